Source: an optimization exercise on an open RTL-to-GDS flow (aim: small area). Production flows keep margins and buffers that such runs may drop. Only simulation tests tie the RTL to the original design; equivalence was not proved. The runs stand in the order in which they began. Some may have run side by side, so a run need not build on the results above it, and the first need not be the original design. Some runs may be left out. An edit can pass the tests and still lose a function that they never use.

<file path="flow/design.v">
module Systolic_CONV_MAC_top
(
    input clk,
    input rst_n,
    input relu,
    input [2:0] out_data_width,
    input dat_vld,
    input [127:0] dat,
    input CHinKyKx_max_now,
    input Wout_loop_start,
    input Wout_loop_end,
    input CHinKyKxWout_loop_end,
    input wt_vld,
    input [127:0] wt,
    input [2:0] wt_cnt,
    input [5:0] conv_out_shift,
    output reg conv_out_dat_vld,
    output reg [63:0] conv_out_dat
);
reg wfree, wfull;
wire wcopy = wfree & wfull;
always @(posedge clk or negedge rst_n)
if (~rst_n) begin
    wfree <= 1'b1;
    wfull <= 1'b0;
end else begin
    wfree <= (wfree & ~wcopy) | (dat_vld & Wout_loop_end);
    wfull <= (wfull & ~wcopy) | (wt_vld & (wt_cnt == 3'd7));
end
reg [127:0] wl [0:7];
reg [127:0] wa [0:7];
genvar go;
generate
    for (go = 0; go < 8; go = go + 1) begin : g_w
        always @(posedge clk) if (wt_vld & (wt_cnt == go)) wl[go] <= wt;
        always @(posedge clk) if (wcopy) wa[go] <= wl[go];
    end
endgenerate
reg [127:0] dat_r;
always @(posedge clk) dat_r <= dat;
reg v1, e1, m1, f1;
always @(posedge clk or negedge rst_n)
if (~rst_n) {v1, e1, m1, f1} <= 4'd0;
else {v1, e1, m1, f1} <= {dat_vld, Wout_loop_end, CHinKyKx_max_now, CHinKyKxWout_loop_end};
wire [9:0] lo [0:7];
wire [7:0] ci;
wire [8:0] r0 [0:7];
wire [8:0] r1 [0:7];
generate
    for (go = 0; go < 8; go = go + 1) begin : g_dot
        dotp u_dot (dat_r, wa[go], lo[go], ci[go], r0[go], r1[go]);
    end
endgenerate
reg [9:0] lo_q [0:7];
reg [7:0] ci_q;
reg [8:0] r0_q [0:7];
reg [8:0] r1_q [0:7];
integer n;
always @(posedge clk) begin
    ci_q <= ci;
    for (n = 0; n < 8; n = n + 1) begin
        lo_q[n] <= lo[n];
        r0_q[n] <= r0[n];
        r1_q[n] <= r1[n];
    end
end
reg v2, e2, m2, f2;
always @(posedge clk or negedge rst_n)
if (~rst_n) {v2, e2, m2, f2} <= 4'd0;
else {v2, e2, m2, f2} <= {v1, e1, m1, f1};
reg [2:0] ptr;
reg first;
always @(posedge clk or negedge rst_n)
if (~rst_n) begin
    ptr <= 3'd0;
    first <= 1'b1;
end else if (v2) begin
    ptr <= e2 ? 3'd0 : ptr + 3'd1;
    if (f2) first <= 1'b1;
    else if (e2) first <= 1'b0;
end
wire [4:0] sh = conv_out_shift[4:0];
wire [31:0] rnd = (sh == 5'd0) ? 32'd0 : (32'd1 << (sh - 5'd1));
wire fmt8 = (out_data_width == 3'b111);
wire fmt4 = (out_data_width == 3'b011);
wire fmt2 = (out_data_width == 3'b001);
wire fmt1 = ~(fmt8 | fmt4 | fmt2);
wire [5:0] th = {1'b0, sh} + (fmt8 ? 6'd7 : fmt4 ? 6'd3 : 6'd1);
wire [31:0] ovm;
genvar gb;
generate
    for (gb = 0; gb < 32; gb = gb + 1) begin : g_ovm
        assign ovm[gb] = (gb >= th);
    end
endgenerate
wire [7:0] vmax = fmt8 ? 8'h7f : fmt4 ? 8'h07 : 8'h01;
wire sh31 = (sh == 5'd31);
wire [8:0] rsel = first ? 9'h100 : (9'h001 << ptr);
wire [7:0] wen = v2 ? (8'h01 << ptr) : 8'h00;
wire [63:0] q;
genvar gn;
generate
    for (gn = 0; gn < 8; gn = gn + 1) begin : g_acc
        reg [31:0] acc [0:7];
        wire [31:0] base;
        for (gb = 0; gb < 32; gb = gb + 1) begin : g_rd
            wire y0, y1, y2;
            seln u0 (rsel[0], acc[0][gb], rsel[1], acc[1][gb], rsel[2], acc[2][gb], y0);
            seln u1 (rsel[3], acc[3][gb], rsel[4], acc[4][gb], rsel[5], acc[5][gb], y1);
            seln u2 (rsel[6], acc[6][gb], rsel[7], acc[7][gb], rsel[8], rnd[gb], y2);
            assign base[gb] = ~(y0 & y1 & y2);
        end
        wire [8:0] ndh = r0_q[gn] + r1_q[gn] + ci_q[gn];
        wire [18:0] nd = {ndh, lo_q[gn]};
        wire [19:0] lo = {1'b0, base[18:0]} + {1'b0, ~nd} + 20'd1;
        wire [12:0] hi = base[31:19] + {13{~lo[19] & ~nd[18]}} + {12'd0, lo[19] & nd[18]};
        wire [31:0] x = {hi, lo[18:0]};
        for (gb = 0; gb < 8; gb = gb + 1) begin : g_wr
            always @(posedge clk) if (wen[gb]) acc[gb] <= x;
        end
        wire sx = x[31] & ~sh31;
        wire [39:0] xe = {{8{sx}}, x};
        wire [14:0] wa8;
        wire [8:0] wa2;
        for (gb = 0; gb < 15; gb = gb + 1) begin : g_w8
            assign wa8[gb] = sh[4] ? (sh[3] ? xe[gb+24] : xe[gb+16]) : (sh[3] ? xe[gb+8] : xe[gb]);
        end
        for (gb = 0; gb < 9; gb = gb + 1) begin : g_w2
            assign wa2[gb] = sh[2] ? (sh[1] ? wa8[gb+6] : wa8[gb+4]) : (sh[1] ? wa8[gb+2] : wa8[gb]);
        end
        wire [7:0] win = sh[0] ? wa2[8:1] : wa2[7:0];
        wire ovf = sx ? |(~x & ovm) : |(x & ovm);
        assign q[8*gn+:8] = fmt1 ? {7'd0, sx} :
                            (relu & sx) ? 8'd0 :
                            ovf ? (sx ? ~vmax : vmax) : win;
    end
endgenerate
always @(posedge clk) conv_out_dat <= q;
always @(posedge clk or negedge rst_n)
if (~rst_n) conv_out_dat_vld <= 1'b0;
else conv_out_dat_vld <= v2 & m2;
endmodule
module fa(input a, input b, input c, output s, output co);
assign s = a ^ b ^ c;
assign co = (a & b) | (a & c) | (b & c);
endmodule
module ha(input a, input b, output s, output co);
assign s = a ^ b;
assign co = a & b;
endmodule
module seln(input a1, input a2, input b1, input b2, input c1, input c2, output y);
assign y = ~((a1 & a2) | (b1 & b2) | (c1 & c2));
endmodule
module selp(input a1, input a2, input b1, input b2, input c1, input c2, output y);
assign y = (a1 & a2) | (b1 & b2) | (c1 & c2);
endmodule
module dotp(input [127:0] d, input [127:0] w,
            output [9:0] lo, output ci, output [8:0] r0, output [8:0] r1);
wire signed [8:0] S0 = $signed(w[0+:8]) + $signed(w[8+:8]);
wire signed [8:0] S1 = $signed(w[16+:8]) + $signed(w[24+:8]);
wire signed [8:0] S2 = $signed(w[32+:8]) + $signed(w[40+:8]);
wire signed [8:0] S3 = $signed(w[48+:8]) + $signed(w[56+:8]);
wire signed [8:0] S4 = $signed(w[64+:8]) + $signed(w[72+:8]);
wire signed [8:0] S5 = $signed(w[80+:8]) + $signed(w[88+:8]);
wire signed [8:0] S6 = $signed(w[96+:8]) + $signed(w[104+:8]);
wire signed [8:0] S7 = $signed(w[112+:8]) + $signed(w[120+:8]);
wire [63:0] s01, s10, s11;
genvar gk, gi;
generate for (gk = 0; gk < 8; gk = gk + 1) begin : g_pair
    for (gi = 0; gi < 8; gi = gi + 1) begin : g_plane
        assign s01[8*gk+gi] = d[16*gk+gi] & ~d[16*gk+8+gi];
        assign s10[8*gk+gi] = ~d[16*gk+gi] & d[16*gk+8+gi];
        assign s11[8*gk+gi] = d[16*gk+gi] & d[16*gk+8+gi];
    end
end endgenerate
wire y000; seln uy000 (s01[0], w[0], s10[0], w[8], s11[0], S0[0], y000);
wire y001; seln uy001 (s01[0], w[1], s10[0], w[9], s11[0], S0[1], y001);
wire y002; seln uy002 (s01[0], w[2], s10[0], w[10], s11[0], S0[2], y002);
wire y003; seln uy003 (s01[0], w[3], s10[0], w[11], s11[0], S0[3], y003);
wire y004; seln uy004 (s01[0], w[4], s10[0], w[12], s11[0], S0[4], y004);
wire y005; seln uy005 (s01[0], w[5], s10[0], w[13], s11[0], S0[5], y005);
wire y006; seln uy006 (s01[0], w[6], s10[0], w[14], s11[0], S0[6], y006);
wire y007; seln uy007 (s01[0], w[7], s10[0], w[15], s11[0], S0[7], y007);
wire y008; selp uy008 (s01[0], w[7], s10[0], w[15], s11[0], S0[8], y008);
wire y010; seln uy010 (s01[1], w[0], s10[1], w[8], s11[1], S0[0], y010);
wire y011; seln uy011 (s01[1], w[1], s10[1], w[9], s11[1], S0[1], y011);
wire y012; seln uy012 (s01[1], w[2], s10[1], w[10], s11[1], S0[2], y012);
wire y013; seln uy013 (s01[1], w[3], s10[1], w[11], s11[1], S0[3], y013);
wire y014; seln uy014 (s01[1], w[4], s10[1], w[12], s11[1], S0[4], y014);
wire y015; seln uy015 (s01[1], w[5], s10[1], w[13], s11[1], S0[5], y015);
wire y016; seln uy016 (s01[1], w[6], s10[1], w[14], s11[1], S0[6], y016);
wire y017; seln uy017 (s01[1], w[7], s10[1], w[15], s11[1], S0[7], y017);
wire y018; selp uy018 (s01[1], w[7], s10[1], w[15], s11[1], S0[8], y018);
wire y020; seln uy020 (s01[2], w[0], s10[2], w[8], s11[2], S0[0], y020);
wire y021; seln uy021 (s01[2], w[1], s10[2], w[9], s11[2], S0[1], y021);
wire y022; seln uy022 (s01[2], w[2], s10[2], w[10], s11[2], S0[2], y022);
wire y023; seln uy023 (s01[2], w[3], s10[2], w[11], s11[2], S0[3], y023);
wire y024; seln uy024 (s01[2], w[4], s10[2], w[12], s11[2], S0[4], y024);
wire y025; seln uy025 (s01[2], w[5], s10[2], w[13], s11[2], S0[5], y025);
wire y026; seln uy026 (s01[2], w[6], s10[2], w[14], s11[2], S0[6], y026);
wire y027; seln uy027 (s01[2], w[7], s10[2], w[15], s11[2], S0[7], y027);
wire y028; selp uy028 (s01[2], w[7], s10[2], w[15], s11[2], S0[8], y028);
wire y030; seln uy030 (s01[3], w[0], s10[3], w[8], s11[3], S0[0], y030);
wire y031; seln uy031 (s01[3], w[1], s10[3], w[9], s11[3], S0[1], y031);
wire y032; seln uy032 (s01[3], w[2], s10[3], w[10], s11[3], S0[2], y032);
wire y033; seln uy033 (s01[3], w[3], s10[3], w[11], s11[3], S0[3], y033);
wire y034; seln uy034 (s01[3], w[4], s10[3], w[12], s11[3], S0[4], y034);
wire y035; seln uy035 (s01[3], w[5], s10[3], w[13], s11[3], S0[5], y035);
wire y036; seln uy036 (s01[3], w[6], s10[3], w[14], s11[3], S0[6], y036);
wire y037; seln uy037 (s01[3], w[7], s10[3], w[15], s11[3], S0[7], y037);
wire y038; selp uy038 (s01[3], w[7], s10[3], w[15], s11[3], S0[8], y038);
wire y040; seln uy040 (s01[4], w[0], s10[4], w[8], s11[4], S0[0], y040);
wire y041; seln uy041 (s01[4], w[1], s10[4], w[9], s11[4], S0[1], y041);
wire y042; seln uy042 (s01[4], w[2], s10[4], w[10], s11[4], S0[2], y042);
wire y043; seln uy043 (s01[4], w[3], s10[4], w[11], s11[4], S0[3], y043);
wire y044; seln uy044 (s01[4], w[4], s10[4], w[12], s11[4], S0[4], y044);
wire y045; seln uy045 (s01[4], w[5], s10[4], w[13], s11[4], S0[5], y045);
wire y046; seln uy046 (s01[4], w[6], s10[4], w[14], s11[4], S0[6], y046);
wire y047; seln uy047 (s01[4], w[7], s10[4], w[15], s11[4], S0[7], y047);
wire y048; selp uy048 (s01[4], w[7], s10[4], w[15], s11[4], S0[8], y048);
wire y050; seln uy050 (s01[5], w[0], s10[5], w[8], s11[5], S0[0], y050);
wire y051; seln uy051 (s01[5], w[1], s10[5], w[9], s11[5], S0[1], y051);
wire y052; seln uy052 (s01[5], w[2], s10[5], w[10], s11[5], S0[2], y052);
wire y053; seln uy053 (s01[5], w[3], s10[5], w[11], s11[5], S0[3], y053);
wire y054; seln uy054 (s01[5], w[4], s10[5], w[12], s11[5], S0[4], y054);
wire y055; seln uy055 (s01[5], w[5], s10[5], w[13], s11[5], S0[5], y055);
wire y056; seln uy056 (s01[5], w[6], s10[5], w[14], s11[5], S0[6], y056);
wire y057; seln uy057 (s01[5], w[7], s10[5], w[15], s11[5], S0[7], y057);
wire y058; selp uy058 (s01[5], w[7], s10[5], w[15], s11[5], S0[8], y058);
wire y060; seln uy060 (s01[6], w[0], s10[6], w[8], s11[6], S0[0], y060);
wire y061; seln uy061 (s01[6], w[1], s10[6], w[9], s11[6], S0[1], y061);
wire y062; seln uy062 (s01[6], w[2], s10[6], w[10], s11[6], S0[2], y062);
wire y063; seln uy063 (s01[6], w[3], s10[6], w[11], s11[6], S0[3], y063);
wire y064; seln uy064 (s01[6], w[4], s10[6], w[12], s11[6], S0[4], y064);
wire y065; seln uy065 (s01[6], w[5], s10[6], w[13], s11[6], S0[5], y065);
wire y066; seln uy066 (s01[6], w[6], s10[6], w[14], s11[6], S0[6], y066);
wire y067; seln uy067 (s01[6], w[7], s10[6], w[15], s11[6], S0[7], y067);
wire y068; selp uy068 (s01[6], w[7], s10[6], w[15], s11[6], S0[8], y068);
wire y070; selp uy070 (s01[7], w[0], s10[7], w[8], s11[7], S0[0], y070);
wire y071; selp uy071 (s01[7], w[1], s10[7], w[9], s11[7], S0[1], y071);
wire y072; selp uy072 (s01[7], w[2], s10[7], w[10], s11[7], S0[2], y072);
wire y073; selp uy073 (s01[7], w[3], s10[7], w[11], s11[7], S0[3], y073);
wire y074; selp uy074 (s01[7], w[4], s10[7], w[12], s11[7], S0[4], y074);
wire y075; selp uy075 (s01[7], w[5], s10[7], w[13], s11[7], S0[5], y075);
wire y076; selp uy076 (s01[7], w[6], s10[7], w[14], s11[7], S0[6], y076);
wire y077; selp uy077 (s01[7], w[7], s10[7], w[15], s11[7], S0[7], y077);
wire y078; seln uy078 (s01[7], w[7], s10[7], w[15], s11[7], S0[8], y078);
wire y100; seln uy100 (s01[8], w[16], s10[8], w[24], s11[8], S1[0], y100);
wire y101; seln uy101 (s01[8], w[17], s10[8], w[25], s11[8], S1[1], y101);
wire y102; seln uy102 (s01[8], w[18], s10[8], w[26], s11[8], S1[2], y102);
wire y103; seln uy103 (s01[8], w[19], s10[8], w[27], s11[8], S1[3], y103);
wire y104; seln uy104 (s01[8], w[20], s10[8], w[28], s11[8], S1[4], y104);
wire y105; seln uy105 (s01[8], w[21], s10[8], w[29], s11[8], S1[5], y105);
wire y106; seln uy106 (s01[8], w[22], s10[8], w[30], s11[8], S1[6], y106);
wire y107; seln uy107 (s01[8], w[23], s10[8], w[31], s11[8], S1[7], y107);
wire y108; selp uy108 (s01[8], w[23], s10[8], w[31], s11[8], S1[8], y108);
wire y110; seln uy110 (s01[9], w[16], s10[9], w[24], s11[9], S1[0], y110);
wire y111; seln uy111 (s01[9], w[17], s10[9], w[25], s11[9], S1[1], y111);
wire y112; seln uy112 (s01[9], w[18], s10[9], w[26], s11[9], S1[2], y112);
wire y113; seln uy113 (s01[9], w[19], s10[9], w[27], s11[9], S1[3], y113);
wire y114; seln uy114 (s01[9], w[20], s10[9], w[28], s11[9], S1[4], y114);
wire y115; seln uy115 (s01[9], w[21], s10[9], w[29], s11[9], S1[5], y115);
wire y116; seln uy116 (s01[9], w[22], s10[9], w[30], s11[9], S1[6], y116);
wire y117; seln uy117 (s01[9], w[23], s10[9], w[31], s11[9], S1[7], y117);
wire y118; selp uy118 (s01[9], w[23], s10[9], w[31], s11[9], S1[8], y118);
wire y120; seln uy120 (s01[10], w[16], s10[10], w[24], s11[10], S1[0], y120);
wire y121; seln uy121 (s01[10], w[17], s10[10], w[25], s11[10], S1[1], y121);
wire y122; seln uy122 (s01[10], w[18], s10[10], w[26], s11[10], S1[2], y122);
wire y123; seln uy123 (s01[10], w[19], s10[10], w[27], s11[10], S1[3], y123);
wire y124; seln uy124 (s01[10], w[20], s10[10], w[28], s11[10], S1[4], y124);
wire y125; seln uy125 (s01[10], w[21], s10[10], w[29], s11[10], S1[5], y125);
wire y126; seln uy126 (s01[10], w[22], s10[10], w[30], s11[10], S1[6], y126);
wire y127; seln uy127 (s01[10], w[23], s10[10], w[31], s11[10], S1[7], y127);
wire y128; selp uy128 (s01[10], w[23], s10[10], w[31], s11[10], S1[8], y128);
wire y130; seln uy130 (s01[11], w[16], s10[11], w[24], s11[11], S1[0], y130);
wire y131; seln uy131 (s01[11], w[17], s10[11], w[25], s11[11], S1[1], y131);
wire y132; seln uy132 (s01[11], w[18], s10[11], w[26], s11[11], S1[2], y132);
wire y133; seln uy133 (s01[11], w[19], s10[11], w[27], s11[11], S1[3], y133);
wire y134; seln uy134 (s01[11], w[20], s10[11], w[28], s11[11], S1[4], y134);
wire y135; seln uy135 (s01[11], w[21], s10[11], w[29], s11[11], S1[5], y135);
wire y136; seln uy136 (s01[11], w[22], s10[11], w[30], s11[11], S1[6], y136);
wire y137; seln uy137 (s01[11], w[23], s10[11], w[31], s11[11], S1[7], y137);
wire y138; selp uy138 (s01[11], w[23], s10[11], w[31], s11[11], S1[8], y138);
wire y140; seln uy140 (s01[12], w[16], s10[12], w[24], s11[12], S1[0], y140);
wire y141; seln uy141 (s01[12], w[17], s10[12], w[25], s11[12], S1[1], y141);
wire y142; seln uy142 (s01[12], w[18], s10[12], w[26], s11[12], S1[2], y142);
wire y143; seln uy143 (s01[12], w[19], s10[12], w[27], s11[12], S1[3], y143);
wire y144; seln uy144 (s01[12], w[20], s10[12], w[28], s11[12], S1[4], y144);
wire y145; seln uy145 (s01[12], w[21], s10[12], w[29], s11[12], S1[5], y145);
wire y146; seln uy146 (s01[12], w[22], s10[12], w[30], s11[12], S1[6], y146);
wire y147; seln uy147 (s01[12], w[23], s10[12], w[31], s11[12], S1[7], y147);
wire y148; selp uy148 (s01[12], w[23], s10[12], w[31], s11[12], S1[8], y148);
wire y150; seln uy150 (s01[13], w[16], s10[13], w[24], s11[13], S1[0], y150);
wire y151; seln uy151 (s01[13], w[17], s10[13], w[25], s11[13], S1[1], y151);
wire y152; seln uy152 (s01[13], w[18], s10[13], w[26], s11[13], S1[2], y152);
wire y153; seln uy153 (s01[13], w[19], s10[13], w[27], s11[13], S1[3], y153);
wire y154; seln uy154 (s01[13], w[20], s10[13], w[28], s11[13], S1[4], y154);
wire y155; seln uy155 (s01[13], w[21], s10[13], w[29], s11[13], S1[5], y155);
wire y156; seln uy156 (s01[13], w[22], s10[13], w[30], s11[13], S1[6], y156);
wire y157; seln uy157 (s01[13], w[23], s10[13], w[31], s11[13], S1[7], y157);
wire y158; selp uy158 (s01[13], w[23], s10[13], w[31], s11[13], S1[8], y158);
wire y160; seln uy160 (s01[14], w[16], s10[14], w[24], s11[14], S1[0], y160);
wire y161; seln uy161 (s01[14], w[17], s10[14], w[25], s11[14], S1[1], y161);
wire y162; seln uy162 (s01[14], w[18], s10[14], w[26], s11[14], S1[2], y162);
wire y163; seln uy163 (s01[14], w[19], s10[14], w[27], s11[14], S1[3], y163);
wire y164; seln uy164 (s01[14], w[20], s10[14], w[28], s11[14], S1[4], y164);
wire y165; seln uy165 (s01[14], w[21], s10[14], w[29], s11[14], S1[5], y165);
wire y166; seln uy166 (s01[14], w[22], s10[14], w[30], s11[14], S1[6], y166);
wire y167; seln uy167 (s01[14], w[23], s10[14], w[31], s11[14], S1[7], y167);
wire y168; selp uy168 (s01[14], w[23], s10[14], w[31], s11[14], S1[8], y168);
wire y170; selp uy170 (s01[15], w[16], s10[15], w[24], s11[15], S1[0], y170);
wire y171; selp uy171 (s01[15], w[17], s10[15], w[25], s11[15], S1[1], y171);
wire y172; selp uy172 (s01[15], w[18], s10[15], w[26], s11[15], S1[2], y172);
wire y173; selp uy173 (s01[15], w[19], s10[15], w[27], s11[15], S1[3], y173);
wire y174; selp uy174 (s01[15], w[20], s10[15], w[28], s11[15], S1[4], y174);
wire y175; selp uy175 (s01[15], w[21], s10[15], w[29], s11[15], S1[5], y175);
wire y176; selp uy176 (s01[15], w[22], s10[15], w[30], s11[15], S1[6], y176);
wire y177; selp uy177 (s01[15], w[23], s10[15], w[31], s11[15], S1[7], y177);
wire y178; seln uy178 (s01[15], w[23], s10[15], w[31], s11[15], S1[8], y178);
wire y200; seln uy200 (s01[16], w[32], s10[16], w[40], s11[16], S2[0], y200);
wire y201; seln uy201 (s01[16], w[33], s10[16], w[41], s11[16], S2[1], y201);
wire y202; seln uy202 (s01[16], w[34], s10[16], w[42], s11[16], S2[2], y202);
wire y203; seln uy203 (s01[16], w[35], s10[16], w[43], s11[16], S2[3], y203);
wire y204; seln uy204 (s01[16], w[36], s10[16], w[44], s11[16], S2[4], y204);
wire y205; seln uy205 (s01[16], w[37], s10[16], w[45], s11[16], S2[5], y205);
wire y206; seln uy206 (s01[16], w[38], s10[16], w[46], s11[16], S2[6], y206);
wire y207; seln uy207 (s01[16], w[39], s10[16], w[47], s11[16], S2[7], y207);
wire y208; selp uy208 (s01[16], w[39], s10[16], w[47], s11[16], S2[8], y208);
wire y210; seln uy210 (s01[17], w[32], s10[17], w[40], s11[17], S2[0], y210);
wire y211; seln uy211 (s01[17], w[33], s10[17], w[41], s11[17], S2[1], y211);
wire y212; seln uy212 (s01[17], w[34], s10[17], w[42], s11[17], S2[2], y212);
wire y213; seln uy213 (s01[17], w[35], s10[17], w[43], s11[17], S2[3], y213);
wire y214; seln uy214 (s01[17], w[36], s10[17], w[44], s11[17], S2[4], y214);
wire y215; seln uy215 (s01[17], w[37], s10[17], w[45], s11[17], S2[5], y215);
wire y216; seln uy216 (s01[17], w[38], s10[17], w[46], s11[17], S2[6], y216);
wire y217; seln uy217 (s01[17], w[39], s10[17], w[47], s11[17], S2[7], y217);
wire y218; selp uy218 (s01[17], w[39], s10[17], w[47], s11[17], S2[8], y218);
wire y220; seln uy220 (s01[18], w[32], s10[18], w[40], s11[18], S2[0], y220);
wire y221; seln uy221 (s01[18], w[33], s10[18], w[41], s11[18], S2[1], y221);
wire y222; seln uy222 (s01[18], w[34], s10[18], w[42], s11[18], S2[2], y222);
wire y223; seln uy223 (s01[18], w[35], s10[18], w[43], s11[18], S2[3], y223);
wire y224; seln uy224 (s01[18], w[36], s10[18], w[44], s11[18], S2[4], y224);
wire y225; seln uy225 (s01[18], w[37], s10[18], w[45], s11[18], S2[5], y225);
wire y226; seln uy226 (s01[18], w[38], s10[18], w[46], s11[18], S2[6], y226);
wire y227; seln uy227 (s01[18], w[39], s10[18], w[47], s11[18], S2[7], y227);
wire y228; selp uy228 (s01[18], w[39], s10[18], w[47], s11[18], S2[8], y228);
wire y230; seln uy230 (s01[19], w[32], s10[19], w[40], s11[19], S2[0], y230);
wire y231; seln uy231 (s01[19], w[33], s10[19], w[41], s11[19], S2[1], y231);
wire y232; seln uy232 (s01[19], w[34], s10[19], w[42], s11[19], S2[2], y232);
wire y233; seln uy233 (s01[19], w[35], s10[19], w[43], s11[19], S2[3], y233);
wire y234; seln uy234 (s01[19], w[36], s10[19], w[44], s11[19], S2[4], y234);
wire y235; seln uy235 (s01[19], w[37], s10[19], w[45], s11[19], S2[5], y235);
wire y236; seln uy236 (s01[19], w[38], s10[19], w[46], s11[19], S2[6], y236);
wire y237; seln uy237 (s01[19], w[39], s10[19], w[47], s11[19], S2[7], y237);
wire y238; selp uy238 (s01[19], w[39], s10[19], w[47], s11[19], S2[8], y238);
wire y240; seln uy240 (s01[20], w[32], s10[20], w[40], s11[20], S2[0], y240);
wire y241; seln uy241 (s01[20], w[33], s10[20], w[41], s11[20], S2[1], y241);
wire y242; seln uy242 (s01[20], w[34], s10[20], w[42], s11[20], S2[2], y242);
wire y243; seln uy243 (s01[20], w[35], s10[20], w[43], s11[20], S2[3], y243);
wire y244; seln uy244 (s01[20], w[36], s10[20], w[44], s11[20], S2[4], y244);
wire y245; seln uy245 (s01[20], w[37], s10[20], w[45], s11[20], S2[5], y245);
wire y246; seln uy246 (s01[20], w[38], s10[20], w[46], s11[20], S2[6], y246);
wire y247; seln uy247 (s01[20], w[39], s10[20], w[47], s11[20], S2[7], y247);
wire y248; selp uy248 (s01[20], w[39], s10[20], w[47], s11[20], S2[8], y248);
wire y250; seln uy250 (s01[21], w[32], s10[21], w[40], s11[21], S2[0], y250);
wire y251; seln uy251 (s01[21], w[33], s10[21], w[41], s11[21], S2[1], y251);
wire y252; seln uy252 (s01[21], w[34], s10[21], w[42], s11[21], S2[2], y252);
wire y253; seln uy253 (s01[21], w[35], s10[21], w[43], s11[21], S2[3], y253);
wire y254; seln uy254 (s01[21], w[36], s10[21], w[44], s11[21], S2[4], y254);
wire y255; seln uy255 (s01[21], w[37], s10[21], w[45], s11[21], S2[5], y255);
wire y256; seln uy256 (s01[21], w[38], s10[21], w[46], s11[21], S2[6], y256);
wire y257; seln uy257 (s01[21], w[39], s10[21], w[47], s11[21], S2[7], y257);
wire y258; selp uy258 (s01[21], w[39], s10[21], w[47], s11[21], S2[8], y258);
wire y260; seln uy260 (s01[22], w[32], s10[22], w[40], s11[22], S2[0], y260);
wire y261; seln uy261 (s01[22], w[33], s10[22], w[41], s11[22], S2[1], y261);
wire y262; seln uy262 (s01[22], w[34], s10[22], w[42], s11[22], S2[2], y262);
wire y263; seln uy263 (s01[22], w[35], s10[22], w[43], s11[22], S2[3], y263);
wire y264; seln uy264 (s01[22], w[36], s10[22], w[44], s11[22], S2[4], y264);
wire y265; seln uy265 (s01[22], w[37], s10[22], w[45], s11[22], S2[5], y265);
wire y266; seln uy266 (s01[22], w[38], s10[22], w[46], s11[22], S2[6], y266);
wire y267; seln uy267 (s01[22], w[39], s10[22], w[47], s11[22], S2[7], y267);
wire y268; selp uy268 (s01[22], w[39], s10[22], w[47], s11[22], S2[8], y268);
wire y270; selp uy270 (s01[23], w[32], s10[23], w[40], s11[23], S2[0], y270);
wire y271; selp uy271 (s01[23], w[33], s10[23], w[41], s11[23], S2[1], y271);
wire y272; selp uy272 (s01[23], w[34], s10[23], w[42], s11[23], S2[2], y272);
wire y273; selp uy273 (s01[23], w[35], s10[23], w[43], s11[23], S2[3], y273);
wire y274; selp uy274 (s01[23], w[36], s10[23], w[44], s11[23], S2[4], y274);
wire y275; selp uy275 (s01[23], w[37], s10[23], w[45], s11[23], S2[5], y275);
wire y276; selp uy276 (s01[23], w[38], s10[23], w[46], s11[23], S2[6], y276);
wire y277; selp uy277 (s01[23], w[39], s10[23], w[47], s11[23], S2[7], y277);
wire y278; seln uy278 (s01[23], w[39], s10[23], w[47], s11[23], S2[8], y278);
wire y300; seln uy300 (s01[24], w[48], s10[24], w[56], s11[24], S3[0], y300);
wire y301; seln uy301 (s01[24], w[49], s10[24], w[57], s11[24], S3[1], y301);
wire y302; seln uy302 (s01[24], w[50], s10[24], w[58], s11[24], S3[2], y302);
wire y303; seln uy303 (s01[24], w[51], s10[24], w[59], s11[24], S3[3], y303);
wire y304; seln uy304 (s01[24], w[52], s10[24], w[60], s11[24], S3[4], y304);
wire y305; seln uy305 (s01[24], w[53], s10[24], w[61], s11[24], S3[5], y305);
wire y306; seln uy306 (s01[24], w[54], s10[24], w[62], s11[24], S3[6], y306);
wire y307; seln uy307 (s01[24], w[55], s10[24], w[63], s11[24], S3[7], y307);
wire y308; selp uy308 (s01[24], w[55], s10[24], w[63], s11[24], S3[8], y308);
wire y310; seln uy310 (s01[25], w[48], s10[25], w[56], s11[25], S3[0], y310);
wire y311; seln uy311 (s01[25], w[49], s10[25], w[57], s11[25], S3[1], y311);
wire y312; seln uy312 (s01[25], w[50], s10[25], w[58], s11[25], S3[2], y312);
wire y313; seln uy313 (s01[25], w[51], s10[25], w[59], s11[25], S3[3], y313);
wire y314; seln uy314 (s01[25], w[52], s10[25], w[60], s11[25], S3[4], y314);
wire y315; seln uy315 (s01[25], w[53], s10[25], w[61], s11[25], S3[5], y315);
wire y316; seln uy316 (s01[25], w[54], s10[25], w[62], s11[25], S3[6], y316);
wire y317; seln uy317 (s01[25], w[55], s10[25], w[63], s11[25], S3[7], y317);
wire y318; selp uy318 (s01[25], w[55], s10[25], w[63], s11[25], S3[8], y318);
wire y320; seln uy320 (s01[26], w[48], s10[26], w[56], s11[26], S3[0], y320);
wire y321; seln uy321 (s01[26], w[49], s10[26], w[57], s11[26], S3[1], y321);
wire y322; seln uy322 (s01[26], w[50], s10[26], w[58], s11[26], S3[2], y322);
wire y323; seln uy323 (s01[26], w[51], s10[26], w[59], s11[26], S3[3], y323);
wire y324; seln uy324 (s01[26], w[52], s10[26], w[60], s11[26], S3[4], y324);
wire y325; seln uy325 (s01[26], w[53], s10[26], w[61], s11[26], S3[5], y325);
wire y326; seln uy326 (s01[26], w[54], s10[26], w[62], s11[26], S3[6], y326);
wire y327; seln uy327 (s01[26], w[55], s10[26], w[63], s11[26], S3[7], y327);
wire y328; selp uy328 (s01[26], w[55], s10[26], w[63], s11[26], S3[8], y328);
wire y330; seln uy330 (s01[27], w[48], s10[27], w[56], s11[27], S3[0], y330);
wire y331; seln uy331 (s01[27], w[49], s10[27], w[57], s11[27], S3[1], y331);
wire y332; seln uy332 (s01[27], w[50], s10[27], w[58], s11[27], S3[2], y332);
wire y333; seln uy333 (s01[27], w[51], s10[27], w[59], s11[27], S3[3], y333);
wire y334; seln uy334 (s01[27], w[52], s10[27], w[60], s11[27], S3[4], y334);
wire y335; seln uy335 (s01[27], w[53], s10[27], w[61], s11[27], S3[5], y335);
wire y336; seln uy336 (s01[27], w[54], s10[27], w[62], s11[27], S3[6], y336);
wire y337; seln uy337 (s01[27], w[55], s10[27], w[63], s11[27], S3[7], y337);
wire y338; selp uy338 (s01[27], w[55], s10[27], w[63], s11[27], S3[8], y338);
wire y340; seln uy340 (s01[28], w[48], s10[28], w[56], s11[28], S3[0], y340);
wire y341; seln uy341 (s01[28], w[49], s10[28], w[57], s11[28], S3[1], y341);
wire y342; seln uy342 (s01[28], w[50], s10[28], w[58], s11[28], S3[2], y342);
wire y343; seln uy343 (s01[28], w[51], s10[28], w[59], s11[28], S3[3], y343);
wire y344; seln uy344 (s01[28], w[52], s10[28], w[60], s11[28], S3[4], y344);
wire y345; seln uy345 (s01[28], w[53], s10[28], w[61], s11[28], S3[5], y345);
wire y346; seln uy346 (s01[28], w[54], s10[28], w[62], s11[28], S3[6], y346);
wire y347; seln uy347 (s01[28], w[55], s10[28], w[63], s11[28], S3[7], y347);
wire y348; selp uy348 (s01[28], w[55], s10[28], w[63], s11[28], S3[8], y348);
wire y350; seln uy350 (s01[29], w[48], s10[29], w[56], s11[29], S3[0], y350);
wire y351; seln uy351 (s01[29], w[49], s10[29], w[57], s11[29], S3[1], y351);
wire y352; seln uy352 (s01[29], w[50], s10[29], w[58], s11[29], S3[2], y352);
wire y353; seln uy353 (s01[29], w[51], s10[29], w[59], s11[29], S3[3], y353);
wire y354; seln uy354 (s01[29], w[52], s10[29], w[60], s11[29], S3[4], y354);
wire y355; seln uy355 (s01[29], w[53], s10[29], w[61], s11[29], S3[5], y355);
wire y356; seln uy356 (s01[29], w[54], s10[29], w[62], s11[29], S3[6], y356);
wire y357; seln uy357 (s01[29], w[55], s10[29], w[63], s11[29], S3[7], y357);
wire y358; selp uy358 (s01[29], w[55], s10[29], w[63], s11[29], S3[8], y358);
wire y360; seln uy360 (s01[30], w[48], s10[30], w[56], s11[30], S3[0], y360);
wire y361; seln uy361 (s01[30], w[49], s10[30], w[57], s11[30], S3[1], y361);
wire y362; seln uy362 (s01[30], w[50], s10[30], w[58], s11[30], S3[2], y362);
wire y363; seln uy363 (s01[30], w[51], s10[30], w[59], s11[30], S3[3], y363);
wire y364; seln uy364 (s01[30], w[52], s10[30], w[60], s11[30], S3[4], y364);
wire y365; seln uy365 (s01[30], w[53], s10[30], w[61], s11[30], S3[5], y365);
wire y366; seln uy366 (s01[30], w[54], s10[30], w[62], s11[30], S3[6], y366);
wire y367; seln uy367 (s01[30], w[55], s10[30], w[63], s11[30], S3[7], y367);
wire y368; selp uy368 (s01[30], w[55], s10[30], w[63], s11[30], S3[8], y368);
wire y370; selp uy370 (s01[31], w[48], s10[31], w[56], s11[31], S3[0], y370);
wire y371; selp uy371 (s01[31], w[49], s10[31], w[57], s11[31], S3[1], y371);
wire y372; selp uy372 (s01[31], w[50], s10[31], w[58], s11[31], S3[2], y372);
wire y373; selp uy373 (s01[31], w[51], s10[31], w[59], s11[31], S3[3], y373);
wire y374; selp uy374 (s01[31], w[52], s10[31], w[60], s11[31], S3[4], y374);
wire y375; selp uy375 (s01[31], w[53], s10[31], w[61], s11[31], S3[5], y375);
wire y376; selp uy376 (s01[31], w[54], s10[31], w[62], s11[31], S3[6], y376);
wire y377; selp uy377 (s01[31], w[55], s10[31], w[63], s11[31], S3[7], y377);
wire y378; seln uy378 (s01[31], w[55], s10[31], w[63], s11[31], S3[8], y378);
wire y400; seln uy400 (s01[32], w[64], s10[32], w[72], s11[32], S4[0], y400);
wire y401; seln uy401 (s01[32], w[65], s10[32], w[73], s11[32], S4[1], y401);
wire y402; seln uy402 (s01[32], w[66], s10[32], w[74], s11[32], S4[2], y402);
wire y403; seln uy403 (s01[32], w[67], s10[32], w[75], s11[32], S4[3], y403);
wire y404; seln uy404 (s01[32], w[68], s10[32], w[76], s11[32], S4[4], y404);
wire y405; seln uy405 (s01[32], w[69], s10[32], w[77], s11[32], S4[5], y405);
wire y406; seln uy406 (s01[32], w[70], s10[32], w[78], s11[32], S4[6], y406);
wire y407; seln uy407 (s01[32], w[71], s10[32], w[79], s11[32], S4[7], y407);
wire y408; selp uy408 (s01[32], w[71], s10[32], w[79], s11[32], S4[8], y408);
wire y410; seln uy410 (s01[33], w[64], s10[33], w[72], s11[33], S4[0], y410);
wire y411; seln uy411 (s01[33], w[65], s10[33], w[73], s11[33], S4[1], y411);
wire y412; seln uy412 (s01[33], w[66], s10[33], w[74], s11[33], S4[2], y412);
wire y413; seln uy413 (s01[33], w[67], s10[33], w[75], s11[33], S4[3], y413);
wire y414; seln uy414 (s01[33], w[68], s10[33], w[76], s11[33], S4[4], y414);
wire y415; seln uy415 (s01[33], w[69], s10[33], w[77], s11[33], S4[5], y415);
wire y416; seln uy416 (s01[33], w[70], s10[33], w[78], s11[33], S4[6], y416);
wire y417; seln uy417 (s01[33], w[71], s10[33], w[79], s11[33], S4[7], y417);
wire y418; selp uy418 (s01[33], w[71], s10[33], w[79], s11[33], S4[8], y418);
wire y420; seln uy420 (s01[34], w[64], s10[34], w[72], s11[34], S4[0], y420);
wire y421; seln uy421 (s01[34], w[65], s10[34], w[73], s11[34], S4[1], y421);
wire y422; seln uy422 (s01[34], w[66], s10[34], w[74], s11[34], S4[2], y422);
wire y423; seln uy423 (s01[34], w[67], s10[34], w[75], s11[34], S4[3], y423);
wire y424; seln uy424 (s01[34], w[68], s10[34], w[76], s11[34], S4[4], y424);
wire y425; seln uy425 (s01[34], w[69], s10[34], w[77], s11[34], S4[5], y425);
wire y426; seln uy426 (s01[34], w[70], s10[34], w[78], s11[34], S4[6], y426);
wire y427; seln uy427 (s01[34], w[71], s10[34], w[79], s11[34], S4[7], y427);
wire y428; selp uy428 (s01[34], w[71], s10[34], w[79], s11[34], S4[8], y428);
wire y430; seln uy430 (s01[35], w[64], s10[35], w[72], s11[35], S4[0], y430);
wire y431; seln uy431 (s01[35], w[65], s10[35], w[73], s11[35], S4[1], y431);
wire y432; seln uy432 (s01[35], w[66], s10[35], w[74], s11[35], S4[2], y432);
wire y433; seln uy433 (s01[35], w[67], s10[35], w[75], s11[35], S4[3], y433);
wire y434; seln uy434 (s01[35], w[68], s10[35], w[76], s11[35], S4[4], y434);
wire y435; seln uy435 (s01[35], w[69], s10[35], w[77], s11[35], S4[5], y435);
wire y436; seln uy436 (s01[35], w[70], s10[35], w[78], s11[35], S4[6], y436);
wire y437; seln uy437 (s01[35], w[71], s10[35], w[79], s11[35], S4[7], y437);
wire y438; selp uy438 (s01[35], w[71], s10[35], w[79], s11[35], S4[8], y438);
wire y440; seln uy440 (s01[36], w[64], s10[36], w[72], s11[36], S4[0], y440);
wire y441; seln uy441 (s01[36], w[65], s10[36], w[73], s11[36], S4[1], y441);
wire y442; seln uy442 (s01[36], w[66], s10[36], w[74], s11[36], S4[2], y442);
wire y443; seln uy443 (s01[36], w[67], s10[36], w[75], s11[36], S4[3], y443);
wire y444; seln uy444 (s01[36], w[68], s10[36], w[76], s11[36], S4[4], y444);
wire y445; seln uy445 (s01[36], w[69], s10[36], w[77], s11[36], S4[5], y445);
wire y446; seln uy446 (s01[36], w[70], s10[36], w[78], s11[36], S4[6], y446);
wire y447; seln uy447 (s01[36], w[71], s10[36], w[79], s11[36], S4[7], y447);
wire y448; selp uy448 (s01[36], w[71], s10[36], w[79], s11[36], S4[8], y448);
wire y450; seln uy450 (s01[37], w[64], s10[37], w[72], s11[37], S4[0], y450);
wire y451; seln uy451 (s01[37], w[65], s10[37], w[73], s11[37], S4[1], y451);
wire y452; seln uy452 (s01[37], w[66], s10[37], w[74], s11[37], S4[2], y452);
wire y453; seln uy453 (s01[37], w[67], s10[37], w[75], s11[37], S4[3], y453);
wire y454; seln uy454 (s01[37], w[68], s10[37], w[76], s11[37], S4[4], y454);
wire y455; seln uy455 (s01[37], w[69], s10[37], w[77], s11[37], S4[5], y455);
wire y456; seln uy456 (s01[37], w[70], s10[37], w[78], s11[37], S4[6], y456);
wire y457; seln uy457 (s01[37], w[71], s10[37], w[79], s11[37], S4[7], y457);
wire y458; selp uy458 (s01[37], w[71], s10[37], w[79], s11[37], S4[8], y458);
wire y460; seln uy460 (s01[38], w[64], s10[38], w[72], s11[38], S4[0], y460);
wire y461; seln uy461 (s01[38], w[65], s10[38], w[73], s11[38], S4[1], y461);
wire y462; seln uy462 (s01[38], w[66], s10[38], w[74], s11[38], S4[2], y462);
wire y463; seln uy463 (s01[38], w[67], s10[38], w[75], s11[38], S4[3], y463);
wire y464; seln uy464 (s01[38], w[68], s10[38], w[76], s11[38], S4[4], y464);
wire y465; seln uy465 (s01[38], w[69], s10[38], w[77], s11[38], S4[5], y465);
wire y466; seln uy466 (s01[38], w[70], s10[38], w[78], s11[38], S4[6], y466);
wire y467; seln uy467 (s01[38], w[71], s10[38], w[79], s11[38], S4[7], y467);
wire y468; selp uy468 (s01[38], w[71], s10[38], w[79], s11[38], S4[8], y468);
wire y470; selp uy470 (s01[39], w[64], s10[39], w[72], s11[39], S4[0], y470);
wire y471; selp uy471 (s01[39], w[65], s10[39], w[73], s11[39], S4[1], y471);
wire y472; selp uy472 (s01[39], w[66], s10[39], w[74], s11[39], S4[2], y472);
wire y473; selp uy473 (s01[39], w[67], s10[39], w[75], s11[39], S4[3], y473);
wire y474; selp uy474 (s01[39], w[68], s10[39], w[76], s11[39], S4[4], y474);
wire y475; selp uy475 (s01[39], w[69], s10[39], w[77], s11[39], S4[5], y475);
wire y476; selp uy476 (s01[39], w[70], s10[39], w[78], s11[39], S4[6], y476);
wire y477; selp uy477 (s01[39], w[71], s10[39], w[79], s11[39], S4[7], y477);
wire y478; seln uy478 (s01[39], w[71], s10[39], w[79], s11[39], S4[8], y478);
wire y500; seln uy500 (s01[40], w[80], s10[40], w[88], s11[40], S5[0], y500);
wire y501; seln uy501 (s01[40], w[81], s10[40], w[89], s11[40], S5[1], y501);
wire y502; seln uy502 (s01[40], w[82], s10[40], w[90], s11[40], S5[2], y502);
wire y503; seln uy503 (s01[40], w[83], s10[40], w[91], s11[40], S5[3], y503);
wire y504; seln uy504 (s01[40], w[84], s10[40], w[92], s11[40], S5[4], y504);
wire y505; seln uy505 (s01[40], w[85], s10[40], w[93], s11[40], S5[5], y505);
wire y506; seln uy506 (s01[40], w[86], s10[40], w[94], s11[40], S5[6], y506);
wire y507; seln uy507 (s01[40], w[87], s10[40], w[95], s11[40], S5[7], y507);
wire y508; selp uy508 (s01[40], w[87], s10[40], w[95], s11[40], S5[8], y508);
wire y510; seln uy510 (s01[41], w[80], s10[41], w[88], s11[41], S5[0], y510);
wire y511; seln uy511 (s01[41], w[81], s10[41], w[89], s11[41], S5[1], y511);
wire y512; seln uy512 (s01[41], w[82], s10[41], w[90], s11[41], S5[2], y512);
wire y513; seln uy513 (s01[41], w[83], s10[41], w[91], s11[41], S5[3], y513);
wire y514; seln uy514 (s01[41], w[84], s10[41], w[92], s11[41], S5[4], y514);
wire y515; seln uy515 (s01[41], w[85], s10[41], w[93], s11[41], S5[5], y515);
wire y516; seln uy516 (s01[41], w[86], s10[41], w[94], s11[41], S5[6], y516);
wire y517; seln uy517 (s01[41], w[87], s10[41], w[95], s11[41], S5[7], y517);
wire y518; selp uy518 (s01[41], w[87], s10[41], w[95], s11[41], S5[8], y518);
wire y520; seln uy520 (s01[42], w[80], s10[42], w[88], s11[42], S5[0], y520);
wire y521; seln uy521 (s01[42], w[81], s10[42], w[89], s11[42], S5[1], y521);
wire y522; seln uy522 (s01[42], w[82], s10[42], w[90], s11[42], S5[2], y522);
wire y523; seln uy523 (s01[42], w[83], s10[42], w[91], s11[42], S5[3], y523);
wire y524; seln uy524 (s01[42], w[84], s10[42], w[92], s11[42], S5[4], y524);
wire y525; seln uy525 (s01[42], w[85], s10[42], w[93], s11[42], S5[5], y525);
wire y526; seln uy526 (s01[42], w[86], s10[42], w[94], s11[42], S5[6], y526);
wire y527; seln uy527 (s01[42], w[87], s10[42], w[95], s11[42], S5[7], y527);
wire y528; selp uy528 (s01[42], w[87], s10[42], w[95], s11[42], S5[8], y528);
wire y530; seln uy530 (s01[43], w[80], s10[43], w[88], s11[43], S5[0], y530);
wire y531; seln uy531 (s01[43], w[81], s10[43], w[89], s11[43], S5[1], y531);
wire y532; seln uy532 (s01[43], w[82], s10[43], w[90], s11[43], S5[2], y532);
wire y533; seln uy533 (s01[43], w[83], s10[43], w[91], s11[43], S5[3], y533);
wire y534; seln uy534 (s01[43], w[84], s10[43], w[92], s11[43], S5[4], y534);
wire y535; seln uy535 (s01[43], w[85], s10[43], w[93], s11[43], S5[5], y535);
wire y536; seln uy536 (s01[43], w[86], s10[43], w[94], s11[43], S5[6], y536);
wire y537; seln uy537 (s01[43], w[87], s10[43], w[95], s11[43], S5[7], y537);
wire y538; selp uy538 (s01[43], w[87], s10[43], w[95], s11[43], S5[8], y538);
wire y540; seln uy540 (s01[44], w[80], s10[44], w[88], s11[44], S5[0], y540);
wire y541; seln uy541 (s01[44], w[81], s10[44], w[89], s11[44], S5[1], y541);
wire y542; seln uy542 (s01[44], w[82], s10[44], w[90], s11[44], S5[2], y542);
wire y543; seln uy543 (s01[44], w[83], s10[44], w[91], s11[44], S5[3], y543);
wire y544; seln uy544 (s01[44], w[84], s10[44], w[92], s11[44], S5[4], y544);
wire y545; seln uy545 (s01[44], w[85], s10[44], w[93], s11[44], S5[5], y545);
wire y546; seln uy546 (s01[44], w[86], s10[44], w[94], s11[44], S5[6], y546);
wire y547; seln uy547 (s01[44], w[87], s10[44], w[95], s11[44], S5[7], y547);
wire y548; selp uy548 (s01[44], w[87], s10[44], w[95], s11[44], S5[8], y548);
wire y550; seln uy550 (s01[45], w[80], s10[45], w[88], s11[45], S5[0], y550);
wire y551; seln uy551 (s01[45], w[81], s10[45], w[89], s11[45], S5[1], y551);
wire y552; seln uy552 (s01[45], w[82], s10[45], w[90], s11[45], S5[2], y552);
wire y553; seln uy553 (s01[45], w[83], s10[45], w[91], s11[45], S5[3], y553);
wire y554; seln uy554 (s01[45], w[84], s10[45], w[92], s11[45], S5[4], y554);
wire y555; seln uy555 (s01[45], w[85], s10[45], w[93], s11[45], S5[5], y555);
wire y556; seln uy556 (s01[45], w[86], s10[45], w[94], s11[45], S5[6], y556);
wire y557; seln uy557 (s01[45], w[87], s10[45], w[95], s11[45], S5[7], y557);
wire y558; selp uy558 (s01[45], w[87], s10[45], w[95], s11[45], S5[8], y558);
wire y560; seln uy560 (s01[46], w[80], s10[46], w[88], s11[46], S5[0], y560);
wire y561; seln uy561 (s01[46], w[81], s10[46], w[89], s11[46], S5[1], y561);
wire y562; seln uy562 (s01[46], w[82], s10[46], w[90], s11[46], S5[2], y562);
wire y563; seln uy563 (s01[46], w[83], s10[46], w[91], s11[46], S5[3], y563);
wire y564; seln uy564 (s01[46], w[84], s10[46], w[92], s11[46], S5[4], y564);
wire y565; seln uy565 (s01[46], w[85], s10[46], w[93], s11[46], S5[5], y565);
wire y566; seln uy566 (s01[46], w[86], s10[46], w[94], s11[46], S5[6], y566);
wire y567; seln uy567 (s01[46], w[87], s10[46], w[95], s11[46], S5[7], y567);
wire y568; selp uy568 (s01[46], w[87], s10[46], w[95], s11[46], S5[8], y568);
wire y570; selp uy570 (s01[47], w[80], s10[47], w[88], s11[47], S5[0], y570);
wire y571; selp uy571 (s01[47], w[81], s10[47], w[89], s11[47], S5[1], y571);
wire y572; selp uy572 (s01[47], w[82], s10[47], w[90], s11[47], S5[2], y572);
wire y573; selp uy573 (s01[47], w[83], s10[47], w[91], s11[47], S5[3], y573);
wire y574; selp uy574 (s01[47], w[84], s10[47], w[92], s11[47], S5[4], y574);
wire y575; selp uy575 (s01[47], w[85], s10[47], w[93], s11[47], S5[5], y575);
wire y576; selp uy576 (s01[47], w[86], s10[47], w[94], s11[47], S5[6], y576);
wire y577; selp uy577 (s01[47], w[87], s10[47], w[95], s11[47], S5[7], y577);
wire y578; seln uy578 (s01[47], w[87], s10[47], w[95], s11[47], S5[8], y578);
wire y600; seln uy600 (s01[48], w[96], s10[48], w[104], s11[48], S6[0], y600);
wire y601; seln uy601 (s01[48], w[97], s10[48], w[105], s11[48], S6[1], y601);
wire y602; seln uy602 (s01[48], w[98], s10[48], w[106], s11[48], S6[2], y602);
wire y603; seln uy603 (s01[48], w[99], s10[48], w[107], s11[48], S6[3], y603);
wire y604; seln uy604 (s01[48], w[100], s10[48], w[108], s11[48], S6[4], y604);
wire y605; seln uy605 (s01[48], w[101], s10[48], w[109], s11[48], S6[5], y605);
wire y606; seln uy606 (s01[48], w[102], s10[48], w[110], s11[48], S6[6], y606);
wire y607; seln uy607 (s01[48], w[103], s10[48], w[111], s11[48], S6[7], y607);
wire y608; selp uy608 (s01[48], w[103], s10[48], w[111], s11[48], S6[8], y608);
wire y610; seln uy610 (s01[49], w[96], s10[49], w[104], s11[49], S6[0], y610);
wire y611; seln uy611 (s01[49], w[97], s10[49], w[105], s11[49], S6[1], y611);
wire y612; seln uy612 (s01[49], w[98], s10[49], w[106], s11[49], S6[2], y612);
wire y613; seln uy613 (s01[49], w[99], s10[49], w[107], s11[49], S6[3], y613);
wire y614; seln uy614 (s01[49], w[100], s10[49], w[108], s11[49], S6[4], y614);
wire y615; seln uy615 (s01[49], w[101], s10[49], w[109], s11[49], S6[5], y615);
wire y616; seln uy616 (s01[49], w[102], s10[49], w[110], s11[49], S6[6], y616);
wire y617; seln uy617 (s01[49], w[103], s10[49], w[111], s11[49], S6[7], y617);
wire y618; selp uy618 (s01[49], w[103], s10[49], w[111], s11[49], S6[8], y618);
wire y620; seln uy620 (s01[50], w[96], s10[50], w[104], s11[50], S6[0], y620);
wire y621; seln uy621 (s01[50], w[97], s10[50], w[105], s11[50], S6[1], y621);
wire y622; seln uy622 (s01[50], w[98], s10[50], w[106], s11[50], S6[2], y622);
wire y623; seln uy623 (s01[50], w[99], s10[50], w[107], s11[50], S6[3], y623);
wire y624; seln uy624 (s01[50], w[100], s10[50], w[108], s11[50], S6[4], y624);
wire y625; seln uy625 (s01[50], w[101], s10[50], w[109], s11[50], S6[5], y625);
wire y626; seln uy626 (s01[50], w[102], s10[50], w[110], s11[50], S6[6], y626);
wire y627; seln uy627 (s01[50], w[103], s10[50], w[111], s11[50], S6[7], y627);
wire y628; selp uy628 (s01[50], w[103], s10[50], w[111], s11[50], S6[8], y628);
wire y630; seln uy630 (s01[51], w[96], s10[51], w[104], s11[51], S6[0], y630);
wire y631; seln uy631 (s01[51], w[97], s10[51], w[105], s11[51], S6[1], y631);
wire y632; seln uy632 (s01[51], w[98], s10[51], w[106], s11[51], S6[2], y632);
wire y633; seln uy633 (s01[51], w[99], s10[51], w[107], s11[51], S6[3], y633);
wire y634; seln uy634 (s01[51], w[100], s10[51], w[108], s11[51], S6[4], y634);
wire y635; seln uy635 (s01[51], w[101], s10[51], w[109], s11[51], S6[5], y635);
wire y636; seln uy636 (s01[51], w[102], s10[51], w[110], s11[51], S6[6], y636);
wire y637; seln uy637 (s01[51], w[103], s10[51], w[111], s11[51], S6[7], y637);
wire y638; selp uy638 (s01[51], w[103], s10[51], w[111], s11[51], S6[8], y638);
wire y640; seln uy640 (s01[52], w[96], s10[52], w[104], s11[52], S6[0], y640);
wire y641; seln uy641 (s01[52], w[97], s10[52], w[105], s11[52], S6[1], y641);
wire y642; seln uy642 (s01[52], w[98], s10[52], w[106], s11[52], S6[2], y642);
wire y643; seln uy643 (s01[52], w[99], s10[52], w[107], s11[52], S6[3], y643);
wire y644; seln uy644 (s01[52], w[100], s10[52], w[108], s11[52], S6[4], y644);
wire y645; seln uy645 (s01[52], w[101], s10[52], w[109], s11[52], S6[5], y645);
wire y646; seln uy646 (s01[52], w[102], s10[52], w[110], s11[52], S6[6], y646);
wire y647; seln uy647 (s01[52], w[103], s10[52], w[111], s11[52], S6[7], y647);
wire y648; selp uy648 (s01[52], w[103], s10[52], w[111], s11[52], S6[8], y648);
wire y650; seln uy650 (s01[53], w[96], s10[53], w[104], s11[53], S6[0], y650);
wire y651; seln uy651 (s01[53], w[97], s10[53], w[105], s11[53], S6[1], y651);
wire y652; seln uy652 (s01[53], w[98], s10[53], w[106], s11[53], S6[2], y652);
wire y653; seln uy653 (s01[53], w[99], s10[53], w[107], s11[53], S6[3], y653);
wire y654; seln uy654 (s01[53], w[100], s10[53], w[108], s11[53], S6[4], y654);
wire y655; seln uy655 (s01[53], w[101], s10[53], w[109], s11[53], S6[5], y655);
wire y656; seln uy656 (s01[53], w[102], s10[53], w[110], s11[53], S6[6], y656);
wire y657; seln uy657 (s01[53], w[103], s10[53], w[111], s11[53], S6[7], y657);
wire y658; selp uy658 (s01[53], w[103], s10[53], w[111], s11[53], S6[8], y658);
wire y660; seln uy660 (s01[54], w[96], s10[54], w[104], s11[54], S6[0], y660);
wire y661; seln uy661 (s01[54], w[97], s10[54], w[105], s11[54], S6[1], y661);
wire y662; seln uy662 (s01[54], w[98], s10[54], w[106], s11[54], S6[2], y662);
wire y663; seln uy663 (s01[54], w[99], s10[54], w[107], s11[54], S6[3], y663);
wire y664; seln uy664 (s01[54], w[100], s10[54], w[108], s11[54], S6[4], y664);
wire y665; seln uy665 (s01[54], w[101], s10[54], w[109], s11[54], S6[5], y665);
wire y666; seln uy666 (s01[54], w[102], s10[54], w[110], s11[54], S6[6], y666);
wire y667; seln uy667 (s01[54], w[103], s10[54], w[111], s11[54], S6[7], y667);
wire y668; selp uy668 (s01[54], w[103], s10[54], w[111], s11[54], S6[8], y668);
wire y670; selp uy670 (s01[55], w[96], s10[55], w[104], s11[55], S6[0], y670);
wire y671; selp uy671 (s01[55], w[97], s10[55], w[105], s11[55], S6[1], y671);
wire y672; selp uy672 (s01[55], w[98], s10[55], w[106], s11[55], S6[2], y672);
wire y673; selp uy673 (s01[55], w[99], s10[55], w[107], s11[55], S6[3], y673);
wire y674; selp uy674 (s01[55], w[100], s10[55], w[108], s11[55], S6[4], y674);
wire y675; selp uy675 (s01[55], w[101], s10[55], w[109], s11[55], S6[5], y675);
wire y676; selp uy676 (s01[55], w[102], s10[55], w[110], s11[55], S6[6], y676);
wire y677; selp uy677 (s01[55], w[103], s10[55], w[111], s11[55], S6[7], y677);
wire y678; seln uy678 (s01[55], w[103], s10[55], w[111], s11[55], S6[8], y678);
wire y700; seln uy700 (s01[56], w[112], s10[56], w[120], s11[56], S7[0], y700);
wire y701; seln uy701 (s01[56], w[113], s10[56], w[121], s11[56], S7[1], y701);
wire y702; seln uy702 (s01[56], w[114], s10[56], w[122], s11[56], S7[2], y702);
wire y703; seln uy703 (s01[56], w[115], s10[56], w[123], s11[56], S7[3], y703);
wire y704; seln uy704 (s01[56], w[116], s10[56], w[124], s11[56], S7[4], y704);
wire y705; seln uy705 (s01[56], w[117], s10[56], w[125], s11[56], S7[5], y705);
wire y706; seln uy706 (s01[56], w[118], s10[56], w[126], s11[56], S7[6], y706);
wire y707; seln uy707 (s01[56], w[119], s10[56], w[127], s11[56], S7[7], y707);
wire y708; selp uy708 (s01[56], w[119], s10[56], w[127], s11[56], S7[8], y708);
wire y710; seln uy710 (s01[57], w[112], s10[57], w[120], s11[57], S7[0], y710);
wire y711; seln uy711 (s01[57], w[113], s10[57], w[121], s11[57], S7[1], y711);
wire y712; seln uy712 (s01[57], w[114], s10[57], w[122], s11[57], S7[2], y712);
wire y713; seln uy713 (s01[57], w[115], s10[57], w[123], s11[57], S7[3], y713);
wire y714; seln uy714 (s01[57], w[116], s10[57], w[124], s11[57], S7[4], y714);
wire y715; seln uy715 (s01[57], w[117], s10[57], w[125], s11[57], S7[5], y715);
wire y716; seln uy716 (s01[57], w[118], s10[57], w[126], s11[57], S7[6], y716);
wire y717; seln uy717 (s01[57], w[119], s10[57], w[127], s11[57], S7[7], y717);
wire y718; selp uy718 (s01[57], w[119], s10[57], w[127], s11[57], S7[8], y718);
wire y720; seln uy720 (s01[58], w[112], s10[58], w[120], s11[58], S7[0], y720);
wire y721; seln uy721 (s01[58], w[113], s10[58], w[121], s11[58], S7[1], y721);
wire y722; seln uy722 (s01[58], w[114], s10[58], w[122], s11[58], S7[2], y722);
wire y723; seln uy723 (s01[58], w[115], s10[58], w[123], s11[58], S7[3], y723);
wire y724; seln uy724 (s01[58], w[116], s10[58], w[124], s11[58], S7[4], y724);
wire y725; seln uy725 (s01[58], w[117], s10[58], w[125], s11[58], S7[5], y725);
wire y726; seln uy726 (s01[58], w[118], s10[58], w[126], s11[58], S7[6], y726);
wire y727; seln uy727 (s01[58], w[119], s10[58], w[127], s11[58], S7[7], y727);
wire y728; selp uy728 (s01[58], w[119], s10[58], w[127], s11[58], S7[8], y728);
wire y730; seln uy730 (s01[59], w[112], s10[59], w[120], s11[59], S7[0], y730);
wire y731; seln uy731 (s01[59], w[113], s10[59], w[121], s11[59], S7[1], y731);
wire y732; seln uy732 (s01[59], w[114], s10[59], w[122], s11[59], S7[2], y732);
wire y733; seln uy733 (s01[59], w[115], s10[59], w[123], s11[59], S7[3], y733);
wire y734; seln uy734 (s01[59], w[116], s10[59], w[124], s11[59], S7[4], y734);
wire y735; seln uy735 (s01[59], w[117], s10[59], w[125], s11[59], S7[5], y735);
wire y736; seln uy736 (s01[59], w[118], s10[59], w[126], s11[59], S7[6], y736);
wire y737; seln uy737 (s01[59], w[119], s10[59], w[127], s11[59], S7[7], y737);
wire y738; selp uy738 (s01[59], w[119], s10[59], w[127], s11[59], S7[8], y738);
wire y740; seln uy740 (s01[60], w[112], s10[60], w[120], s11[60], S7[0], y740);
wire y741; seln uy741 (s01[60], w[113], s10[60], w[121], s11[60], S7[1], y741);
wire y742; seln uy742 (s01[60], w[114], s10[60], w[122], s11[60], S7[2], y742);
wire y743; seln uy743 (s01[60], w[115], s10[60], w[123], s11[60], S7[3], y743);
wire y744; seln uy744 (s01[60], w[116], s10[60], w[124], s11[60], S7[4], y744);
wire y745; seln uy745 (s01[60], w[117], s10[60], w[125], s11[60], S7[5], y745);
wire y746; seln uy746 (s01[60], w[118], s10[60], w[126], s11[60], S7[6], y746);
wire y747; seln uy747 (s01[60], w[119], s10[60], w[127], s11[60], S7[7], y747);
wire y748; selp uy748 (s01[60], w[119], s10[60], w[127], s11[60], S7[8], y748);
wire y750; seln uy750 (s01[61], w[112], s10[61], w[120], s11[61], S7[0], y750);
wire y751; seln uy751 (s01[61], w[113], s10[61], w[121], s11[61], S7[1], y751);
wire y752; seln uy752 (s01[61], w[114], s10[61], w[122], s11[61], S7[2], y752);
wire y753; seln uy753 (s01[61], w[115], s10[61], w[123], s11[61], S7[3], y753);
wire y754; seln uy754 (s01[61], w[116], s10[61], w[124], s11[61], S7[4], y754);
wire y755; seln uy755 (s01[61], w[117], s10[61], w[125], s11[61], S7[5], y755);
wire y756; seln uy756 (s01[61], w[118], s10[61], w[126], s11[61], S7[6], y756);
wire y757; seln uy757 (s01[61], w[119], s10[61], w[127], s11[61], S7[7], y757);
wire y758; selp uy758 (s01[61], w[119], s10[61], w[127], s11[61], S7[8], y758);
wire y760; seln uy760 (s01[62], w[112], s10[62], w[120], s11[62], S7[0], y760);
wire y761; seln uy761 (s01[62], w[113], s10[62], w[121], s11[62], S7[1], y761);
wire y762; seln uy762 (s01[62], w[114], s10[62], w[122], s11[62], S7[2], y762);
wire y763; seln uy763 (s01[62], w[115], s10[62], w[123], s11[62], S7[3], y763);
wire y764; seln uy764 (s01[62], w[116], s10[62], w[124], s11[62], S7[4], y764);
wire y765; seln uy765 (s01[62], w[117], s10[62], w[125], s11[62], S7[5], y765);
wire y766; seln uy766 (s01[62], w[118], s10[62], w[126], s11[62], S7[6], y766);
wire y767; seln uy767 (s01[62], w[119], s10[62], w[127], s11[62], S7[7], y767);
wire y768; selp uy768 (s01[62], w[119], s10[62], w[127], s11[62], S7[8], y768);
wire y770; selp uy770 (s01[63], w[112], s10[63], w[120], s11[63], S7[0], y770);
wire y771; selp uy771 (s01[63], w[113], s10[63], w[121], s11[63], S7[1], y771);
wire y772; selp uy772 (s01[63], w[114], s10[63], w[122], s11[63], S7[2], y772);
wire y773; selp uy773 (s01[63], w[115], s10[63], w[123], s11[63], S7[3], y773);
wire y774; selp uy774 (s01[63], w[116], s10[63], w[124], s11[63], S7[4], y774);
wire y775; selp uy775 (s01[63], w[117], s10[63], w[125], s11[63], S7[5], y775);
wire y776; selp uy776 (s01[63], w[118], s10[63], w[126], s11[63], S7[6], y776);
wire y777; selp uy777 (s01[63], w[119], s10[63], w[127], s11[63], S7[7], y777);
wire y778; seln uy778 (s01[63], w[119], s10[63], w[127], s11[63], S7[8], y778);
wire t1, t2; fa ut1 (y020, y011, y002, t1, t2);
wire t3, t4; fa ut3 (y030, y021, y012, t3, t4);
wire t5, t6; fa ut5 (y003, t2, t3, t5, t6);
wire t7, t8; fa ut7 (y040, y031, y022, t7, t8);
wire t9, t10; fa ut9 (y013, y004, t4, t9, t10);
wire t11, t12; fa ut11 (t7, t6, t9, t11, t12);
wire t13, t14; fa ut13 (y050, y041, y032, t13, t14);
wire t15, t16; fa ut15 (y023, y014, t8, t15, t16);
wire t17, t18; fa ut17 (y005, t13, t10, t17, t18);
wire t19, t20; fa ut19 (t15, t17, t12, t19, t20);
wire t21, t22; fa ut21 (y060, y051, y042, t21, t22);
wire t23, t24; fa ut23 (y033, y024, t14, t23, t24);
wire t25, t26; fa ut25 (y015, t21, y006, t25, t26);
wire t27, t28; fa ut27 (t16, t23, t25, t27, t28);
wire t29, t30; fa ut29 (t18, t27, t20, t29, t30);
wire t31, t32; fa ut31 (y061, y070, y052, t31, t32);
wire t33, t34; fa ut33 (y043, y034, t22, t33, t34);
wire t35, t36; fa ut35 (y025, t31, y016, t35, t36);
wire t37, t38; fa ut37 (y007, t24, t33, t37, t38);
wire t39, t40; fa ut39 (t26, t35, t37, t39, t40);
wire t41, t42; fa ut41 (t28, t39, t30, t41, t42);
wire t43, t44; fa ut43 (y062, y071, y053, t43, t44);
wire t45, t46; fa ut45 (y044, t32, y035, t45, t46);
wire t47, t48; fa ut47 (y026, t43, y017, t47, t48);
wire t49, t50; fa ut49 (t34, y008, t36, t49, t50);
wire t51, t52; fa ut51 (t45, t47, t38, t51, t52);
wire t53, t54; fa ut53 (t49, t40, t51, t53, t54);
wire t55, t56; fa ut55 (y063, y072, y054, t55, t56);
wire t57, t58; fa ut57 (y045, t44, y036, t57, t58);
wire t59, t60; fa ut59 (y027, t55, t46, t59, t60);
wire t61, t62; fa ut61 (y018, t48, t57, t61, t62);
wire t63, t64; fa ut63 (t59, t50, t52, t63, t64);
wire t65, t66; fa ut65 (t61, t63, t54, t65, t66);
wire t67, t68; fa ut67 (y064, y073, y055, t67, t68);
wire t69, t70; fa ut69 (y046, t56, y037, t69, t70);
wire t71, t72; fa ut71 (t67, y028, t58, t71, t72);
wire t73, t74; fa ut73 (t60, t69, t62, t73, t74);
wire t75, t76; fa ut75 (t71, t73, t64, t75, t76);
wire t77, t78; fa ut77 (y065, y074, y056, t77, t78);
wire t79, t80; fa ut79 (y047, t68, y038, t79, t80);
wire t81, t82; fa ut81 (t77, t70, t72, t81, t82);
wire t83, t84; fa ut83 (t79, t81, t74, t83, t84);
wire t85, t86; fa ut85 (y066, y075, y057, t85, t86);
wire t87, t88; fa ut87 (t78, y048, t85, t87, t88);
wire t89, t90; fa ut89 (t80, t87, t82, t89, t90);
wire t91, t92; fa ut91 (y067, y076, y058, t91, t92);
wire t93, t94; fa ut93 (t86, t91, t88, t93, t94);
wire t95, t96; fa ut95 (y077, y068, t92, t95, t96);
wire t97, t98; fa ut97 (y120, y111, y102, t97, t98);
wire t99, t100; fa ut99 (y130, y121, y112, t99, t100);
wire t101, t102; fa ut101 (y103, t98, t99, t101, t102);
wire t103, t104; fa ut103 (y140, y131, y122, t103, t104);
wire t105, t106; fa ut105 (y113, y104, t100, t105, t106);
wire t107, t108; fa ut107 (t103, t102, t105, t107, t108);
wire t109, t110; fa ut109 (y150, y141, y132, t109, t110);
wire t111, t112; fa ut111 (y123, y114, t104, t111, t112);
wire t113, t114; fa ut113 (y105, t109, t106, t113, t114);
wire t115, t116; fa ut115 (t111, t113, t108, t115, t116);
wire t117, t118; fa ut117 (y160, y151, y142, t117, t118);
wire t119, t120; fa ut119 (y133, y124, t110, t119, t120);
wire t121, t122; fa ut121 (y115, t117, y106, t121, t122);
wire t123, t124; fa ut123 (t112, t119, t121, t123, t124);
wire t125, t126; fa ut125 (t114, t123, t116, t125, t126);
wire t127, t128; fa ut127 (y161, y170, y152, t127, t128);
wire t129, t130; fa ut129 (y143, y134, t118, t129, t130);
wire t131, t132; fa ut131 (y125, t127, y116, t131, t132);
wire t133, t134; fa ut133 (y107, t120, t129, t133, t134);
wire t135, t136; fa ut135 (t122, t131, t133, t135, t136);
wire t137, t138; fa ut137 (t124, t135, t126, t137, t138);
wire t139, t140; fa ut139 (y162, y171, y153, t139, t140);
wire t141, t142; fa ut141 (y144, t128, y135, t141, t142);
wire t143, t144; fa ut143 (y126, t139, y117, t143, t144);
wire t145, t146; fa ut145 (t130, y108, t132, t145, t146);
wire t147, t148; fa ut147 (t141, t143, t134, t147, t148);
wire t149, t150; fa ut149 (t145, t136, t147, t149, t150);
wire t151, t152; fa ut151 (y163, y172, y154, t151, t152);
wire t153, t154; fa ut153 (y145, t140, y136, t153, t154);
wire t155, t156; fa ut155 (y127, t151, t142, t155, t156);
wire t157, t158; fa ut157 (y118, t144, t153, t157, t158);
wire t159, t160; fa ut159 (t155, t146, t148, t159, t160);
wire t161, t162; fa ut161 (t157, t159, t150, t161, t162);
wire t163, t164; fa ut163 (y164, y173, y155, t163, t164);
wire t165, t166; fa ut165 (y146, t152, y137, t165, t166);
wire t167, t168; fa ut167 (t163, y128, t154, t167, t168);
wire t169, t170; fa ut169 (t156, t165, t158, t169, t170);
wire t171, t172; fa ut171 (t167, t169, t160, t171, t172);
wire t173, t174; fa ut173 (y165, y174, y156, t173, t174);
wire t175, t176; fa ut175 (y147, t164, y138, t175, t176);
wire t177, t178; fa ut177 (t173, t166, t168, t177, t178);
wire t179, t180; fa ut179 (t175, t177, t170, t179, t180);
wire t181, t182; fa ut181 (y166, y175, y157, t181, t182);
wire t183, t184; fa ut183 (t174, y148, t181, t183, t184);
wire t185, t186; fa ut185 (t176, t183, t178, t185, t186);
wire t187, t188; fa ut187 (y167, y176, y158, t187, t188);
wire t189, t190; fa ut189 (t182, t187, t184, t189, t190);
wire t191, t192; fa ut191 (y177, y168, t188, t191, t192);
wire t193, t194; fa ut193 (y220, y211, y202, t193, t194);
wire t195, t196; fa ut195 (y230, y221, y212, t195, t196);
wire t197, t198; fa ut197 (y203, t194, t195, t197, t198);
wire t199, t200; fa ut199 (y240, y231, y222, t199, t200);
wire t201, t202; fa ut201 (y213, y204, t196, t201, t202);
wire t203, t204; fa ut203 (t199, t198, t201, t203, t204);
wire t205, t206; fa ut205 (y250, y241, y232, t205, t206);
wire t207, t208; fa ut207 (y223, y214, t200, t207, t208);
wire t209, t210; fa ut209 (y205, t205, t202, t209, t210);
wire t211, t212; fa ut211 (t207, t209, t204, t211, t212);
wire t213, t214; fa ut213 (y260, y251, y242, t213, t214);
wire t215, t216; fa ut215 (y233, y224, t206, t215, t216);
wire t217, t218; fa ut217 (y215, t213, y206, t217, t218);
wire t219, t220; fa ut219 (t208, t215, t217, t219, t220);
wire t221, t222; fa ut221 (t210, t219, t212, t221, t222);
wire t223, t224; fa ut223 (y261, y270, y252, t223, t224);
wire t225, t226; fa ut225 (y243, y234, t214, t225, t226);
wire t227, t228; fa ut227 (y225, t223, y216, t227, t228);
wire t229, t230; fa ut229 (y207, t216, t225, t229, t230);
wire t231, t232; fa ut231 (t218, t227, t229, t231, t232);
wire t233, t234; fa ut233 (t220, t231, t222, t233, t234);
wire t235, t236; fa ut235 (y262, y271, y253, t235, t236);
wire t237, t238; fa ut237 (y244, t224, y235, t237, t238);
wire t239, t240; fa ut239 (y226, t235, y217, t239, t240);
wire t241, t242; fa ut241 (t226, y208, t228, t241, t242);
wire t243, t244; fa ut243 (t237, t239, t230, t243, t244);
wire t245, t246; fa ut245 (t241, t232, t243, t245, t246);
wire t247, t248; fa ut247 (y263, y272, y254, t247, t248);
wire t249, t250; fa ut249 (y245, t236, y236, t249, t250);
wire t251, t252; fa ut251 (y227, t247, t238, t251, t252);
wire t253, t254; fa ut253 (y218, t240, t249, t253, t254);
wire t255, t256; fa ut255 (t251, t242, t244, t255, t256);
wire t257, t258; fa ut257 (t253, t255, t246, t257, t258);
wire t259, t260; fa ut259 (y264, y273, y255, t259, t260);
wire t261, t262; fa ut261 (y246, t248, y237, t261, t262);
wire t263, t264; fa ut263 (t259, y228, t250, t263, t264);
wire t265, t266; fa ut265 (t252, t261, t254, t265, t266);
wire t267, t268; fa ut267 (t263, t265, t256, t267, t268);
wire t269, t270; fa ut269 (y265, y274, y256, t269, t270);
wire t271, t272; fa ut271 (y247, t260, y238, t271, t272);
wire t273, t274; fa ut273 (t269, t262, t264, t273, t274);
wire t275, t276; fa ut275 (t271, t273, t266, t275, t276);
wire t277, t278; fa ut277 (y266, y275, y257, t277, t278);
wire t279, t280; fa ut279 (t270, y248, t277, t279, t280);
wire t281, t282; fa ut281 (t272, t279, t274, t281, t282);
wire t283, t284; fa ut283 (y267, y276, y258, t283, t284);
wire t285, t286; fa ut285 (t278, t283, t280, t285, t286);
wire t287, t288; fa ut287 (y277, y268, t284, t287, t288);
wire t289, t290; fa ut289 (y320, y311, y302, t289, t290);
wire t291, t292; fa ut291 (y330, y321, y312, t291, t292);
wire t293, t294; fa ut293 (y303, t290, t291, t293, t294);
wire t295, t296; fa ut295 (y340, y331, y322, t295, t296);
wire t297, t298; fa ut297 (y313, y304, t292, t297, t298);
wire t299, t300; fa ut299 (t295, t294, t297, t299, t300);
wire t301, t302; fa ut301 (y350, y341, y332, t301, t302);
wire t303, t304; fa ut303 (y323, y314, t296, t303, t304);
wire t305, t306; fa ut305 (y305, t301, t298, t305, t306);
wire t307, t308; fa ut307 (t303, t305, t300, t307, t308);
wire t309, t310; fa ut309 (y360, y351, y342, t309, t310);
wire t311, t312; fa ut311 (y333, y324, t302, t311, t312);
wire t313, t314; fa ut313 (y315, t309, y306, t313, t314);
wire t315, t316; fa ut315 (t304, t311, t313, t315, t316);
wire t317, t318; fa ut317 (t306, t315, t308, t317, t318);
wire t319, t320; fa ut319 (y361, y370, y352, t319, t320);
wire t321, t322; fa ut321 (y343, y334, t310, t321, t322);
wire t323, t324; fa ut323 (y325, t319, y316, t323, t324);
wire t325, t326; fa ut325 (y307, t312, t321, t325, t326);
wire t327, t328; fa ut327 (t314, t323, t325, t327, t328);
wire t329, t330; fa ut329 (t316, t327, t318, t329, t330);
wire t331, t332; fa ut331 (y362, y371, y353, t331, t332);
wire t333, t334; fa ut333 (y344, t320, y335, t333, t334);
wire t335, t336; fa ut335 (y326, t331, y317, t335, t336);
wire t337, t338; fa ut337 (t322, y308, t324, t337, t338);
wire t339, t340; fa ut339 (t333, t335, t326, t339, t340);
wire t341, t342; fa ut341 (t337, t328, t339, t341, t342);
wire t343, t344; fa ut343 (y363, y372, y354, t343, t344);
wire t345, t346; fa ut345 (y345, t332, y336, t345, t346);
wire t347, t348; fa ut347 (y327, t343, t334, t347, t348);
wire t349, t350; fa ut349 (y318, t336, t345, t349, t350);
wire t351, t352; fa ut351 (t347, t338, t340, t351, t352);
wire t353, t354; fa ut353 (t349, t351, t342, t353, t354);
wire t355, t356; fa ut355 (y364, y373, y355, t355, t356);
wire t357, t358; fa ut357 (y346, t344, y337, t357, t358);
wire t359, t360; fa ut359 (t355, y328, t346, t359, t360);
wire t361, t362; fa ut361 (t348, t357, t350, t361, t362);
wire t363, t364; fa ut363 (t359, t361, t352, t363, t364);
wire t365, t366; fa ut365 (y365, y374, y356, t365, t366);
wire t367, t368; fa ut367 (y347, t356, y338, t367, t368);
wire t369, t370; fa ut369 (t365, t358, t360, t369, t370);
wire t371, t372; fa ut371 (t367, t369, t362, t371, t372);
wire t373, t374; fa ut373 (y366, y375, y357, t373, t374);
wire t375, t376; fa ut375 (t366, y348, t373, t375, t376);
wire t377, t378; fa ut377 (t368, t375, t370, t377, t378);
wire t379, t380; fa ut379 (y367, y376, y358, t379, t380);
wire t381, t382; fa ut381 (t374, t379, t376, t381, t382);
wire t383, t384; fa ut383 (y377, y368, t380, t383, t384);
wire t385, t386; fa ut385 (y420, y411, y402, t385, t386);
wire t387, t388; fa ut387 (y430, y421, y412, t387, t388);
wire t389, t390; fa ut389 (y403, t386, t387, t389, t390);
wire t391, t392; fa ut391 (y440, y431, y422, t391, t392);
wire t393, t394; fa ut393 (y413, y404, t388, t393, t394);
wire t395, t396; fa ut395 (t391, t390, t393, t395, t396);
wire t397, t398; fa ut397 (y450, y441, y432, t397, t398);
wire t399, t400; fa ut399 (y423, y414, t392, t399, t400);
wire t401, t402; fa ut401 (y405, t397, t394, t401, t402);
wire t403, t404; fa ut403 (t399, t401, t396, t403, t404);
wire t405, t406; fa ut405 (y460, y451, y442, t405, t406);
wire t407, t408; fa ut407 (y433, y424, t398, t407, t408);
wire t409, t410; fa ut409 (y415, t405, y406, t409, t410);
wire t411, t412; fa ut411 (t400, t407, t409, t411, t412);
wire t413, t414; fa ut413 (t402, t411, t404, t413, t414);
wire t415, t416; fa ut415 (y461, y470, y452, t415, t416);
wire t417, t418; fa ut417 (y443, y434, t406, t417, t418);
wire t419, t420; fa ut419 (y425, t415, y416, t419, t420);
wire t421, t422; fa ut421 (y407, t408, t417, t421, t422);
wire t423, t424; fa ut423 (t410, t419, t421, t423, t424);
wire t425, t426; fa ut425 (t412, t423, t414, t425, t426);
wire t427, t428; fa ut427 (y462, y471, y453, t427, t428);
wire t429, t430; fa ut429 (y444, t416, y435, t429, t430);
wire t431, t432; fa ut431 (y426, t427, y417, t431, t432);
wire t433, t434; fa ut433 (t418, y408, t420, t433, t434);
wire t435, t436; fa ut435 (t429, t431, t422, t435, t436);
wire t437, t438; fa ut437 (t433, t424, t435, t437, t438);
wire t439, t440; fa ut439 (y463, y472, y454, t439, t440);
wire t441, t442; fa ut441 (y445, t428, y436, t441, t442);
wire t443, t444; fa ut443 (y427, t439, t430, t443, t444);
wire t445, t446; fa ut445 (y418, t432, t441, t445, t446);
wire t447, t448; fa ut447 (t443, t434, t436, t447, t448);
wire t449, t450; fa ut449 (t445, t447, t438, t449, t450);
wire t451, t452; fa ut451 (y464, y473, y455, t451, t452);
wire t453, t454; fa ut453 (y446, t440, y437, t453, t454);
wire t455, t456; fa ut455 (t451, y428, t442, t455, t456);
wire t457, t458; fa ut457 (t444, t453, t446, t457, t458);
wire t459, t460; fa ut459 (t455, t457, t448, t459, t460);
wire t461, t462; fa ut461 (y465, y474, y456, t461, t462);
wire t463, t464; fa ut463 (y447, t452, y438, t463, t464);
wire t465, t466; fa ut465 (t461, t454, t456, t465, t466);
wire t467, t468; fa ut467 (t463, t465, t458, t467, t468);
wire t469, t470; fa ut469 (y466, y475, y457, t469, t470);
wire t471, t472; fa ut471 (t462, y448, t469, t471, t472);
wire t473, t474; fa ut473 (t464, t471, t466, t473, t474);
wire t475, t476; fa ut475 (y467, y476, y458, t475, t476);
wire t477, t478; fa ut477 (t470, t475, t472, t477, t478);
wire t479, t480; fa ut479 (y477, y468, t476, t479, t480);
wire t481, t482; fa ut481 (y520, y511, y502, t481, t482);
wire t483, t484; fa ut483 (y530, y521, y512, t483, t484);
wire t485, t486; fa ut485 (y503, t482, t483, t485, t486);
wire t487, t488; fa ut487 (y540, y531, y522, t487, t488);
wire t489, t490; fa ut489 (y513, y504, t484, t489, t490);
wire t491, t492; fa ut491 (t487, t486, t489, t491, t492);
wire t493, t494; fa ut493 (y550, y541, y532, t493, t494);
wire t495, t496; fa ut495 (y523, y514, t488, t495, t496);
wire t497, t498; fa ut497 (y505, t493, t490, t497, t498);
wire t499, t500; fa ut499 (t495, t497, t492, t499, t500);
wire t501, t502; fa ut501 (y560, y551, y542, t501, t502);
wire t503, t504; fa ut503 (y533, y524, t494, t503, t504);
wire t505, t506; fa ut505 (y515, t501, y506, t505, t506);
wire t507, t508; fa ut507 (t496, t503, t505, t507, t508);
wire t509, t510; fa ut509 (t498, t507, t500, t509, t510);
wire t511, t512; fa ut511 (y561, y570, y552, t511, t512);
wire t513, t514; fa ut513 (y543, y534, t502, t513, t514);
wire t515, t516; fa ut515 (y525, t511, y516, t515, t516);
wire t517, t518; fa ut517 (y507, t504, t513, t517, t518);
wire t519, t520; fa ut519 (t506, t515, t517, t519, t520);
wire t521, t522; fa ut521 (t508, t519, t510, t521, t522);
wire t523, t524; fa ut523 (y562, y571, y553, t523, t524);
wire t525, t526; fa ut525 (y544, t512, y535, t525, t526);
wire t527, t528; fa ut527 (y526, t523, y517, t527, t528);
wire t529, t530; fa ut529 (t514, y508, t516, t529, t530);
wire t531, t532; fa ut531 (t525, t527, t518, t531, t532);
wire t533, t534; fa ut533 (t529, t520, t531, t533, t534);
wire t535, t536; fa ut535 (y563, y572, y554, t535, t536);
wire t537, t538; fa ut537 (y545, t524, y536, t537, t538);
wire t539, t540; fa ut539 (y527, t535, t526, t539, t540);
wire t541, t542; fa ut541 (y518, t528, t537, t541, t542);
wire t543, t544; fa ut543 (t539, t530, t532, t543, t544);
wire t545, t546; fa ut545 (t541, t543, t534, t545, t546);
wire t547, t548; fa ut547 (y564, y573, y555, t547, t548);
wire t549, t550; fa ut549 (y546, t536, y537, t549, t550);
wire t551, t552; fa ut551 (t547, y528, t538, t551, t552);
wire t553, t554; fa ut553 (t540, t549, t542, t553, t554);
wire t555, t556; fa ut555 (t551, t553, t544, t555, t556);
wire t557, t558; fa ut557 (y565, y574, y556, t557, t558);
wire t559, t560; fa ut559 (y547, t548, y538, t559, t560);
wire t561, t562; fa ut561 (t557, t550, t552, t561, t562);
wire t563, t564; fa ut563 (t559, t561, t554, t563, t564);
wire t565, t566; fa ut565 (y566, y575, y557, t565, t566);
wire t567, t568; fa ut567 (t558, y548, t565, t567, t568);
wire t569, t570; fa ut569 (t560, t567, t562, t569, t570);
wire t571, t572; fa ut571 (y567, y576, y558, t571, t572);
wire t573, t574; fa ut573 (t566, t571, t568, t573, t574);
wire t575, t576; fa ut575 (y577, y568, t572, t575, t576);
wire t577, t578; fa ut577 (y620, y611, y602, t577, t578);
wire t579, t580; fa ut579 (y630, y621, y612, t579, t580);
wire t581, t582; fa ut581 (y603, t578, t579, t581, t582);
wire t583, t584; fa ut583 (y640, y631, y622, t583, t584);
wire t585, t586; fa ut585 (y613, y604, t580, t585, t586);
wire t587, t588; fa ut587 (t583, t582, t585, t587, t588);
wire t589, t590; fa ut589 (y650, y641, y632, t589, t590);
wire t591, t592; fa ut591 (y623, y614, t584, t591, t592);
wire t593, t594; fa ut593 (y605, t589, t586, t593, t594);
wire t595, t596; fa ut595 (t591, t593, t588, t595, t596);
wire t597, t598; fa ut597 (y660, y651, y642, t597, t598);
wire t599, t600; fa ut599 (y633, y624, t590, t599, t600);
wire t601, t602; fa ut601 (y615, t597, y606, t601, t602);
wire t603, t604; fa ut603 (t592, t599, t601, t603, t604);
wire t605, t606; fa ut605 (t594, t603, t596, t605, t606);
wire t607, t608; fa ut607 (y661, y670, y652, t607, t608);
wire t609, t610; fa ut609 (y643, y634, t598, t609, t610);
wire t611, t612; fa ut611 (y625, t607, y616, t611, t612);
wire t613, t614; fa ut613 (y607, t600, t609, t613, t614);
wire t615, t616; fa ut615 (t602, t611, t613, t615, t616);
wire t617, t618; fa ut617 (t604, t615, t606, t617, t618);
wire t619, t620; fa ut619 (y662, y671, y653, t619, t620);
wire t621, t622; fa ut621 (y644, t608, y635, t621, t622);
wire t623, t624; fa ut623 (y626, t619, y617, t623, t624);
wire t625, t626; fa ut625 (t610, y608, t612, t625, t626);
wire t627, t628; fa ut627 (t621, t623, t614, t627, t628);
wire t629, t630; fa ut629 (t625, t616, t627, t629, t630);
wire t631, t632; fa ut631 (y663, y672, y654, t631, t632);
wire t633, t634; fa ut633 (y645, t620, y636, t633, t634);
wire t635, t636; fa ut635 (y627, t631, t622, t635, t636);
wire t637, t638; fa ut637 (y618, t624, t633, t637, t638);
wire t639, t640; fa ut639 (t635, t626, t628, t639, t640);
wire t641, t642; fa ut641 (t637, t639, t630, t641, t642);
wire t643, t644; fa ut643 (y664, y673, y655, t643, t644);
wire t645, t646; fa ut645 (y646, t632, y637, t645, t646);
wire t647, t648; fa ut647 (t643, y628, t634, t647, t648);
wire t649, t650; fa ut649 (t636, t645, t638, t649, t650);
wire t651, t652; fa ut651 (t647, t649, t640, t651, t652);
wire t653, t654; fa ut653 (y665, y674, y656, t653, t654);
wire t655, t656; fa ut655 (y647, t644, y638, t655, t656);
wire t657, t658; fa ut657 (t653, t646, t648, t657, t658);
wire t659, t660; fa ut659 (t655, t657, t650, t659, t660);
wire t661, t662; fa ut661 (y666, y675, y657, t661, t662);
wire t663, t664; fa ut663 (t654, y648, t661, t663, t664);
wire t665, t666; fa ut665 (t656, t663, t658, t665, t666);
wire t667, t668; fa ut667 (y667, y676, y658, t667, t668);
wire t669, t670; fa ut669 (t662, t667, t664, t669, t670);
wire t671, t672; fa ut671 (y677, y668, t668, t671, t672);
wire t673, t674; fa ut673 (y720, y711, y702, t673, t674);
wire t675, t676; fa ut675 (y730, y721, y712, t675, t676);
wire t677, t678; fa ut677 (y703, t674, t675, t677, t678);
wire t679, t680; fa ut679 (y740, y731, y722, t679, t680);
wire t681, t682; fa ut681 (y713, y704, t676, t681, t682);
wire t683, t684; fa ut683 (t679, t678, t681, t683, t684);
wire t685, t686; fa ut685 (y750, y741, y732, t685, t686);
wire t687, t688; fa ut687 (y723, y714, t680, t687, t688);
wire t689, t690; fa ut689 (y705, t685, t682, t689, t690);
wire t691, t692; fa ut691 (t687, t689, t684, t691, t692);
wire t693, t694; fa ut693 (y760, y751, y742, t693, t694);
wire t695, t696; fa ut695 (y733, y724, t686, t695, t696);
wire t697, t698; fa ut697 (y715, t693, y706, t697, t698);
wire t699, t700; fa ut699 (t688, t695, t697, t699, t700);
wire t701, t702; fa ut701 (t690, t699, t692, t701, t702);
wire t703, t704; fa ut703 (y761, y770, y752, t703, t704);
wire t705, t706; fa ut705 (y743, y734, t694, t705, t706);
wire t707, t708; fa ut707 (y725, t703, y716, t707, t708);
wire t709, t710; fa ut709 (y707, t696, t705, t709, t710);
wire t711, t712; fa ut711 (t698, t707, t709, t711, t712);
wire t713, t714; fa ut713 (t700, t711, t702, t713, t714);
wire t715, t716; fa ut715 (y762, y771, y753, t715, t716);
wire t717, t718; fa ut717 (y744, t704, y735, t717, t718);
wire t719, t720; fa ut719 (y726, t715, y717, t719, t720);
wire t721, t722; fa ut721 (t706, y708, t708, t721, t722);
wire t723, t724; fa ut723 (t717, t719, t710, t723, t724);
wire t725, t726; fa ut725 (t721, t712, t723, t725, t726);
wire t727, t728; fa ut727 (y763, y772, y754, t727, t728);
wire t729, t730; fa ut729 (y745, t716, y736, t729, t730);
wire t731, t732; fa ut731 (y727, t727, t718, t731, t732);
wire t733, t734; fa ut733 (y718, t720, t729, t733, t734);
wire t735, t736; fa ut735 (t731, t722, t724, t735, t736);
wire t737, t738; fa ut737 (t733, t735, t726, t737, t738);
wire t739, t740; fa ut739 (y764, y773, y755, t739, t740);
wire t741, t742; fa ut741 (y746, t728, y737, t741, t742);
wire t743, t744; fa ut743 (t739, y728, t730, t743, t744);
wire t745, t746; fa ut745 (t732, t741, t734, t745, t746);
wire t747, t748; fa ut747 (t743, t745, t736, t747, t748);
wire t749, t750; fa ut749 (y765, y774, y756, t749, t750);
wire t751, t752; fa ut751 (y747, t740, y738, t751, t752);
wire t753, t754; fa ut753 (t749, t742, t744, t753, t754);
wire t755, t756; fa ut755 (t751, t753, t746, t755, t756);
wire t757, t758; fa ut757 (y766, y775, y757, t757, t758);
wire t759, t760; fa ut759 (t750, y748, t757, t759, t760);
wire t761, t762; fa ut761 (t752, t759, t754, t761, t762);
wire t763, t764; fa ut763 (y767, y776, y758, t763, t764);
wire t765, t766; fa ut765 (t758, t763, t760, t765, t766);
wire t767, t768; fa ut767 (y777, y768, t764, t767, t768);
wire t769, t770; fa ut769 (y000, y100, y200, t769, t770);
wire t771, t772; fa ut771 (y300, y400, y500, t771, t772);
wire t773, t774; fa ut773 (y600, y700, t769, t773, t774);
wire t775, t776; fa ut775 (y010, y110, y210, t775, t776);
wire t777, t778; fa ut777 (y310, y410, y510, t777, t778);
wire t779, t780; fa ut779 (y610, y710, y001, t779, t780);
wire t781, t782; fa ut781 (y101, y201, y301, t781, t782);
wire t783, t784; fa ut783 (y401, y501, y601, t783, t784);
wire t785, t786; fa ut785 (y701, t770, t772, t785, t786);
wire t787, t788; fa ut787 (t775, t777, t779, t787, t788);
wire t789, t790; fa ut789 (t781, t783, t774, t789, t790);
wire t791, t792; ha ut791 (t785, t787, t791, t792);
wire t793, t794; fa ut793 (t776, t778, t780, t793, t794);
wire t795, t796; fa ut795 (t782, t784, t1, t795, t796);
wire t797, t798; fa ut797 (t97, t193, t289, t797, t798);
wire t799, t800; fa ut799 (t385, t481, t577, t799, t800);
wire t801, t802; fa ut801 (t673, t786, t788, t801, t802);
wire t803, t804; fa ut803 (t793, t795, t797, t803, t804);
wire t805, t806; fa ut805 (t799, t790, t792, t805, t806);
wire t807, t808; ha ut807 (t801, t803, t807, t808);
wire t809, t810; fa ut809 (1'b1, t794, t796, t809, t810);
wire t811, t812; fa ut811 (t798, t800, t5, t811, t812);
wire t813, t814; fa ut813 (t101, t197, t293, t813, t814);
wire t815, t816; fa ut815 (t389, t485, t581, t815, t816);
wire t817, t818; fa ut817 (t677, t802, t809, t817, t818);
wire t819, t820; fa ut819 (t804, t811, t813, t819, t820);
wire t821, t822; fa ut821 (t815, t806, t808, t821, t822);
wire t823, t824; ha ut823 (t817, t819, t823, t824);
wire t825, t826; fa ut825 (1'b1, t810, t812, t825, t826);
wire t827, t828; fa ut827 (t814, t816, t11, t827, t828);
wire t829, t830; fa ut829 (t107, t203, t299, t829, t830);
wire t831, t832; fa ut831 (t395, t491, t587, t831, t832);
wire t833, t834; fa ut833 (t683, t818, t825, t833, t834);
wire t835, t836; fa ut835 (t820, t827, t829, t835, t836);
wire t837, t838; fa ut837 (t831, t822, t833, t837, t838);
wire t839, t840; ha ut839 (t824, t835, t839, t840);
wire t841, t842; fa ut841 (1'b1, t826, t19, t841, t842);
wire t843, t844; fa ut843 (t115, t211, t307, t843, t844);
wire t845, t846; fa ut845 (t403, t499, t595, t845, t846);
wire t847, t848; fa ut847 (t691, t828, t830, t847, t848);
wire t849, t850; fa ut849 (t832, t834, t841, t849, t850);
wire t851, t852; fa ut851 (t843, t845, t836, t851, t852);
wire t853, t854; fa ut853 (t847, t838, t849, t853, t854);
wire t855, t856; ha ut855 (t840, t851, t855, t856);
wire t857, t858; fa ut857 (1'b1, t29, t125, t857, t858);
wire t859, t860; fa ut859 (t221, t317, t413, t859, t860);
wire t861, t862; fa ut861 (t509, t605, t701, t861, t862);
wire t863, t864; fa ut863 (t842, t844, t846, t863, t864);
wire t865, t866; fa ut865 (t848, t850, t857, t865, t866);
wire t867, t868; fa ut867 (t859, t861, t852, t867, t868);
wire t869, t870; fa ut869 (t863, t854, t856, t869, t870);
wire t871, t872; ha ut871 (t865, t867, t871, t872);
wire t873, t874; fa ut873 (1'b1, t41, t137, t873, t874);
wire t875, t876; fa ut875 (t233, t329, t425, t875, t876);
wire t877, t878; fa ut877 (t521, t617, t713, t877, t878);
wire t879, t880; fa ut879 (t858, t860, t862, t879, t880);
wire t881, t882; fa ut881 (t864, t873, t875, t881, t882);
wire t883, t884; fa ut883 (t877, t866, t879, t883, t884);
wire t885, t886; fa ut885 (t868, t872, t870, t885, t886);
wire t887, t888; ha ut887 (t881, t883, t887, t888);
wire t889, t890; fa ut889 (1'b1, t53, t149, t889, t890);
wire t891, t892; fa ut891 (t245, t341, t437, t891, t892);
wire t893, t894; fa ut893 (t533, t629, t725, t893, t894);
wire t895, t896; fa ut895 (t42, t138, t234, t895, t896);
wire t897, t898; fa ut897 (t330, t426, t522, t897, t898);
wire t899, t900; fa ut899 (t618, t714, t889, t899, t900);
wire t901, t902; fa ut901 (t891, t893, t874, t901, t902);
wire t903, t904; fa ut903 (t876, t878, t895, t903, t904);
wire t905, t906; fa ut905 (t897, t880, t899, t905, t906);
wire t907, t908; fa ut907 (t901, t882, t903, t907, t908);
wire t909, t910; fa ut909 (t884, t905, t888, t909, t910);
wire t911, t912; ha ut911 (t886, t907, t911, t912);
wire t913, t914; fa ut913 (1'b1, t65, t161, t913, t914);
wire t915, t916; fa ut915 (t257, t353, t449, t915, t916);
wire t917, t918; fa ut917 (t545, t641, t737, t917, t918);
wire t919, t920; fa ut919 (t890, t892, t894, t919, t920);
wire t921, t922; fa ut921 (t896, t898, t900, t921, t922);
wire t923, t924; fa ut923 (t913, t915, t917, t923, t924);
wire t925, t926; fa ut925 (t919, t902, t904, t925, t926);
wire t927, t928; fa ut927 (t906, t921, t923, t927, t928);
wire t929, t930; fa ut929 (t925, t908, t927, t929, t930);
wire t931, t932; ha ut931 (t910, t912, t931, t932);
wire t933, t934; fa ut933 (t66, t75, t162, t933, t934);
wire t935, t936; fa ut935 (t171, t258, t267, t935, t936);
wire t937, t938; fa ut937 (t354, t363, t450, t937, t938);
wire t939, t940; fa ut939 (t459, t546, t555, t939, t940);
wire t941, t942; fa ut941 (t642, t651, t738, t941, t942);
wire t943, t944; fa ut943 (t747, t914, t916, t943, t944);
wire t945, t946; fa ut945 (t918, t933, t935, t945, t946);
wire t947, t948; fa ut947 (t937, t939, t941, t947, t948);
wire t949, t950; fa ut949 (t920, t922, t924, t949, t950);
wire t951, t952; fa ut951 (t943, t945, t947, t951, t952);
wire t953, t954; fa ut953 (t926, t949, t928, t953, t954);
wire t955, t956; fa ut955 (t951, t932, t930, t955, t956);
wire t957, t958; fa ut957 (1'b1, t76, t83, t957, t958);
wire t959, t960; fa ut959 (t172, t179, t268, t959, t960);
wire t961, t962; fa ut961 (t275, t364, t371, t961, t962);
wire t963, t964; fa ut963 (t460, t467, t556, t963, t964);
wire t965, t966; fa ut965 (t563, t652, t659, t965, t966);
wire t967, t968; fa ut967 (t748, t755, t934, t967, t968);
wire t969, t970; fa ut969 (t936, t938, t940, t969, t970);
wire t971, t972; fa ut971 (t942, t957, t959, t971, t972);
wire t973, t974; fa ut973 (t961, t963, t965, t973, t974);
wire t975, t976; fa ut975 (t967, t944, t946, t975, t976);
wire t977, t978; fa ut977 (t948, t969, t971, t977, t978);
wire t979, t980; fa ut979 (t973, t950, t952, t979, t980);
wire t981, t982; fa ut981 (t975, t977, t954, t981, t982);
wire t983, t984; ha ut983 (t979, t956, t983, t984);
wire t985, t986; fa ut985 (t89, t185, t281, t985, t986);
wire t987, t988; fa ut987 (t377, t473, t569, t987, t988);
wire t989, t990; fa ut989 (t665, t761, t84, t989, t990);
wire t991, t992; fa ut991 (t180, t276, t372, t991, t992);
wire t993, t994; fa ut993 (t468, t564, t660, t993, t994);
wire t995, t996; fa ut995 (t756, t985, t987, t995, t996);
wire t997, t998; fa ut997 (t989, t958, t960, t997, t998);
wire t999, t1000; fa ut999 (t962, t964, t966, t999, t1000);
wire t1001, t1002; fa ut1001 (t991, t993, t968, t1001, t1002);
wire t1003, t1004; fa ut1003 (t995, t970, t972, t1003, t1004);
wire t1005, t1006; fa ut1005 (t974, t997, t999, t1005, t1006);
wire t1007, t1008; fa ut1007 (t1001, t976, t978, t1007, t1008);
wire t1009, t1010; fa ut1009 (t1003, t1005, t980, t1009, t1010);
wire t1011, t1012; fa ut1011 (t1007, t982, t1009, t1011, t1012);
wire t1013, t1014; fa ut1013 (t93, t189, t285, t1013, t1014);
wire t1015, t1016; fa ut1015 (t381, t477, t573, t1015, t1016);
wire t1017, t1018; fa ut1017 (t669, t765, t90, t1017, t1018);
wire t1019, t1020; fa ut1019 (t186, t282, t378, t1019, t1020);
wire t1021, t1022; fa ut1021 (t474, t570, t666, t1021, t1022);
wire t1023, t1024; fa ut1023 (t762, t1013, t1015, t1023, t1024);
wire t1025, t1026; fa ut1025 (t1017, t986, t988, t1025, t1026);
wire t1027, t1028; fa ut1027 (t990, t1019, t1021, t1027, t1028);
wire t1029, t1030; fa ut1029 (t992, t994, t1023, t1029, t1030);
wire t1031, t1032; fa ut1031 (t996, t1025, t1027, t1031, t1032);
wire t1033, t1034; fa ut1033 (t998, t1000, t1029, t1033, t1034);
wire t1035, t1036; fa ut1035 (t1002, t1031, t1004, t1035, t1036);
wire t1037, t1038; fa ut1037 (t1006, t1033, t1035, t1037, t1038);
wire t1039, t1040; fa ut1039 (t1008, t1037, t1010, t1039, t1040);
wire t1041, t1042; fa ut1041 (t95, t191, t287, t1041, t1042);
wire t1043, t1044; fa ut1043 (t383, t479, t575, t1043, t1044);
wire t1045, t1046; fa ut1045 (t671, t767, t94, t1045, t1046);
wire t1047, t1048; fa ut1047 (t190, t286, t382, t1047, t1048);
wire t1049, t1050; fa ut1049 (t478, t574, t670, t1049, t1050);
wire t1051, t1052; fa ut1051 (t766, t1041, t1043, t1051, t1052);
wire t1053, t1054; fa ut1053 (t1045, t1014, t1016, t1053, t1054);
wire t1055, t1056; fa ut1055 (t1047, t1049, t1018, t1055, t1056);
wire t1057, t1058; fa ut1057 (t1020, t1022, t1051, t1057, t1058);
wire t1059, t1060; fa ut1059 (t1024, t1053, t1055, t1059, t1060);
wire t1061, t1062; fa ut1061 (t1026, t1028, t1057, t1061, t1062);
wire t1063, t1064; fa ut1063 (t1030, t1059, t1032, t1063, t1064);
wire t1065, t1066; fa ut1065 (t1061, t1034, t1063, t1065, t1066);
wire t1067, t1068; fa ut1067 (t1036, t1065, t1038, t1067, t1068);
wire t1069, t1070; fa ut1069 (y078, y178, y278, t1069, t1070);
wire t1071, t1072; fa ut1071 (y378, y478, y578, t1071, t1072);
wire t1073, t1074; fa ut1073 (y678, y778, t1069, t1073, t1074);
wire t1075, t1076; fa ut1075 (t1071, t96, t192, t1075, t1076);
wire t1077, t1078; fa ut1077 (t288, t384, t480, t1077, t1078);
wire t1079, t1080; fa ut1079 (t576, t672, t768, t1079, t1080);
wire t1081, t1082; fa ut1081 (t1073, t1042, t1044, t1081, t1082);
wire t1083, t1084; fa ut1083 (t1046, t1075, t1077, t1083, t1084);
wire t1085, t1086; fa ut1085 (t1079, t1048, t1050, t1085, t1086);
wire t1087, t1088; fa ut1087 (t1052, t1081, t1083, t1087, t1088);
wire t1089, t1090; fa ut1089 (t1054, t1056, t1085, t1089, t1090);
wire t1091, t1092; fa ut1091 (t1058, t1087, t1060, t1091, t1092);
wire t1093, t1094; fa ut1093 (t1089, t1062, t1091, t1093, t1094);
wire t1095, t1096; fa ut1095 (t1064, t1093, t1066, t1095, t1096);
wire t1097, t1098; fa ut1097 (t1070, t1072, t1074, t1097, t1098);
wire t1099, t1100; fa ut1099 (t1076, t1078, t1080, t1099, t1100);
wire t1101, t1102; fa ut1101 (t1097, t1082, t1084, t1101, t1102);
wire t1103, t1104; fa ut1103 (t1099, t1086, t1088, t1103, t1104);
wire t1105, t1106; fa ut1105 (t1101, t1090, t1103, t1105, t1106);
wire t1107, t1108; fa ut1107 (t1092, t1105, t1094, t1107, t1108);
wire t1109, t1110; fa ut1109 (t1098, t1100, t1102, t1109, t1110);
wire t1111, t1112; fa ut1111 (t1109, t1104, t1106, t1111, t1112);
wire t1113, t1114; ha ut1113 (t771, t773, t1113, t1114);
wire t1115, t1116; fa ut1115 (t789, t791, t1114, t1115, t1116);
wire t1117, t1118; fa ut1117 (t805, t807, t1116, t1117, t1118);
wire t1119, t1120; fa ut1119 (t821, t823, t1118, t1119, t1120);
wire t1121, t1122; fa ut1121 (t837, t839, t1120, t1121, t1122);
wire t1123, t1124; fa ut1123 (t853, t855, t1122, t1123, t1124);
wire t1125, t1126; fa ut1125 (t871, t869, t1124, t1125, t1126);
wire t1127, t1128; fa ut1127 (t887, t885, t1126, t1127, t1128);
wire t1129, t1130; fa ut1129 (t911, t909, t1128, t1129, t1130);
wire t1131, t1132; fa ut1131 (t931, t929, t1130, t1131, t1132);
assign lo = {t1131,t1129,t1127,t1125,t1123,t1121,t1119,t1117,t1115,t1113};
assign ci = t1132;
assign r0 = {t1110,t1111,t1107,t1095,t1067,t1012,t984,t981,t953};
assign r1 = {t1112,t1108,t1096,t1068,t1040,t1039,t1011,t983,t955};
endmodule
</file>
<file path="flow/run.sh">
#!/bin/bash
# synth_recipe.tcl (not shown) runs the flow's synth.tcl, then flattens the netlist and writes it again
# the make line also repeats each setting of config.mk as NAME=value (left out here)
make -C /OpenROAD-flow-scripts/flow DESIGN_CONFIG=/design/flow/config.mk WORK_HOME=/design/flow/orfs CLKGATE_MAP_FILE= SYNTH_SCRIPT=/design/flow/synth_recipe.tcl finish
</file>
<file path="flow/config.mk">
export PLATFORM = sky130hd
export DESIGN_NAME = Systolic_CONV_MAC_top
export DESIGN_NICKNAME = Systolic_CONV_MAC_top
export VERILOG_FILES = /design/flow/design.v
export SDC_FILE = /design/flow/constraint.sdc
export NUM_CORES = 8
export LEC_CHECK = 0
export CAP_MARGIN = 20
export CORE_MARGIN = 2
export CORE_UTILIZATION = 40
export CTS_CLUSTER_DIAMETER = 80
export CTS_CLUSTER_SIZE = 24
export PLACE_DENSITY = 0.45
export SLEW_MARGIN = 20
export SYNTH_HIERARCHICAL = 1
</file>
<file path="flow/constraint.sdc">
create_clock -name core_clock -period 8.5 [get_ports {clk}]
set_input_delay 1.7000 -clock core_clock [delete_from_list [all_inputs] [get_ports {clk}]]
set_output_delay 1.7000 -clock core_clock [all_outputs]
set_load 0.01 [all_outputs]
</file>
==> out/summary.txt, run 1 <==
First-pass GRT wire length: 2270 mm
Initial core utilization: 40.1%
Critical path launch point type: flip-flop
Largest net degree at the start of global routing: 124
Synth unique cells: 123
Worst Hold End: wa[5][114]
Total Routing Usage GR: 38.0%
Total Wirelength: 1680 mm
Crit Path Max Fanout: 9
Worst-margin pin slew: 1.25 ns
Most common cell after layout, fill and taps aside: a222oi_1
Worst skew pair latency: 1.15 ns
Cells after synthesis: 23900
DP HPWL: 1310 mm
Nets@finish: 32500
Crit-path cells: ha_1, o21ai_1, nor3_1, mux2_2, or4_1, a222oi_1, fa_1, fa_1, fa_1, fa_1, fa_1, fa_1, fa_1, fa_1, fa_1, fa_1
Global route overflow: 0
Initial antenna violation count: 174
Vias per cell: 7.17
Max_slew headroom: 16.1%
Clk Tree Root Cell: clkbuf_16
Final core occ: 46.0%
Yosys reg bits: 4535
Crit-path max cell delay: 0.95 ns
Post-route DRC: 0
Reg2reg end: r1_q[0][2]
Required @ worst endpoint: 9.47 ns
Area grow syn2layout: 14.7%
Worst Hold Launch: wl[5][114]
Die X: 925 um
Drt pass-1 iters: 27
R2R cell count: 16
Post-synth EDFFs: 4096
Met2 wire length: 715 mm
Number of global-route vias before repair: 267000
Die Height: 925 um
Crit-path most repeated cell: fa_1
WL/cell: 43.7 um
GPL Wtd Cong: 1.04
Worst-path clk slew: 0.10 ns
Critical path's slowest cell: fa_1
Final Hold Vio Count: 0
Worst Hold Path Cells: 0
Share of cells above drive strength 1: 13.2%
Final Max Slew Viols: 0
Worst hold slack: 0.346 ns
Status: timing/DRC/antenna clean
# rows: 338
Synth warnings: 33
Remaining antenna violation count: 0
Max Clock Skew: 0.112 ns
Register area share after synthesis: 38.8%
CP Class: reg -> reg
Final min period: 8.31 ns
Clock Path Buffers: 4
Final period utilization: 97.8%
Predominant post-synthesis flop cell: edfxtp_1
Ys async rst share: 0.331%
Endpoints failing setup: 0
Unrepaired setup endpoints after global routing: false
I/O pins: 342
Core ar.: 0.847 mm2
Max-cap viol count: 0
Met3 wire length: 218 mm
RR Startpoint: wa[0][50]
Htree depth: 5
Die area: 0.856 mm2
Syn avg cell area: 14.2 um2
Crit end category: flip-flop
Clock sinks: 4535
CTS tree: done
TritonCTS Buffers: 336
# port buffers: 339
Via count: 277000
Met1 Routed Length: 622 mm
Mapped Area: 0.340 mm2
Filler cells: 76100
DR top layer: met5
Worst reg-to-reg setup slack: 0.19 ns
CP Data Arrival Time: 9.28 ns
Min-Delay Path Class: reg -> reg
Fmax achieved: 120 MHz
Commonest cells after routing, fill and taps aside: a222oi_1, fa_1, edfxtp_1, buf_4, inv_1
Initial DRC Count: 67600
## sequential cells by signal, indices dropped and copies added, names as in the netlist, 3 cells and up
name          cells
ci_q              8
conv_out_dat     64
r0_q             72
lo_q             80
g_acc.acc      2048
ptr               3
wl             1024
r1_q             72
dat_r           128
wa             1024
## per-layer routing
metal	vias to the layer above	GRT usage, %
li1	109000	-
met1	144000	48.4
met2	20200	54.7
met3	3502	13.4
met4	86	24.8
met5	-	0.293
## cell usage after synthesis (all sizes together) (94+ instances only)
| cell type | number | area share [%] |
|---|---|---|
| nor3 | 179 | 0.27 |
| nor2 | 399 | 0.44 |
| nand2 | 398 | 0.44 |
| o21ai | 393 | 0.59 |
| fa | 4545 | 27 |
| a211oi | 205 | 0.47 |
| edfxtp | 4096 | 36 |
| and2 | 571 | 1.1 |
| xnor2 | 393 | 1.0 |
| a21o | 290 | 0.64 |
| dfxtp | 424 | 2.5 |
| a222oi | 5392 | 16 |
| nand3 | 389 | 0.57 |
| clkbuf | 127 | 0.14 |
| ha | 908 | 3.3 |
| inv | 1311 | 1.4 |
| nor2b | 1100 | 2.0 |
| o22ai | 94 | 0.17 |
| o21bai | 98 | 0.22 |
| a21oi | 670 | 0.99 |
| xor2 | 196 | 0.51 |
| buf | 278 | 0.57 |
## Yosys stat by module, one instance, submodules excluded
module	flip-flops and latches	times used	cell area, um2	cells inside
Systolic_CONV_MAC_top	4535	1	161000	8871
seln	0	4416	10.0	1
ha	0	88	12.5	1
dotp	0	8	3920	519
selp	0	960	13.8	2
fa	0	4440	20.0	1
## stage by stage
step / cells / setup TNS, ns / area, um2 / setup WS [ns]
finish: 38600 / 0 / 389000 / 0.189
CTS: 38200 / 0 / 389000 / 0.168
floorplan: 24000 / -9253.01 / 340000 / -6.55
global route: 38300 / 0 / 389000 / 0.00544
detailed placement: 37600 / -15.68 / 376000 / -0.474
global placement: 37600 / -15.74 / 376000 / -0.522
## how the worst max path moves through the flow
stage	start	to	slack, ns	cells after the start
after floorplan	first	conv_out_dat[20]	-6.55	23
after global placement	conv_out_shift[1]	conv_out_dat[52]	-0.52	33
after detailed placement	conv_out_shift[1]	conv_out_dat[20]	-0.47	30
after CTS	ci_q[3]	conv_out_dat[30]	0.17	29
after global routing	ptr[0]	conv_out_dat[20]	0.005	32
final	wa[0][50]	r1_q[0][2]	0.19	16
## cell type report
type | count | area, um2 | share of cell area (%)
sequential | 4535 | 132000 | 33.9
tap | 11200 | 14000 | 3.60
inverter | 1314 | 4940 | 1.27
clock buffer | 381 | 8710 | 2.24
clock inverter | 229 | 3600 | 0.926
timing repair buffer | 2870 | 24100 | 6.19
antenna | 313 | 783 | 0.201
multi-input combinational | 17700 | 201000 | 51.7
## timing repair
item	CTS	global route
resized for setup	0	1
endpoints found under the setup margin	0	8
hold buffers	0	0
setup buffers	0	1
## worst max-delay path: cells and delay by family, from the launching register on
family	cells	cell delay, ns
adder cells (fa/ha/maj)	11	5.67
AND/OR/NAND/NOR	2	0.90
flip-flops	1	0.66
AO/OA/AOI/OAI	2	0.56
multiplexers	1	0.36
## cell families (layout without fill, tap and decap cells)
logic type | Yosys count | in the layout | share of synthesized area (%)
adders and majority gates | 5454 | 5454 | 30.1
xor gates and xnor gates | 590 | 590 | 1.53
muxes | 180 | 180 | 0.650
other | 9 | 385 | 0.00995
buffers and inverters | 1719 | 4794 | 2.17
AOI/OAI and AO/OA | 7960 | 7960 | 21.0
DFF | 4535 | 4535 | 38.8
and+or+nand+nor | 3440 | 3440 | 5.65
Power of run 1 is not shown: default switching activity piles up to over one toggle a cycle in this logic, so the estimate is an artifact.
==> run 2, diff against run 1 <==
--- a/flow/design.v
+++ b/flow/design.v
@@ -1133,190 +1133,190 @@
 wire t763, t764; fa ut763 (y767, y776, y758, t763, t764);
 wire t765, t766; fa ut765 (t758, t763, t760, t765, t766);
 wire t767, t768; fa ut767 (y777, y768, t764, t767, t768);
-wire t769, t770; fa ut769 (y000, y100, y200, t769, t770);
-wire t771, t772; fa ut771 (y300, y400, y500, t771, t772);
-wire t773, t774; fa ut773 (y600, y700, t769, t773, t774);
-wire t775, t776; fa ut775 (y010, y110, y210, t775, t776);
-wire t777, t778; fa ut777 (y310, y410, y510, t777, t778);
-wire t779, t780; fa ut779 (y610, y710, y001, t779, t780);
-wire t781, t782; fa ut781 (y101, y201, y301, t781, t782);
-wire t783, t784; fa ut783 (y401, y501, y601, t783, t784);
-wire t785, t786; fa ut785 (y701, t770, t772, t785, t786);
-wire t787, t788; fa ut787 (t775, t777, t779, t787, t788);
-wire t789, t790; fa ut789 (t781, t783, t774, t789, t790);
-wire t791, t792; ha ut791 (t785, t787, t791, t792);
-wire t793, t794; fa ut793 (t776, t778, t780, t793, t794);
-wire t795, t796; fa ut795 (t782, t784, t1, t795, t796);
-wire t797, t798; fa ut797 (t97, t193, t289, t797, t798);
-wire t799, t800; fa ut799 (t385, t481, t577, t799, t800);
-wire t801, t802; fa ut801 (t673, t786, t788, t801, t802);
-wire t803, t804; fa ut803 (t793, t795, t797, t803, t804);
-wire t805, t806; fa ut805 (t799, t790, t792, t805, t806);
-wire t807, t808; ha ut807 (t801, t803, t807, t808);
-wire t809, t810; fa ut809 (1'b1, t794, t796, t809, t810);
-wire t811, t812; fa ut811 (t798, t800, t5, t811, t812);
-wire t813, t814; fa ut813 (t101, t197, t293, t813, t814);
-wire t815, t816; fa ut815 (t389, t485, t581, t815, t816);
-wire t817, t818; fa ut817 (t677, t802, t809, t817, t818);
-wire t819, t820; fa ut819 (t804, t811, t813, t819, t820);
-wire t821, t822; fa ut821 (t815, t806, t808, t821, t822);
-wire t823, t824; ha ut823 (t817, t819, t823, t824);
-wire t825, t826; fa ut825 (1'b1, t810, t812, t825, t826);
-wire t827, t828; fa ut827 (t814, t816, t11, t827, t828);
-wire t829, t830; fa ut829 (t107, t203, t299, t829, t830);
-wire t831, t832; fa ut831 (t395, t491, t587, t831, t832);
-wire t833, t834; fa ut833 (t683, t818, t825, t833, t834);
-wire t835, t836; fa ut835 (t820, t827, t829, t835, t836);
-wire t837, t838; fa ut837 (t831, t822, t833, t837, t838);
-wire t839, t840; ha ut839 (t824, t835, t839, t840);
-wire t841, t842; fa ut841 (1'b1, t826, t19, t841, t842);
-wire t843, t844; fa ut843 (t115, t211, t307, t843, t844);
-wire t845, t846; fa ut845 (t403, t499, t595, t845, t846);
-wire t847, t848; fa ut847 (t691, t828, t830, t847, t848);
-wire t849, t850; fa ut849 (t832, t834, t841, t849, t850);
-wire t851, t852; fa ut851 (t843, t845, t836, t851, t852);
-wire t853, t854; fa ut853 (t847, t838, t849, t853, t854);
-wire t855, t856; ha ut855 (t840, t851, t855, t856);
-wire t857, t858; fa ut857 (1'b1, t29, t125, t857, t858);
-wire t859, t860; fa ut859 (t221, t317, t413, t859, t860);
-wire t861, t862; fa ut861 (t509, t605, t701, t861, t862);
-wire t863, t864; fa ut863 (t842, t844, t846, t863, t864);
-wire t865, t866; fa ut865 (t848, t850, t857, t865, t866);
-wire t867, t868; fa ut867 (t859, t861, t852, t867, t868);
-wire t869, t870; fa ut869 (t863, t854, t856, t869, t870);
-wire t871, t872; ha ut871 (t865, t867, t871, t872);
-wire t873, t874; fa ut873 (1'b1, t41, t137, t873, t874);
-wire t875, t876; fa ut875 (t233, t329, t425, t875, t876);
-wire t877, t878; fa ut877 (t521, t617, t713, t877, t878);
-wire t879, t880; fa ut879 (t858, t860, t862, t879, t880);
-wire t881, t882; fa ut881 (t864, t873, t875, t881, t882);
-wire t883, t884; fa ut883 (t877, t866, t879, t883, t884);
-wire t885, t886; fa ut885 (t868, t872, t870, t885, t886);
-wire t887, t888; ha ut887 (t881, t883, t887, t888);
-wire t889, t890; fa ut889 (1'b1, t53, t149, t889, t890);
-wire t891, t892; fa ut891 (t245, t341, t437, t891, t892);
-wire t893, t894; fa ut893 (t533, t629, t725, t893, t894);
-wire t895, t896; fa ut895 (t42, t138, t234, t895, t896);
-wire t897, t898; fa ut897 (t330, t426, t522, t897, t898);
-wire t899, t900; fa ut899 (t618, t714, t889, t899, t900);
-wire t901, t902; fa ut901 (t891, t893, t874, t901, t902);
-wire t903, t904; fa ut903 (t876, t878, t895, t903, t904);
-wire t905, t906; fa ut905 (t897, t880, t899, t905, t906);
-wire t907, t908; fa ut907 (t901, t882, t903, t907, t908);
-wire t909, t910; fa ut909 (t884, t905, t888, t909, t910);
-wire t911, t912; ha ut911 (t886, t907, t911, t912);
-wire t913, t914; fa ut913 (1'b1, t65, t161, t913, t914);
-wire t915, t916; fa ut915 (t257, t353, t449, t915, t916);
-wire t917, t918; fa ut917 (t545, t641, t737, t917, t918);
-wire t919, t920; fa ut919 (t890, t892, t894, t919, t920);
-wire t921, t922; fa ut921 (t896, t898, t900, t921, t922);
-wire t923, t924; fa ut923 (t913, t915, t917, t923, t924);
-wire t925, t926; fa ut925 (t919, t902, t904, t925, t926);
-wire t927, t928; fa ut927 (t906, t921, t923, t927, t928);
-wire t929, t930; fa ut929 (t925, t908, t927, t929, t930);
-wire t931, t932; ha ut931 (t910, t912, t931, t932);
-wire t933, t934; fa ut933 (t66, t75, t162, t933, t934);
-wire t935, t936; fa ut935 (t171, t258, t267, t935, t936);
-wire t937, t938; fa ut937 (t354, t363, t450, t937, t938);
-wire t939, t940; fa ut939 (t459, t546, t555, t939, t940);
-wire t941, t942; fa ut941 (t642, t651, t738, t941, t942);
-wire t943, t944; fa ut943 (t747, t914, t916, t943, t944);
-wire t945, t946; fa ut945 (t918, t933, t935, t945, t946);
-wire t947, t948; fa ut947 (t937, t939, t941, t947, t948);
-wire t949, t950; fa ut949 (t920, t922, t924, t949, t950);
-wire t951, t952; fa ut951 (t943, t945, t947, t951, t952);
-wire t953, t954; fa ut953 (t926, t949, t928, t953, t954);
-wire t955, t956; fa ut955 (t951, t932, t930, t955, t956);
-wire t957, t958; fa ut957 (1'b1, t76, t83, t957, t958);
-wire t959, t960; fa ut959 (t172, t179, t268, t959, t960);
-wire t961, t962; fa ut961 (t275, t364, t371, t961, t962);
-wire t963, t964; fa ut963 (t460, t467, t556, t963, t964);
-wire t965, t966; fa ut965 (t563, t652, t659, t965, t966);
-wire t967, t968; fa ut967 (t748, t755, t934, t967, t968);
-wire t969, t970; fa ut969 (t936, t938, t940, t969, t970);
-wire t971, t972; fa ut971 (t942, t957, t959, t971, t972);
-wire t973, t974; fa ut973 (t961, t963, t965, t973, t974);
-wire t975, t976; fa ut975 (t967, t944, t946, t975, t976);
-wire t977, t978; fa ut977 (t948, t969, t971, t977, t978);
-wire t979, t980; fa ut979 (t973, t950, t952, t979, t980);
-wire t981, t982; fa ut981 (t975, t977, t954, t981, t982);
-wire t983, t984; ha ut983 (t979, t956, t983, t984);
-wire t985, t986; fa ut985 (t89, t185, t281, t985, t986);
-wire t987, t988; fa ut987 (t377, t473, t569, t987, t988);
-wire t989, t990; fa ut989 (t665, t761, t84, t989, t990);
-wire t991, t992; fa ut991 (t180, t276, t372, t991, t992);
-wire t993, t994; fa ut993 (t468, t564, t660, t993, t994);
-wire t995, t996; fa ut995 (t756, t985, t987, t995, t996);
-wire t997, t998; fa ut997 (t989, t958, t960, t997, t998);
-wire t999, t1000; fa ut999 (t962, t964, t966, t999, t1000);
-wire t1001, t1002; fa ut1001 (t991, t993, t968, t1001, t1002);
-wire t1003, t1004; fa ut1003 (t995, t970, t972, t1003, t1004);
-wire t1005, t1006; fa ut1005 (t974, t997, t999, t1005, t1006);
-wire t1007, t1008; fa ut1007 (t1001, t976, t978, t1007, t1008);
-wire t1009, t1010; fa ut1009 (t1003, t1005, t980, t1009, t1010);
-wire t1011, t1012; fa ut1011 (t1007, t982, t1009, t1011, t1012);
-wire t1013, t1014; fa ut1013 (t93, t189, t285, t1013, t1014);
-wire t1015, t1016; fa ut1015 (t381, t477, t573, t1015, t1016);
-wire t1017, t1018; fa ut1017 (t669, t765, t90, t1017, t1018);
-wire t1019, t1020; fa ut1019 (t186, t282, t378, t1019, t1020);
-wire t1021, t1022; fa ut1021 (t474, t570, t666, t1021, t1022);
-wire t1023, t1024; fa ut1023 (t762, t1013, t1015, t1023, t1024);
-wire t1025, t1026; fa ut1025 (t1017, t986, t988, t1025, t1026);
-wire t1027, t1028; fa ut1027 (t990, t1019, t1021, t1027, t1028);
-wire t1029, t1030; fa ut1029 (t992, t994, t1023, t1029, t1030);
-wire t1031, t1032; fa ut1031 (t996, t1025, t1027, t1031, t1032);
-wire t1033, t1034; fa ut1033 (t998, t1000, t1029, t1033, t1034);
-wire t1035, t1036; fa ut1035 (t1002, t1031, t1004, t1035, t1036);
-wire t1037, t1038; fa ut1037 (t1006, t1033, t1035, t1037, t1038);
-wire t1039, t1040; fa ut1039 (t1008, t1037, t1010, t1039, t1040);
-wire t1041, t1042; fa ut1041 (t95, t191, t287, t1041, t1042);
-wire t1043, t1044; fa ut1043 (t383, t479, t575, t1043, t1044);
-wire t1045, t1046; fa ut1045 (t671, t767, t94, t1045, t1046);
-wire t1047, t1048; fa ut1047 (t190, t286, t382, t1047, t1048);
-wire t1049, t1050; fa ut1049 (t478, t574, t670, t1049, t1050);
-wire t1051, t1052; fa ut1051 (t766, t1041, t1043, t1051, t1052);
-wire t1053, t1054; fa ut1053 (t1045, t1014, t1016, t1053, t1054);
-wire t1055, t1056; fa ut1055 (t1047, t1049, t1018, t1055, t1056);
-wire t1057, t1058; fa ut1057 (t1020, t1022, t1051, t1057, t1058);
-wire t1059, t1060; fa ut1059 (t1024, t1053, t1055, t1059, t1060);
-wire t1061, t1062; fa ut1061 (t1026, t1028, t1057, t1061, t1062);
-wire t1063, t1064; fa ut1063 (t1030, t1059, t1032, t1063, t1064);
-wire t1065, t1066; fa ut1065 (t1061, t1034, t1063, t1065, t1066);
-wire t1067, t1068; fa ut1067 (t1036, t1065, t1038, t1067, t1068);
-wire t1069, t1070; fa ut1069 (y078, y178, y278, t1069, t1070);
-wire t1071, t1072; fa ut1071 (y378, y478, y578, t1071, t1072);
-wire t1073, t1074; fa ut1073 (y678, y778, t1069, t1073, t1074);
-wire t1075, t1076; fa ut1075 (t1071, t96, t192, t1075, t1076);
-wire t1077, t1078; fa ut1077 (t288, t384, t480, t1077, t1078);
-wire t1079, t1080; fa ut1079 (t576, t672, t768, t1079, t1080);
-wire t1081, t1082; fa ut1081 (t1073, t1042, t1044, t1081, t1082);
-wire t1083, t1084; fa ut1083 (t1046, t1075, t1077, t1083, t1084);
-wire t1085, t1086; fa ut1085 (t1079, t1048, t1050, t1085, t1086);
-wire t1087, t1088; fa ut1087 (t1052, t1081, t1083, t1087, t1088);
-wire t1089, t1090; fa ut1089 (t1054, t1056, t1085, t1089, t1090);
-wire t1091, t1092; fa ut1091 (t1058, t1087, t1060, t1091, t1092);
-wire t1093, t1094; fa ut1093 (t1089, t1062, t1091, t1093, t1094);
-wire t1095, t1096; fa ut1095 (t1064, t1093, t1066, t1095, t1096);
-wire t1097, t1098; fa ut1097 (t1070, t1072, t1074, t1097, t1098);
-wire t1099, t1100; fa ut1099 (t1076, t1078, t1080, t1099, t1100);
-wire t1101, t1102; fa ut1101 (t1097, t1082, t1084, t1101, t1102);
-wire t1103, t1104; fa ut1103 (t1099, t1086, t1088, t1103, t1104);
-wire t1105, t1106; fa ut1105 (t1101, t1090, t1103, t1105, t1106);
-wire t1107, t1108; fa ut1107 (t1092, t1105, t1094, t1107, t1108);
-wire t1109, t1110; fa ut1109 (t1098, t1100, t1102, t1109, t1110);
-wire t1111, t1112; fa ut1111 (t1109, t1104, t1106, t1111, t1112);
-wire t1113, t1114; ha ut1113 (t771, t773, t1113, t1114);
-wire t1115, t1116; fa ut1115 (t789, t791, t1114, t1115, t1116);
-wire t1117, t1118; fa ut1117 (t805, t807, t1116, t1117, t1118);
-wire t1119, t1120; fa ut1119 (t821, t823, t1118, t1119, t1120);
-wire t1121, t1122; fa ut1121 (t837, t839, t1120, t1121, t1122);
-wire t1123, t1124; fa ut1123 (t853, t855, t1122, t1123, t1124);
-wire t1125, t1126; fa ut1125 (t871, t869, t1124, t1125, t1126);
-wire t1127, t1128; fa ut1127 (t887, t885, t1126, t1127, t1128);
-wire t1129, t1130; fa ut1129 (t911, t909, t1128, t1129, t1130);
-wire t1131, t1132; fa ut1131 (t931, t929, t1130, t1131, t1132);
+wire t769, t770; fa ut769 (y010, y110, y001, t769, t770);
+wire t771, t772; fa ut771 (t770, t1, t97, t771, t772);
+wire t773, t774; fa ut773 (t772, t5, t101, t773, t774);
+wire t775, t776; fa ut775 (t774, t11, t107, t775, t776);
+wire t777, t778; fa ut777 (t19, t115, t776, t777, t778);
+wire t779, t780; fa ut779 (t29, t125, t778, t779, t780);
+wire t781, t782; fa ut781 (t41, t137, t780, t781, t782);
+wire t783, t784; fa ut783 (t53, t149, t42, t783, t784);
+wire t785, t786; fa ut785 (t138, t783, t782, t785, t786);
+wire t787, t788; fa ut787 (t65, t161, t784, t787, t788);
+wire t789, t790; fa ut789 (t66, t75, t162, t789, t790);
+wire t791, t792; fa ut791 (t171, t788, t789, t791, t792);
+wire t793, t794; fa ut793 (t76, t83, t172, t793, t794);
+wire t795, t796; fa ut795 (t179, t790, t793, t795, t796);
+wire t797, t798; fa ut797 (t89, t185, t84, t797, t798);
+wire t799, t800; fa ut799 (t180, t797, t794, t799, t800);
+wire t801, t802; fa ut801 (t93, t189, t90, t801, t802);
+wire t803, t804; fa ut803 (t186, t801, t798, t803, t804);
+wire t805, t806; fa ut805 (t95, t191, t94, t805, t806);
+wire t807, t808; fa ut807 (t190, t805, t802, t807, t808);
+wire t809, t810; fa ut809 (y078, y178, t96, t809, t810);
+wire t811, t812; fa ut811 (t192, t809, t806, t811, t812);
+wire t813, t814; fa ut813 (y210, y310, y201, t813, t814);
+wire t815, t816; fa ut815 (t814, t193, t289, t815, t816);
+wire t817, t818; fa ut817 (t816, t197, t293, t817, t818);
+wire t819, t820; fa ut819 (t818, t203, t299, t819, t820);
+wire t821, t822; fa ut821 (t211, t307, t820, t821, t822);
+wire t823, t824; fa ut823 (t221, t317, t822, t823, t824);
+wire t825, t826; fa ut825 (t233, t329, t824, t825, t826);
+wire t827, t828; fa ut827 (t245, t341, t234, t827, t828);
+wire t829, t830; fa ut829 (t330, t827, t826, t829, t830);
+wire t831, t832; fa ut831 (t257, t353, t828, t831, t832);
+wire t833, t834; fa ut833 (t258, t267, t354, t833, t834);
+wire t835, t836; fa ut835 (t363, t832, t833, t835, t836);
+wire t837, t838; fa ut837 (t268, t275, t364, t837, t838);
+wire t839, t840; fa ut839 (t371, t834, t837, t839, t840);
+wire t841, t842; fa ut841 (t281, t377, t276, t841, t842);
+wire t843, t844; fa ut843 (t372, t841, t838, t843, t844);
+wire t845, t846; fa ut845 (t285, t381, t282, t845, t846);
+wire t847, t848; fa ut847 (t378, t845, t842, t847, t848);
+wire t849, t850; fa ut849 (t287, t383, t286, t849, t850);
+wire t851, t852; fa ut851 (t382, t849, t846, t851, t852);
+wire t853, t854; fa ut853 (y278, y378, t288, t853, t854);
+wire t855, t856; fa ut855 (t384, t853, t850, t855, t856);
+wire t857, t858; fa ut857 (y410, y510, y401, t857, t858);
+wire t859, t860; fa ut859 (t858, t385, t481, t859, t860);
+wire t861, t862; fa ut861 (t860, t389, t485, t861, t862);
+wire t863, t864; fa ut863 (t862, t395, t491, t863, t864);
+wire t865, t866; fa ut865 (t403, t499, t864, t865, t866);
+wire t867, t868; fa ut867 (t413, t509, t866, t867, t868);
+wire t869, t870; fa ut869 (t425, t521, t868, t869, t870);
+wire t871, t872; fa ut871 (t437, t533, t426, t871, t872);
+wire t873, t874; fa ut873 (t522, t871, t870, t873, t874);
+wire t875, t876; fa ut875 (t449, t545, t872, t875, t876);
+wire t877, t878; fa ut877 (t450, t459, t546, t877, t878);
+wire t879, t880; fa ut879 (t555, t876, t877, t879, t880);
+wire t881, t882; fa ut881 (t460, t467, t556, t881, t882);
+wire t883, t884; fa ut883 (t563, t878, t881, t883, t884);
+wire t885, t886; fa ut885 (t473, t569, t468, t885, t886);
+wire t887, t888; fa ut887 (t564, t885, t882, t887, t888);
+wire t889, t890; fa ut889 (t477, t573, t474, t889, t890);
+wire t891, t892; fa ut891 (t570, t889, t886, t891, t892);
+wire t893, t894; fa ut893 (t479, t575, t478, t893, t894);
+wire t895, t896; fa ut895 (t574, t893, t890, t895, t896);
+wire t897, t898; fa ut897 (y478, y578, t480, t897, t898);
+wire t899, t900; fa ut899 (t576, t897, t894, t899, t900);
+wire t901, t902; fa ut901 (y610, y710, y601, t901, t902);
+wire t903, t904; fa ut903 (t902, t577, t673, t903, t904);
+wire t905, t906; fa ut905 (t904, t581, t677, t905, t906);
+wire t907, t908; fa ut907 (t906, t587, t683, t907, t908);
+wire t909, t910; fa ut909 (t595, t691, t908, t909, t910);
+wire t911, t912; fa ut911 (t605, t701, t910, t911, t912);
+wire t913, t914; fa ut913 (t617, t713, t912, t913, t914);
+wire t915, t916; fa ut915 (t629, t725, t618, t915, t916);
+wire t917, t918; fa ut917 (t714, t915, t914, t917, t918);
+wire t919, t920; fa ut919 (t641, t737, t916, t919, t920);
+wire t921, t922; fa ut921 (t642, t651, t738, t921, t922);
+wire t923, t924; fa ut923 (t747, t920, t921, t923, t924);
+wire t925, t926; fa ut925 (t652, t659, t748, t925, t926);
+wire t927, t928; fa ut927 (t755, t922, t925, t927, t928);
+wire t929, t930; fa ut929 (t665, t761, t660, t929, t930);
+wire t931, t932; fa ut931 (t756, t929, t926, t931, t932);
+wire t933, t934; fa ut933 (t669, t765, t666, t933, t934);
+wire t935, t936; fa ut935 (t762, t933, t930, t935, t936);
+wire t937, t938; fa ut937 (t671, t767, t670, t937, t938);
+wire t939, t940; fa ut939 (t766, t937, t934, t939, t940);
+wire t941, t942; fa ut941 (y678, y778, t672, t941, t942);
+wire t943, t944; fa ut943 (t768, t941, t938, t943, t944);
+wire t945, t946; fa ut945 (y000, y100, y200, t945, t946);
+wire t947, t948; fa ut947 (y101, y301, t946, t947, t948);
+wire t949, t950; fa ut949 (t769, t813, t947, t949, t950);
+wire t951, t952; fa ut951 (t948, t950, t771, t951, t952);
+wire t953, t954; fa ut953 (t952, t773, t817, t953, t954);
+wire t955, t956; fa ut955 (t954, t775, t819, t955, t956);
+wire t957, t958; fa ut957 (t777, t821, t956, t957, t958);
+wire t959, t960; fa ut959 (t779, t823, t958, t959, t960);
+wire t961, t962; fa ut961 (t781, t825, t960, t961, t962);
+wire t963, t964; fa ut963 (t785, t829, t962, t963, t964);
+wire t965, t966; fa ut965 (t787, t831, t786, t965, t966);
+wire t967, t968; fa ut967 (t830, t965, t964, t967, t968);
+wire t969, t970; fa ut969 (t791, t835, t966, t969, t970);
+wire t971, t972; fa ut971 (t792, t795, t836, t971, t972);
+wire t973, t974; fa ut973 (t839, t970, t971, t973, t974);
+wire t975, t976; fa ut975 (t799, t843, t796, t975, t976);
+wire t977, t978; fa ut977 (t840, t975, t972, t977, t978);
+wire t979, t980; fa ut979 (t803, t847, t800, t979, t980);
+wire t981, t982; fa ut981 (t844, t979, t976, t981, t982);
+wire t983, t984; fa ut983 (t807, t851, t804, t983, t984);
+wire t985, t986; fa ut985 (t848, t983, t980, t985, t986);
+wire t987, t988; fa ut987 (t811, t855, t808, t987, t988);
+wire t989, t990; fa ut989 (t852, t987, t984, t989, t990);
+wire t991, t992; fa ut991 (t810, t854, t812, t991, t992);
+wire t993, t994; fa ut993 (t856, t991, t988, t993, t994);
+wire t995, t996; fa ut995 (y400, y500, y600, t995, t996);
+wire t997, t998; fa ut997 (y501, y701, t996, t997, t998);
+wire t999, t1000; fa ut999 (t857, t901, t997, t999, t1000);
+wire t1001, t1002; fa ut1001 (t998, t1000, t859, t1001, t1002);
+wire t1003, t1004; fa ut1003 (t1002, t861, t905, t1003, t1004);
+wire t1005, t1006; fa ut1005 (t1004, t863, t907, t1005, t1006);
+wire t1007, t1008; fa ut1007 (t865, t909, t1006, t1007, t1008);
+wire t1009, t1010; fa ut1009 (t867, t911, t1008, t1009, t1010);
+wire t1011, t1012; fa ut1011 (t869, t913, t1010, t1011, t1012);
+wire t1013, t1014; fa ut1013 (t873, t917, t1012, t1013, t1014);
+wire t1015, t1016; fa ut1015 (t875, t919, t874, t1015, t1016);
+wire t1017, t1018; fa ut1017 (t918, t1015, t1014, t1017, t1018);
+wire t1019, t1020; fa ut1019 (t879, t923, t1016, t1019, t1020);
+wire t1021, t1022; fa ut1021 (t880, t883, t924, t1021, t1022);
+wire t1023, t1024; fa ut1023 (t927, t1020, t1021, t1023, t1024);
+wire t1025, t1026; fa ut1025 (t887, t931, t884, t1025, t1026);
+wire t1027, t1028; fa ut1027 (t928, t1025, t1022, t1027, t1028);
+wire t1029, t1030; fa ut1029 (t891, t935, t888, t1029, t1030);
+wire t1031, t1032; fa ut1031 (t932, t1029, t1026, t1031, t1032);
+wire t1033, t1034; fa ut1033 (t895, t939, t892, t1033, t1034);
+wire t1035, t1036; fa ut1035 (t936, t1033, t1030, t1035, t1036);
+wire t1037, t1038; fa ut1037 (t899, t943, t896, t1037, t1038);
+wire t1039, t1040; fa ut1039 (t940, t1037, t1034, t1039, t1040);
+wire t1041, t1042; fa ut1041 (t898, t942, t900, t1041, t1042);
+wire t1043, t1044; fa ut1043 (t944, t1041, t1038, t1043, t1044);
+wire t1045, t1046; fa ut1045 (y300, y700, t945, t1045, t1046);
+wire t1047, t1048; ha ut1047 (t1046, t949, t1047, t1048);
+wire t1049, t1050; fa ut1049 (t815, t903, t1048, t1049, t1050);
+wire t1051, t1052; ha ut1051 (t951, t1001, t1051, t1052);
+wire t1053, t1054; fa ut1053 (1'b1, t1050, t1052, t1053, t1054);
+wire t1055, t1056; ha ut1055 (t953, t1003, t1055, t1056);
+wire t1057, t1058; fa ut1057 (1'b1, t1054, t1056, t1057, t1058);
+wire t1059, t1060; ha ut1059 (t955, t1005, t1059, t1060);
+wire t1061, t1062; fa ut1061 (1'b1, t1058, t1060, t1061, t1062);
+wire t1063, t1064; ha ut1063 (t957, t1007, t1063, t1064);
+wire t1065, t1066; fa ut1065 (1'b1, t1062, t1064, t1065, t1066);
+wire t1067, t1068; ha ut1067 (t959, t1009, t1067, t1068);
+wire t1069, t1070; fa ut1069 (1'b1, t1068, t1066, t1069, t1070);
+wire t1071, t1072; ha ut1071 (t961, t1011, t1071, t1072);
+wire t1073, t1074; fa ut1073 (1'b1, t1072, t1070, t1073, t1074);
+wire t1075, t1076; ha ut1075 (t963, t1013, t1075, t1076);
+wire t1077, t1078; fa ut1077 (1'b1, t1076, t1074, t1077, t1078);
+wire t1079, t1080; ha ut1079 (t967, t1017, t1079, t1080);
+wire t1081, t1082; fa ut1081 (t968, t969, t1018, t1081, t1082);
+wire t1083, t1084; fa ut1083 (t1019, t1080, t1078, t1083, t1084);
+wire t1085, t1086; fa ut1085 (1'b1, t973, t1023, t1085, t1086);
+wire t1087, t1088; ha ut1087 (t1082, t1084, t1087, t1088);
+wire t1089, t1090; fa ut1089 (t977, t1027, t974, t1089, t1090);
+wire t1091, t1092; fa ut1091 (t1024, t1089, t1086, t1091, t1092);
+wire t1093, t1094; fa ut1093 (t981, t1031, t978, t1093, t1094);
+wire t1095, t1096; fa ut1095 (t1028, t1093, t1090, t1095, t1096);
+wire t1097, t1098; fa ut1097 (t985, t1035, t982, t1097, t1098);
+wire t1099, t1100; fa ut1099 (t1032, t1097, t1094, t1099, t1100);
+wire t1101, t1102; fa ut1101 (t989, t1039, t986, t1101, t1102);
+wire t1103, t1104; fa ut1103 (t1036, t1101, t1098, t1103, t1104);
+wire t1105, t1106; fa ut1105 (t993, t1043, t990, t1105, t1106);
+wire t1107, t1108; fa ut1107 (t1040, t1105, t1102, t1107, t1108);
+wire t1109, t1110; fa ut1109 (t992, t1042, t994, t1109, t1110);
+wire t1111, t1112; fa ut1111 (t1044, t1109, t1106, t1111, t1112);
+wire t1113, t1114; ha ut1113 (t995, t1045, t1113, t1114);
+wire t1115, t1116; fa ut1115 (t999, t1047, t1114, t1115, t1116);
+wire t1117, t1118; fa ut1117 (t1049, t1051, t1116, t1117, t1118);
+wire t1119, t1120; fa ut1119 (t1053, t1055, t1118, t1119, t1120);
+wire t1121, t1122; fa ut1121 (t1057, t1059, t1120, t1121, t1122);
+wire t1123, t1124; fa ut1123 (t1063, t1061, t1122, t1123, t1124);
+wire t1125, t1126; fa ut1125 (t1067, t1065, t1124, t1125, t1126);
+wire t1127, t1128; fa ut1127 (t1071, t1069, t1126, t1127, t1128);
+wire t1129, t1130; fa ut1129 (t1075, t1073, t1128, t1129, t1130);
+wire t1131, t1132; fa ut1131 (t1079, t1077, t1130, t1131, t1132);
 assign lo = {t1131,t1129,t1127,t1125,t1123,t1121,t1119,t1117,t1115,t1113};
 assign ci = t1132;
-assign r0 = {t1110,t1111,t1107,t1095,t1067,t1012,t984,t981,t953};
-assign r1 = {t1112,t1108,t1096,t1068,t1040,t1039,t1011,t983,t955};
+assign r0 = {t1110,t1111,t1107,t1103,t1099,t1095,t1088,t1085,t1081};
+assign r1 = {t1112,t1108,t1104,t1100,t1096,t1092,t1091,t1087,t1083};
 endmodule
--- a/flow/config.mk
+++ b/flow/config.mk
@@ -6,6 +6,8 @@
 export NUM_CORES = 8
 export LEC_CHECK = 0
 export CAP_MARGIN = 20
+export CELL_PAD_IN_SITES_DETAIL_PLACEMENT = 1
+export CELL_PAD_IN_SITES_GLOBAL_PLACEMENT = 1
 export CORE_MARGIN = 2
 export CORE_UTILIZATION = 40
 export CTS_CLUSTER_DIAMETER = 80
==> out/summary.txt, run 2 <==
Initial core utilization: 40.1%
Die X: 925 um
Count leader, synth: a222oi_1
First-pass GRT wire length: 2260 mm
Synth warnings: 33
Final min period: 8.42 ns
Worst-path clk slew: 0.09 ns
Global route overflow: 0
# port buffers: 339
Ys async rst share: 0.331%
Share of the synthesized area in the top cell type: 36.2%
# rows: 338
DP Worst Slack: -0.618 ns
Required @ worst endpoint: 9.46 ns
Max Clock Skew: 0.121 ns
Core ar.: 0.847 mm2
Post-CTS Hold Fix Bufs: 0
Mapped Area: 0.340 mm2
Main combinational cell family by area after synthesis: adder cells
Nets@finish: 32600
Worst-margin pin slew: 1.30 ns
Final core occ: 46.1%
Total Routing Usage GR: 37.2%
Biggest register: g_acc.acc
Register area share after synthesis: 38.8%
Regs by FF count: g_acc.acc x2048, wa x1024, wl x1024
Predominant post-synthesis flop cell: edfxtp_1
Compound-Gate Fraction of Synth Area: 21.0%
TritonCTS Buffers: 324
Leading post-synthesis cells by cell area: edfxtp_1, fa_1, a222oi_1, ha_1, dfxtp_1
Commonest cells after routing, fill and taps aside: a222oi_1, fa_1, edfxtp_1, buf_4, inv_1
Initial DRC Count: 60400
Clk Tree Root Cell: clkbuf_16
Most common cell after layout, fill and taps aside: a222oi_1
Worst skew pair latency: 1.15 ns
Remaining antenna violation count: 0
R2R cell count: 17
Status: timing/DRC/antenna clean
Synth unique cells: 123
Max-cap viol count: 0
Max_slew headroom: 12.9%
Endpoints failing setup: 0
Synth Area in XOR/XNOR: 1.53%
Post-route DRC: 0
Final period utilization: 99.1%
Via count: 274000
Htree depth: 5
Clock sinks: 4535
Final Max Slew Viols: 0
Share of cells above drive strength 1: 13.5%
Worst Hold Path Cells: 0
CP Data Arrival Time: 9.38 ns
Synth area leader: edfxtp_1
Fin area: 0.390 mm2
Clock Path Buffers: 4
Largest net degree at the start of global routing: 128
Vias per cell: 7.12
Total Wirelength: 1640 mm
Crit Path Max Fanout: 21
Placement Cell Area: 0.377 mm2
Critical path launch point type: flip-flop
Fmax achieved: 119 MHz
Final Hold Vio Count: 0
CP Class: reg -> reg
Largest register FFs: 2048
WL/cell: 42.6 um
Area grow syn2layout: 14.9%
Cells after synthesis: 23900
Drt pass-1 iters: 21
Synth Area in Adders: 30.1%
I/O pins: 342
Post-synthesis simple-gate area fraction: 5.65%
Die area: 0.856 mm2
Synth cell count leaders: a222oi_1, fa_1, edfxtp_1
Number of global-route vias before repair: 280000
Worst setup margin: 0.0805 ns
DP HPWL: 1270 mm
Mux contribution to synthesized area: 0.650%
Die Height: 925 um
CTS tree: done
Min-Delay Path Class: reg -> reg
GPL Wtd Cong: 1.08
Crit end category: flip-flop
Initial antenna violation count: 188
Yosys reg bits: 4535
Worst hold slack: 0.354 ns
Post-synth EDFFs: 4096
Syn avg cell area: 14.2 um2
Unrepaired setup endpoints after global routing: false
-- run 2: changes by cell type in the layout (fill, tap and decap cells not counted), moves of 11 or more --
| cell | delta |
|---|---|
| buf_4 | +190 |
| diode_2 | -155 |
| buf_2 | -38 |
| clkdlybuf4s50_1 | +37 |
| inv_16 | -22 |
| buf_12 | -15 |
| dfxtp_1 | +14 |
| dfxtp_2 | -14 |
| clkinv_16 | +11 |
-- run 2: final timing paths --
check	start	endpoint	slack (ns)
worst max-delay path	dat_r[96]	lo_q[4][9]	0.08
worst min-delay path	f1	f2	0.35
worst max register to register	dat_r[96]	lo_q[4][9]	0.08
worst min register to register	f1	f2	0.35
max in group asynchronous	rst_n	ptr[2]	6.82
min in group asynchronous	rst_n	wfull	1.10
-- run 2: what timing repair did --
action	CTS	global route
setup endpoints to repair	0	24
buffers inserted	0	9
resized for setup	0	19
hold endpoints to repair	0	0
-- run 2: kinds of logic (layout without fill, tap and decap cells) --
kind of cell / count (synthesis) / after routing
multiplexers: 180 / 180
AND/OR/NAND/NOR: 3440 / 3441
AO/OA/AOI/OAI: 7960 / 7960
flip-flops: 4535 / 4535
buffers and inverters: 1719 / 4936
other: 9 / 230
adder cells (fa/ha/maj): 5454 / 5454
XOR/XNOR: 590 / 590
-- run 2: layout make-up --
class / instances / area (um2)
fillers: 84900 / 457000
multi-input cells: 17700 / 201000
flip-flops and latches: 4535 / 132000
repair buffers: 3042 / 25400
well taps: 11200 / 14000
clock buffers: 369 / 8520
inverters: 1314 / 4940
clock inverters: 211 / 3490
diodes: 158 / 395
-- run 2: stage by stage --
| step | TNS (ns) | cells |
|---|---|---|
| floorplan | -9253.01 | 24000 |
| global placement | -11.85 | 37800 |
| detailed placement | -15.04 | 37800 |
| CTS | 0 | 38400 |
| global route | 0 | 38400 |
| finish | 0 | 38500 |
-- run 2: Yosys stat by module, one instance, submodules excluded --
module                 times used  area (um2)
Systolic_CONV_MAC_top           1      161000
dotp                            8        3920
fa                           4440        20.0
ha                             88        12.5
seln                         4416        10.0
selp                          960        13.8
-- run 2: per-layer routing --
layer	global-route usage [%]	vias to the layer above	wire, um
met5	0	-	341
met4	25.4	48	140000
met3	9.76	2919	180000
met2	55.3	17100	710000
met1	47.6	146000	612000
li1	-	109000	-
-- run 2: critical path, stage by stage, from the launching register on --
cell	delay (ns)
dfxtp_1	0.32
buf_4	0.42
nor2b_1	0.70
a222oi_1	0.33
buf_4	0.23
fa_1	0.38
fa_1	0.47
fa_1	0.40
fa_1	0.52
fa_1	0.48
fa_1	0.45
fa_1	0.39
fa_1	0.42
fa_1	1.00
ha_1	0.39
fa_1	0.45
fa_1	0.39
fa_1	0.44
Power of run 2 is left out for the same reason.
==> run 3, diff against run 2 <==
==> flow/design.v: back to that of run 1 <==
==> flow/config.mk (replaced) <==
export PLATFORM = sky130hd
export DESIGN_NAME = Systolic_CONV_MAC_top
export DESIGN_NICKNAME = Systolic_CONV_MAC_top
export VERILOG_FILES = /design/flow/design.v
export SDC_FILE = /design/flow/constraint.sdc
export NUM_CORES = 8
export LEC_CHECK = 0
export CAP_MARGIN = 20
export CORE_MARGIN = 2
export CORE_UTILIZATION = 40
export CTS_CLUSTER_DIAMETER = 120
export CTS_CLUSTER_SIZE = 20
export PLACE_DENSITY = 0.55
export SLEW_MARGIN = 20
export SYNTH_HIERARCHICAL = 1
==> out/summary.txt, run 3 <==
CP Data Arrival Time: 9.36 ns
First-pass GRT wire length: 2390 mm
Total Wirelength: 1790 mm
Final Hold Vio Count: 0
Global route overflow: 0
TritonCTS Buffers: 292
Biggest register: g_acc.acc
# rows: 338
Clk Tree Root Cell: clkbuf_16
Number of global-route vias before repair: 271000
Initial antenna violation count: 230
Drt pass-1 iters: 31
Critical path launch point type: flip-flop
Register area share after synthesis: 38.8%
Crit-path most repeated cell: fa_1
Initial DRC Count: 72300
Final Max Slew Viols: 0
Vias per cell: 7.24
Max-cap viol count: 0
Max_slew headroom: 10.1%
Share of the synthesized area in the top cell type: 36.2%
Synth warnings: 33
Unrepaired setup endpoints after global routing: false
Yosys reg bits: 4535
Mapped Area: 0.340 mm2
WL/cell: 46.2 um
Area grow syn2layout: 14.3%
Crit-path max cell delay: 0.80 ns
Setup TNS: 0 ns
Regs by FF count: g_acc.acc x2048, wa x1024, wl x1024
Synth unique cells: 123
Worst-path clk slew: 0.09 ns
Commonest cells after routing, fill and taps aside: a222oi_1, fa_1, edfxtp_1, buf_4, inv_1
Predominant post-synthesis flop cell: edfxtp_1
Crit Path Max Fanout: 9
DP Worst Slack: -0.454 ns
Syn avg cell area: 14.2 um2
Largest register FFs: 2048
Crit-path cells: ha_1, fa_1, xor2_1, a222oi_1, fa_1, fa_1, fa_1, fa_1, fa_1, fa_1, fa_1, fa_1, fa_1, fa_1, fa_1, fa_1
Cells after synthesis: 23900
Ys async rst share: 0.331%
Clock Path Buffers: 4
Post-synth EDFFs: 4096
Max Clock Skew: 0.0818 ns
Crit path buf inv count: 0
Via count: 281000
Reg area: 0.132 mm2
Critical path's slowest cell: fa_1
Clock sinks: 4535
Share of cells above drive strength 1: 13.5%
Required @ worst endpoint: 9.47 ns
GPL Wtd Cong: 1.09
Leading post-synthesis cells by cell area: edfxtp_1, fa_1, a222oi_1, ha_1, dfxtp_1
Worst skew pair latency: 1.12 ns
Htree depth: 5
Status: complete, but fails checks
Largest net degree at the start of global routing: 142
Crit end category: flip-flop
Endpoints failing setup: 0
Min-Delay Path Class: reg -> reg
Count leader, synth: a222oi_1
Fmax achieved: 119 MHz
Cell family with most CP delay: adder cells
Initial core utilization: 40.1%
CP Class: reg -> reg
Most common cell after layout, fill and taps aside: a222oi_1
Die area: 0.856 mm2
DP HPWL: 1400 mm
Die Height: 925 um
Final period utilization: 98.7%
Final core occ: 45.9%
Total Routing Usage GR: 40.5%
Worst setup margin: 0.113 ns
# port buffers: 339
Filler cells: 76000
Synth area leader: edfxtp_1
Area occupied by multi-input gates: 0.201 mm2
Post-route DRC: 0
I/O pins: 342
Core ar.: 0.847 mm2
Setup bufs post-CTS: 0
Die X: 925 um
Synth cell count leaders: a222oi_1, fa_1, edfxtp_1
Final min period: 8.39 ns
Worst-margin pin slew: 1.35 ns
Nets@finish: 32800
Layout Check Fails: antenna rules
CTS tree: done
Remaining antenna violation count: 1
==> run 3: cell types whose count changed in the layout (fill, tap and decap cells not counted), moves of 22 or more <==
| cell | before | now |
|---|---|---|
| nor2_2 | 38 | 11 |
| dfxtp_2 | 1 | 25 |
| clkinv_16 | 30 | 8 |
| dfxtp_1 | 423 | 399 |
| clkbuf_16 | 333 | 296 |
| diode_2 | 158 | 292 |
| buf_2 | 74 | 104 |
| buf_4 | 2539 | 2712 |
| nor2_1 | 353 | 380 |
| clkbuf_1 | 30 | 127 |
| clkdlybuf4s50_1 | 261 | 233 |
==> run 3: worst register-to-register path, stage by stage, from the launching register on <==
cell and delay [ns]:
edfxtp_1 0.56, ha_1 0.31, fa_1 0.41, xor2_1 0.63
a222oi_1 0.24, fa_1 0.47, fa_1 0.55, fa_1 0.45
fa_1 0.40, fa_1 0.43, fa_1 0.67, fa_1 0.81
fa_1 0.51, fa_1 0.44, fa_1 0.39, fa_1 0.51
fa_1 0.50
==> run 3: kinds of logic (layout without fill, tap and decap cells) <==
family                   after synthesis  after routing  share of synthesized area, %
AO/OA/AOI/OAI                       7960           7960                          21.0
flip-flops                          4535           4535                          38.8
buffers and inverters               1719           5021                          2.17
multiplexers                         180            180                         0.650
adder cells (fa/ha/maj)             5454           5454                          30.1
AND/OR/NAND/NOR                     3440           3440                          5.65
other                                  9            364                       0.00995
XOR/XNOR                             590            590                          1.53
==> run 3: metal layers <==
layer	up-vias	share of wire [%]	global-route usage (%)
met1	146000	35	49.7
met2	21700	41	57.0
met3	4156	13	14.1
li1	109000	-	-
met4	102	11	34.4
met5	-	0.041	0.0498
==> run 3: area by class of cell <==
| type | instances | area share [%] |
|---|---|---|
| diodes | 292 | 0.188 |
| clock buffers | 427 | 2.04 |
| clock inverters | 79 | 0.310 |
| inverters | 1314 | 1.27 |
| multi-input cells | 17700 | 51.8 |
| flip-flops and latches | 4535 | 34.0 |
| well taps | 11200 | 3.62 |
| repair buffers | 3201 | 6.75 |
==> run 3: repair_timing <==
action	CTS	global route
gates resized for setup	0	2
hold endpoints to repair	0	0
hold buffers	0	0
endpoints found under the setup margin	0	8
==> run 3: final timing paths <==
path | startpoint | to | slack (ns) | depth (start not counted)
min | v1 | v2 | 0.35 | 0
max reg2reg | wa[6][24] | r1_q[6][2] | 0.11 | 16
min in group asynchronous | rst_n | wfull | 1.19 | 1
min reg2reg | v1 | v2 | 0.35 | 0
max | wa[6][24] | r1_q[6][2] | 0.11 | 16
max in group asynchronous | rst_n | ptr[2] | 6.61 | 1
==> run 3: per-module statistics from Yosys (local to each module, per instance) <==
module / copies in the design / flops+latches / area, um2
ha: 88 / 0 / 12.5
seln: 4416 / 0 / 10.0
Systolic_CONV_MAC_top: 1 / 4535 / 161000
selp: 960 / 0 / 13.8
dotp: 8 / 0 / 3920
fa: 4440 / 0 / 20.0
==> run 3: per-stage QoR <==
step                cell area [um2]  hold slack (ns)  cells
finish                       388000            0.354  38800
global route                 388000            0.371  38600
CTS                          387000            0.349  38500
detailed placement           378000            0.336  38000
global placement             378000            0.334  38000
floorplan                    340000            0.331  24000
Power of run 3 is left out for the same reason.
==> run 4, diff against run 3 <==
--- a/flow/config.mk
+++ b/flow/config.mk
@@ -8,8 +8,8 @@
 export CAP_MARGIN = 20
 export CORE_MARGIN = 2
 export CORE_UTILIZATION = 40
-export CTS_CLUSTER_DIAMETER = 120
-export CTS_CLUSTER_SIZE = 20
-export PLACE_DENSITY = 0.55
+export CTS_CLUSTER_DIAMETER = 110
+export CTS_CLUSTER_SIZE = 22
+export PLACE_DENSITY = 0.45
 export SLEW_MARGIN = 20
 export SYNTH_HIERARCHICAL = 1
==> out/summary.txt, run 4 <==
Core ar.: 0.847 mm2
I/O pins: 342
Die area: 0.856 mm2
Unrepaired setup endpoints after global routing: false
DP HPWL: 1310 mm
Clock Path Buffers: 4
Reg2reg end: r1_q[0][2]
Syn avg cell area: 14.2 um2
Global route overflow: 0
Synth area leader: edfxtp_1
Max-cap viol count: 0
Synth cell count leaders: a222oi_1, fa_1, edfxtp_1
Initial DRC Count: 68400
Htree depth: 5
Final min period: 8.31 ns
Most common cell after layout, fill and taps aside: a222oi_1
Total Routing Usage GR: 38.0%
Biggest register: g_acc.acc
Die Height: 925 um
Worst Hold Path Cells: 0
Synth unique cells: 123
Nets@finish: 32400
Largest net degree at the start of global routing: 124
RR Startpoint: wa[0][50]
Crit Path Max Fanout: 9
Max Clock Skew: 0.121 ns
Commonest cells after routing, fill and taps aside: a222oi_1, fa_1, edfxtp_1, buf_4, inv_1
Post-synth EDFFs: 4096
GPL Wtd Cong: 1.04
Yosys reg bits: 4535
Endpoints failing setup: 0
Cells after synthesis: 23900
Critical path launch point type: flip-flop
Share of the synthesized area in the top cell type: 36.2%
Worst Hold Launch: wl[7][82]
CP Class: reg -> reg
Required @ worst endpoint: 9.47 ns
Mapped Area: 0.340 mm2
Area grow syn2layout: 13.8%
Synth warnings: 33
Worst-path clk slew: 0.10 ns
Final period utilization: 97.7%
Leading post-synthesis cells by cell area: edfxtp_1, fa_1, a222oi_1, ha_1, dfxtp_1
Predominant post-synthesis flop cell: edfxtp_1
Number of global-route vias before repair: 267000
Fmax achieved: 120 MHz
Ys async rst share: 0.331%
Final Hold Vio Count: 0
Worst-margin pin slew: 1.24 ns
Worst setup margin: 0.192 ns
Fin area: 0.386 mm2
Worst skew pair latency: 1.11 ns
TritonCTS Buffers: 280
Post-CTS Hold Fix Bufs: 0
First-pass GRT wire length: 2270 mm
CP Data Arrival Time: 9.27 ns
Max_slew headroom: 17.2%
Worst reg-to-reg setup slack: 0.19 ns
WL/cell: 43.8 um
Min-Delay Path Class: reg -> reg
# rows: 338
Via count: 277000
Register area share after synthesis: 38.8%
Clock sinks: 4535
Total Wirelength: 1680 mm
Count leader, synth: a222oi_1
DP Worst Slack: -0.474 ns
Initial antenna violation count: 174
Status: timing/DRC/antenna clean
CTS tree: done
Largest register FFs: 2048
Share of cells above drive strength 1: 12.6%
# port buffers: 339
Crit end category: flip-flop
Placement Cell Area: 0.376 mm2
Final Max Slew Viols: 0
Die X: 925 um
Drt pass-1 iters: 22
Regs by FF count: g_acc.acc x2048, wa x1024, wl x1024
Initial core utilization: 40.1%
Post-route DRC: 0
Remaining antenna violation count: 0
Worst Hold End: wa[7][82]
R2R cell count: 16
Clk Tree Root Cell: clkbuf_16
Vias per cell: 7.20
[run 4: cell counts after synthesis]
Identical to the previous run, type by type.
[run 4: worst max path at each step]
stage                      start               end  slack, ns  cells after the start
4_1_cts                  ci_q[3]  conv_out_dat[30]       0.11                     29
3_5_place_dp   conv_out_shift[1]  conv_out_dat[20]      -0.47                     30
3_3_place_gp   conv_out_shift[1]  conv_out_dat[52]      -0.52                     33
6_report               wa[0][50]        r1_q[0][2]       0.19                     16
2_1_floorplan              first  conv_out_dat[20]      -6.55                     23
5_1_grt                   ptr[2]  conv_out_dat[20]      0.001                     32
[run 4: cell type report]
cell class / instances / area, um2
Sequential cell: 4535 / 132000
Inverter: 1314 / 4940
Timing Repair Buffer: 2871 / 24100
Tap cell: 11200 / 14000
Clock buffer: 390 / 7520
Fill cell: 76400 / 460000
Multi-Input combinational cell: 17700 / 201000
Antenna cell: 334 / 836
Clock inverter: 105 / 1770
[run 4: kinds of logic after synthesis]
logic type / after synthesis / synth area share [%]
AOI/OAI and AO/OA: 7960 / 21.0
adders and majority gates: 5454 / 30.1
DFF: 4535 / 38.8
and+or+nand+nor: 3440 / 5.65
buffers and inverters: 1719 / 2.17
xor gates and xnor gates: 590 / 1.53
muxes: 180 / 0.650
other: 9 / 0.00995
[run 4: Yosys stat by module (local to each module, per instance)]
| module | times used | flops+latches | cell area (um2) |
|---|---|---|---|
| seln | 4416 | 0 | 10.0 |
| dotp | 8 | 0 | 3920 |
| fa | 4440 | 0 | 20.0 |
| selp | 960 | 0 | 13.8 |
| ha | 88 | 0 | 12.5 |
| Systolic_CONV_MAC_top | 1 | 4535 | 161000 |
[run 4: per-stage QoR]
step	cells	hold slack, ns	utilization [%]	setup TNS [ns]
final	38500	0.318	45.6	0
after global placement	37600	0.334	44.4	-15.74
after detailed placement	37600	0.339	44.4	-15.68
after floorplan	24000	0.331	-	-9253.01
after CTS	38100	0.306	45.5	0
after global routing	38200	0.321	45.6	0
[run 4: worst max-delay path, cell delays in order, from the launching register on]
cell,delay (ns)
edfxtp_1,0.66
ha_1,0.48
o21ai_1,0.11
nor3_1,0.21
mux2_2,0.36
or4_1,0.69
a222oi_1,0.56
fa_1,0.52
fa_1,0.42
fa_1,0.42
fa_1,0.95
fa_1,0.58
fa_1,0.43
fa_1,0.47
fa_1,0.42
fa_1,0.40
fa_1,0.51
[run 4: per-layer routing]
metal	vias to the layer above	track usage [%]	share of wire, %
li1	109000	-	-
met1	144000	48.6	37
met2	20400	54.5	42
met3	3501	13.2	13
met4	68	25.2	7.7
met5	-	0.232	0.042
[run 4: repair_timing]
action	CTS	global route
endpoints found under the setup margin	0	8
buffers inserted	0	1
gates resized for setup	0	1
Power of run 4 is left out for the same reason.

re-timing with driven ports:
In the flow no input, the clock included, has a driving cell. The finished layouts below were timed again as built, in two steps.
Step 1 assumes that a clkbuf_16 drives the clock port and a buf_2 every other input.
Step 2 adds t to the input delays and takes it off the output delays; t is the mean of the earliest and latest rising clock arrival at the registers after step 1. Input paths then give back, and output paths get back, about the clock's delay inside the block.
Three values: ideal, step 1, step 2; two values: the first two.
run	t, ns	slack for setup (ns)	worst hold slack (ns)	latest minus earliest clock arrival (ns)
run 1	1.268	0.189 / 0.189 / -0.575	0.346 / 0.346 / 0.346	0.126 / 0.127
run 2	1.245	0.081 / 0.081 / -0.601	0.354 / 0.354 / 0.354	0.145 / 0.144
run 3	1.259	0.113 / 0.113 / -0.591	0.354 / 0.354 / 0.354	0.095 / 0.095
run 4	1.216	0.192 / 0.192 / -0.640	0.318 / 0.318 / 0.318	0.127 / 0.127
The setup slack of run 4, which loses most, moves by 0.000 ns with the drivers and by -0.832 ns with both steps.
